Source: an optimization exercise on an open RTL-to-GDS flow (aim: small area). Production flows keep margins and buffers that such runs may drop.
In this exercise RTL edits were held to simulation tests only and were not proved equivalent to the original.
Runs are listed by start time; runs that overlapped did not see each other's results, and the first one shown may already differ from the original design.
Some runs may be left out. An edit can pass the tests and still lose a function that they never use.
Power and IR drop assume default switching activity.

`flow/config.mk`:
```
export PLATFORM = sky130hd
export DESIGN_NAME = starsea_core
export DESIGN_NICKNAME = starsea_core
export VERILOG_FILES = /design/flow/design.v
export SDC_FILE = /design/flow/constraint.sdc
export NUM_CORES = 4
export LEC_CHECK = 0
export CAP_MARGIN = 35
export CORE_MARGIN = 2
export CORE_UTILIZATION = 30
export SLEW_MARGIN = 35
```
`flow/constraint.sdc`:
```
create_clock -name core_clock -period 12.0 [get_ports {clk}]
set_input_delay 2.4000 -clock core_clock [delete_from_list [all_inputs] [get_ports {clk}]]
set_output_delay 2.4000 -clock core_clock [all_outputs]
set_load 0.01 [all_outputs]
```
`flow/design.v`:
```
module pc
(
    input             clk                       ,
    input             rst_n,
    input             ecall_bran_take           ,
    input             ebreak_bran_take          ,
    input             mret_bran_take            ,
    input     [31:0]  trap_addr                 ,
    input             jalr_inst                 ,
    input     [31:0]  target_addr               ,
    input             jalr_bran_take            ,
    input             jal_inst,
    input     [20:0]  jal_imm                   ,
    input             btype_inst                ,
    input             halt_pc                   ,
    input     [12:0]  b_type_imm_ex             ,
    input     [12:0]  pc_off                    ,
    input             pc_jump_en                ,
    output reg[31:0]  pc                        ,
    output            misalign_exception        ,
    input             misalign_bran_take        ,
    output            j_misalign_exception      ,
    input             j_misalign_bran_take      ,
    output            jalr_misalign_exception   ,
    input             jalr_misalign_bran_take   ,
    input             intr_bran_take
);
reg [12:0] pc_off_d;
reg [12:0] pc_off_d1;
always@(posedge clk or negedge rst_n)
    if(~rst_n)  pc_off_d1 <= 13'b0   ; 
    else        pc_off_d1   <= b_type_imm_ex;
wire  [31:0] pc_nxt;
reg   [31:0] pc_save;
reg   [31:0] pc_inc;
wire  [31:0] pc_add = pc_inc+32'h4;
always@(posedge clk or negedge rst_n)
    if(~rst_n)
        pc_inc <= 32'b0;
    else if(jal_inst)
       pc_inc <= pc + {{(11){jal_imm[20]}},jal_imm};
    else if(pc_jump_en)
        pc_inc <= pc + 32'h4;
    else
        pc_inc <= pc_add;
always@(posedge clk or negedge rst_n)
    if(~rst_n)
        pc_save <= 32'b0;
    else if(pc_jump_en)
        pc_save <= pc;
    else if( btype_inst)
        pc_save <= pc_inc;
reg [31:0] pc_save_d;
always@(posedge clk )
     pc_save_d <= pc_save;  
wire [3:0] pc_sel = {(intr_bran_take|misalign_bran_take|jalr_misalign_bran_take|j_misalign_bran_take | mret_bran_take|ebreak_bran_take),ecall_bran_take,jalr_bran_take,pc_jump_en};
always@(*) begin
    pc = pc_inc;
    case(pc_sel)
    4'b0000  : pc = pc_inc;
    4'b0001  : pc = (pc_save_d + {{(19){pc_off_d1[12]}},pc_off_d1});
    4'b0011  : pc = {target_addr[31:1],1'b0};
    4'b0101  : pc = trap_addr;
    4'b1001  : pc = trap_addr;
    default : pc = pc_inc;
    endcase
end
wire [31:0] jal_pc = pc + {{(11){jal_imm[20]}},jal_imm};
assign j_misalign_exception = (jal_inst & (|jal_pc[1:0]));
assign jalr_misalign_exception = (jalr_bran_take&target_addr[1]);
reg    btype_inst_ex;
reg    btype_inst_wb;
always@(posedge clk)begin
    btype_inst_ex <= btype_inst;
    btype_inst_wb <= btype_inst_ex;
end
assign misalign_exception = btype_inst_wb & (|pc[1:0]);
endmodule
module id(
input                clk                          ,
input                rst_n                        ,
input      [31:0]    inst                         ,
output     [ 4:0]    rs1                          ,
output     [ 4:0]    rs2                          ,
output reg [ 4:0]    rs1_ex                       ,
output reg [ 4:0]    rs2_ex                       ,
output reg [ 4:0]    rd_ex                        ,
input      [31:0]    rs1_din                      ,
input      [31:0]    rs2_din                      ,
output     [ 4:0]    rd                           ,
output               rd_val                       ,
output     [31:0]    rd_dat                       ,
output               sw_en                        ,
output     [11:0]    si_type_imm                  ,
output reg           store_ex                     ,
output reg [ 2:0]    s_type_store_funct3_ex       ,
output reg           load_ex                      ,
output reg [ 2:0]    i_type_load_funct3_ex        ,
output reg           i_type_ari_ex                ,
output reg [ 2:0]    i_type_ari_funct3_ex         ,
output reg [ 6:0]    i_type_ari_funct7_ex         ,
output reg           r_type_ex                    ,
output reg [ 2:0]    r_type_funct3_ex             ,
output reg [ 6:0]    r_type_funct7_ex             ,
output reg           lui_ex                       ,
output reg           auipc_ex                     ,
output     [19:0]    u_type_imm                   ,
output               jal_inst                     ,
output reg           jal_ex                       ,
output     [20:0]    jal_imm                      ,
output reg [20:0]    jal_imm_ex                   ,
output reg           jalr_ex                      ,
output               jalr_inst                    ,
output reg [ 2:0]    b_type_funct3_ex             ,
output               btype_inst                   ,
output reg           btype_ex                     ,
output reg [12:0]    b_type_imm_ex                ,
output     [12:0]    pc_off                       ,
output reg           system_ex                    ,
output reg [ 2:0]    system_funct3_ex             ,
output reg [11:0]    system_funct12_ex
);
wire [ 6:0] opcode                       ;                             
wire [ 2:0] funct3                       ;                             
wire [ 6:0] funct7                       ;                             
wire [12:0] funct12                      ;                             
wire        r_type                       ;                             
wire        s_type                       ;                             
wire        u_type_lui                   ;                             
wire        u_type_auipc                 ;                             
wire        b_type                       ;                             
wire        j_type                       ;
wire        i_type                       ;
assign opcode       = inst[6:0];                                                                                       
assign funct3       = inst[14:12];
assign funct7       = inst[31:25];
assign funct12      = inst[31:20];
assign r_type       = opcode == 7'b0110011 ? 1 : 0;
assign s_type       = opcode == 7'b0100011 ? 1 : 0;
assign i_type       = opcode == 7'b0000011 | opcode == 7'b0010011 | opcode == 7'b1100111;
assign u_type_lui   = opcode == 7'b0110111;
assign u_type_auipc = opcode == 7'b0010111;
assign b_type       = opcode == 7'b1100011;
assign j_type       = opcode == 7'b1101111;
assign rd           = b_type | s_type ? 0 :inst[11:7];
assign rd_val       = 1'b0;
assign rd_dat       = 32'b0;
assign u_type_imm   = u_type_lui | u_type_auipc ? inst[31:12] : 0;
assign jal_imm      = j_type ? {inst[31],inst[19:12],inst[20],inst[30:21],1'b0} : 0;
always@(posedge clk or negedge rst_n)
    if(~rst_n) jal_ex <= 0;
    else       jal_ex <= jal_inst;
always@(posedge clk or negedge rst_n)
    if(~rst_n) jal_imm_ex <= 0;
    else       jal_imm_ex <= jal_imm;
wire [11:0] s_type_imm = s_type ? {inst[31:25],inst[11:7]} :0;
assign      sw_en = funct3 == 3'b010 ;
assign      rs1 = u_type_lui | j_type? 0 : inst[19:15];
assign      rs2 = i_type | j_type? 0 : inst[24:20];
always@(posedge clk or negedge rst_n)
    if(~rst_n) i_type_ari_ex <= 0;
    else       i_type_ari_ex <= opcode == 7'b0010011 ;  
always@(posedge clk or negedge rst_n)
    if(~rst_n) i_type_ari_funct3_ex <= 0;
    else       i_type_ari_funct3_ex <= (opcode == 7'b0010011) ? funct3 : 0;  
always@(posedge clk or negedge rst_n)
    if(~rst_n) i_type_ari_funct7_ex <= 0;
    else       i_type_ari_funct7_ex <= (opcode == 7'b0010011)&&(funct3==3'b001 || funct3==3'b101) ? funct7 : 0;  
always@(posedge clk or negedge rst_n)
    if(~rst_n) load_ex <= 0;
    else       load_ex <= opcode == 7'b0000011;  
always@(posedge clk or negedge rst_n)
    if(~rst_n) i_type_load_funct3_ex <= 0;
    else       i_type_load_funct3_ex <= (opcode == 7'b0000011) ? funct3 : 0;  
always@(posedge clk or negedge rst_n)
    if(~rst_n) store_ex <= 0;
    else       store_ex <= s_type;
always@(posedge clk or negedge rst_n)
    if(~rst_n) s_type_store_funct3_ex <= 0;
    else       s_type_store_funct3_ex <= s_type ? funct3 : 0; 
wire[11:0] i_type_imm  = i_type ? inst[31:20] : 0;
assign     si_type_imm = s_type_imm | i_type_imm;
always@(posedge clk or negedge rst_n)
    if(~rst_n) lui_ex <= 0;
    else       lui_ex <= u_type_lui;
always@(posedge clk or negedge rst_n)
    if(~rst_n) auipc_ex <= 0;
    else       auipc_ex <= u_type_auipc;
always@(posedge clk or negedge rst_n)
    if(~rst_n) r_type_ex <= 0;
    else       r_type_ex <= r_type ;
always@(posedge clk or negedge rst_n)
    if(~rst_n) r_type_funct3_ex <= 0;
    else       r_type_funct3_ex <= r_type ? funct3 : 0;
always@(posedge clk or negedge rst_n)
    if(~rst_n) r_type_funct7_ex <= 0;
    else       r_type_funct7_ex <= r_type ? funct7 : 0;
assign jalr_inst =  opcode == 7'b1100111 & funct3 == 3'b000;  
always@(posedge clk or negedge rst_n)
    if(~rst_n) jalr_ex <= 0;
    else       jalr_ex <= jalr_inst;
assign jal_inst = j_type;
always@(posedge clk or negedge rst_n)
    if(~rst_n) begin rd_ex <= 0; rs1_ex <= 0;   rs2_ex <= 0; end
    else       begin rd_ex <= rd;rs1_ex <= rs1; rs2_ex <= rs2; end
wire [12:0] b_type_imm = b_type ? {inst[31],inst[7],inst[30:25],inst[11:8],1'b0} : 0;
assign pc_off = b_type_imm;
assign btype_inst = b_type;
always@(posedge clk or negedge rst_n)
    if(~rst_n) btype_ex <= 0;
    else       btype_ex <= btype_inst;
always@(posedge clk or negedge rst_n)
    if(~rst_n) b_type_funct3_ex <= 0;
    else       b_type_funct3_ex <= funct3 ;
always@(posedge clk or negedge rst_n)
    if(~rst_n) b_type_imm_ex <= 0;
    else       b_type_imm_ex <= b_type_imm;
always@(posedge clk or negedge rst_n)
    if(~rst_n) system_ex <= 0;
    else       system_ex <= opcode == 'h73;
always@(posedge clk or negedge rst_n)
    if(~rst_n) system_funct12_ex <= 0;
    else       system_funct12_ex <=  funct12;
always@(posedge clk or negedge rst_n)
    if(~rst_n) system_funct3_ex <= 0;
    else       system_funct3_ex <=  funct3;
endmodule
module regs (
input         clk                          ,
input         rst_n                        ,
input  [ 4:0] rs1                          ,
input  [ 4:0] rs2                          ,
output [31:0] rs1_dat                      ,
output [31:0] rs2_dat                      ,
output        rs1_dat_val                  ,
output        rs2_dat_val                  ,
input         alu_rd_val                   ,
input  [ 4:0] rd                           ,
input         rd_val                       ,
input  [31:0] rd_dat
);
reg [32*32-1:0] regs;
always@(posedge clk or negedge rst_n) begin
    if(~rst_n) begin
      regs <= {(32*32){1'b0}};
    end else if(rd_val & (|rd))
        regs[rd*32 +: 32] <= rd_dat;
end
assign rs1_dat = regs[rs1*32 +: 32];
assign rs2_dat = regs[rs2*32 +: 32];
assign rs1_dat_val = (alu_rd_val & rd_val) & (rs1 == rd) ? 0 : 1;
assign rs2_dat_val = (alu_rd_val & rd_val) & (rs2 == rd) ? 0 : 1;
endmodule
module alu(
input                  clk,
input                  rst_n,
input                  hazard_rs1,
input                  hazard_rs2,
input                  hazard_rs_rd,
input                  r_type_ex,
input       [2:0]      r_type_funct3_ex,
input       [6:0]      r_type_funct7_ex,
input                  add_ex,
input                  sub_ex,
input                  alu_rd_val,
input       [4:0]      rd,
input       [31:0]     rd_dat,
input       [31:0]     rs2_dat,
input       [31:0]     rs1_dat_ex,
input       [31:0]     rs2_dat_ex,
input       [31:0]     pc,
input                  lui_ex,
input                  auipc_ex,
input       [19:0]     u_type_imm,
input                  jalr_ex,
output reg  [31:0]     target_addr,
output reg             jalr_bran_take,
input                  i_type_ari_ex,
input       [2:0]      i_type_ari_funct3_ex,
input       [6:0]      i_type_ari_funct7_ex,
input       [31:0]     rs1_dat,
input       [11:0]     imm,
output reg             add_res_val,
output reg  [31:0]     add_res,
input                  store_ex,
input       [2:0]      s_type_store_funct3_ex,
output reg  [31:0]     store_wdat,
output reg             dram_we,
output reg  [2:0]      s_type_store_funct3_wb,
input                  load_ex,
input       [2:0]      i_type_load_funct3_ex,
output reg  [31:0]     dram_addr,
output reg             dram_as,
output reg  [2:0]      i_type_load_funct3_wb,  
output                 load_misalign_exception,
output      [31:0]     load_misalign_addr,
output                 store_misalign_exception,
output      [31:0]     store_misalign_addr,
input                  btype_ex, 
output reg             btype_bran_take, 
input       [2:0]      b_type_funct3_ex,
input                  jal_ex,
input       [20:0]     jal_imm_ex
);
reg   [11:0]     imm_d;
wire  [31:0]     alu_res;
reg   [19:0]     u_type_imm_d;
reg   [31:0]     pc_d;
reg   [31:0]     a;
reg   [31:0]     b;
always@(posedge clk or negedge rst_n)
    if(~rst_n)  pc_d <= 32'b0;
    else        pc_d <= pc;
always@(*) begin
   if((store_ex|load_ex | i_type_ari_ex) & hazard_rs1) begin a=rd_dat; b=$signed({{(20){imm_d[11]}},imm_d}); end
   else if((store_ex|load_ex|i_type_ari_ex))           begin a= rs1_dat_ex; b=$signed({{(20){imm_d[11]}},imm_d});end
   else                                                begin a =0 ; b=0;end
end
wire [31:0] sum = a +b;
always@(posedge clk or negedge rst_n)
    if(~rst_n)  add_res <= 32'b0;
    else if(r_type_ex & hazard_rs2 & hazard_rs1)  
                                         case({r_type_funct7_ex,r_type_funct3_ex})  
                                         {10'b0000000_000}:  add_res <= $signed(rd_dat) + $signed(rd_dat);
                                         {10'b0000000_001}:  add_res <= rd_dat<<rd_dat[4:0];
                                         {10'b0000000_010}:  add_res <= 0;
                                         {10'b0000000_011}:  add_res <= 0;
                                         {10'b0000000_100}:  add_res <= rd_dat^rd_dat;
                                         {10'b0000000_101}:  add_res <= rd_dat>>rd_dat[4:0];
                                         {10'b0000000_110}:  add_res <= rd_dat|rd_dat;
                                         {10'b0000000_111}:  add_res <= rd_dat&rd_dat;
                                         {10'b0100000_000}:  add_res <= 0;
                                         {10'b0100000_101}:  add_res <= ({32{rd_dat[31]}}<<(~rd_dat[4:0]))|rd_dat>>rd_dat[4:0];
                                         endcase
    else if(r_type_ex & hazard_rs2)       
                                         case({r_type_funct7_ex,r_type_funct3_ex})  
                                         {10'b0000000_000}:  add_res <= $signed(rs1_dat_ex) + $signed(rd_dat);
                                         {10'b0000000_001}:  add_res <= rs1_dat_ex<<rd_dat[4:0];
                                         {10'b0000000_010}:  add_res <= $signed(rs1_dat_ex)<$signed(rd_dat) ? 1 :0;
                                         {10'b0000000_011}:  add_res <= (rs1_dat_ex)<(rd_dat) ? 1 :0;
                                         {10'b0000000_100}:  add_res <= rs1_dat_ex^rd_dat;
                                         {10'b0000000_101}:  add_res <= rs1_dat_ex>>rd_dat[4:0];
                                         {10'b0000000_110}:  add_res <= rs1_dat_ex|rd_dat;
                                         {10'b0000000_111}:  add_res <= rs1_dat_ex&rd_dat;
                                         {10'b0100000_000}:  add_res <= $signed(rs1_dat_ex) - $signed(rd_dat);
                                         {10'b0100000_101}:  add_res <= ({32{rs1_dat_ex[31]}}<<(~rd_dat[4:0]))|rs1_dat_ex>>rd_dat[4:0];
                                         endcase
    else if(r_type_ex & hazard_rs1)      
                                         case({r_type_funct7_ex,r_type_funct3_ex})  
                                         {10'b0000000_000}:  add_res <= $signed(rs2_dat_ex) + $signed(rd_dat);
                                         {10'b0000000_001}:  add_res <= rd_dat<<rs2_dat_ex[4:0];
                                         {10'b0000000_010}:  add_res <= $signed(rd_dat)<$signed(rs2_dat_ex) ? 1 :0;
                                         {10'b0000000_011}:  add_res <= (rd_dat)<(rs2_dat_ex) ? 1 :0;
                                         {10'b0000000_100}:  add_res <= rd_dat^rs2_dat_ex;
                                         {10'b0000000_101}:  add_res <= rd_dat>>rs2_dat_ex[4:0];
                                         {10'b0000000_110}:  add_res <= rd_dat|rs2_dat_ex;
                                         {10'b0000000_111}:  add_res <= rd_dat&rs2_dat_ex;
                                         {10'b0100000_000}:  add_res <= $signed(rd_dat) - $signed(rs2_dat_ex);
                                         {10'b0100000_101}:  add_res <= ({32{rd_dat[31]}}<<(~rs2_dat_ex[4:0]))|rd_dat>>rs2_dat_ex[4:0];
                                         endcase
    else if(r_type_ex)        
                                         case({r_type_funct7_ex,r_type_funct3_ex})  
                                         {10'b0000000_000}:  add_res <= $signed(rs1_dat_ex) + $signed(rs2_dat_ex);
                                         {10'b0000000_001}:  add_res <= rs1_dat_ex<<rs2_dat_ex[4:0];
                                         {10'b0000000_010}:  add_res <= $signed(rs1_dat_ex)<$signed(rs2_dat_ex) ? 1 :0;
                                         {10'b0000000_011}:  add_res <= (rs1_dat_ex)<(rs2_dat_ex) ? 1 :0;
                                         {10'b0000000_100}:  add_res <= rs1_dat_ex^rs2_dat_ex;
                                         {10'b0000000_101}:  add_res <= rs1_dat_ex>>rs2_dat_ex[4:0];
                                         {10'b0000000_110}:  add_res <= rs1_dat_ex|rs2_dat_ex;
                                         {10'b0000000_111}:  add_res <= rs1_dat_ex&rs2_dat_ex;
                                         {10'b0100000_000}:  add_res <= $signed(rs1_dat_ex) - $signed(rs2_dat_ex);
                                         {10'b0100000_101}:  add_res <= ({32{rs1_dat_ex[31]}}<<(~rs2_dat_ex[4:0]))|rs1_dat_ex>>rs2_dat_ex[4:0];
                                         endcase
    else if(i_type_ari_ex)        
                                         case({i_type_ari_funct7_ex,i_type_ari_funct3_ex})  
                                         {10'b0000000_000}:  add_res <= $signed(a) + $signed(b);
                                         {10'b0000000_001}:  add_res <= a<<b[4:0];
                                         {10'b0000000_010}:  add_res <= $signed(a)<$signed(b) ? 1 :0;
                                         {10'b0000000_011}:  add_res <= (a)<(b) ? 1 :0;
                                         {10'b0000000_100}:  add_res <= a^b;
                                         {10'b0000000_101}:  add_res <= a>>b[4:0];
                                         {10'b0000000_110}:  add_res <= a|b;
                                         {10'b0000000_111}:  add_res <= a&b;
                                         {10'b0100000_101}:  add_res <= ({32{a[31]}}<<(~b[4:0]))|a>>b[4:0];
                                         endcase
    else if(lui_ex)                   add_res <= {u_type_imm_d,12'b0};
    else if(auipc_ex)                 add_res <= {u_type_imm_d,12'b0} + pc_d;
    else if(jalr_ex | jal_ex )        add_res <= $signed(4) + $signed(pc_d);
always@(posedge clk or negedge rst_n)
    if(~rst_n)  target_addr <= 32'b0;
    else if(jalr_ex & hazard_rs1)        target_addr <= $signed(rd_dat) + $signed({{(20){imm_d[11]}},imm_d});
    else if(jalr_ex )                    target_addr <= $signed(rs1_dat_ex) + $signed({{(20){imm_d[11]}},imm_d});
always@(posedge clk or negedge rst_n)
    if(~rst_n)  store_wdat <= 32'b0;
    else if(store_ex & hazard_rs2)       store_wdat <= $signed(rd_dat);
    else if(store_ex)                    store_wdat <= $signed(rs2_dat_ex) ;
always@(posedge clk or negedge rst_n)
    if(~rst_n)                           begin s_type_store_funct3_wb <= 1'b0; dram_we <= 1'b0;end
    else if(store_ex & ~store_misalign_exception)  begin     s_type_store_funct3_wb <= s_type_store_funct3_ex; dram_we <= 1'b1;end
    else                                 begin s_type_store_funct3_wb <= 0;    dram_we <= 1'b0;end
always@(posedge clk or negedge rst_n)
    if(~rst_n)                           dram_addr <= 32'b0;
    else if(load_ex)                     dram_addr <= sum;
    else if(store_ex)                    dram_addr <= sum;
always@(posedge clk or negedge rst_n)
    if(~rst_n)  dram_as <= 1'b0;
    else if(load_ex & hazard_rs1 & ~load_misalign_exception)        dram_as <= 1;
    else if(load_ex & ~load_misalign_exception)                     dram_as <= 1;
    else                                                            dram_as <= 0;
always@(posedge clk or negedge rst_n)
    if(~rst_n)                           i_type_load_funct3_wb <= 1'b0;
    else if(load_ex & hazard_rs1)        i_type_load_funct3_wb <= i_type_load_funct3_ex;
    else if(load_ex)                     i_type_load_funct3_wb <= i_type_load_funct3_ex;
    else                                 i_type_load_funct3_wb <= 0;
assign load_misalign_exception = ( i_type_load_funct3_ex == 2 & (|sum[1:0]) ) |   
                                 ( i_type_load_funct3_ex == 1 & (sum[0])    ) |   
                                 ( i_type_load_funct3_ex == 5 & (sum[0])    );    
assign load_misalign_addr      = sum;
assign store_misalign_exception= ( s_type_store_funct3_ex == 2 & (|sum[1:0]) ) |  
                                 ( s_type_store_funct3_ex == 1 & (sum[0])    );   
assign store_misalign_addr     = sum;
always@(posedge clk or negedge rst_n)
    if(~rst_n)                           jalr_bran_take <= 1'b0;
    else if(jalr_ex & hazard_rs1)        jalr_bran_take <= 1'b1;
    else if(jalr_ex )                    jalr_bran_take <= 1'b1; 
    else                                 jalr_bran_take <= 1'b0; 
always@(posedge clk or negedge rst_n)
    if(~rst_n)                           add_res_val <= 1'b0;
    else if(i_type_ari_ex )              add_res_val <= 1'b1;
    else if(r_type_ex)                   add_res_val <= 1'b1;
    else if(lui_ex | auipc_ex)           add_res_val <= 1'b1;
    else if(jalr_ex | jal_ex)            add_res_val <= 1'b1;
    else                                 add_res_val <= 1'b0;
always@(posedge clk or negedge rst_n)
    if(~rst_n) begin
        imm_d        <= 11'b0;
        u_type_imm_d <= 20'b0;
    end else begin
        imm_d        <= imm;
        u_type_imm_d <= u_type_imm;
    end
always@(posedge clk or negedge rst_n)
    if(~rst_n)  
         btype_bran_take <= 1'b0;
    else if(btype_ex & hazard_rs2 & hazard_rs1)
         btype_bran_take <= 1'b1;
    else if(btype_ex & hazard_rs2 ) begin
         case(b_type_funct3_ex)
         3'b000:
             btype_bran_take <=  $signed(rs1_dat_ex) == $signed(rd_dat);
         3'b001:
             btype_bran_take <=  $signed(rs1_dat_ex) != $signed(rd_dat);
         3'b100:
             btype_bran_take <=  $signed(rs1_dat_ex) < $signed(rd_dat); 
         3'b101:
             btype_bran_take <=  $signed(rs1_dat_ex) >= $signed(rd_dat);
         3'b110:
             btype_bran_take <=  (rs1_dat_ex) < (rd_dat); 
         3'b111:
             btype_bran_take <=  rs1_dat_ex >= rd_dat;  
         default:
             btype_bran_take <=  $signed(rs1_dat_ex) >= $signed(rd_dat);
         endcase
   end else if(btype_ex & hazard_rs1) begin 
         case(b_type_funct3_ex)
         3'b000:
             btype_bran_take <=  $signed(rd_dat) == $signed(rs2_dat_ex);
         3'b001:
             btype_bran_take <=  $signed(rd_dat) != $signed(rs2_dat_ex);
         3'b100:
             btype_bran_take <=  $signed(rd_dat) < $signed(rs2_dat_ex);
         3'b101:
             btype_bran_take <=  $signed(rd_dat) >= $signed(rs2_dat_ex);
         3'b110:
             btype_bran_take <=  (rd_dat) < (rs2_dat_ex);
         3'b111:
             btype_bran_take <=  rd_dat >= rs2_dat_ex;
         default:
             btype_bran_take <=  $signed(rd_dat) >= $signed(rs2_dat_ex);
         endcase
   end else if(btype_ex)begin 
         case(b_type_funct3_ex)
         3'b000:
             btype_bran_take <=  $signed(rs1_dat_ex) == $signed(rs2_dat_ex);
         3'b001:
             btype_bran_take <=  $signed(rs1_dat_ex) != $signed(rs2_dat_ex);
         3'b100:
             btype_bran_take <=  $signed(rs1_dat_ex) < $signed(rs2_dat_ex);
         3'b101:
             btype_bran_take <=  $signed(rs1_dat_ex) >= $signed(rs2_dat_ex);
         3'b110:
             btype_bran_take <=  (rs1_dat_ex) < (rs2_dat_ex);
         3'b111:
             btype_bran_take <=  (rs1_dat_ex) >= (rs2_dat_ex);
         default:
             btype_bran_take <=  $signed(rs1_dat_ex) >= $signed(rs2_dat_ex);
         endcase
   end else
         btype_bran_take <= 1'b0;
endmodule
module ctrl (
input           clk                          ,
input           rst_n                        ,
input           add_inst                     ,
input           rs1_dat_val                  ,
input           rs2_dat_val                  ,
input  [31:0]   store_wdat                   ,
output [31:0]   dram_wdat                    ,
input           dram_we                      ,
input  [ 2:0]   s_type_store_funct3_wb       ,
output [ 3:0]   dram_we_byte                 ,
input           dram_dout_wb                 ,
input  [31:0]   dram_addr                    ,
input  [31:0]   dram_dout                    ,
input  [ 2:0]   i_type_load_funct3_wb        ,
input  [ 4:0]   inst_rd                      ,
input           inst_rd_val                  ,
input  [31:0]   inst_rd_dat                  ,
input  [ 4:0]   alu_rd                       ,
input           alu_rd_val                   ,
input  [31:0]   alu_rd_dat                   ,
output [ 4:0]   rd                           ,
output          rd_val                       ,
output [31:0]   rd_dat                       ,
output          add_en                       ,
output          halt_pc                      
);                             
wire [31:0] load_data;
reg rd_val_d;
reg add_en_d;                             
always@(posedge clk or negedge rst_n)
    if(~rst_n)
        add_en_d <= 1'b0;                             
    else if(add_inst & ~(rs1_dat_val & rs2_dat_val))
        add_en_d <= 1'b1;                             
    else
        add_en_d <= 1'b0;
assign add_en = (add_inst&rs1_dat_val&rs2_dat_val) | add_en_d;
always@(posedge clk or negedge rst_n)
    if(~rst_n)
        rd_val_d <= 1'b0;
    else if(alu_rd_val & inst_rd_val) 
        rd_val_d <= 1'b1;
    else
        rd_val_d <= 1'b0;
assign load_data = i_type_load_funct3_wb == 3'b000 & dram_addr[1:0]==0? {{(24){dram_dout[7]}},dram_dout[7:0]} :
                   i_type_load_funct3_wb == 3'b000 & dram_addr[1:0]==1? {{(24){dram_dout[15]}},dram_dout[15:8]} :
                   i_type_load_funct3_wb == 3'b000 & dram_addr[1:0]==2? {{(24){dram_dout[23]}},dram_dout[23:16]} :
                   i_type_load_funct3_wb == 3'b000 & dram_addr[1:0]==3? {{(24){dram_dout[31]}},dram_dout[31:24]} :
                   i_type_load_funct3_wb == 3'b100 & dram_addr[1:0]==0? {24'b0,dram_dout[7:0]} :
                   i_type_load_funct3_wb == 3'b100 & dram_addr[1:0]==1? {24'b0,dram_dout[15:8]} :
                   i_type_load_funct3_wb == 3'b100 & dram_addr[1:0]==2? {24'b0,dram_dout[23:16]} :
                   i_type_load_funct3_wb == 3'b100 & dram_addr[1:0]==3? {24'b0,dram_dout[31:24]} :
                   i_type_load_funct3_wb == 3'b001 & dram_addr[1:0]==0? {{(16){dram_dout[15]}},dram_dout[15:0]} :
                   i_type_load_funct3_wb == 3'b001 & dram_addr[1:0]==2? {{(16){dram_dout[31]}},dram_dout[31:16]} :
                   i_type_load_funct3_wb == 3'b101 & dram_addr[1:0]==0? {16'b0,dram_dout[15:0]} :  
                   i_type_load_funct3_wb == 3'b101 & dram_addr[1:0]==2? {16'b0,dram_dout[31:16]} :
                   i_type_load_funct3_wb == 3'b010 & dram_addr[1:0]==0? {dram_dout} : 
                   0;
assign halt_pc = 1'b0;
assign rd_val =  dram_dout_wb | alu_rd_val; 
assign rd     =  alu_rd       ;
assign rd_dat =  dram_dout_wb ? load_data : alu_rd_dat; 
assign dram_we_byte = s_type_store_funct3_wb == 3'b000 & dram_addr[1:0]==0? {3'b0,dram_we}  : 
                      s_type_store_funct3_wb == 3'b000 & dram_addr[1:0]==1? {2'b0,dram_we,1'b0}  : 
                      s_type_store_funct3_wb == 3'b000 & dram_addr[1:0]==2? {1'b0,dram_we,2'b0}  : 
                      s_type_store_funct3_wb == 3'b000 & dram_addr[1:0]==3? {dram_we,3'b0}       : 
                      s_type_store_funct3_wb == 3'b001 & dram_addr[1:0]==0? {2'b0,dram_we,dram_we}  : 
                      s_type_store_funct3_wb == 3'b001 & dram_addr[1:0]==1? {1'b0,dram_we,dram_we,1'b0}  : 
                      s_type_store_funct3_wb == 3'b001 & dram_addr[1:0]==2? {dram_we,dram_we,2'b0}  : 
                      s_type_store_funct3_wb == 3'b010 ? {4{dram_we}}  : 
                      0;
assign  dram_wdat = s_type_store_funct3_wb == 3'b000 & dram_addr[1:0]==0 ? {24'b0,store_wdat[7:0]} :
                    s_type_store_funct3_wb == 3'b000 & dram_addr[1:0]==1 ? {16'b0,store_wdat[7:0],8'b0} :
                    s_type_store_funct3_wb == 3'b000 & dram_addr[1:0]==2 ? {8'b0,store_wdat[7:0],16'b0} :
                    s_type_store_funct3_wb == 3'b000 & dram_addr[1:0]==3 ? {store_wdat[7:0],24'b0} :
                    s_type_store_funct3_wb == 3'b001 & dram_addr[1:0]==0 ? {16'b0,store_wdat[15:0]} :
                    s_type_store_funct3_wb == 3'b001 & dram_addr[1:0]==1 ? {8'b0,store_wdat[15:0],8'b0} :
                    s_type_store_funct3_wb == 3'b001 & dram_addr[1:0]==2 ? {store_wdat[15:0],16'b0} :
                    s_type_store_funct3_wb == 3'b010  ? {store_wdat} :
                    0;
endmodule
module machine (
input               clk                          ,
input               rst_n                        ,
input       [31:0]  rs1_dat_ex                   ,
input       [31:0]  rd_dat                       ,
input               hazard_rs1                   ,
input       [31:0]  pc                           ,
input               system_ex                    ,
input       [ 2:0]  system_funct3_ex             ,
input       [11:0]  system_funct12_ex            ,
output  reg         ecall_bran_take              ,
output  reg         ebreak_bran_take             ,
output  reg         mret_bran_take               ,
output      [31:0]  trap_addr                    ,
output  reg         csrr_rd_en                   ,
output  reg [31:0]  csrr_rd_dat                  ,
input               store_misalign_exception     ,
input       [31:0]  store_misalign_addr          ,
input               load_misalign_exception      ,
input       [31:0]  load_misalign_addr           ,
input               misalign_exception           ,
output  reg         misalign_bran_take           ,
input               jalr_misalign_exception      ,
output  reg         jalr_misalign_bran_take      ,
input               j_misalign_exception         ,
output  reg         j_misalign_bran_take         ,
input               intr                         ,
output  reg         intr_bran_take
);
reg  [31:0] mtvec                        ;                             
reg  [31:0] mcause                       ;                             
reg  [31:0] mepc                         ;                             
reg  [31:0] mstatus                      ;                             
wire        mret_ex                      ;                             
reg  [31:0] mtval                        ;
reg  [31:0] mret_addr                    ;
wire [6:0]  system_funct7_ex = system_funct12_ex[11:5];
assign trap_addr = mret_bran_take ? mret_addr : mtvec;
reg intr_d;
always@(posedge clk or negedge rst_n)
    if(~rst_n) 
        intr_d <= 0;
    else
        intr_d <= intr;
always@(posedge clk or negedge rst_n)
    if(~rst_n) 
        ecall_bran_take <= 0;
    else if(system_ex & system_funct12_ex==0 &&system_funct3_ex==0)
        ecall_bran_take <= 1;
    else
        ecall_bran_take <= 0;
always@(posedge clk or negedge rst_n)
    if(~rst_n) 
        ebreak_bran_take <= 0;
    else if(system_ex & system_funct12_ex==1 &&system_funct3_ex==0)
        ebreak_bran_take <= 1;
    else
        ebreak_bran_take <= 0;
always@(posedge clk or negedge rst_n)
    if(~rst_n) 
        mret_addr <= 0;
    else if(system_ex & system_funct7_ex=='h18 &&system_funct3_ex==0)
        mret_addr <= mepc;
always@(posedge clk or negedge rst_n)
    if(~rst_n) 
        mret_bran_take <= 0;
    else if(system_ex & system_funct7_ex=='h18 &&system_funct3_ex==0)
        mret_bran_take <= 1;
    else
        mret_bran_take <= 0;
reg [31:0] pc_ex;
always@(posedge clk or negedge rst_n)
    if(~rst_n)   pc_ex <= 0;
    else         pc_ex <= pc;
always@(posedge clk or negedge rst_n)
    if(~rst_n) 
        mcause <= 32'h0; 
    else if(system_ex & system_funct12_ex==0 &&system_funct3_ex==0)
        mcause <= 11;
    else if(system_ex & system_funct12_ex==1 &&system_funct3_ex==0) 
        mcause <= 3;
    else if(load_misalign_exception)
        mcause <= 4;
    else if(store_misalign_exception)
        mcause <= 6;
    else if(misalign_exception)
        mcause <= 0;
always@(posedge clk or negedge rst_n)
    if(~rst_n) 
        csrr_rd_en <= 0;
    else if(system_ex &&(system_funct3_ex==2 || system_funct3_ex==1
                                             || system_funct3_ex==7 ))  
        csrr_rd_en <= 1;
    else
        csrr_rd_en <= 0;
always@(posedge clk or negedge rst_n)
    if(~rst_n) 
        csrr_rd_dat <= 0;
    else if(system_ex &&system_funct3_ex==2)
        case (system_funct12_ex)
        12'h300 :  csrr_rd_dat <= mstatus;
        12'h305 :  csrr_rd_dat <= mtvec;
        12'h341 :  csrr_rd_dat <= mepc;
        12'h342 :  csrr_rd_dat <= mcause;
        12'h343 :  csrr_rd_dat <= mtval;
        default:   csrr_rd_dat <= 0;
        endcase
    else
        csrr_rd_dat <= 0;
always@(posedge clk or negedge rst_n)
    if(~rst_n) 
        mtvec <= 4;
    else if(system_ex && (system_funct3_ex==1) && system_funct12_ex == 'h305)
        mtvec <= hazard_rs1 ? rd_dat : rs1_dat_ex;
always@(posedge clk or negedge rst_n)
    if(~rst_n) 
        mstatus <= 0;
    else if(system_ex && (system_funct3_ex==1) && system_funct12_ex == 'h300)
        mstatus <= hazard_rs1 ? rd_dat : rs1_dat_ex;
wire MIE = mstatus[3]; 
always@(posedge clk or negedge rst_n)
    if(~rst_n) 
        mepc <= 0;
    else if(system_ex & system_funct12_ex==0 &&system_funct3_ex==0) 
        mepc <= pc_ex;
    else if(system_ex & system_funct12_ex==1 &&system_funct3_ex==0) 
        mepc <= pc_ex;
    else if(system_ex && (system_funct3_ex==1) && system_funct12_ex == 'h341)
        mepc <= hazard_rs1 ? rd_dat : rs1_dat_ex;
    else if (store_misalign_exception | load_misalign_exception | misalign_exception)
        mepc <= pc_ex;
    else if(intr & ~intr_d & MIE)
        mepc <= pc_ex;
reg j_misalign_exception_ex;
always@(posedge clk or negedge rst_n)
    if(~rst_n) 
        j_misalign_exception_ex <= 0;
    else
        j_misalign_exception_ex <= j_misalign_exception;
always@(posedge clk or negedge rst_n)
    if(~rst_n) 
        j_misalign_bran_take <= 0;
    else if(j_misalign_exception_ex)
        j_misalign_bran_take <= 1;
    else
        j_misalign_bran_take <= 0;
always@(posedge clk or negedge rst_n)
    if(~rst_n) 
        mtval <= 0;
    else if (misalign_exception|jalr_misalign_exception | j_misalign_exception_ex)
        mtval <= pc;
    else if (load_misalign_exception)
        mtval <= load_misalign_addr;
    else if (store_misalign_exception)
        mtval <= store_misalign_addr;
always@(posedge clk or negedge rst_n)
    if(~rst_n) 
        jalr_misalign_bran_take <= 0;
    else if(jalr_misalign_exception)
        jalr_misalign_bran_take <= 1;
    else
        jalr_misalign_bran_take <= 0;
always@(posedge clk or negedge rst_n)
    if(~rst_n) 
        misalign_bran_take <= 0;
    else if(misalign_exception | load_misalign_exception| store_misalign_exception)
        misalign_bran_take <= 1;
    else
        misalign_bran_take <= 0;
always@(posedge clk or negedge rst_n)
    if(~rst_n) 
        intr_bran_take <= 0;
    else if(intr & ~intr_d & MIE)
        intr_bran_take <= 1;
    else
        intr_bran_take <= 0;
endmodule
module starsea_core
(
  input          clk                ,
  input          rst_n              ,
  input          intr               ,
  output  [31:0] inst_addr          ,
  input   [31:0] inst_data          ,
  output         dram_we_o          ,
  output  [ 3:0] dram_be_o          ,
  output         dram_rd_o          ,
  output  [31:0] dram_addr_o        ,
  output  [31:0] dram_wdat_o        ,
  input   [31:0] dram_rdat          ,
  output         reg_bus_we         ,
  output  [31:0] reg_bus_addr       ,
  output  [31:0] reg_bus_wdat       ,
  output         reg_bus_rd         ,
  input   [31:0] reg_bus_rdat
);
wire [31:0] pc;
wire [31:0] inst_to_id  ;
wire [31:0] inst_dout = inst_data;
wire [31:0] dram_addr   ;
wire [31:0] dram_dout   ;
wire        dram_as     ;
wire [31:0] dram_wdat   ;
wire        dram_we     ;
wire [ 3:0] dram_we_byte;
wire [ 4:0] rs1         ;
wire [ 4:0] rs2         ;
wire [ 4:0] rd_ex       ;
wire [ 4:0] rs1_ex      ;
wire [ 4:0] rs2_ex      ;
wire [31:0] rs1_dat     ;
wire [31:0] rs2_dat     ;
wire [31:0] rs1_dat_ex  ;
wire [31:0] rs2_dat_ex  ;
reg  [31:0] rs2_dat_d   ;
reg  [31:0] rs2_dat_d_pre;
wire [ 4:0] rd          ;
wire        rd_val      ;
wire [31:0] rd_dat      ;
reg  [ 4:0] rd_d        ;
reg  [ 4:0] rd_d_pre    ;
wire        sw_en       ;
wire [11:0] si_type_imm ;
wire        i_type_ari_ex;
wire [ 2:0] i_type_ari_funct3_ex;
wire [ 6:0] i_type_ari_funct7_ex;
wire        r_type_ex           ;
wire [ 2:0] r_type_funct3_ex    ;
wire [ 6:0] r_type_funct7_ex    ;
wire        lui_ex              ;
wire        auipc_ex            ;
wire [19:0] u_type_imm          ;
wire        add_en              ;
wire        btype_inst          ;
wire        jal_inst            ;
wire        jalr_inst           ;
wire        jalr_ex             ;
wire        jal_ex              ;
wire [20:0] jal_imm             ;
wire [20:0] jal_imm_ex          ;
wire        btype_ex            ;
wire [ 2:0] b_type_funct3_ex    ;                    
wire [12:0] b_type_imm_ex       ;                    
wire [ 4:0] inst_rd             ;                    
wire        inst_rd_val         ;                    
wire [31:0] inst_rd_dat         ;                    
wire        load_ex             ;                    
wire [ 2:0] i_type_load_funct3_ex;                    
wire [ 2:0] i_type_load_funct3_wb;                    
wire        load_misalign_exception;                    
wire [31:0] load_misalign_addr  ;                    
wire        store_misalign_exception;                    
wire [31:0] store_misalign_addr ;                    
wire        store_ex            ;                    
wire [ 2:0] s_type_store_funct3_ex;                    
wire [ 2:0] s_type_store_funct3_wb;                    
wire        system_ex           ;                    
wire [11:0] system_funct12_ex   ;                    
wire [ 2:0] system_funct3_ex    ;                    
wire [12:0] pc_off              ;                    
wire        pc_jump_en          ;                                         
wire        misalign_exception  ;                     
wire        j_misalign_exception;                     
wire        jalr_misalign_exception;                     
wire [31:0] add_res             ;                     
wire        add_res_val         ;                     
wire        btype_bran_take     ;                     
wire        alu_rd_val          ;                     
wire [31:0] alu_rd_dat          ;                     
wire        jalr_bran_take      ;                     
wire [31:0] target_addr         ;                     
wire [31:0] store_wdat          ;                     
wire [31:0] dbus_addr           ;                     
wire [31:0] dbus_dat            ;                     
wire        wr_dub_en           ;                     
wire        wr_rd_en            ;                     
wire        add_inst            ;                     
wire        rs1_dat_val         ;
wire        rs2_dat_val         ;
wire        halt_pc             ;
wire        hazard_rs1          ;
wire        hazard_rs2          ;
wire        hazard_rs_rd        ;
wire        ecall_bran_take     ;
wire        ebreak_bran_take    ;
wire        mret_bran_take      ;
wire        misalign_bran_take  ;
wire        j_misalign_bran_take;
wire        jalr_misalign_bran_take;
wire        intr_bran_take      ;
wire [31:0] trap_addr           ;
wire        csrr_rd_en          ;
wire [31:0] csrr_rd_dat         ;
wire        dram_dout_wb        ;
assign      inst_addr  = pc;
assign      inst_to_id = inst_dout;
assign      dbus_addr  = add_res_val ? add_res   : 0;
assign      dbus_dat   = add_res_val ? rs2_dat_d : 0;
assign rs1_dat  = 32'b0;
assign rs2_dat  = 32'b0;
assign add_inst = 1'b0;
always@(posedge clk or negedge rst_n)
    if(~rst_n)  begin rd_d <= 5'b0; rd_d_pre <= 5'b0;end
    else        begin rd_d <= rd_d_pre; rd_d_pre <= inst_rd;end
always@(posedge clk or negedge rst_n)
    if(~rst_n)  begin rs2_dat_d <= 32'b0;rs2_dat_d_pre <= 32'b0; end
    else        begin rs2_dat_d <= rs2_dat_d_pre;rs2_dat_d_pre <= rs2_dat; end
assign  pc_jump_en = intr_bran_take |   
                    misalign_bran_take |jalr_misalign_bran_take|j_misalign_bran_take | mret_bran_take | ebreak_bran_take | ecall_bran_take | jalr_bran_take | btype_bran_take;
pc u_pc
(
.clk                          (clk                          ),
.rst_n                        (rst_n                        ),
.misalign_bran_take           (misalign_bran_take           ),
.j_misalign_bran_take         (j_misalign_bran_take         ),
.jalr_misalign_bran_take      (jalr_misalign_bran_take      ),
.intr_bran_take               (intr_bran_take               ),
.ecall_bran_take              (ecall_bran_take              ),
.ebreak_bran_take             (ebreak_bran_take             ),
.mret_bran_take               (mret_bran_take               ),
.trap_addr                    (trap_addr                    ),
.jal_inst                     (jal_inst                     ),
.jalr_inst                    (jalr_inst                    ),
.jalr_bran_take               (jalr_bran_take               ),
.target_addr                  (target_addr                  ),
.jal_imm                      (jal_imm                      ),
.halt_pc                      (halt_pc                      ),
.btype_inst                   (btype_inst                   ),
.pc_off                       (pc_off                       ),
.b_type_imm_ex                (b_type_imm_ex                ),
.pc_jump_en                   (pc_jump_en                   ),
.pc                           (pc                           ),
.misalign_exception           (misalign_exception           ),
.j_misalign_exception         (j_misalign_exception         ),
.jalr_misalign_exception      (jalr_misalign_exception      )
);
wire[31:0] dram_dout_to_dbus = dram_rdat;
assign dram_we_o   = dram_we&(~dram_addr[31]);
assign dram_be_o   = dram_we_byte;
assign dram_rd_o   = ~dram_addr[31] & dram_dout_wb;
assign dram_addr_o = dram_addr-'h4000_0000;
assign dram_wdat_o = dram_wdat;
assign dram_dout_wb  = dram_as;
assign reg_bus_we    = dram_addr[31] ? dram_we   : 0;
assign reg_bus_addr  = dram_addr[31] ? dram_addr : 0;
assign reg_bus_wdat  = dram_addr[31] ? dram_wdat : 0;
assign reg_bus_rd    = dram_addr[31] & dram_dout_wb;
assign dram_dout     = dram_addr[31] ? reg_bus_rdat : dram_dout_to_dbus;
id u_id
(
.clk                          (clk                          ),
.rst_n                        (rst_n                        ),
.inst                         (inst_to_id                   ),
.rs1                          (rs1                          ),
.rs2                          (rs2                          ),
.rd_ex                        (rd_ex                        ),
.rs1_ex                       (rs1_ex                       ),
.rs2_ex                       (rs2_ex                       ),
.rs1_din                      (rs1_dat                      ),
.rs2_din                      (rs2_dat                      ),
.rd                           (inst_rd                      ),
.rd_val                       (inst_rd_val                  ),
.rd_dat                       (inst_rd_dat                  ),
.sw_en                        (sw_en                        ),
.si_type_imm                  (si_type_imm                  ),
.store_ex                     (store_ex                     ),
.s_type_store_funct3_ex       (s_type_store_funct3_ex       ),
.load_ex                      (load_ex                      ),
.i_type_load_funct3_ex        (i_type_load_funct3_ex        ),
.i_type_ari_ex                (i_type_ari_ex                ),
.i_type_ari_funct3_ex         (i_type_ari_funct3_ex         ),
.i_type_ari_funct7_ex         (i_type_ari_funct7_ex         ),
.r_type_funct3_ex             (r_type_funct3_ex             ),
.r_type_funct7_ex             (r_type_funct7_ex             ),
.r_type_ex                    (r_type_ex                    ),
.lui_ex                       (lui_ex                       ),
.auipc_ex                     (auipc_ex                     ),
.u_type_imm                   (u_type_imm                   ),
.pc_off                       (pc_off                       ),
.b_type_funct3_ex             (b_type_funct3_ex             ),
.btype_inst                   (btype_inst                   ),
.btype_ex                     (btype_ex                     ),
.b_type_imm_ex                (b_type_imm_ex                ),
.jalr_inst                    (jalr_inst                    ),
.jalr_ex                      (jalr_ex                      ),
.jal_inst                     (jal_inst                     ),
.jal_ex                       (jal_ex                       ),
.jal_imm_ex                   (jal_imm_ex                   ),
.jal_imm                      (jal_imm                      ),
.system_ex                    (system_ex                    ),
.system_funct3_ex             (system_funct3_ex             ),
.system_funct12_ex            (system_funct12_ex            )
);
regs u_regs
(                             
.clk                          (clk                          ),
.rst_n                        (rst_n                        ),
.rs1                          (rs1_ex                       ),
.rs2                          (rs2_ex                       ),
.rs1_dat                      (rs1_dat_ex                   ),
.rs2_dat                      (rs2_dat_ex                   ),
.rs1_dat_val                  (rs1_dat_val                  ),
.rs2_dat_val                  (rs2_dat_val                  ),
.rd                           (rd                           ),
.alu_rd_val                   (add_res_val                  ),
.rd_val                       (rd_val                       ),
.rd_dat                       (rd_dat                       )
);
reg pc_jump_en_d;
always@(posedge                       clk)
    pc_jump_en_d <= pc_jump_en;
wire [4:0] rd_d_wb    = rd_d & ~pc_jump_en_d; 
wire [4:0] rs2_ex_vld = pc_jump_en_d ? 0 : rs2_ex ;  
wire [4:0] rs1_ex_vld = pc_jump_en_d ? 0 : rs1_ex ;  
assign hazard_rs2     = rs2_ex_vld == rd_d_wb && |rd_d_wb;
assign hazard_rs1     = rs1_ex_vld == rd_d_wb && |rd_d_wb;  
assign hazard_rs_rd   = rs1_ex == rd_ex && |rd_ex;  
alu u_alu
(                             
.clk                          (clk                          ),
.rst_n                        (rst_n                        ),
.hazard_rs1                   (hazard_rs1                   ),
.hazard_rs2                   (hazard_rs2                   ),
.hazard_rs_rd                 (hazard_rs_rd                 ),
.r_type_funct3_ex             (r_type_funct3_ex             ),
.r_type_funct7_ex             (r_type_funct7_ex             ),
.r_type_ex                    (r_type_ex & ~pc_jump_en      ),
.rd                           (rd                           ),
.alu_rd_val                   (add_res_val                  ),
.rd_dat                       (rd_dat                       ),
.rs2_dat                      (rs2_dat                      ),
.rs1_dat_ex                   (rs1_dat_ex                   ),
.rs2_dat_ex                   (rs2_dat_ex                   ),
.pc                           (pc                           ),
.lui_ex                       (lui_ex  & ~pc_jump_en        ),
.auipc_ex                     (auipc_ex& ~pc_jump_en        ),
.u_type_imm                   (u_type_imm                   ),
.i_type_ari_funct3_ex         (i_type_ari_funct3_ex         ),
.i_type_ari_funct7_ex         (i_type_ari_funct7_ex         ),
.i_type_ari_ex                (i_type_ari_ex & ~pc_jump_en  ),
.rs1_dat                      (rs1_dat                      ),
.imm                          (si_type_imm                  ),
.add_res_val                  (add_res_val                  ),
.add_res                      (add_res                      ),
.store_ex                     (store_ex& ~pc_jump_en        ),
.s_type_store_funct3_ex       (s_type_store_funct3_ex       ),
.store_wdat                   (store_wdat                   ),
.dram_we                      (dram_we                      ),
.s_type_store_funct3_wb       (s_type_store_funct3_wb       ),
.load_ex                      (load_ex & ~pc_jump_en        ),
.i_type_load_funct3_ex        (i_type_load_funct3_ex        ),
.dram_addr                    (dram_addr                    ),
.dram_as                      (dram_as                      ),
.i_type_load_funct3_wb        (i_type_load_funct3_wb        ),
.load_misalign_addr           (load_misalign_addr           ),
.load_misalign_exception      (load_misalign_exception      ),
.store_misalign_addr          (store_misalign_addr          ),
.store_misalign_exception     (store_misalign_exception     ),
.btype_ex                     (btype_ex & ~pc_jump_en       ),
.btype_bran_take              (btype_bran_take              ),
.b_type_funct3_ex             (b_type_funct3_ex             ),
.jal_ex                       (jal_ex & ~pc_jump_en                      ),
.jalr_ex                      (jalr_ex& ~pc_jump_en         ),
.jalr_bran_take               (jalr_bran_take               ),
.target_addr                  (target_addr                  )
);
ctrl                          u_ctrl(                             
.clk                          (clk                          ),
.rst_n                        (rst_n                        ),
.add_inst                     (add_inst                     ),
.rs1_dat_val                  (rs1_dat_val                  ),
.rs2_dat_val                  (rs2_dat_val                  ),
.inst_rd                      (inst_rd                      ),
.inst_rd_val                  (inst_rd_val                  ),
.inst_rd_dat                  (inst_rd_dat                  ),
.store_wdat                   (store_wdat                   ),
.dram_wdat                    (dram_wdat                    ),
.dram_we                      (dram_we                      ),
.dram_we_byte                 (dram_we_byte                 ),
.s_type_store_funct3_wb       (s_type_store_funct3_wb       ),
.dram_dout_wb                 (dram_dout_wb                 ),
.dram_addr                    (dram_addr                    ),
.dram_dout                    (dram_dout                    ),
.i_type_load_funct3_wb        (i_type_load_funct3_wb        ),
.alu_rd                       (rd_d                         ),
.alu_rd_val                   (add_res_val | csrr_rd_en     ),
.alu_rd_dat                   (csrr_rd_en ? csrr_rd_dat : add_res   ),
.rd                           (rd                           ),
.rd_val                       (rd_val                       ),
.rd_dat                       (rd_dat                       ),
.add_en                       (                             ),
.halt_pc                      (halt_pc                      )
);
machine u_machine(                             
.clk                          (clk                          ),
.rst_n                        (rst_n                        ),
.rs1_dat_ex                   (rs1_dat_ex                   ),
.rd_dat                       (rd_dat                       ),
.hazard_rs1                   (hazard_rs1                   ),
.pc                           (pc                           ),
.system_ex                    (system_ex&~pc_jump_en        ),
.system_funct3_ex             (system_funct3_ex             ),
.system_funct12_ex            (system_funct12_ex            ),
.ecall_bran_take              (ecall_bran_take              ),
.ebreak_bran_take             (ebreak_bran_take             ),
.mret_bran_take               (mret_bran_take               ),
.trap_addr                    (trap_addr                    ),
.store_misalign_exception     (store_misalign_exception     ),
.store_misalign_addr          (store_misalign_addr          ),
.load_misalign_exception      (load_misalign_exception      ),
.load_misalign_addr           (load_misalign_addr           ),
.misalign_exception           (misalign_exception           ),
.misalign_bran_take           (misalign_bran_take           ),
.j_misalign_exception         (j_misalign_exception         ),
.j_misalign_bran_take         (j_misalign_bran_take         ),
.jalr_misalign_exception      (jalr_misalign_exception      ),
.jalr_misalign_bran_take      (jalr_misalign_bran_take      ),
.intr                         (intr                         ),
.intr_bran_take               (intr_bran_take               ),
.csrr_rd_en                   (csrr_rd_en                   ),
.csrr_rd_dat                  (csrr_rd_dat                  )
);
endmodule
```
`flow/run.sh`:
```
#!/bin/bash
# synth_recipe.tcl (not shown) runs the flow's synth.tcl, then flattens the netlist and writes it again
# the make line also repeats each setting of config.mk as NAME=value (left out here)
make -C /OpenROAD-flow-scripts/flow DESIGN_CONFIG=/design/flow/config.mk WORK_HOME=/design/flow/orfs CLKGATE_MAP_FILE= SYNTH_SCRIPT=/design/flow/synth_recipe.tcl finish
```
==> impl_metrics.csv, run 1 <==
group,metric,value,unit
global_routing,grt-ovfl-total,0,
clock_tree,clock_latency,0.94,ns
worst_setup_path,critPathMaxFanout,28,
global_routing,grt_pass1_wl,978,mm
routing,drc,0,
finish,fill_cells,42400,
logic_synthesis,yosysWarnings,7,
floorplanning,dieArea,418000,um^2
routing,drt_pass1_iterations,9,
worst_setup_path,ff2ff_path_depth,25,
global_routing,antenna_found_initial,98,
finish,area_growth,13.2,%
clock_tree,cts.sinks,1626,
sta,finalHoldViolations,0,
placement,place_congestion,1.15,
routing,wirelength,718,mm
worst_hold_path,hp-class,"flip-flop to flip-flop",
placement,hpwlAfterDp,514,mm
sta,min_period_over_period,77.9,%
worst_hold_path,worst_hold_startpoint,"u_pc.btype_inst_ex$_DFF_P_",
finish,largest_register_ffs,1024,
sta,fmax,107,MHz
floorplanning,die_h,646,um
logic_synthesis,syn-cell-area,124000,um^2
logic_synthesis,synth.top_cell.area_share,32.1,%
clock_tree,cts_tree,"done",
floorplanning,core-area,410000,um^2
logic_synthesis,synth_seq_cells,1626,
worst_setup_path,end_kind,"flip-flop",
worst_setup_path,required,12.73,ns
logic_synthesis,synth.net_count,14900,
logic_synthesis,synthDistinctLibCells,114,
placement,place_ws,2.46,ns
worst_setup_path,worstReg2RegEnd,"u_alu.add_res[26]$_DFFE_PN0P_",
logic_synthesis,syn-instance-count,14300,
finish,seq_area,40600,um^2
status,outcome,"timing/DRC/antenna clean",
floorplanning,start_util,30.2,%
sta,final-max-slew-violation-count,0,
finish,drive_above_1_share,13.1,%
clock_tree,hold_buffers,0,
sta,timing.final.ws_setup,2.65,ns
clock_tree,ctsLongestPathBuffers,4,
worst_setup_path,arrival,10.08,ns
placement,io_buffers,266,
job,maxCapViolCount,0,
logic_synthesis,yosysMostFrequentCell,"nand2_1",
logic_synthesis,synth_flop_cell,"dfrtp_1",
logic_synthesis,synth_top_cells_by_count,"nand2_1, o21ai_0, dfrtp_1",
logic_synthesis,yosysSeqAreaShare,32.7,%
sta,whs,0.327,ns
logic_synthesis,async_reset_ff_share,97.8,%
worst_setup_path,critical_path_class,"flip-flop to flip-flop",
sta,setup_violations,0,
worst_setup_path,max_stage_delay,0.68,ns
global_routing,grt_usage,33.2,%
power_and_ir_drop,powerDensity,167,nW/um^2
clock_tree,clk_pin_slew,0.06,ns
clock_tree,cts-root-buf,"clkbuf_16",
routing,postRouteAntennaNets,0,
sta,setup-tns-final,0,ns
floorplanning,die_w,646,um
worst_hold_path,whs_path_depth,0,
sta,worstMarginPinSlew,1.16,ns
routing,drt_iter0_drc,18700,
finish,top_register,"u_regs.regs",
sta,min_period,9.35,ns
logic_synthesis,yosys.area.top_type,"dfrtp_1",
finish,multiInputGateArea,77600,um^2
finish,num-nets-final,14600,
placement,place_area,133000,um^2
logic_synthesis,syn_area_per_cell,8.66,um^2
routing,wl_per_cell,36.5,um
sta,rsz0062_at_grt,"no",
routing,routed_via_density,6.39,
worst_setup_path,r2r_slack,2.65,ns
routing,num_vias,126000,
global_routing,grt_max_degree,172,
worst_setup_path,crit_path_top_delay_cell,"dfrtp_4",
global_routing,grt_pass1_vias,116000,
floorplanning,top_level_ports,267,
sta,final.setup_skew,0.0582,ns
finish,final_cell_area,140000,um^2
power_and_ir_drop,ir_worst_vdd,0.113,mV
floorplanning,rows,235,
worst_setup_path,cpMostUsedCell,"buf_4",
sta,max-slew-margin-rel,21.5,%
clock_tree,cts_max_level,4,
logic_synthesis,synth_edf_count,0,
power_and_ir_drop,p_leak,0.0587,uW
worst_setup_path,start_kind,"flip-flop",
worst_setup_path,timing.rr.start,"u_id.rs1_ex[1]$_DFF_PN0_",
clock_tree,cts_made_buffers,191,
logic_synthesis,synth_area_leaders,"dfrtp_1, mux4_2, o21ai_0",
worst_hold_path,min_to,"u_pc.btype_inst_wb$_DFF_P_",
clock_tree,post_cts_resized,0,
clock_tree,post-cts-setup-buffers,0,
-- worst max-delay path, delay by kind of cell (launching register included) --
kind                       cells  cell delay, ns
buffers and inverters          5            2.25
and+or+nand+nor                7            2.33
DFF                            1            0.68
AOI/OAI and AO/OA             11            2.88
adders and majority gates      1            0.37
xor gates and xnor gates       1            0.53
-- layer usage --
layer  up-vias  part of all wire (%)  routed length (um)  global-route usage (%)
met4        55                   8.8               62900                    23.9
li1      51800                     -                   -                       -
met5         -                  0.12                 875                   0.636
met3      2531                    13               91500                    12.5
met2      9189                    40              285000                    45.9
met1     62400                    39              277000                    42.0
-- report_power, final --
group | switching, uW | internal [uW]
combinational | 7670 | 3030
sequential | 489 | 5990
clock | 2620 | 3590
-- per-stage QoR --
step	cells	power (uW)	utilization, %
6_report	19700	23400	34.2
2_1_floorplan	14300	12000	-
3_3_place_gp	19300	16600	32.3
3_5_place_dp	19300	16500	32.4
5_1_grt	19600	23900	34.1
4_1_cts	19600	22800	34.0
-- logic make-up after synthesis --
| family | after synthesis | share of synthesized area (%) |
|---|---|---|
| flops | 1626 | 32.7 |
| compound gates | 4552 | 22.8 |
| mux | 1424 | 16.5 |
| xor+xnor | 253 | 1.79 |
| simple gates | 4313 | 15.4 |
| fa+ha+maj | 513 | 5.25 |
| buf+inv | 1618 | 5.51 |
-- cell type report --
| class | count | share of cell area [%] |
|---|---|---|
| Multi-Input combinational cell | 11100 | 55.4 |
| Sequential cell | 1626 | 28.9 |
| Timing Repair Buffer | 818 | 5.13 |
| Tap cell | 5451 | 4.87 |
| Clock buffer | 271 | 3.89 |
| Inverter | 317 | 0.864 |
| Clock inverter | 81 | 0.815 |
| Antenna cell | 82 | 0.146 |
-- worst max path at each step --
| stage | start | to | slack [ns] | depth (start not counted) |
|---|---|---|---|---|
| CTS | u_id.rs1_ex[1]$_DFF_PN0_ | u_alu.add_res[28]$_DFFE_PN0P_ | 3.24 | 26 |
| floorplan | reg_bus_rdat[18] | u_alu.add_res[28]$_DFFE_PN0P_ | 3.74 | 27 |
| global placement | reg_bus_rdat[19] | u_alu.add_res[28]$_DFFE_PN0P_ | 2.36 | 23 |
| global route | u_id.rs1_ex[1]$_DFF_PN0_ | u_alu.add_res[28]$_DFFE_PN0P_ | 2.77 | 26 |
| finish | u_id.rs1_ex[1]$_DFF_PN0_ | u_alu.add_res[26]$_DFFE_PN0P_ | 2.65 | 25 |
| detailed placement | reg_bus_rdat[23] | u_alu.add_res[28]$_DFFE_PN0P_ | 2.46 | 22 |
-- layout by cell type (no fill, tap or decap), drive strengths merged, types with 101 or more instances in the layout --
master,instances
mux2,192
inv,307
xnor2,170
buf,552
a211oi,163
clkbuf,272
dfrtp,1590
a21o,122
ha,502
mux2i,756
nor2,1080
nand3,225
a221oi,152
mux4,476
a22oi,185
nand2,2022
a31oi,129
nor3,228
clkdlybuf4s50,265
o221ai,101
a21oi,899
o21ai,1866
and2,184
o211ai,139
==> run 2, diff against run 1 <==
==> flow/design.v (replaced) <==
module regs (
input         clk,
input         rst_n,
input  [ 4:0] rs1_nx,      
input  [ 4:0] rs2_nx,
output [31:0] rs1_dat,
output [31:0] rs2_dat,
input         we,
input  [ 4:0] rd,
input  [31:0] rd_dat
);
reg  [31:1] valid;
reg  [32*32-1:32] mem;
reg  [31:1] sel1, sel2;    
wire [31:1] wsel;
genvar i;
generate for (i = 1; i < 32; i = i + 1) begin : g_reg
    assign wsel[i] = we & (rd == i);
    always @(posedge clk or negedge rst_n)
        if (~rst_n)       valid[i] <= 1'b0;
        else if (wsel[i]) valid[i] <= 1'b1;
    always @(posedge clk)
        if (wsel[i]) mem[i*32 +: 32] <= rd_dat;
    always @(posedge clk) begin
        sel1[i] <= (rs1_nx == i) & (valid[i] | wsel[i]);
        sel2[i] <= (rs2_nx == i) & (valid[i] | wsel[i]);
    end
end endgenerate
reg [31:0] r1, r2;
integer k;
always @(*) begin
    r1 = 32'b0;
    r2 = 32'b0;
    for (k = 1; k < 32; k = k + 1) begin
        r1 = r1 | ({32{sel1[k]}} & mem[k*32 +: 32]);
        r2 = r2 | ({32{sel2[k]}} & mem[k*32 +: 32]);
    end
end
assign rs1_dat = r1;
assign rs2_dat = r2;
endmodule
module alu (
input      [31:0] a,
input      [31:0] b,
input      [ 2:0] funct3,
input             arith,      
input             sub,        
input             force_add,  
output     [31:0] sum,
output            eq,
output            lts,
output            ltu,
output reg [31:0] res
);
wire [32:0] s33 = {1'b0, a} + {1'b0, b ^ {32{sub}}} + {32'b0, sub};
assign sum = s33[31:0];
assign eq  = ~|sum;
assign ltu = ~s33[32];
assign lts = (a[31] ^ b[31]) ? a[31] : sum[31];
wire        left = (funct3 == 3'b001);
wire [31:0] a_rev;
wire [31:0] sr;
wire [31:0] sr_rev;
genvar i;
generate for (i = 0; i < 32; i = i + 1) begin : g_rev
    assign a_rev[i]  = a[31-i];
    assign sr_rev[i] = sr[31-i];
end endgenerate
wire [31:0] sin  = left ? a_rev : a;
wire        fill = ~left & arith & a[31];
wire [32:0] sx   = $signed({fill, sin}) >>> b[4:0];
assign sr = sx[31:0];
wire [31:0] shf = left ? sr_rev : sr;
always @(*) begin
    if (force_add) res = sum;
    else case (funct3)
        3'b000: res = sum;
        3'b001: res = shf;
        3'b010: res = {31'b0, lts};
        3'b011: res = {31'b0, ltu};
        3'b100: res = a ^ b;
        3'b101: res = shf;
        3'b110: res = a | b;
        default: res = a & b;
    endcase
end
endmodule
module starsea_core
(
  input          clk                ,
  input          rst_n              ,
  input          intr               ,
  output  [31:0] inst_addr          ,
  input   [31:0] inst_data          ,
  output         dram_we_o          ,
  output  [ 3:0] dram_be_o          ,
  output         dram_rd_o          ,
  output  [31:0] dram_addr_o        ,
  output  [31:0] dram_wdat_o        ,
  input   [31:0] dram_rdat          ,
  output         reg_bus_we         ,
  output  [31:0] reg_bus_addr       ,
  output  [31:0] reg_bus_wdat       ,
  output         reg_bus_rd         ,
  input   [31:0] reg_bus_rdat
);
reg  [31:0] pc_inc;         
reg  [31:0] inst_ex;        
reg  [31:0] pc_d;           
reg         pc_jump_en_d;
reg  [ 4:0] rd_d;           
reg  [31:0] add_res;        
reg         add_res_val;
reg  [31:0] addr;           
reg  [31:0] wdat;           
reg  [ 2:0] funct3_wb;
reg         dram_we;
reg         dram_as;
reg         csrr_rd_en;
reg         btype_inst_wb;
reg         jalr_bran_take;
reg         btype_bran_take;
reg         ecall_bran_take;
reg         ebreak_bran_take;
reg         mret_bran_take;
reg         misalign_bran_take;
reg         jalr_misalign_bran_take;
reg         j_misalign_exception_ex;
reg         j_misalign_bran_take;
reg         intr_d;
reg         intr_bran_take;
reg  [31:0] mtvec;
reg  [31:0] mstatus;
reg  [31:0] mepc;
reg  [31:0] mtval;
reg  [ 3:0] mcause;
wire grp_x      = intr_bran_take | misalign_bran_take | jalr_misalign_bran_take |
                  j_misalign_bran_take | mret_bran_take | ebreak_bran_take;
wire pc_jump_en = grp_x | ecall_bran_take | jalr_bran_take | btype_bran_take;
wire [3:0] pc_sel = {grp_x, ecall_bran_take, jalr_bran_take, pc_jump_en};
reg [31:0] pc;
always @(*) begin
    case (pc_sel)
    4'b0001: pc = addr;
    4'b0011: pc = {addr[31:1], 1'b0};
    4'b0101: pc = mtvec;
    4'b1001: pc = mret_bran_take ? addr : mtvec;
    default: pc = pc_inc;
    endcase
end
assign inst_addr = pc;
wire        jal_inst = inst_data[6:0] == 7'b1101111;
wire [31:0] jal_imm  = {{11{inst_data[31]}}, inst_data[31], inst_data[19:12], inst_data[20], inst_data[30:21], 1'b0};
wire        j_misalign_exception = jal_inst & (pc[0] | (pc[1] ^ inst_data[21]));
always @(posedge clk or negedge rst_n)
    if (~rst_n) pc_inc <= 32'b0;
    else        pc_inc <= pc + (jal_inst ? jal_imm : 32'd4);
always @(posedge clk or negedge rst_n)
    if (~rst_n) inst_ex <= 32'b0;
    else        inst_ex <= inst_data;
always @(posedge clk) begin
    pc_d         <= pc;
    pc_jump_en_d <= pc_jump_en;
end
wire [6:0] op     = inst_ex[6:0];
wire [2:0] f3     = inst_ex[14:12];
wire [6:0] f7     = inst_ex[31:25];
wire [11:0] f12   = inst_ex[31:20];
wire is_r     = op == 7'b0110011;
wire is_iari  = op == 7'b0010011;
wire is_load  = op == 7'b0000011;
wire is_store = op == 7'b0100011;
wire is_lui   = op == 7'b0110111;
wire is_auipc = op == 7'b0010111;
wire is_br    = op == 7'b1100011;
wire is_jal   = op == 7'b1101111;
wire is_jalr  = op == 7'b1100111 && f3 == 3'b000;
wire is_sys   = op == 7'b1110011;
wire is_i     = is_load | is_iari | (op == 7'b1100111);
wire [4:0] rs1_ex = is_lui ? 5'b0 : inst_ex[19:15];
wire [4:0] rs2_ex = inst_ex[24:20];
wire [4:0] rd_ex  = (is_br | is_store) ? 5'b0 : inst_ex[11:7];
wire [31:0] imm_s = {{20{inst_ex[31]}}, inst_ex[31:25], is_store ? inst_ex[11:7] : inst_ex[24:20]};
wire [31:0] imm_u = {inst_ex[31:12], 12'b0};
wire [31:0] imm_b = {{20{inst_ex[31]}}, inst_ex[7], inst_ex[30:25], inst_ex[11:8], 1'b0};
wire go = ~pc_jump_en;
wire [4:0] rs1_nx = (inst_data[6:0] == 7'b0110111) ? 5'b0 : inst_data[19:15];
wire [4:0] rs2_nx = inst_data[24:20];      
wire [31:0] rs1_rf, rs2_rf;
wire [31:0] rd_dat;
wire        rd_val = dram_as | add_res_val | csrr_rd_en;
regs u_regs (
.clk     (clk                ),
.rst_n   (rst_n              ),
.rs1_nx  (rs1_nx             ),
.rs2_nx  (rs2_nx             ),
.rs1_dat (rs1_rf             ),
.rs2_dat (rs2_rf             ),
.we      (rd_val             ),
.rd      (rd_d               ),
.rd_dat  (rd_dat             )
);
wire hazard_rs1 = ~pc_jump_en_d & (rs1_ex == rd_d) & (|rd_d);
wire hazard_rs2 = ~pc_jump_en_d & (rs2_ex == rd_d) & (|rd_d);
wire [31:0] opa = hazard_rs1 ? rd_dat : rs1_rf;
wire [31:0] opb = hazard_rs2 ? rd_dat : rs2_rf;
wire [31:0] alu_b = (is_r | is_br) ? opb : is_lui ? imm_u : imm_s;
wire        alu_sub = is_br | ((is_r | is_iari) & (f3 == 3'b010 | f3 == 3'b011)) |
                      (is_r & f3 == 3'b000 & f7[5]);
wire [31:0] sum, alu_res;
wire        eq, lts, ltu;
alu u_alu (
.a         (opa        ),
.b         (alu_b      ),
.funct3    (f3         ),
.arith     (f7[5]      ),
.sub       (alu_sub    ),
.force_add (is_lui     ),
.sum       (sum        ),
.eq        (eq         ),
.lts       (lts        ),
.ltu       (ltu        ),
.res       (alu_res    )
);
wire op_ok = (f7 == 7'b0000000) |
             (f7 == 7'b0100000 & (f3 == 3'b101 | (is_r & f3 == 3'b000))) |
             (is_iari & f3 != 3'b001 & f3 != 3'b101);
wire [31:0] pc_b   = is_auipc ? imm_u : is_br ? imm_b : 32'd4;
wire [31:0] pc_sum = pc_d + pc_b;
reg br_cond;
always @(*) begin
    case (f3)
    3'b000: br_cond = eq;
    3'b001: br_cond = ~eq;
    3'b100: br_cond = lts;
    3'b110: br_cond = ltu;
    3'b111: br_cond = ~ltu;
    default: br_cond = ~lts;
    endcase
end
wire load_misalign_exception  = go & is_load &
                                ((f3 == 3'b010 & (|sum[1:0])) | ((f3 == 3'b001 | f3 == 3'b101) & sum[0]));
wire store_misalign_exception = go & is_store &
                                ((f3 == 3'b010 & (|sum[1:0])) | (f3 == 3'b001 & sum[0]));
wire misalign_exception       = btype_inst_wb & (|pc[1:0]);
wire jalr_misalign_exception  = jalr_bran_take & addr[1];
wire ecall_ex  = go & is_sys & f12 == 12'h000 & f3 == 3'b000;
wire ebreak_ex = go & is_sys & f12 == 12'h001 & f3 == 3'b000;
wire mret_ex   = go & is_sys & f7 == 7'h18 & f3 == 3'b000;
wire csrw      = go & is_sys & f3 == 3'b001;
wire intr_take = intr & ~intr_d & mstatus[3];
wire upd_res = go & (((is_r | is_iari) & op_ok) | is_lui | is_auipc | is_jal | is_jalr);
always @(posedge clk or negedge rst_n)
    if (~rst_n)       add_res <= 32'b0;
    else if (upd_res) add_res <= (is_auipc | is_jal | is_jalr) ? pc_sum : alu_res;
reg [31:0] csr_rd;
always @(*) begin
    case (f12)
    12'h300: csr_rd = mstatus;
    12'h305: csr_rd = mtvec;
    12'h341: csr_rd = mepc;
    12'h342: csr_rd = {28'b0, mcause};
    12'h343: csr_rd = mtval;
    default: csr_rd = 32'b0;
    endcase
end
always @(posedge clk) begin
    addr          <= is_br ? pc_sum : is_sys ? mepc : sum;
    wdat          <= is_store ? opb : (is_sys & f3 == 3'b010) ? csr_rd : 32'b0;
    funct3_wb     <= f3;
    rd_d          <= rd_ex;
    btype_inst_wb <= is_br;
end
always @(posedge clk or negedge rst_n)
    if (~rst_n) begin
        add_res_val             <= 1'b0;
        dram_we                 <= 1'b0;
        dram_as                 <= 1'b0;
        csrr_rd_en              <= 1'b0;
        jalr_bran_take          <= 1'b0;
        btype_bran_take         <= 1'b0;
        ecall_bran_take         <= 1'b0;
        ebreak_bran_take        <= 1'b0;
        mret_bran_take          <= 1'b0;
        misalign_bran_take      <= 1'b0;
        jalr_misalign_bran_take <= 1'b0;
        j_misalign_exception_ex <= 1'b0;
        j_misalign_bran_take    <= 1'b0;
        intr_d                  <= 1'b0;
        intr_bran_take          <= 1'b0;
    end else begin
        add_res_val             <= go & (is_r | is_iari | is_lui | is_auipc | is_jal | is_jalr);
        dram_we                 <= go & is_store & ~store_misalign_exception;
        dram_as                 <= go & is_load & ~load_misalign_exception;
        csrr_rd_en              <= go & is_sys & (f3 == 3'b001 | f3 == 3'b010 | f3 == 3'b111);
        jalr_bran_take          <= go & is_jalr;
        btype_bran_take         <= go & is_br & ((hazard_rs1 & hazard_rs2) | br_cond);
        ecall_bran_take         <= ecall_ex;
        ebreak_bran_take        <= ebreak_ex;
        mret_bran_take          <= mret_ex;
        misalign_bran_take      <= misalign_exception | load_misalign_exception | store_misalign_exception;
        jalr_misalign_bran_take <= jalr_misalign_exception;
        j_misalign_exception_ex <= j_misalign_exception;
        j_misalign_bran_take    <= j_misalign_exception_ex;
        intr_d                  <= intr;
        intr_bran_take          <= intr_take;
    end
always @(posedge clk or negedge rst_n)
    if (~rst_n)                       mtvec <= 32'd4;
    else if (csrw && f12 == 12'h305)  mtvec <= opa;
always @(posedge clk or negedge rst_n)
    if (~rst_n)                       mstatus <= 32'b0;
    else if (csrw && f12 == 12'h300)  mstatus <= opa;
always @(posedge clk or negedge rst_n)
    if (~rst_n)                       mepc <= 32'b0;
    else if (csrw && f12 == 12'h341)  mepc <= opa;
    else if (ecall_ex | ebreak_ex | store_misalign_exception | load_misalign_exception |
             misalign_exception | intr_take)
                                      mepc <= pc_d;
always @(posedge clk or negedge rst_n)
    if (~rst_n)                       mcause <= 4'd0;
    else if (ecall_ex)                mcause <= 4'd11;
    else if (ebreak_ex)               mcause <= 4'd3;
    else if (load_misalign_exception) mcause <= 4'd4;
    else if (store_misalign_exception) mcause <= 4'd6;
    else if (misalign_exception)      mcause <= 4'd0;
always @(posedge clk or negedge rst_n)
    if (~rst_n) mtval <= 32'b0;
    else if (misalign_exception | jalr_misalign_exception | j_misalign_exception_ex)
                mtval <= pc;
    else if (load_misalign_exception | store_misalign_exception)
                mtval <= sum;
wire [31:0] dout = addr[31] ? reg_bus_rdat : dram_rdat;
reg  [ 7:0] ld_byte;
always @(*) begin
    case (addr[1:0])
    2'd0: ld_byte = dout[ 7: 0];
    2'd1: ld_byte = dout[15: 8];
    2'd2: ld_byte = dout[23:16];
    default: ld_byte = dout[31:24];
    endcase
end
wire [15:0] ld_half = addr[1] ? dout[31:16] : dout[15:0];
reg  [31:0] load_data;
always @(*) begin
    case (funct3_wb)
    3'b000: load_data = {{24{ld_byte[7]}}, ld_byte};
    3'b100: load_data = {24'b0, ld_byte};
    3'b001: load_data = {{16{ld_half[15]}}, ld_half};
    3'b101: load_data = {16'b0, ld_half};
    3'b010: load_data = dout;
    default: load_data = 32'b0;
    endcase
end
assign rd_dat = dram_as ? load_data : csrr_rd_en ? wdat : add_res;
wire sb = funct3_wb == 3'b000;
wire sh = funct3_wb == 3'b001;
wire sw = funct3_wb == 3'b010;
wire [3:0] be;
assign be[0] = (sb & addr[1:0] == 2'd0) | (sh & ~addr[1]) | sw;
assign be[1] = (sb & addr[1:0] == 2'd1) | (sh & ~addr[1]) | sw;
assign be[2] = (sb & addr[1:0] == 2'd2) | (sh &  addr[1]) | sw;
assign be[3] = (sb & addr[1:0] == 2'd3) | (sh &  addr[1]) | sw;
wire [31:0] st_dat;
assign st_dat[ 7: 0] = be[0] ? wdat[7:0] : 8'b0;
assign st_dat[15: 8] = be[1] ? (sb ? wdat[7:0] : wdat[15:8]) : 8'b0;
assign st_dat[23:16] = be[2] ? (sw ? wdat[23:16] : wdat[7:0]) : 8'b0;
assign st_dat[31:24] = be[3] ? (sb ? wdat[7:0] : sh ? wdat[15:8] : wdat[31:24]) : 8'b0;
assign dram_we_o    = dram_we & ~addr[31];
assign dram_rd_o    = dram_as & ~addr[31];
assign dram_be_o    = be;
assign dram_addr_o  = {~addr[30], ~addr[30], addr[29:0]};
assign dram_wdat_o  = st_dat;
assign reg_bus_we   = dram_we & addr[31];
assign reg_bus_rd   = dram_as & addr[31];
assign reg_bus_addr = addr;
assign reg_bus_wdat = st_dat;
endmodule
==> run 2 against run 1 <==
Critical path type is now input port to flip-flop. Sequential power fell by 5.9%. Still clean. Setup slack improved by 0.26 ns. Clock skew rose by 0.0077 ns. Cell area fell by 40%. Total power fell by 40%. Sequential share of layout area rose by 19 points.
==> impl_metrics.csv, run 2 <==
group,metric,value,unit
status,outcome,"timing/DRC/antenna clean",
worst_setup_path,timing.rr.start,"inst_ex[5]$_DFF_PN0_",
clock_tree,clock_latency,0.88,ns
finish,num-nets-final,6666,
finish,fill_cells,23100,
logic_synthesis,synth_top_family_by_area,"compound AO/OA/AOI/OAI gates",
finish,layout_common_cells,"edfxtp_1, a22oi_1, nand2_1, nor2_1, a21oi_1",
logic_synthesis,synthSimpleGateAreaFrac,9.62,%
sta,setup_violations,0,
worst_setup_path,cpLargestDelayFamily,"compound AO/OA/AOI/OAI gates",
logic_synthesis,synth_seq_cells,1434,
logic_synthesis,synth.top_cell.area_share,41.9,%
worst_setup_path,path_buf_inv,2,
finish,area_growth,18.4,%
logic_synthesis,syn-instance-count,6191,
clock_tree,cts_max_level,4,
worst_hold_path,worst_hold_startpoint,"j_misalign_exception_ex$_DFF_PN0_",
clock_tree,cts_tree,"done",
clock_tree,hold_buffers,0,
logic_synthesis,yosysSeqAreaShare,56.2,%
sta,max-slew-margin-rel,22.4,%
finish,final_cell_area,84300,um^2
placement,place_congestion,1.04,
logic_synthesis,syn_area_per_cell,11.5,um^2
sta,rsz0062_at_grt,"no",
routing,num_vias,66100,
logic_synthesis,synthMuxAreaShare,3.70,%
clock_tree,clk_pin_slew,0.06,ns
routing,routed_via_density,6.82,
routing,postRouteAntennaNets,0,
clock_tree,post-cts-setup-buffers,0,
worst_setup_path,startpoint,"reg_bus_rdat[31]",
logic_synthesis,synth_compound_area_share,22.3,%
floorplanning,dieArea,241000,um^2
logic_synthesis,syn-cell-area,71100,um^2
global_routing,grt_pass1_vias,62100,
sta,setup-tns-final,0,ns
global_routing,grt_max_degree,85,
placement,place_ws,2.32,ns
logic_synthesis,synth_flop_cell,"edfxtp_1",
sta,finalHoldViolations,0,
power_and_ir_drop,finalPower,14000,uW
finish,largest_register_ffs,992,
worst_setup_path,cpMostUsedCell,"a21o_1",
routing,wl_per_cell,41.8,um
logic_synthesis,async_reset_ff_share,19.1,%
sta,min_period,9.09,ns
floorplanning,rows,178,
finish,top_register,"u_regs.mem",
sta,worstMarginPinSlew,1.16,ns
worst_setup_path,start_kind,"input port",
floorplanning,die_w,491,um
worst_setup_path,critical_path_class,"input port to flip-flop",
clock_tree,ctsLongestPathBuffers,3,
logic_synthesis,yosys.area.top_type,"edfxtp_1",
clock_tree,cts_made_buffers,157,
worst_setup_path,crit_path_top_delay_cell,"o22ai_2",
placement,place_area,78800,um^2
floorplanning,die_h,491,um
logic_synthesis,synthDistinctLibCells,102,
clock_tree,cts-root-buf,"clkbuf_16",
routing,drt_iter0_drc,14100,
logic_synthesis,yosysWarnings,3,
sta,timing.final.ws_setup,2.91,ns
floorplanning,core-area,236000,um^2
logic_synthesis,synth.net_count,6448,
logic_synthesis,synthAdderAreaFrac,2.81,%
worst_hold_path,hp-class,"flip-flop to flip-flop",
power_and_ir_drop,powerDensity,166,nW/um^2
logic_synthesis,synthXorXnorAreaFrac,1.45,%
finish,layout_commonest_cell,"edfxtp_1",
placement,hpwlAfterDp,259,mm
global_routing,grt_usage,32.3,%
sta,final.setup_skew,0.0659,ns
worst_setup_path,critPathMaxFanout,33,
sta,final-max-slew-violation-count,0,
power_and_ir_drop,ir_worst_vdd,0.135,mV
clock_tree,post_cts_resized,0,
worst_setup_path,max_stage_delay,0.72,ns
finish,postLayoutCoreUtil,35.8,%
placement,io_buffers,266,
power_and_ir_drop,p_leak,0.0297,uW
routing,wirelength,405,mm
routing,drt_pass1_iterations,11,
sta,min_period_over_period,75.7,%
logic_synthesis,synth_area_leaders,"edfxtp_1, dfrtp_1, dfxtp_1",
global_routing,grt-ovfl-total,0,
floorplanning,top_level_ports,267,
routing,drc,0,
worst_setup_path,required,12.76,ns
floorplanning,start_util,30.2,%
worst_setup_path,arrival,9.84,ns
logic_synthesis,synth_top_cells_by_count,"edfxtp_1, a22oi_1, nand2_1",
global_routing,antenna_found_initial,33,
clock_tree,cts.sinks,1434,
finish,drive_above_1_share,12.4,%
worst_setup_path,end_kind,"flip-flop",
job,maxCapViolCount,0,
sta,fmax,110,MHz
global_routing,grt_pass1_wl,539,mm
logic_synthesis,synth_edf_count,992,
logic_synthesis,yosysMostFrequentCell,"edfxtp_1",
## run 2: metrics by stage
| stage | instances | hold slack (ns) |
|---|---|---|
| after floorplan | 6191 | 0.345 |
| after global routing | 9683 | 0.376 |
| after global placement | 9385 | 0.361 |
| after detailed placement | 9397 | 0.362 |
| after CTS | 9678 | 0.362 |
| final | 9693 | 0.370 |
## run 2: power breakdown
| group | internal [uW] | switching (uW) |
|---|---|---|
| combinational | 855 | 2000 |
| clock | 2880 | 2180 |
| sequential | 5870 | 237 |
| total | 9600 | 4420 |
## run 2: final cells by class
class	count	area [um^2]	share of cell area (%)
antenna	12	30.0	0.0356
clock buffer	207	4270	5.07
clock inverter	74	1010	1.20
inverter	161	609	0.723
multi-input combinational	4096	29200	34.7
sequential	1434	40100	47.6
tap	3150	3940	4.68
timing repair buffer	559	5090	6.04
## run 2: worst paths after layout
| check | to | slack, ns | cells past startpoint |
|---|---|---|---|
| max | btype_bran_take$_DFF_PN0_ | 2.91 | 25 |
| min | j_misalign_bran_take$_DFF_PN0_ | 0.37 | 0 |
| max reg2reg | btype_bran_take$_DFF_PN0_ | 3.67 | 26 |
| min reg2reg | j_misalign_bran_take$_DFF_PN0_ | 0.37 | 0 |
| max in group asynchronous | inst_ex[20]$_DFF_PN0_ | 8.53 | 3 |
| min in group asynchronous | add_res[31]$_DFFE_PN0P_ | 1.61 | 1 |
## run 2: cells by family after synthesis
group,after synthesis
AOI/OAI and AO/OA,2169
xor gates and xnor gates,117
adders and majority gates,158
buffers and inverters,661
DFF,1434
muxes,245
and+or+nand+nor,1407
## run 2: metal layers
metal  part of all wire, %  vias to the layer above  track usage, %
li1                      -                    25000               -
met3                    15                     2136            13.2
met1                    32                    32100            36.7
met2                    41                     6845            47.5
met5                  0.11                        -           0.714
met4                    11                       30            26.2
==> run 3, diff against run 2 <==
--- a/flow/design.v
+++ b/flow/design.v
@@ -254,18 +254,13 @@
     if (~rst_n)       add_res <= 32'b0;
     else if (upd_res) add_res <= (is_auipc | is_jal | is_jalr) ? pc_sum : alu_res;
-reg [31:0] csr_rd;
-always @(*) begin
-    case (f12)
-    12'h300: csr_rd = mstatus;
-    12'h305: csr_rd = mtvec;
-    12'h341: csr_rd = mepc;
-    12'h342: csr_rd = {28'b0, mcause};
-    12'h343: csr_rd = mtval;
-    default: csr_rd = 32'b0;
-    endcase
-end
+wire csr_r = is_sys & f3 == 3'b010;
+wire [31:0] csr_rd = ({32{csr_r & f12 == 12'h300}} & mstatus) |
+                     ({32{csr_r & f12 == 12'h305}} & mtvec) |
+                     ({32{(csr_r & f12 == 12'h341) | f3 == 3'b000}} & mepc) |
+                     ({32{csr_r & f12 == 12'h342}} & {28'b0, mcause}) |
+                     ({32{csr_r & f12 == 12'h343}} & mtval);
 always @(posedge clk) begin
-    addr          <= is_br ? pc_sum : is_sys ? mepc : sum;
-    wdat          <= is_store ? opb : (is_sys & f3 == 3'b010) ? csr_rd : 32'b0;
+    addr          <= is_br ? pc_sum : is_sys ? csr_rd : sum;
+    wdat          <= opb;
     funct3_wb     <= f3;
     rd_d          <= rd_ex;
@@ -353,5 +348,5 @@
     endcase
 end
-assign rd_dat = dram_as ? load_data : csrr_rd_en ? wdat : add_res;
+assign rd_dat = dram_as ? load_data : csrr_rd_en ? addr : add_res;
 wire sb = funct3_wb == 3'b000;
 wire sh = funct3_wb == 3'b001;
==> flow/flow/run.sh (new file) <==
#!/bin/bash
# Standard ORFS layout (standard.sh), with these changes to how it is made:
#  - ABC maps the logic with an area-oriented script (abc_area_nf.script) in place
#    of ORFS's delay-oriented one; registers are mapped before ABC, so they are
#    the standard synthesis's registers;
#  - the port buffers are buf_1 cells instead of clkdlybuf4s50_1;
#  - clock tree synthesis uses small clock buffers and no dummy loads.
# ORFS writes each step's full log to orfs/logs/; make's own output goes to
# flow_make.log in the work folder.
set -euo pipefail
cd "$(dirname "$0")/.."
W=$PWD
rm -rf "$W/scripts_alt"
cp -r "$FLOW_HOME/scripts" "$W/scripts_alt"
cp "$W/flow/abc_area_nf.script" "$W/scripts_alt/abc_speed.script"
bash "$W/standard.sh" "SCRIPTS_DIR=$W/scripts_alt" \
    "BUFFER_PORTS_ARGS=-buffer_cell sky130_fd_sc_hd__buf_1" \
    "CTS_ARGS=-sink_clustering_enable -repair_clock_nets -dont_use_dummy_load -buf_list sky130_fd_sc_hd__clkbuf_4 -root_buf sky130_fd_sc_hd__clkbuf_8" \
    finish > "$W/flow_make.log" 2>&1
==> flow/flow/abc_area_nf.script (new file) <==
&get -n
&st
&dch
&nf -R 1000 -p -F 8 -A 4
&put
==> flow/standard.sh (new file) <==
#!/bin/bash
# synth_recipe.tcl (not shown) runs the flow's synth.tcl, then flattens the netlist and writes it again
# the make line also repeats each setting of config.mk as NAME=value (left out here)
make -C /OpenROAD-flow-scripts/flow DESIGN_CONFIG=/design/flow/config.mk WORK_HOME=/design/flow/orfs CLKGATE_MAP_FILE= SYNTH_SCRIPT=/design/flow/synth_recipe.tcl "${@:-finish}"
--- a/flow/config.mk
+++ b/flow/config.mk
@@ -6,6 +6,6 @@
 export NUM_CORES = 4
 export LEC_CHECK = 0
-export CAP_MARGIN = 35
+export CAP_MARGIN = 20
 export CORE_MARGIN = 2
-export CORE_UTILIZATION = 30
-export SLEW_MARGIN = 35
+export CORE_UTILIZATION = 40
+export SLEW_MARGIN = 20
removed: flow/run.sh
==> run 3 against run 2 <==
Critical path depth up 7. Die area down 30%. Final cell count down 11%. Register-to-register slack worse by 1.1 ns. Critical endpoint unchanged. Largest cell class unchanged. Hold slack better by 0.015 ns. Flip-flop and latch count unchanged. Synthesized area down 6.6%. Setup slack worse by 0.41 ns. Critical path type unchanged. Highest routed layer unchanged. Global-route usage up 2.5 points. Clock skew up 0.042 ns.
==> impl_metrics.csv, run 3 <==
group,metric,value,unit
finish,layout_commonest_cell,"edfxtp_1",
worst_setup_path,cpMostUsedCell,"o21ai_0",
logic_synthesis,synthDistinctLibCells,61,
logic_synthesis,yosysMostFrequentCell,"edfxtp_1",
sta,finalHoldViolations,0,
worst_setup_path,startpoint,"dram_rdat[25]",
clock_tree,hold_buffers,0,
logic_synthesis,synth_top_cells_by_count,"edfxtp_1, nand2_1, a222oi_1",
sta,final-max-slew-violation-count,0,
sta,timing.final.ws_setup,2.51,ns
worst_setup_path,arrival,10.37,ns
sta,min_period_over_period,79.1,%
routing,wl_per_cell,35.0,um
worst_setup_path,r2r_slack,2.57,ns
sta,fmax,105,MHz
clock_tree,clk_pin_slew,0.05,ns
floorplanning,die_h,411,um
logic_synthesis,synthMuxAreaShare,2.13,%
floorplanning,dieArea,169000,um^2
logic_synthesis,syn-cell-area,66400,um^2
global_routing,grt_usage,34.7,%
logic_synthesis,synthXorXnorAreaFrac,1.70,%
power_and_ir_drop,p_leak,0.0267,uW
floorplanning,start_util,40.3,%
clock_tree,ctsLongestPathBuffers,4,
logic_synthesis,synth.top_cell.area_share,44.8,%
logic_synthesis,async_reset_ff_share,19.1,%
job,maxCapViolCount,0,
floorplanning,rows,149,
power_and_ir_drop,powerDensity,138,nW/um^2
clock_tree,post_cts_resized,0,
routing,wirelength,303,mm
logic_synthesis,syn_area_per_cell,11.8,um^2
sta,setup-tns-final,0,ns
sta,setup_violations,0,
routing,num_vias,59700,
logic_synthesis,synth.net_count,5872,
global_routing,antenna_found_initial,12,
placement,place_congestion,1.04,
status,outcome,"timing/DRC/antenna clean",
sta,max-slew-margin-rel,8.47,%
power_and_ir_drop,ir_worst_vdd,0.129,mV
clock_tree,cts_tree,"done",
clock_tree,post-cts-setup-buffers,0,
finish,top_register,"u_regs.mem",
finish,layout_common_cells,"edfxtp_1, nand2_1, a222oi_1, a21oi_1, nor2_1",
global_routing,grt_max_degree,68,
worst_setup_path,max_stage_delay,0.54,ns
worst_setup_path,timing.rr.start,"addr[0]$_DFF_P_",
logic_synthesis,synth_seq_cells,1434,
routing,drt_iter0_drc,12000,
worst_hold_path,worst_hold_startpoint,"j_misalign_exception_ex$_DFF_PN0_",
worst_setup_path,worstSetupEndpoint,"btype_bran_take$_DFF_PN0_",
routing,drc,0,
clock_tree,cts_max_level,5,
worst_setup_path,critical_path_class,"input port to flip-flop",
sta,worstMarginPinSlew,1.37,ns
logic_synthesis,synthAdderAreaFrac,3.01,%
logic_synthesis,synth_flop_cell,"edfxtp_1",
worst_setup_path,ff2ff_path_depth,33,
logic_synthesis,yosysSeqAreaShare,60.2,%
finish,postLayoutCoreUtil,45.6,%
finish,largest_register_ffs,992,
worst_setup_path,crit_path_top_delay_cell,"fa_1",
sta,rsz0062_at_grt,"no",
floorplanning,top_level_ports,267,
worst_setup_path,critPathMaxFanout,33,
logic_synthesis,synth_edf_count,992,
global_routing,grt-ovfl-total,0,
finish,drive_above_1_share,11.4,%
routing,drt_pass1_iterations,31,
finish,area_growth,13.3,%
placement,hpwlAfterDp,204,mm
clock_tree,cts.sinks,1434,
clock_tree,clock_latency,1.06,ns
logic_synthesis,synth_area_leaders,"edfxtp_1, dfrtp_1, a222oi_1",
logic_synthesis,synth_top_family_by_area,"compound AO/OA/AOI/OAI gates",
worst_setup_path,start_kind,"input port",
worst_setup_path,worstReg2RegEnd,"btype_bran_take$_DFF_PN0_",
global_routing,grt_pass1_vias,57000,
placement,place_ws,1.78,ns
worst_hold_path,hp-class,"flip-flop to flip-flop",
sta,final.setup_skew,0.108,ns
clock_tree,cts-root-buf,"clkbuf_8",
worst_setup_path,required,12.88,ns
logic_synthesis,synthSimpleGateAreaFrac,11.6,%
logic_synthesis,syn-instance-count,5615,
logic_synthesis,synth_compound_area_share,19.9,%
floorplanning,die_w,411,um
global_routing,grt_pass1_wl,418,mm
routing,postRouteAntennaNets,0,
worst_setup_path,end_kind,"flip-flop",
finish,fill_cells,15200,
floorplanning,core-area,165000,um^2
logic_synthesis,yosysWarnings,3,
finish,num-nets-final,6717,
placement,io_buffers,266,
routing,routed_via_density,6.90,
logic_synthesis,yosys.area.top_type,"edfxtp_1",
clock_tree,cts_made_buffers,379,
sta,min_period,9.49,ns
==> run 3: cell types whose count changed after synthesis, sizes merged, moves of 77 or more <==
cell and change:
a21oi +91, mux2i -95, a22oi -118, a22o -271, clkbuf -321, a222oi +325, clkinv +135, a221oi -211
o22ai -77, inv -159, nand2 +354, buf -116
==> run 3: metrics by stage <==
step	hold WS [ns]	power (uW)	instance area, um^2	cells
global placement	0.380	6970	72100	8267
finish	0.385	10300	75300	8657
floorplan	0.369	6410	66400	5615
CTS	0.380	10300	75200	8646
global route	0.390	10700	75200	8650
detailed placement	0.388	6980	72100	8267
==> run 3: worst max-delay path, delay by kind of cell <==
| family | cells | cell delay [ns] |
|---|---|---|
| AOI/OAI and AO/OA | 17 | 4.07 |
| xor gates and xnor gates | 1 | 0.31 |
| and+or+nand+nor | 10 | 2.33 |
| buffers and inverters | 2 | 0.43 |
| muxes | 1 | 0.27 |
| adders and majority gates | 1 | 0.54 |
==> run 3: how the worst min path moves through the flow <==
stage,to,slack [ns],cells after the start
detailed placement,j_misalign_bran_take$_DFF_PN0_,0.39,0
floorplan,j_misalign_bran_take$_DFF_PN0_,0.37,0
finish,j_misalign_bran_take$_DFF_PN0_,0.38,0
global placement,j_misalign_bran_take$_DFF_PN0_,0.38,0
CTS,j_misalign_bran_take$_DFF_PN0_,0.38,0
global route,j_misalign_bran_take$_DFF_PN0_,0.39,0
==> run 3: layout make-up <==
class                      instances  area, um^2  share of cell area [%]
antenna                           10        25.0                  0.0333
sequential                      1434       40000                    53.2
clock buffer                     379        3050                    4.06
multi-input combinational       3981       25900                    34.5
inverter                         137         514                   0.683
timing repair buffer             527        2960                    3.93
tap                             2189        2740                    3.64
==> run 3: cell families (layout without fill, tap and decap cells) <==
group | Yosys count | count (layout)
fa+ha+maj | 158 | 158
xor+xnor | 129 | 129
buf+inv | 200 | 1043
simple gates | 1715 | 1715
other cells | 0 | 10
compound gates | 1841 | 1841
mux | 138 | 138
flops | 1434 | 1434
==> run 3: per-layer routing <==
| layer | vias up | global-route usage (%) | part of all wire (%) |
|---|---|---|---|
| li1 | 24400 | - | - |
| met4 | 17 | 20.5 | 6.4 |
| met5 | - | 0.311 | 0.058 |
| met1 | 29200 | 45.7 | 37 |
| met3 | 892 | 13.1 | 16 |
| met2 | 5226 | 48.5 | 41 |
==> run 3: report_power, final <==
part | switching, uW | leakage [uW] | internal, uW
Clock | 1850 | 0.00183 | 1560
Combinational | 930 | 0.0114 | 370
Sequential | 153 | 0.0135 | 5480
Total | 2930 | 0.0267 | 7420
==> run 4, diff against run 3 <==
--- a/flow/design.v
+++ b/flow/design.v
@@ -2,6 +2,8 @@
 input         clk,
 input         rst_n,
-input  [ 4:0] rs1_nx,      
-input  [ 4:0] rs2_nx,
+input  [ 4:0] rs1,
+input  [ 4:0] rs2,
+input         hz1,         
+input         hz2,
 output [31:0] rs1_dat,
 output [31:0] rs2_dat,
@@ -12,6 +14,7 @@
 reg  [31:1] valid;
 reg  [32*32-1:32] mem;
-reg  [31:1] sel1, sel2;    
 wire [31:1] wsel;
+wire [31:1] sel1;
+wire [31:1] sel2;
 genvar i;
 generate for (i = 1; i < 32; i = i + 1) begin : g_reg
@@ -22,21 +25,17 @@
     always @(posedge clk)
         if (wsel[i]) mem[i*32 +: 32] <= rd_dat;
-    always @(posedge clk) begin
-        sel1[i] <= (rs1_nx == i) & (valid[i] | wsel[i]);
-        sel2[i] <= (rs2_nx == i) & (valid[i] | wsel[i]);
-    end
+    assign sel1[i] = (rs1 == i) & valid[i] & ~hz1;
+    assign sel2[i] = (rs2 == i) & valid[i] & ~hz2;
 end endgenerate
-reg [31:0] r1, r2;
-integer k;
-always @(*) begin
-    r1 = 32'b0;
-    r2 = 32'b0;
-    for (k = 1; k < 32; k = k + 1) begin
-        r1 = r1 | ({32{sel1[k]}} & mem[k*32 +: 32]);
-        r2 = r2 | ({32{sel2[k]}} & mem[k*32 +: 32]);
+genvar b;
+generate for (b = 0; b < 32; b = b + 1) begin : g_rd
+    wire [31:1] t1, t2;
+    for (i = 1; i < 32; i = i + 1) begin : g_t
+        assign t1[i] = sel1[i] & mem[i*32 + b];
+        assign t2[i] = sel2[i] & mem[i*32 + b];
     end
-end
-assign rs1_dat = r1;
-assign rs2_dat = r2;
+    assign rs1_dat[b] = (|t1) | (hz1 & rd_dat[b]);
+    assign rs2_dat[b] = (|t2) | (hz2 & rd_dat[b]);
+end endgenerate
 endmodule
 module alu (
@@ -108,5 +107,4 @@
 reg  [31:0] inst_ex;        
 reg  [31:0] pc_d;           
-reg         pc_jump_en_d;
 reg  [ 4:0] rd_d;           
 reg  [31:0] add_res;        
@@ -135,18 +133,22 @@
 reg  [31:0] mtval;
 reg  [ 3:0] mcause;
+reg         v_mtvec;
+reg         v_mstatus;
+reg         started;
+reg         v_mepc;
+reg         v_mtval;
+reg         v_add_res;
 wire grp_x      = intr_bran_take | misalign_bran_take | jalr_misalign_bran_take |
                   j_misalign_bran_take | mret_bran_take | ebreak_bran_take;
 wire pc_jump_en = grp_x | ecall_bran_take | jalr_bran_take | btype_bran_take;
 wire [3:0] pc_sel = {grp_x, ecall_bran_take, jalr_bran_take, pc_jump_en};
-reg [31:0] pc;
-always @(*) begin
-    case (pc_sel)
-    4'b0001: pc = addr;
-    4'b0011: pc = {addr[31:1], 1'b0};
-    4'b0101: pc = mtvec;
-    4'b1001: pc = mret_bran_take ? addr : mtvec;
-    default: pc = pc_inc;
-    endcase
-end
+wire s_jalr  = pc_sel == 4'b0011;
+wire s_addr  = pc_sel == 4'b0001 | s_jalr | (pc_sel == 4'b1001 & mret_bran_take);
+wire s_mtvec = pc_sel == 4'b0101 | (pc_sel == 4'b1001 & ~mret_bran_take);
+wire s_inc   = ~s_addr & ~s_mtvec & started;
+wire [31:0] pc = ({32{s_addr}} & {addr[31:1], addr[0] & ~s_jalr}) |
+                 ({32{s_mtvec & v_mtvec}} & mtvec) |
+                 ({32{s_mtvec & ~v_mtvec}} & 32'd4) |
+                 ({32{s_inc}} & pc_inc);
 assign inst_addr = pc;
 wire        jal_inst = inst_data[6:0] == 7'b1101111;
@@ -154,12 +156,12 @@
 wire        j_misalign_exception = jal_inst & (pc[0] | (pc[1] ^ inst_data[21]));
 always @(posedge clk or negedge rst_n)
-    if (~rst_n) pc_inc <= 32'b0;
-    else        pc_inc <= pc + (jal_inst ? jal_imm : 32'd4);
-always @(posedge clk or negedge rst_n)
-    if (~rst_n) inst_ex <= 32'b0;
-    else        inst_ex <= inst_data;
+    if (~rst_n) started <= 1'b0;
+    else        started <= 1'b1;
+always @(posedge clk) begin
+    pc_inc  <= pc + (jal_inst ? jal_imm : 32'd4);
+    inst_ex <= inst_data;
+end
 always @(posedge clk) begin
     pc_d         <= pc;
-    pc_jump_en_d <= pc_jump_en;
 end
 wire [6:0] op     = inst_ex[6:0];
@@ -180,12 +182,19 @@
 wire [4:0] rs1_ex = is_lui ? 5'b0 : inst_ex[19:15];
 wire [4:0] rs2_ex = inst_ex[24:20];
-wire [4:0] rd_ex  = (is_br | is_store) ? 5'b0 : inst_ex[11:7];
+wire [4:0] rd_ex  = (is_br | is_store | ~started) ? 5'b0 : inst_ex[11:7];
 wire [31:0] imm_s = {{20{inst_ex[31]}}, inst_ex[31:25], is_store ? inst_ex[11:7] : inst_ex[24:20]};
 wire [31:0] imm_u = {inst_ex[31:12], 12'b0};
 wire [31:0] imm_b = {{20{inst_ex[31]}}, inst_ex[7], inst_ex[30:25], inst_ex[11:8], 1'b0};
-wire go = ~pc_jump_en;
+wire go = ~pc_jump_en & started;      
 wire [4:0] rs1_nx = (inst_data[6:0] == 7'b0110111) ? 5'b0 : inst_data[19:15];
-wire [4:0] rs2_nx = inst_data[24:20];      
-wire [31:0] rs1_rf, rs2_rf;
+wire [4:0] rs2_nx = inst_data[24:20];
+wire hz1_nx = go & (rs1_nx == rd_ex) & (|rd_ex);
+wire hz2_nx = go & (rs2_nx == rd_ex) & (|rd_ex);
+always @(posedge clk) begin
+    hazard_rs1 <= hz1_nx;
+    hazard_rs2 <= hz2_nx;
+end
+wire [31:0] opa, opb;       
+reg         hazard_rs1, hazard_rs2;
 wire [31:0] rd_dat;
 wire        rd_val = dram_as | add_res_val | csrr_rd_en;
@@ -193,16 +202,14 @@
 .clk     (clk                ),
 .rst_n   (rst_n              ),
-.rs1_nx  (rs1_nx             ),
-.rs2_nx  (rs2_nx             ),
-.rs1_dat (rs1_rf             ),
-.rs2_dat (rs2_rf             ),
+.rs1     (rs1_ex             ),
+.rs2     (rs2_ex             ),
+.hz1     (hazard_rs1         ),
+.hz2     (hazard_rs2         ),
+.rs1_dat (opa                ),
+.rs2_dat (opb                ),
 .we      (rd_val             ),
 .rd      (rd_d               ),
 .rd_dat  (rd_dat             )
 );
-wire hazard_rs1 = ~pc_jump_en_d & (rs1_ex == rd_d) & (|rd_d);
-wire hazard_rs2 = ~pc_jump_en_d & (rs2_ex == rd_d) & (|rd_d);
-wire [31:0] opa = hazard_rs1 ? rd_dat : rs1_rf;
-wire [31:0] opb = hazard_rs2 ? rd_dat : rs2_rf;
 wire [31:0] alu_b = (is_r | is_br) ? opb : is_lui ? imm_u : imm_s;
 wire        alu_sub = is_br | ((is_r | is_iari) & (f3 == 3'b010 | f3 == 3'b011)) |
@@ -249,15 +256,15 @@
 wire mret_ex   = go & is_sys & f7 == 7'h18 & f3 == 3'b000;
 wire csrw      = go & is_sys & f3 == 3'b001;
-wire intr_take = intr & ~intr_d & mstatus[3];
+wire intr_take = intr & ~intr_d & mstatus[3] & v_mstatus;
 wire upd_res = go & (((is_r | is_iari) & op_ok) | is_lui | is_auipc | is_jal | is_jalr);
-always @(posedge clk or negedge rst_n)
-    if (~rst_n)       add_res <= 32'b0;
-    else if (upd_res) add_res <= (is_auipc | is_jal | is_jalr) ? pc_sum : alu_res;
+always @(posedge clk)
+    if (upd_res) add_res <= (is_auipc | is_jal | is_jalr) ? pc_sum : alu_res;
 wire csr_r = is_sys & f3 == 3'b010;
-wire [31:0] csr_rd = ({32{csr_r & f12 == 12'h300}} & mstatus) |
-                     ({32{csr_r & f12 == 12'h305}} & mtvec) |
-                     ({32{(csr_r & f12 == 12'h341) | f3 == 3'b000}} & mepc) |
+wire [31:0] csr_rd = ({32{csr_r & f12 == 12'h300 & v_mstatus}} & mstatus) |
+                     ({32{csr_r & f12 == 12'h305 & v_mtvec}} & mtvec) |
+                     ({32{csr_r & f12 == 12'h305 & ~v_mtvec}} & 32'd4) |
+                     ({32{((csr_r & f12 == 12'h341) | f3 == 3'b000) & v_mepc}} & mepc) |
                      ({32{csr_r & f12 == 12'h342}} & {28'b0, mcause}) |
-                     ({32{csr_r & f12 == 12'h343}} & mtval);
+                     ({32{csr_r & f12 == 12'h343 & v_mtval}} & mtval);
 always @(posedge clk) begin
     addr          <= is_br ? pc_sum : is_sys ? csr_rd : sum;
@@ -265,5 +272,5 @@
     funct3_wb     <= f3;
     rd_d          <= rd_ex;
-    btype_inst_wb <= is_br;
+    btype_inst_wb <= is_br & started;
 end
 always @(posedge clk or negedge rst_n)
@@ -301,16 +308,35 @@
         intr_bran_take          <= intr_take;
     end
+always @(posedge clk)
+    if (wr_mtvec) mtvec <= opa;
+wire wr_mtvec   = csrw && f12 == 12'h305;
+wire wr_mstatus = csrw && f12 == 12'h300;
+wire wr_mepc_rs = csrw && f12 == 12'h341;
+wire wr_mepc_pc = ecall_ex | ebreak_ex | store_misalign_exception | load_misalign_exception |
+                  misalign_exception | intr_take;
+wire wr_mtval_pc  = misalign_exception | jalr_misalign_exception | j_misalign_exception_ex;
+wire wr_mtval_sum = load_misalign_exception | store_misalign_exception;
+always @(posedge clk)
+    if (wr_mstatus) mstatus <= opa;
+always @(posedge clk)
+    if (wr_mepc_rs)      mepc <= opa;
+    else if (wr_mepc_pc) mepc <= pc_d;
+always @(posedge clk)
+    if (wr_mtval_pc)       mtval <= pc;
+    else if (wr_mtval_sum) mtval <= sum;
 always @(posedge clk or negedge rst_n)
-    if (~rst_n)                       mtvec <= 32'd4;
-    else if (csrw && f12 == 12'h305)  mtvec <= opa;
-always @(posedge clk or negedge rst_n)
-    if (~rst_n)                       mstatus <= 32'b0;
-    else if (csrw && f12 == 12'h300)  mstatus <= opa;
-always @(posedge clk or negedge rst_n)
-    if (~rst_n)                       mepc <= 32'b0;
-    else if (csrw && f12 == 12'h341)  mepc <= opa;
-    else if (ecall_ex | ebreak_ex | store_misalign_exception | load_misalign_exception |
-             misalign_exception | intr_take)
-                                      mepc <= pc_d;
+    if (~rst_n) begin
+        v_mtvec   <= 1'b0;
+        v_mstatus <= 1'b0;
+        v_mepc    <= 1'b0;
+        v_mtval   <= 1'b0;
+        v_add_res <= 1'b0;
+    end else begin
+        if (wr_mtvec)                   v_mtvec   <= 1'b1;
+        if (wr_mstatus)                 v_mstatus <= 1'b1;
+        if (wr_mepc_rs | wr_mepc_pc)    v_mepc    <= 1'b1;
+        if (wr_mtval_pc | wr_mtval_sum) v_mtval   <= 1'b1;
+        if (upd_res)                    v_add_res <= 1'b1;
+    end
 always @(posedge clk or negedge rst_n)
     if (~rst_n)                       mcause <= 4'd0;
@@ -320,10 +346,4 @@
     else if (store_misalign_exception) mcause <= 4'd6;
     else if (misalign_exception)      mcause <= 4'd0;
-always @(posedge clk or negedge rst_n)
-    if (~rst_n) mtval <= 32'b0;
-    else if (misalign_exception | jalr_misalign_exception | j_misalign_exception_ex)
-                mtval <= pc;
-    else if (load_misalign_exception | store_misalign_exception)
-                mtval <= sum;
 wire [31:0] dout = addr[31] ? reg_bus_rdat : dram_rdat;
 reg  [ 7:0] ld_byte;
@@ -348,5 +368,5 @@
     endcase
 end
-assign rd_dat = dram_as ? load_data : csrr_rd_en ? addr : add_res;
+assign rd_dat = dram_as ? load_data : csrr_rd_en ? addr : (add_res & {32{v_add_res}});
 wire sb = funct3_wb == 3'b000;
 wire sh = funct3_wb == 3'b001;
==> flow/flow/run.sh (replaced) <==
#!/bin/bash
# Standard ORFS layout (standard.sh), with these changes to how it is made:
#  - ABC maps the logic with an area-oriented script (abc_area_nf.script) in place
#    of ORFS's delay-oriented one; registers are mapped before ABC, so they are
#    the standard synthesis's registers; adders are mapped with Yosys's own
#    carry-lookahead instead of ORFS's Kogge-Stone map;
#  - the port buffers are buf_1 cells instead of clkdlybuf4s50_1;
#  - clock tree synthesis uses small clock buffers, larger sink clusters and
#    no dummy loads.
# ORFS writes each step's full log to orfs/logs/; make's own output goes to
# flow_make.log in the work folder.
set -euo pipefail
cd "$(dirname "$0")/.."
W=$PWD
rm -rf "$W/scripts_alt"
cp -r "$FLOW_HOME/scripts" "$W/scripts_alt"
cp "$W/flow/abc_area_nf.script" "$W/scripts_alt/abc_speed.script"
bash "$W/standard.sh" "SCRIPTS_DIR=$W/scripts_alt" \
    "SYNTH_OPERATIONS_ARGS=-nofsm" \
    "BUFFER_PORTS_ARGS=-buffer_cell sky130_fd_sc_hd__buf_1" \
    'CTS_ARGS=-sink_clustering_enable -repair_clock_nets -dont_use_dummy_load -buf_list sky130_fd_sc_hd__clkbuf_8 -root_buf sky130_fd_sc_hd__clkbuf_8 -sink_clustering_size 12 -sink_clustering_max_diameter 60' \
    finish > "$W/flow_make.log" 2>&1
==> run 4 against run 3 <==
Still clean. Synthesized area decreased by 3.6%. Setup slack got worse by 1.4 ns. Combinational power shrank 49%. Highest routed layer unchanged.
==> impl_metrics.csv, run 4 <==
group,metric,value,unit
status,outcome,"timing/DRC/antenna clean",
global_routing,grt_pass1_wl,433,mm
routing,drc,0,
logic_synthesis,synth_edf_count,1152,
clock_tree,cts_tree,"done",
clock_tree,post_cts_resized,0,
worst_setup_path,crit_path_top_delay_cell,"clkinv_1",
routing,postRouteAntennaNets,0,
logic_synthesis,synth_seq_cells,1378,
worst_setup_path,end_kind,"flip-flop",
clock_tree,post-cts-setup-buffers,0,
logic_synthesis,yosysWarnings,3,
logic_synthesis,synthDistinctLibCells,61,
logic_synthesis,synth_top_cells_by_count,"edfxtp_1, a22oi_1, nand2_1",
placement,io_buffers,266,
placement,place_congestion,1.01,
logic_synthesis,yosysSeqAreaShare,61.5,%
logic_synthesis,syn-instance-count,5009,
logic_synthesis,synth.net_count,5305,
logic_synthesis,syn_area_per_cell,12.8,um^2
floorplanning,top_level_ports,267,
logic_synthesis,yosysMostFrequentCell,"edfxtp_1",
routing,wirelength,325,mm
clock_tree,cts.sinks,1378,
logic_synthesis,syn-cell-area,64000,um^2
routing,routed_via_density,7.38,
floorplanning,die_h,404,um
routing,drt_iter0_drc,13300,
worst_setup_path,start_kind,"flip-flop",
finish,layout_common_cells,"edfxtp_1, a22oi_1, nand2_1, a222oi_1, buf_1",
power_and_ir_drop,p_leak,0.0248,uW
clock_tree,hold_buffers,0,
logic_synthesis,synth.top_cell.area_share,54.0,%
sta,setup-tns-final,0,ns
logic_synthesis,synth_area_leaders,"edfxtp_1, a22oi_1, dfxtp_1",
clock_tree,cts_made_buffers,142,
sta,finalHoldViolations,0,
global_routing,grt_usage,38.6,%
routing,num_vias,56800,
logic_synthesis,async_reset_ff_share,4.06,%
placement,placed_cells,7536,
finish,largest_register_ffs,992,
finish,top_register,"u_regs.mem",
floorplanning,core-area,159000,um^2
worst_setup_path,critPathMaxFanout,16,
placement,hpwlAfterDp,211,mm
floorplanning,rows,146,
floorplanning,dieArea,163000,um^2
clock_tree,cts_max_level,4,
floorplanning,die_w,404,um
worst_setup_path,arrival,11.46,ns
sta,max-slew-margin-rel,12.3,%
worst_setup_path,required,12.61,ns
power_and_ir_drop,ir_worst_vdd,0.118,mV
sta,final.setup_skew,0.170,ns
routing,wl_per_cell,42.2,um
power_and_ir_drop,powerDensity,120,nW/um^2
sta,fmax,92.2,MHz
global_routing,grt-ovfl-total,0,
sta,setup_violations,0,
finish,layout_commonest_cell,"edfxtp_1",
sta,min_period,10.85,ns
global_routing,grt_max_degree,66,
job,maxCapViolCount,0,
worst_setup_path,max_stage_delay,0.78,ns
finish,num-nets-final,5905,
finish,fill_cells,14400,
sta,rsz0062_at_grt,"no",
clock_tree,clk_pin_slew,0.07,ns
logic_synthesis,yosys.area.top_type,"edfxtp_1",
finish,area_growth,12.2,%
sta,min_period_over_period,90.4,%
clock_tree,clock_latency,0.99,ns
global_routing,grt_pass1_vias,52700,
global_routing,antenna_found_initial,31,
floorplanning,start_util,40.3,%
worst_setup_path,critical_path_class,"flip-flop to flip-flop",
sta,final-max-slew-violation-count,0,
worst_hold_path,hp-class,"flip-flop to flip-flop",
finish,drive_above_1_share,9.97,%
clock_tree,ctsLongestPathBuffers,3,
clock_tree,cts-root-buf,"clkbuf_8",
finish,final_cells,7697,
routing,drt_pass1_iterations,14,
logic_synthesis,synth_flop_cell,"edfxtp_1",
worst_setup_path,cpMostUsedCell,"a211oi_1",
sta,worstMarginPinSlew,1.31,ns
[run 4: cell types whose count changed after synthesis, sizes merged, moves of 45 or more]
cell,before,now
a21oi,392,224
a222oi,422,282
a22o,25,73
a22oi,315,518
dfrtp,273,56
edfxtp,992,1152
nand2,738,474
nand3,178,133
nand4,109,163
nor2,389,265
o21ai,356,222
[run 4: kinds of logic (layout without fill, tap and decap cells)]
group                      after synthesis  in the layout  synth area share [%]
AOI/OAI and AO/OA                     1667           1667                  19.4
xor gates and xnor gates                85             85                  1.16
adders and majority gates              197            197                  4.38
buffers and inverters                  223            821                  1.68
DFF                                   1378           1378                  61.5
muxes                                  123            123                  1.97
other                                    1             19               0.00586
and+or+nand+nor                       1335           1335                  9.85
[run 4: worst paths after layout]
kind,startpoint,to,slack (ns),cells after the start
min in group asynchronous,rst_n,u_regs.valid[22]$_DFFE_PN0P_,1.66,2
max in group asynchronous,rst_n,dram_as$_DFF_PN0_,9.63,2
worst min register to register,j_misalign_exception_ex$_DFF_PN0_,j_misalign_bran_take$_DFF_PN0_,0.38,0
worst max register to register,hazard_rs1$_DFF_P_,add_res[0]$_DFFE_PP_,1.15,32
worst max-delay path,hazard_rs1$_DFF_P_,add_res[0]$_DFFE_PP_,1.15,32
worst min-delay path,j_misalign_exception_ex$_DFF_PN0_,j_misalign_bran_take$_DFF_PN0_,0.38,0
[run 4: report_power, final]
group | internal (uW) | leakage (uW) | switching [uW]
clock network | 1050 | 0.00102 | 1640
logic | 178 | 0.0104 | 483
registers | 5190 | 0.0133 | 70.1
[run 4: worst max-delay path, delay by kind of cell (launching register included)]
| family | cells | cell delay, ns |
|---|---|---|
| AOI/OAI and AO/OA | 16 | 4.40 |
| xor gates and xnor gates | 1 | 0.25 |
| adders and majority gates | 2 | 1.08 |
| buffers and inverters | 2 | 0.96 |
| DFF | 1 | 0.62 |
| muxes | 1 | 0.49 |
| and+or+nand+nor | 10 | 2.71 |
[run 4: per-layer routing]
metal  global-route usage [%]  vias up  routed length, um
met1                     48.1    27900             112000
met5                     1.69        -                441
li1                         -    21800                  -
met3                     18.6     1342              56600
met4                     23.1       20              23700
met2                     53.9     5715             132000
[run 4: per-stage QoR]
| stage | setup WS [ns] | utilization (%) | hold slack, ns | instance area [um^2] | power [uW] |
|---|---|---|---|---|---|
| floorplan | 0.872 | - | 0.348 | 64000 | 5670 |
| global placement | 1.01 | 43.9 | 0.371 | 69800 | 5990 |
| detailed placement | 0.789 | 44.0 | 0.385 | 69800 | 5990 |
| CTS | 1.74 | 45.2 | 0.392 | 71800 | 8560 |
| global route | 1.06 | 45.3 | 0.394 | 71800 | 8780 |
| finish | 1.15 | 45.3 | 0.385 | 71900 | 8610 |
[run 4: cell type report]
cell class                 instances  area [um^2]  share of cell area (%)
multi-input combinational       3408        24400                    33.9
timing repair buffer             519         2900                    4.03
inverter                         160          601                   0.836
antenna                           18         45.0                  0.0627
sequential                      1378        39400                    54.8
tap                             2072         2590                    3.61
clock buffer                     142         1950                    2.72
==> run 5, diff against run 4 <==
--- a/flow/flow/run.sh
+++ b/flow/flow/run.sh
@@ -5,4 +5,6 @@
 #    the standard synthesis's registers; adders are mapped with Yosys's own
 #    carry-lookahead instead of ORFS's Kogge-Stone map;
+#  - after global routing, gates off the critical paths are downsized
+#    (ORFS's power recovery, RECOVER_POWER 100);
 #  - the port buffers are buf_1 cells instead of clkdlybuf4s50_1;
 #  - clock tree synthesis uses small clock buffers, larger sink clusters and
@@ -17,5 +19,5 @@
 cp "$W/flow/abc_area_nf.script" "$W/scripts_alt/abc_speed.script"
 bash "$W/standard.sh" "SCRIPTS_DIR=$W/scripts_alt" \
-    "SYNTH_OPERATIONS_ARGS=-nofsm" \
+    "SYNTH_OPERATIONS_ARGS=-nofsm" "RECOVER_POWER=100" \
     "BUFFER_PORTS_ARGS=-buffer_cell sky130_fd_sc_hd__buf_1" \
     'CTS_ARGS=-sink_clustering_enable -repair_clock_nets -dont_use_dummy_load -buf_list sky130_fd_sc_hd__clkbuf_8 -root_buf sky130_fd_sc_hd__clkbuf_8 -sink_clustering_size 12 -sink_clustering_max_diameter 60' \
==> run 5 against run 4 <==
Now fails the layout checks on capacitance limit, slew limit. Via count hardly changed. Die area stayed put. Hold slack worse by 0.0068 ns. Clock skew is 0.0095 ns lower. Non-clock buffer count stayed put. Clock power hardly changed. Sequential power hardly changed. Total power hardly changed. Count of clock-buffer cells in the layout stayed put. Flip-flop and latch count stayed put. Largest cell class unchanged.
==> impl_metrics.csv, run 5 <==
group,metric,value,unit
floorplanning,die_w,404,um
global_routing,grt_pass1_vias,52700,
floorplanning,core-area,159000,um^2
logic_synthesis,yosysSeqAreaShare,61.5,%
clock_tree,cts_tree,"done",
finish,layout_commonest_cell,"edfxtp_1",
worst_setup_path,arrival,11.96,ns
job,maxCapViolCount,70,
finish,num-nets-final,5905,
logic_synthesis,synth_seq_cells,1378,
sta,min_period_over_period,94.5,%
clock_tree,cts_made_buffers,142,
floorplanning,dieArea,163000,um^2
status,checkFailReasons,"capacitance limit, slew limit",
logic_synthesis,synth_top_cells_by_count,"edfxtp_1, a22oi_1, nand2_1",
routing,postRouteAntennaNets,0,
power_and_ir_drop,powerDensity,121,nW/um^2
sta,fmax,88.2,MHz
sta,finalHoldViolations,0,
finish,layout_common_cells,"edfxtp_1, a22oi_1, nand2_1, a222oi_1, buf_1",
logic_synthesis,syn_area_per_cell,12.8,um^2
worst_setup_path,critical_path_class,"input port to flip-flop",
placement,hpwlAfterDp,211,mm
placement,placed_cells,7536,
clock_tree,hold_buffers,0,
logic_synthesis,synth_edf_count,1152,
logic_synthesis,yosysWarnings,3,
clock_tree,cts_max_level,4,
sta,setup_violations,0,
finish,top_register,"u_regs.mem",
worst_setup_path,r2r_slack,0.76,ns
clock_tree,cts.sinks,1378,
finish,largest_register_ffs,992,
routing,routed_via_density,7.36,
floorplanning,die_h,404,um
logic_synthesis,yosys.area.top_type,"edfxtp_1",
global_routing,grt_max_degree,66,
logic_synthesis,syn-instance-count,5009,
floorplanning,start_util,40.3,%
sta,min_period,11.34,ns
sta,worstMarginPinSlew,4.25,ns
logic_synthesis,synth_flop_cell,"edfxtp_1",
clock_tree,post_cts_resized,0,
finish,postLayoutCoreUtil,44.9,%
finish,final_cells,7719,
routing,drc,0,
worst_hold_path,hp-class,"flip-flop to flip-flop",
power_and_ir_drop,ir_worst_vdd,0.118,mV
clock_tree,clock_latency,0.99,ns
worst_setup_path,critPathMaxFanout,32,
routing,drt_pass1_iterations,11,
floorplanning,top_level_ports,267,
worst_setup_path,max_stage_delay,0.93,ns
worst_setup_path,crit_path_top_delay_cell,"clkbuf_1",
placement,io_buffers,266,
worst_setup_path,start_kind,"input port",
global_routing,grt-ovfl-total,0,
clock_tree,clk_pin_slew,0.07,ns
worst_setup_path,end_kind,"flip-flop",
logic_synthesis,synthDistinctLibCells,61,
logic_synthesis,yosysMostFrequentCell,"edfxtp_1",
worst_setup_path,cpMostUsedCell,"a211oi_1",
power_and_ir_drop,p_leak,0.0244,uW
sta,final-max-slew-violation-count,1837,
clock_tree,ctsLongestPathBuffers,3,
finish,drive_above_1_share,7.33,%
routing,wirelength,324,mm
finish,area_growth,11.3,%
sta,rsz0062_at_grt,"no",
logic_synthesis,syn-cell-area,64000,um^2
logic_synthesis,synth_area_leaders,"edfxtp_1, a22oi_1, dfxtp_1",
sta,final.setup_skew,0.161,ns
logic_synthesis,synth.top_cell.area_share,54.0,%
global_routing,antenna_found_initial,33,
global_routing,grt_usage,38.6,%
routing,wl_per_cell,42.0,um
global_routing,grt_pass1_wl,433,mm
clock_tree,cts-root-buf,"clkbuf_8",
sta,max-slew-margin-rel,-183,%
floorplanning,rows,146,
clock_tree,post-cts-setup-buffers,0,
logic_synthesis,async_reset_ff_share,4.06,%
routing,drt_iter0_drc,12700,
logic_synthesis,synth.net_count,5305,
sta,setup-tns-final,0,ns
routing,num_vias,56800,
status,outcome,"complete, but fails checks",
placement,place_congestion,1.01,
worst_setup_path,required,12.62,ns
==> run 5: worst max-delay path, delay by kind of cell <==
family                     cells  cell delay, ns
xor gates and xnor gates       2            0.43
AOI/OAI and AO/OA             17            4.65
muxes                          3            0.98
and+or+nand+nor                8            1.02
buffers and inverters          4            1.65
adders and majority gates      2            0.81
==> run 5: final cells by class <==
cell class,instances,area (um^2)
Antenna cell,40,100
Inverter,160,601
Tap cell,2072,2590
Sequential cell,1378,39400
Multi-Input combinational cell,3408,24100
Clock buffer,142,1950
Timing Repair Buffer,519,2550
Fill cell,14500,87500
==> run 5: power by group <==
group,switching [uW],internal (uW)
combinational,480,171
clock,1640,1050
sequential,69.8,5190
total,2190,6410
==> run 5: path summary, 6_finish.rpt <==
path                                                   start                        endpoint  depth (start not counted)
setup / recovery                               dram_rdat[11]            add_res[0]$_DFFE_PP_                         36
hold / removal             j_misalign_exception_ex$_DFF_PN0_  j_misalign_bran_take$_DFF_PN0_                          0
setup reg to reg                        csrr_rd_en$_DFF_PN0_            add_res[0]$_DFFE_PP_                         29
hold reg to reg            j_misalign_exception_ex$_DFF_PN0_  j_misalign_bran_take$_DFF_PN0_                          0
max in group asynchronous                              rst_n       btype_bran_take$_DFF_PN0_                          2
min in group asynchronous                              rst_n               dram_we$_DFF_PN0_                          2
==> run 5: routing by layer <==
layer / vias to the layer above / track usage, % / routed length (um)
met2: 5775 / 53.9 / 131000
met4: 22 / 23.1 / 24100
met5: - / 1.69 / 616
li1: 21900 / - / -
met1: 27800 / 48.1 / 114000
met3: 1336 / 18.6 / 54900
==> run 5: cell families after synthesis <==
logic type | Yosys count | synth area share (%)
AOI/OAI and AO/OA | 1667 | 19.4
DFF | 1378 | 61.5
and+or+nand+nor | 1335 | 9.85
buffers and inverters | 223 | 1.68
adders and majority gates | 197 | 4.38
muxes | 123 | 1.97
xor gates and xnor gates | 85 | 1.16
other | 1 | 0.00586
==> run 5: through the flow <==
step                      total power [uW]  worst slack, ns  cell area, um^2  hold slack, ns
after detailed placement              5990            0.789            69800           0.385
final                                 8600            0.657            71300           0.378
after global placement                5990             1.01            69800           0.371
after floorplan                       5670            0.872            64000           0.348
after CTS                             8560             1.74            71800           0.392
after global routing                  8770            0.555            71200           0.386
==> run 6, diff against run 5 <==
--- a/flow/config.mk
+++ b/flow/config.mk
@@ -8,4 +8,4 @@
 export CAP_MARGIN = 20
 export CORE_MARGIN = 2
-export CORE_UTILIZATION = 40
+export CORE_UTILIZATION = 50
 export SLEW_MARGIN = 20
==> run 6 against run 5 <==
The layout still fails its checks (capacitance limit, slew limit). Synthesized area is the same. Count of clock-buffer cells in the layout grew 1. Setup slack improved by 0.054 ns. Maximum frequency increased by 0.48%. Critical path depth shrank 3. Combinational power is 1% higher. Largest cell class unchanged.
==> impl_metrics.csv, run 6 <==
group,metric,value,unit
status,outcome,"complete, but fails checks",
status,checkFailReasons,"capacitance limit, slew limit",
global_routing,antenna_found_initial,22,
sta,fmax,88.6,MHz
power_and_ir_drop,powerDensity,122,nW/um^2
clock_tree,cts.sinks,1378,
power_and_ir_drop,swShare,25.2,%
clock_tree,cts_max_level,4,
worst_setup_path,cpMostUsedCell,"a211oi_1",
floorplanning,start_util,50.3,%
finish,layout_common_cells,"edfxtp_1, a22oi_1, nand2_1, a222oi_1, buf_1",
logic_synthesis,synth.net_count,5305,
sta,worstMarginPinSlew,4.33,ns
clock_tree,clock_latency,0.92,ns
routing,wirelength,316,mm
sta,setup-tns-final,0,ns
finish,seq_area,39400,um^2
sta,rsz0062_at_grt,"no",
routing,wl_met1,115,mm
worst_setup_path,cpLargestDelayFamily,"simple AND/OR/NAND/NOR gates",
global_routing,grt_max_degree,66,
routing,drt_pass1_iterations,14,
power_and_ir_drop,switchingPower,2160,uW
routing,wl_met2,120,mm
finish,area_growth,10.2,%
logic_synthesis,yosys.area.top_type,"edfxtp_1",
global_routing,grt_pass1_vias,51600,
sta,min_period,11.29,ns
routing,drc,0,
worst_setup_path,path_buf_inv,2,
worst_setup_path,critical_path_class,"flip-flop to flip-flop",
power_and_ir_drop,clkPwrFrac,31.1,%
worst_setup_path,end_kind,"flip-flop",
routing,met3_length,59.1,mm
placement,place_congestion,1.03,
logic_synthesis,syn-cell-area,64000,um^2
finish,multiInputGateArea,24100,um^2
sta,max-slew-margin-rel,-189,%
placement,hpwlAfterDp,208,mm
worst_setup_path,crit_path_top_delay_cell,"and3_1",
clock_tree,post-cts-setup-buffers,0,
sta,setup_violations,0,
sta,final.setup_skew,0.123,ns
routing,num_vias,56400,
job,maxCapViolCount,70,
sta,min_period_over_period,94.1,%
power_and_ir_drop,p_int,6420,uW
sta,finalHoldViolations,0,
clock_tree,post_cts_resized,0,
logic_synthesis,async_reset_ff_share,4.06,%
worst_setup_path,start_kind,"flip-flop",
global_routing,grt-ovfl-total,0,
finish,fill_cells,10800,
clock_tree,ctsLongestPathBuffers,3,
power_and_ir_drop,ir_worst_vdd,0.132,mV
placement,io_buffers,266,
worst_hold_path,hp-class,"flip-flop to flip-flop",
logic_synthesis,synth_top_cells_by_count,"edfxtp_1, a22oi_1, nand2_1",
logic_synthesis,syn_area_per_cell,12.8,um^2
logic_synthesis,synth.top_cell.area_share,54.0,%
finish,layout_commonest_cell,"edfxtp_1",
logic_synthesis,syn-instance-count,5009,
logic_synthesis,synth_seq_cells,1378,
clock_tree,cts_tree,"done",
routing,postRouteAntennaNets,0,
finish,top_register,"u_regs.mem",
clock_tree,cts_made_buffers,143,
floorplanning,dieArea,131000,um^2
floorplanning,die_w,362,um
floorplanning,core-area,127000,um^2
worst_setup_path,critPathMaxFanout,17,
finish,largest_register_ffs,992,
routing,top_layer,"met5",
logic_synthesis,synth_area_leaders,"edfxtp_1, a22oi_1, dfxtp_1",
power_and_ir_drop,p_leak,0.0242,uW
logic_synthesis,synth_flop_cell,"edfxtp_1",
floorplanning,top_level_ports,267,
worst_setup_path,max_stage_delay,1.53,ns
routing,wl_per_cell,43.5,um
power_and_ir_drop,pwr-share-comb,7.7,%
clock_tree,clk_pin_slew,0.09,ns
logic_synthesis,yosysWarnings,3,
logic_synthesis,yosysMostFrequentCell,"edfxtp_1",
logic_synthesis,synth_edf_count,1152,
worst_setup_path,required,12.55,ns
floorplanning,rows,131,
finish,drive_above_1_share,6.99,%
finish,postLayoutCoreUtil,55.4,%
floorplanning,die_h,362,um
sta,final-max-slew-violation-count,2040,
worst_setup_path,arrival,11.84,ns
finish,num-nets-final,5891,
global_routing,grt_usage,47.0,%
global_routing,grt_pass1_wl,423,mm
logic_synthesis,synthDistinctLibCells,61,
routing,routed_via_density,7.76,
clock_tree,hold_buffers,0,
logic_synthesis,yosysSeqAreaShare,61.5,%
clock_tree,cts-root-buf,"clkbuf_8",
power_and_ir_drop,sequentialPowerShare,61.3,%
routing,drt_iter0_drc,13100,
## run 6: power groups by stage
stage	Sequential [uW]	Combinational [uW]	Clock, uW
after floorplan	5340	332	0
after global routing	5260	684	2810
after CTS	5250	631	2650
after global placement	5360	628	0
final	5260	659	2660
after detailed placement	5360	629	0
## run 6: routing by layer
layer / up-vias / global-route usage (%)
li1: 21800 / -
met1: 27700 / 64.4
met2: 5756 / 61.5
met3: 1081 / 21.7
met4: 14 / 25.1
met5: - / 0
## run 6: cells by family (layout without fill, tap and decap cells)
family | Yosys count | after routing | share of synthesized area [%]
adders and majority gates | 197 | 197 | 4.38
muxes | 123 | 123 | 1.97
xor gates and xnor gates | 85 | 85 | 1.16
AOI/OAI and AO/OA | 1667 | 1667 | 19.4
and+or+nand+nor | 1335 | 1335 | 9.85
DFF | 1378 | 1378 | 61.5
other | 1 | 10 | 0.00586
buffers and inverters | 223 | 807 | 1.68
## run 6: per-stage QoR
step / setup WS, ns / hold WS, ns / instance area (um^2) / cells / total power, uW
final: 0.711 / 0.363 / 70600 / 7264 / 8580
after global routing: 0.416 / 0.383 / 70500 / 7256 / 8750
after CTS: 1.63 / 0.367 / 71100 / 7253 / 8530
after detailed placement: 1.11 / 0.364 / 69100 / 7110 / 5990
after global placement: 1.29 / 0.366 / 69100 / 7110 / 5990
after floorplan: 0.872 / 0.348 / 64000 / 5009 / 5670
## run 6: worst paths after layout
kind / start / to / slack [ns] / cells after the start
max: inst_ex[6]$_DFF_P_ / add_res[0]$_DFFE_PP_ / 0.71 / 33
min: j_misalign_exception_ex$_DFF_PN0_ / j_misalign_bran_take$_DFF_PN0_ / 0.36 / 0
max reg2reg: inst_ex[6]$_DFF_P_ / add_res[0]$_DFFE_PP_ / 0.71 / 33
min reg2reg: j_misalign_exception_ex$_DFF_PN0_ / j_misalign_bran_take$_DFF_PN0_ / 0.36 / 0
max in group asynchronous: rst_n / dram_as$_DFF_PN0_ / 6.61 / 2
min in group asynchronous: rst_n / j_misalign_bran_take$_DFF_PN0_ / 2.91 / 2
## run 6: cell type report
type | instances | share of cell area, %
Multi-Input combinational cell | 3408 | 34.1
Clock buffer | 143 | 2.79
Sequential cell | 1378 | 55.8
Antenna cell | 9 | 0.0319
Timing Repair Buffer | 504 | 3.42
Inverter | 160 | 0.851
Tap cell | 1662 | 2.95
==> run 7, diff against run 6 <==
--- a/flow/flow/run.sh
+++ b/flow/flow/run.sh
@@ -5,6 +5,4 @@
 #    the standard synthesis's registers; adders are mapped with Yosys's own
 #    carry-lookahead instead of ORFS's Kogge-Stone map;
-#  - after global routing, gates off the critical paths are downsized
-#    (ORFS's power recovery, RECOVER_POWER 100);
 #  - the port buffers are buf_1 cells instead of clkdlybuf4s50_1;
 #  - clock tree synthesis uses small clock buffers, larger sink clusters and
@@ -19,5 +17,5 @@
 cp "$W/flow/abc_area_nf.script" "$W/scripts_alt/abc_speed.script"
 bash "$W/standard.sh" "SCRIPTS_DIR=$W/scripts_alt" \
-    "SYNTH_OPERATIONS_ARGS=-nofsm" "RECOVER_POWER=100" \
+    "SYNTH_OPERATIONS_ARGS=-nofsm" \
     "BUFFER_PORTS_ARGS=-buffer_cell sky130_fd_sc_hd__buf_1" \
     'CTS_ARGS=-sink_clustering_enable -repair_clock_nets -dont_use_dummy_load -buf_list sky130_fd_sc_hd__clkbuf_8 -root_buf sky130_fd_sc_hd__clkbuf_8 -sink_clustering_size 12 -sink_clustering_max_diameter 60' \
==> run 7 against run 6 <==
Global-route usage is the same. Clock skew up 0.0058 ns. Critical endpoint unchanged. Hold slack worse by 0.00068 ns. Largest cell class unchanged. Now clean on timing, DRC and antenna.
==> impl_metrics.csv, run 7 <==
group,metric,value,unit
routing,wl_per_cell,43.5,um
logic_synthesis,yosysMostFrequentCell,"edfxtp_1",
power_and_ir_drop,swShare,25.2,%
logic_synthesis,synthMuxAreaShare,1.97,%
logic_synthesis,synth.top_cell.area_share,54.0,%
logic_synthesis,synthAdderAreaFrac,4.38,%
global_routing,grt_usage,47.0,%
floorplanning,core-area,127000,um^2
logic_synthesis,async_reset_ff_share,4.06,%
logic_synthesis,synth_edf_count,1152,
placement,io_buffers,266,
routing,drt_pass1_iterations,10,
sta,final.setup_skew,0.129,ns
job,maxCapViolCount,0,
worst_hold_path,hp-class,"flip-flop to flip-flop",
sta,max-slew-margin-rel,8.50,%
logic_synthesis,syn-instance-count,5009,
worst_setup_path,cpLargestDelayFamily,"compound AO/OA/AOI/OAI gates",
global_routing,antenna_found_initial,21,
worst_setup_path,end_kind,"flip-flop",
sta,setup_violations,0,
logic_synthesis,synthSimpleGateAreaFrac,9.85,%
floorplanning,die_h,362,um
sta,setup-tns-final,0,ns
global_routing,grt_max_degree,66,
power_and_ir_drop,p_int,6420,uW
logic_synthesis,yosysSeqAreaShare,61.5,%
placement,placed_cells,7110,
sta,rsz0062_at_grt,"no",
worst_setup_path,critical_path_class,"flip-flop to flip-flop",
floorplanning,rows,131,
clock_tree,clock_latency,0.92,ns
power_and_ir_drop,switchingPower,2160,uW
logic_synthesis,synth_compound_area_share,19.4,%
sta,min_period,10.94,ns
logic_synthesis,synth.net_count,5305,
worst_setup_path,critPathMaxFanout,17,
finish,layout_common_cells,"edfxtp_1, a22oi_1, nand2_1, a222oi_1, buf_1",
logic_synthesis,syn_area_per_cell,12.8,um^2
clock_tree,post_cts_resized,0,
routing,drc,0,
global_routing,grt_pass1_vias,51600,
power_and_ir_drop,ir_worst_vdd,0.132,mV
floorplanning,dieArea,131000,um^2
worst_setup_path,required,12.53,ns
sta,worstMarginPinSlew,1.36,ns
logic_synthesis,synthXorXnorAreaFrac,1.16,%
clock_tree,cts_tree,"done",
logic_synthesis,synth_top_cells_by_count,"edfxtp_1, a22oi_1, nand2_1",
worst_setup_path,path_buf_inv,1,
logic_synthesis,synthDistinctLibCells,61,
finish,seq_area,39400,um^2
clock_tree,cts_max_level,4,
sta,min_period_over_period,91.2,%
logic_synthesis,synth_seq_cells,1378,
logic_synthesis,syn-cell-area,64000,um^2
routing,routed_via_density,7.78,
worst_setup_path,crit_path_top_delay_cell,"a21oi_1",
routing,num_vias,56500,
finish,layout_commonest_cell,"edfxtp_1",
worst_setup_path,cpMostUsedCell,"a211oi_1",
placement,hpwlAfterDp,208,mm
worst_setup_path,max_stage_delay,1.08,ns
clock_tree,ctsLongestPathBuffers,3,
finish,fill_cells,10700,
finish,top_register,"u_regs.mem",
sta,finalHoldViolations,0,
power_and_ir_drop,powerDensity,121,nW/um^2
power_and_ir_drop,p_leak,0.0247,uW
logic_synthesis,yosys.area.top_type,"edfxtp_1",
sta,timing.final.ws_setup,1.06,ns
power_and_ir_drop,pwr-share-comb,7.8,%
global_routing,grt_pass1_wl,423,mm
sta,final-max-slew-violation-count,0,
logic_synthesis,synth_top_family_by_area,"compound AO/OA/AOI/OAI gates",
global_routing,grt-ovfl-total,0,
finish,drive_above_1_share,9.49,%
placement,place_ws,1.11,ns
logic_synthesis,synth_area_leaders,"edfxtp_1, a22oi_1, dfxtp_1",
power_and_ir_drop,sequentialPowerShare,61.2,%
logic_synthesis,synth_flop_cell,"edfxtp_1",
routing,drt_iter0_drc,13300,
finish,num-nets-final,5891,
clock_tree,hold_buffers,0,
finish,multiInputGateArea,24300,um^2
power_and_ir_drop,finalPower,8580,uW
worst_setup_path,start_kind,"flip-flop",
worst_setup_path,arrival,11.48,ns
routing,wirelength,316,mm
clock_tree,cts_made_buffers,143,
clock_tree,clk_pin_slew,0.08,ns
floorplanning,die_w,362,um
clock_tree,cts.sinks,1378,
logic_synthesis,yosysWarnings,3,
power_and_ir_drop,clkPwrFrac,31.0,%
floorplanning,top_level_ports,267,
finish,largest_register_ffs,992,
placement,place_congestion,1.03,
floorplanning,start_util,50.3,%
clock_tree,post-cts-setup-buffers,0,
finish,postLayoutCoreUtil,55.8,%
sta,fmax,91.4,MHz
status,outcome,"timing/DRC/antenna clean",
finish,final_cells,7258,
clock_tree,cts-root-buf,"clkbuf_8",
routing,postRouteAntennaNets,0,
finish,area_growth,11.1,%
[run 7: changes by cell type in the layout (fill, tap and decap cells not counted), sizes merged]
cell	previous run	this run
diode	9	3
buf	386	503
clkbuf	261	144
[run 7: metrics by stage]
stage	hold slack (ns)	area, um^2
floorplan	0.348	64000
global placement	0.366	69100
detailed placement	0.364	69100
CTS	0.367	71100
global route	0.383	71100
finish	0.362	71100
[run 7: layout make-up]
| type | instances | area share (%) |
|---|---|---|
| Clock buffer | 143 | 2.77 |
| Antenna cell | 3 | 0.0106 |
| Tap cell | 1662 | 2.92 |
| Multi-Input combinational cell | 3408 | 34.1 |
| Timing Repair Buffer | 504 | 3.92 |
| Sequential cell | 1378 | 55.4 |
| Inverter | 160 | 0.844 |
[run 7: power groups by stage]
stage	clock network (uW)	registers (uW)	logic, uW
2_1_floorplan	0	5340	332
3_3_place_gp	0	5360	628
3_5_place_dp	0	5360	629
4_1_cts	2650	5250	631
5_1_grt	2810	5250	691
6_report	2660	5250	666
[run 7: logic make-up (layout without fill, tap and decap cells)]
family | after synthesis | count (layout)
XOR/XNOR | 85 | 85
other | 1 | 4
adder cells (fa/ha/maj) | 197 | 197
AO/OA/AOI/OAI | 1667 | 1667
buffers and inverters | 223 | 807
flip-flops | 1378 | 1378
AND/OR/NAND/NOR | 1335 | 1335
multiplexers | 123 | 123
[run 7: per-layer routing]
layer	vias to the layer above	global-route usage (%)	part of all wire [%]
met2	5902	61.5	38
met4	12	25.1	6.6
met5	-	0	0.022
met1	27700	64.4	37
li1	21800	-	-
met3	1068	21.7	18
[run 7: path summary, 6_finish.rpt]
| kind | cells after the start | endpoint | slack (ns) | from |
|---|---|---|---|---|
| max | 31 | add_res[0]$_DFFE_PP_ | 1.06 | inst_ex[6]$_DFF_P_ |
| max in group asynchronous | 2 | csrr_rd_en$_DFF_PN0_ | 9.56 | rst_n |
| min in group asynchronous | 2 | j_misalign_bran_take$_DFF_PN0_ | 1.70 | rst_n |
| max reg2reg | 31 | add_res[0]$_DFFE_PP_ | 1.06 | inst_ex[6]$_DFF_P_ |
| min reg2reg | 0 | j_misalign_bran_take$_DFF_PN0_ | 0.36 | j_misalign_exception_ex$_DFF_PN0_ |
| min | 0 | j_misalign_bran_take$_DFF_PN0_ | 0.36 | j_misalign_exception_ex$_DFF_PN0_ |
==> run 8, diff against run 7 <==
--- a/flow/design.v
+++ b/flow/design.v
@@ -179,5 +179,4 @@
 wire is_jalr  = op == 7'b1100111 && f3 == 3'b000;
 wire is_sys   = op == 7'b1110011;
-wire is_i     = is_load | is_iari | (op == 7'b1100111);
 wire [4:0] rs1_ex = is_lui ? 5'b0 : inst_ex[19:15];
 wire [4:0] rs2_ex = inst_ex[24:20];
@@ -191,4 +190,5 @@
 wire hz1_nx = go & (rs1_nx == rd_ex) & (|rd_ex);
 wire hz2_nx = go & (rs2_nx == rd_ex) & (|rd_ex);
+reg  hazard_rs1, hazard_rs2;
 always @(posedge clk) begin
     hazard_rs1 <= hz1_nx;
@@ -196,5 +196,4 @@
 end
 wire [31:0] opa, opb;       
-reg         hazard_rs1, hazard_rs2;
 wire [31:0] rd_dat;
 wire        rd_val = dram_as | add_res_val | csrr_rd_en;
--- a/flow/config.mk
+++ b/flow/config.mk
@@ -9,3 +9,4 @@
 export CORE_MARGIN = 2
 export CORE_UTILIZATION = 50
+export PLACE_DENSITY = 0.75
 export SLEW_MARGIN = 20
==> run 8 against run 7 <==
Sequential share of layout area hardly changed. Hold slack better by 0.055 ns. Setup slack better by 0.12 ns. Highest routed layer unchanged.
==> impl_metrics.csv, run 8 <==
group,metric,value,unit
finish,postLayoutCoreUtil,55.9,%
logic_synthesis,yosysMostFrequentCell,"edfxtp_1",
logic_synthesis,synth_area_leaders,"edfxtp_1, a22oi_1, dfxtp_1",
finish,multiInputGateArea,24300,um^2
logic_synthesis,synthXorXnorAreaFrac,1.16,%
sta,rsz0062_at_grt,"no",
finish,seq_area,39400,um^2
routing,drt_iter0_drc,14400,
worst_setup_path,max_stage_delay,1.21,ns
sta,worstMarginPinSlew,1.34,ns
routing,num_vias,57100,
clock_tree,cts.sinks,1378,
sta,setup_violations,0,
clock_tree,clk_pin_slew,0.09,ns
sta,finalHoldViolations,0,
sta,final.setup_skew,0.121,ns
logic_synthesis,async_reset_ff_share,4.06,%
finish,area_growth,11.2,%
finish,drive_above_1_share,9.07,%
global_routing,antenna_found_initial,12,
clock_tree,cts-root-buf,"clkbuf_8",
logic_synthesis,yosysSeqAreaShare,61.5,%
logic_synthesis,syn_area_per_cell,12.8,um^2
clock_tree,cts_made_buffers,143,
routing,wl_per_cell,41.3,um
clock_tree,post-cts-setup-buffers,0,
placement,place_congestion,1.09,
logic_synthesis,synth.net_count,5305,
floorplanning,dieArea,131000,um^2
sta,max-slew-margin-rel,10.4,%
sta,min_period_over_period,90.2,%
worst_setup_path,end_kind,"flip-flop",
clock_tree,clock_latency,0.95,ns
logic_synthesis,synth_top_family_by_area,"compound AO/OA/AOI/OAI gates",
placement,hpwlAfterDp,196,mm
logic_synthesis,synth_seq_cells,1378,
power_and_ir_drop,powerDensity,120,nW/um^2
logic_synthesis,yosys.area.top_type,"edfxtp_1",
sta,min_period,10.82,ns
finish,num-nets-final,5899,
clock_tree,post_cts_resized,0,
global_routing,grt_usage,44.7,%
logic_synthesis,synth_edf_count,1152,
logic_synthesis,synthMuxAreaShare,1.97,%
floorplanning,top_level_ports,267,
logic_synthesis,yosysWarnings,3,
global_routing,grt_pass1_wl,407,mm
logic_synthesis,synthAdderAreaFrac,4.38,%
routing,routed_via_density,7.86,
power_and_ir_drop,p_leak,0.0248,uW
finish,top_register,"u_regs.mem",
placement,io_buffers,266,
worst_setup_path,required,12.65,ns
sta,fmax,92.4,MHz
clock_tree,cts_max_level,4,
worst_hold_path,hp-class,"flip-flop to flip-flop",
clock_tree,hold_buffers,0,
worst_setup_path,arrival,11.47,ns
global_routing,grt_max_degree,65,
logic_synthesis,synth_compound_area_share,19.4,%
routing,postRouteAntennaNets,0,
routing,wirelength,300,mm
finish,fill_cells,10400,
global_routing,grt_pass1_vias,53600,
worst_setup_path,critical_path_class,"input port to flip-flop",
finish,layout_common_cells,"edfxtp_1, a22oi_1, nand2_1, a222oi_1, buf_1",
logic_synthesis,synth_flop_cell,"edfxtp_1",
worst_setup_path,crit_path_top_delay_cell,"a2111oi_1",
sta,final-max-slew-violation-count,0,
sta,timing.final.ws_setup,1.18,ns
finish,layout_commonest_cell,"edfxtp_1",
routing,drc,0,
floorplanning,core-area,127000,um^2
worst_setup_path,start_kind,"input port",
floorplanning,rows,131,
status,outcome,"timing/DRC/antenna clean",
floorplanning,die_h,362,um
logic_synthesis,syn-cell-area,64000,um^2
routing,drt_pass1_iterations,14,
floorplanning,die_w,362,um
logic_synthesis,synth.top_cell.area_share,54.0,%
global_routing,grt-ovfl-total,0,
sta,setup-tns-final,0,ns
worst_setup_path,critPathMaxFanout,33,
placement,place_ws,0.931,ns
logic_synthesis,synth_top_cells_by_count,"edfxtp_1, a22oi_1, nand2_1",
clock_tree,ctsLongestPathBuffers,3,
power_and_ir_drop,ir_worst_vdd,0.121,mV
logic_synthesis,synthSimpleGateAreaFrac,9.85,%
floorplanning,start_util,50.3,%
finish,largest_register_ffs,992,
clock_tree,cts_tree,"done",
logic_synthesis,syn-instance-count,5009,
job,maxCapViolCount,0,
logic_synthesis,synthDistinctLibCells,61,
==> run 8: cell counts after synthesis <==
Identical to the previous run, type by type.
==> run 8: final cells by class <==
| class | instances | area share (%) |
|---|---|---|
| Sequential cell | 1378 | 55.4 |
| Timing Repair Buffer | 512 | 4.00 |
| Clock buffer | 143 | 2.77 |
| Tap cell | 1662 | 2.92 |
| Antenna cell | 9 | 0.0316 |
| Multi-Input combinational cell | 3408 | 34.1 |
| Inverter | 160 | 0.844 |
==> run 8: cell families after synthesis <==
family	Yosys count
AOI/OAI and AO/OA	1667
xor gates and xnor gates	85
adders and majority gates	197
buffers and inverters	223
DFF	1378
muxes	123
other	1
and+or+nand+nor	1335
==> run 8: path summary, 6_finish.rpt <==
check / end / cells past startpoint / slack, ns / start
setup / recovery: add_res[0]$_DFFE_PP_ / 35 / 1.18 / reg_bus_rdat[23]
hold / removal: j_misalign_bran_take$_DFF_PN0_ / 0 / 0.42 / j_misalign_exception_ex$_DFF_PN0_
setup reg to reg: add_res[0]$_DFFE_PP_ / 35 / 1.52 / addr[31]$_DFF_P_
hold reg to reg: j_misalign_bran_take$_DFF_PN0_ / 0 / 0.42 / j_misalign_exception_ex$_DFF_PN0_
max in group asynchronous: dram_as$_DFF_PN0_ / 2 / 9.67 / rst_n
min in group asynchronous: u_regs.valid[11]$_DFFE_PN0P_ / 2 / 1.66 / rst_n
==> run 8: metal layers <==
metal | global-route usage (%) | vias up | share of wire (%)
met2 | 58.2 | 6559 | 38
met1 | 57.4 | 27300 | 34
li1 | - | 21800 | -
met5 | 3.88 | - | 0.33
met3 | 23.5 | 1437 | 20
met4 | 28.4 | 28 | 8.3
==> run 8: power breakdown <==
part	switching [uW]	total (uW)	internal, uW
logic	488	668	179
registers	73.9	5260	5190
clock network	1590	2650	1060
==> run 8: worst max-delay path: cells and delay by family <==
family | cells | cell delay, ns
compound gates | 17 | 4.88
buf+inv | 4 | 0.73
xor+xnor | 2 | 0.78
fa+ha+maj | 2 | 0.82
mux | 3 | 0.71
simple gates | 7 | 1.12
==> run 8: per-stage QoR <==
| step | cell area, um^2 | instances | total power (uW) | hold WS [ns] |
|---|---|---|---|---|
| 2_1_floorplan | 64000 | 5009 | 5670 | 0.348 |
| 3_3_place_gp | 69100 | 7114 | 5980 | 0.398 |
| 3_5_place_dp | 69100 | 7117 | 5980 | 0.393 |
| 4_1_cts | 71100 | 7260 | 8490 | 0.417 |
| 5_1_grt | 71200 | 7265 | 8730 | 0.434 |
| 6_report | 71200 | 7272 | 8580 | 0.417 |
==> run 9, diff against run 8 <==
--- a/flow/config.mk
+++ b/flow/config.mk
@@ -9,4 +9,4 @@
 export CORE_MARGIN = 2
 export CORE_UTILIZATION = 50
-export PLACE_DENSITY = 0.75
+export PLACE_DENSITY = 0.9
 export SLEW_MARGIN = 20
==> run 9 against run 8 <==
Maximum frequency rose by 4.9%. Non-clock buffer count fell by 7. Wire length fell by 0.30%. Register-to-register slack improved by 0.22 ns. Critical path type unchanged. Synthesized cell count did not move. Count of clock-buffer cells in the layout did not move. Setup slack improved by 0.51 ns. Cell area fell by 0.10%. Sequential share of layout area rose by 0.056 points. Global-route usage fell by 0.13 points. Utilization fell by 0.056 points. Via count rose by 0.48%.
==> impl_metrics.csv, run 9 <==
group,metric,value,unit
logic_synthesis,yosysMostFrequentCell,"edfxtp_1",
status,outcome,"timing/DRC/antenna clean",
sta,worstMarginPinSlew,1.33,ns
worst_hold_path,worst_hold_startpoint,"j_misalign_exception_ex$_DFF_PN0_",
finish,layout_commonest_cell,"edfxtp_1",
worst_setup_path,critical_path_class,"input port to flip-flop",
power_and_ir_drop,p_leak,0.0247,uW
logic_synthesis,synthDistinctLibCells,61,
clock_tree,hold_buffers,0,
finish,top_register,"u_regs.mem",
worst_hold_path,whs_path_depth,0,
sta,timing.final.ws_setup,1.69,ns
floorplanning,top_level_ports,267,
logic_synthesis,synth.top_cell.area_share,54.0,%
clock_tree,cts_tree,"done",
routing,drt_iter0_drc,14500,
logic_synthesis,syn-cell-area,64000,um^2
logic_synthesis,synth_seq_cells,1378,
worst_hold_path,hp-class,"flip-flop to flip-flop",
sta,fmax,97.0,MHz
clock_tree,cts-root-buf,"clkbuf_8",
logic_synthesis,synth_edf_count,1152,
routing,drt_pass1_iterations,15,
worst_setup_path,start_kind,"input port",
floorplanning,start_util,50.3,%
logic_synthesis,synth_flop_cell,"edfxtp_1",
clock_tree,cts.sinks,1378,
worst_setup_path,crit_path_top_delay_cell,"nor4_1",
finish,fill_cells,10200,
worst_setup_path,required,12.74,ns
logic_synthesis,yosysSeqAreaShare,61.5,%
sta,setup_violations,0,
placement,placed_cells,7109,
routing,num_vias,57400,
clock_tree,clock_latency,0.93,ns
logic_synthesis,yosysWarnings,3,
sta,max-slew-margin-rel,11.2,%
floorplanning,die_h,362,um
floorplanning,core-area,127000,um^2
worst_setup_path,cpLargestDelayFamily,"compound AO/OA/AOI/OAI gates",
sta,min_period_over_period,85.9,%
floorplanning,die_w,362,um
clock_tree,clk_pin_slew,0.09,ns
finish,num-nets-final,5892,
logic_synthesis,yosys.area.top_type,"edfxtp_1",
clock_tree,cts_max_level,4,
sta,whs,0.405,ns
floorplanning,dieArea,131000,um^2
logic_synthesis,synth_top_cells_by_count,"edfxtp_1, a22oi_1, nand2_1",
power_and_ir_drop,powerDensity,120,nW/um^2
global_routing,grt_pass1_wl,408,mm
finish,largest_register_ffs,992,
worst_setup_path,startpoint,"reg_bus_rdat[28]",
sta,final-max-slew-violation-count,0,
global_routing,grt-ovfl-total,0,
sta,setup-tns-final,0,ns
clock_tree,ctsLongestPathBuffers,3,
power_and_ir_drop,finalPower,8530,uW
logic_synthesis,synth_area_leaders,"edfxtp_1, a22oi_1, dfxtp_1",
worst_setup_path,path_buf_inv,4,
sta,final.setup_skew,0.124,ns
worst_setup_path,cpMostUsedCell,"nand2_1",
floorplanning,rows,131,
logic_synthesis,syn_area_per_cell,12.8,um^2
job,maxCapViolCount,0,
finish,layout_common_cells,"edfxtp_1, a22oi_1, nand2_1, a222oi_1, buf_1",
logic_synthesis,syn-instance-count,5009,
power_and_ir_drop,ir_worst_vdd,0.112,mV
worst_setup_path,critPathMaxFanout,32,
global_routing,grt_usage,44.6,%
clock_tree,post-cts-setup-buffers,0,
placement,place_ws,1.09,ns
finish,final_cells,7272,
sta,rsz0062_at_grt,"no",
placement,place_congestion,1.05,
worst_setup_path,timing.rr.start,"inst_ex[4]$_DFF_P_",
finish,drive_above_1_share,8.87,%
worst_setup_path,end_kind,"flip-flop",
logic_synthesis,synth.net_count,5305,
sta,finalHoldViolations,0,
placement,hpwlAfterDp,197,mm
clock_tree,post_cts_resized,0,
routing,drc,0,
worst_setup_path,critical_path_depth,33,
worst_setup_path,ff2ff_path_depth,29,
finish,area_growth,11.0,%
routing,routed_via_density,7.90,
clock_tree,cts_made_buffers,143,
worst_setup_path,arrival,11.05,ns
logic_synthesis,async_reset_ff_share,4.06,%
worst_setup_path,r2r_slack,1.74,ns
routing,wirelength,300,mm
global_routing,grt_pass1_vias,54000,
sta,min_period,10.31,ns
routing,wl_per_cell,41.2,um
global_routing,grt_max_degree,66,
global_routing,antenna_found_initial,26,
worst_setup_path,max_stage_delay,0.84,ns
routing,postRouteAntennaNets,0,
placement,io_buffers,266,
## run 9: cell counts after synthesis
No cell type changed its count.
## run 9: path summary, 6_finish.rpt
path                                                        to
worst max-delay path                 btype_bran_take$_DFF_PN0_
worst min-delay path            j_misalign_bran_take$_DFF_PN0_
worst max register to register       btype_bran_take$_DFF_PN0_
worst min register to register  j_misalign_bran_take$_DFF_PN0_
max in group asynchronous                    dram_as$_DFF_PN0_
min in group asynchronous                    dram_we$_DFF_PN0_
## run 9: per-layer routing
metal | global-route usage [%] | share of wire, %
met2 | 60.6 | 39
met1 | 53.1 | 32
met3 | 23.2 | 19
met5 | 2.74 | 0.26
met4 | 33.5 | 9.7
## run 9: where the power goes
part | switching, uW | internal, uW
Sequential | 63.9 | 5190
Clock | 1580 | 1060
Combinational | 471 | 177
Total | 2110 | 6420
## run 9: kinds of logic (layout without fill, tap and decap cells)
kind of cell	Yosys count	count (layout)	synth area share [%]
AO/OA/AOI/OAI	1667	1667	19.4
XOR/XNOR	85	85	1.16
buffers and inverters	223	808	1.68
flip-flops	1378	1378	61.5
AND/OR/NAND/NOR	1335	1335	9.85
multiplexers	123	123	1.97
adder cells (fa/ha/maj)	197	197	4.38
other	1	17	0.00586
## run 9: cell type report
| class | instances | area [um^2] | share of cell area, % |
|---|---|---|---|
| flip-flops and latches | 1378 | 39400 | 55.4 |
| repair buffers | 505 | 2800 | 3.94 |
| multi-input cells | 3408 | 24200 | 34.1 |
| well taps | 1662 | 2080 | 2.92 |
| clock buffers | 143 | 1970 | 2.77 |
| diodes | 16 | 40.0 | 0.0563 |
| inverters | 160 | 601 | 0.845 |
## run 9: metrics by stage
step	cell area, um^2	utilization, %
floorplan	64000	-
global placement	69000	54.2
detailed placement	69000	54.2
CTS	71000	55.7
global route	71100	55.8
finish	71100	55.8
==> run 10, diff against run 9 <==
--- a/flow/config.mk
+++ b/flow/config.mk
@@ -9,4 +9,4 @@
 export CORE_MARGIN = 2
 export CORE_UTILIZATION = 50
-export PLACE_DENSITY = 0.9
+export GPL_ROUTABILITY_DRIVEN = 0
 export SLEW_MARGIN = 20
==> run 10 against run 9 <==
Register-to-register slack got worse by 0.10 ns. Cell area about the same. Synthesized cell count unchanged. Die area unchanged. Hold slack got worse by 0.00061 ns. Highest routed layer unchanged. Non-clock buffer count decreased by 5. Wire length increased by 3.3%.
==> impl_metrics.csv, run 10 <==
group,metric,value,unit
status,outcome,"timing/DRC/antenna clean",
job,maxCapViolCount,0,
floorplanning,die_w,362,um
sta,min_period_over_period,86.4,%
floorplanning,top_level_ports,267,
sta,setup_violations,0,
clock_tree,ctsLongestPathBuffers,3,
floorplanning,die_h,362,um
worst_hold_path,hp-class,"flip-flop to flip-flop",
finish,area_growth,11.0,%
placement,placed_cells,7107,
logic_synthesis,synth_top_cells_by_count,"edfxtp_1, a22oi_1, nand2_1",
worst_setup_path,critical_path_class,"flip-flop to flip-flop",
finish,postLayoutCoreUtil,55.8,%
logic_synthesis,yosys.area.top_type,"edfxtp_1",
logic_synthesis,synth.top_cell.area_share,54.0,%
routing,routed_via_density,7.91,
clock_tree,clk_pin_slew,0.08,ns
clock_tree,cts_tree,"done",
logic_synthesis,synth_seq_cells,1378,
global_routing,grt_pass1_vias,52700,
sta,setup-tns-final,0,ns
floorplanning,dieArea,131000,um^2
finish,layout_commonest_cell,"edfxtp_1",
global_routing,grt_pass1_wl,417,mm
worst_setup_path,max_stage_delay,1.15,ns
logic_synthesis,synthMuxAreaShare,1.97,%
power_and_ir_drop,ir_worst_vdd,0.127,mV
logic_synthesis,synth_top_family_by_area,"compound AO/OA/AOI/OAI gates",
power_and_ir_drop,clkPwrFrac,31.2,%
clock_tree,cts_max_level,4,
logic_synthesis,synth_compound_area_share,19.4,%
worst_setup_path,crit_path_top_delay_cell,"a21oi_1",
sta,fmax,96.5,MHz
power_and_ir_drop,powerDensity,121,nW/um^2
placement,hpwlAfterDp,200,mm
global_routing,grt-ovfl-total,0,
logic_synthesis,yosysMostFrequentCell,"edfxtp_1",
logic_synthesis,async_reset_ff_share,4.06,%
worst_setup_path,end_kind,"flip-flop",
logic_synthesis,yosysSeqAreaShare,61.5,%
routing,wirelength,309,mm
routing,drc,0,
routing,num_vias,57500,
clock_tree,cts_made_buffers,142,
logic_synthesis,synthDistinctLibCells,61,
logic_synthesis,synthAdderAreaFrac,4.38,%
sta,finalHoldViolations,0,
floorplanning,rows,131,
clock_tree,hold_buffers,0,
clock_tree,clock_latency,0.94,ns
routing,drt_pass1_iterations,15,
floorplanning,start_util,50.3,%
logic_synthesis,synthSimpleGateAreaFrac,9.85,%
sta,timing.final.ws_setup,1.64,ns
logic_synthesis,syn_area_per_cell,12.8,um^2
worst_setup_path,start_kind,"flip-flop",
logic_synthesis,syn-instance-count,5009,
global_routing,grt_usage,46.1,%
clock_tree,post-cts-setup-buffers,0,
sta,min_period,10.36,ns
power_and_ir_drop,p_int,6410,uW
clock_tree,cts-root-buf,"clkbuf_8",
sta,final.setup_skew,0.101,ns
finish,drive_above_1_share,9.34,%
sta,rsz0062_at_grt,"no",
finish,largest_register_ffs,992,
logic_synthesis,synth_edf_count,1152,
logic_synthesis,yosysWarnings,3,
worst_hold_path,whs_path_depth,0,
finish,fill_cells,10600,
logic_synthesis,synth_area_leaders,"edfxtp_1, a22oi_1, dfxtp_1",
logic_synthesis,synth.net_count,5305,
worst_setup_path,ff2ff_path_depth,32,
finish,layout_common_cells,"edfxtp_1, a22oi_1, nand2_1, a222oi_1, buf_1",
power_and_ir_drop,sequentialPowerShare,61.3,%
routing,wl_per_cell,42.6,um
finish,top_register,"u_regs.mem",
clock_tree,post_cts_resized,0,
logic_synthesis,syn-cell-area,64000,um^2
clock_tree,cts.sinks,1378,
worst_setup_path,required,12.69,ns
power_and_ir_drop,p_leak,0.0247,uW
routing,drt_iter0_drc,14500,
placement,place_area,69100,um^2
logic_synthesis,synthXorXnorAreaFrac,1.16,%
placement,place_ws,1.49,ns
global_routing,antenna_found_initial,20,
sta,max-slew-margin-rel,9.67,%
finish,final_cell_area,71100,um^2
worst_setup_path,cpMostUsedCell,"a211oi_1",
finish,num-nets-final,5886,
power_and_ir_drop,swShare,25.2,%
logic_synthesis,synth_flop_cell,"edfxtp_1",
power_and_ir_drop,switchingPower,2160,uW
worst_setup_path,critPathMaxFanout,19,
routing,postRouteAntennaNets,0,
worst_setup_path,arrival,11.06,ns
placement,io_buffers,266,
finish,final_cells,7268,
sta,worstMarginPinSlew,1.34,ns
floorplanning,core-area,127000,um^2
sta,final-max-slew-violation-count,0,
global_routing,grt_max_degree,66,
power_and_ir_drop,pwr-share-comb,7.5,%
## run 10: cell type report
type                            count  area (um^2)  share of cell area, %
Sequential cell                  1378        39400                   55.4
Multi-Input combinational cell   3408        24300                   34.1
Timing Repair Buffer              500         2760                   3.88
Tap cell                         1662         2080                   2.92
Clock buffer                      142         1950                   2.75
Inverter                          160          601                  0.845
Antenna cell                       18         45.0                 0.0634
## run 10: power groups by stage
stage          combinational, uW  sequential, uW  clock (uW)
2_1_floorplan                332            5340           0
5_1_grt                      664            5250        2810
3_3_place_gp                 595            5360           0
4_1_cts                      601            5250        2650
3_5_place_dp                 599            5360           0
6_report                     644            5260        2670
## run 10: worst paths after layout
kind	start	endpoint	slack [ns]
min in group asynchronous	rst_n	j_misalign_exception_ex$_DFF_PN0_	1.69
worst max register to register	inst_ex[6]$_DFF_P_	add_res[0]$_DFFE_PP_	1.64
worst min register to register	j_misalign_exception_ex$_DFF_PN0_	j_misalign_bran_take$_DFF_PN0_	0.40
worst min-delay path	j_misalign_exception_ex$_DFF_PN0_	j_misalign_bran_take$_DFF_PN0_	0.40
max in group asynchronous	rst_n	dram_as$_DFF_PN0_	9.67
worst max-delay path	inst_ex[6]$_DFF_P_	add_res[0]$_DFFE_PP_	1.64
## run 10: through the flow
stage | power [uW] | hold slack (ns)
final | 8570 | 0.405
after floorplan | 5670 | 0.348
after detailed placement | 5960 | 0.373
after CTS | 8500 | 0.404
after global placement | 5950 | 0.378
after global routing | 8720 | 0.409
## run 10: logic make-up after synthesis
family | count (synthesis)
AOI/OAI and AO/OA | 1667
xor gates and xnor gates | 85
adders and majority gates | 197
buffers and inverters | 223
DFF | 1378
muxes | 123
other | 1
and+or+nand+nor | 1335
## run 10: routing by layer
metal | vias up | track usage (%) | wire [um] | share of wire (%)
li1 | 21800 | - | - | -
met1 | 27900 | 60.0 | 106000 | 34
met2 | 6374 | 59.8 | 117000 | 38
met3 | 1462 | 23.3 | 60000 | 19
met4 | 32 | 28.8 | 24800 | 8.0
met5 | - | 4.11 | 942 | 0.30
## run 10: critical path: cells and delay by family (launching register included)
family	cells	cell delay (ns)
AOI/OAI and AO/OA	16	4.64
DFF	1	0.40
muxes	1	0.27
xor gates and xnor gates	1	0.52
buffers and inverters	1	0.18
adders and majority gates	2	0.80
and+or+nand+nor	11	3.32
==> run 11, diff against run 10 <==
--- a/flow/flow/run.sh
+++ b/flow/flow/run.sh
@@ -19,4 +19,4 @@
     "SYNTH_OPERATIONS_ARGS=-nofsm" \
     "BUFFER_PORTS_ARGS=-buffer_cell sky130_fd_sc_hd__buf_1" \
-    'CTS_ARGS=-sink_clustering_enable -repair_clock_nets -dont_use_dummy_load -buf_list sky130_fd_sc_hd__clkbuf_8 -root_buf sky130_fd_sc_hd__clkbuf_8 -sink_clustering_size 12 -sink_clustering_max_diameter 60' \
+    'CTS_ARGS=-sink_clustering_enable -repair_clock_nets -dont_use_dummy_load -buf_list sky130_fd_sc_hd__clkbuf_8 -root_buf sky130_fd_sc_hd__clkbuf_8 -sink_clustering_size 14 -sink_clustering_max_diameter 60' \
     finish > "$W/flow_make.log" 2>&1
--- a/flow/config.mk
+++ b/flow/config.mk
@@ -9,4 +9,4 @@
 export CORE_MARGIN = 2
 export CORE_UTILIZATION = 50
-export GPL_ROUTABILITY_DRIVEN = 0
+export PLACE_DENSITY = 0.9
 export SLEW_MARGIN = 20
==> run 11 against run 10 <==
Combinational power about the same. Via count down 0.30%. First-iteration DRC count up 4.5%. Synthesized cell count unchanged. Largest power group unchanged. Clock skew up 0.10 ns. Still clean on timing, DRC and antenna. Non-clock buffer count up 3. Die area unchanged. Final cell count down 0.18%.
==> impl_metrics.csv, run 11 <==
group,metric,value,unit
floorplanning,dieArea,131000,um^2
job,maxCapViolCount,0,
worst_setup_path,cpLargestDelayFamily,"compound AO/OA/AOI/OAI gates",
finish,largest_register_ffs,992,
logic_synthesis,synth_seq_cells,1378,
finish,fill_cells,10200,
finish,num-nets-final,5866,
placement,place_congestion,1.05,
clock_tree,clk_pin_slew,0.08,ns
logic_synthesis,synth_top_cells_by_count,"edfxtp_1, a22oi_1, nand2_1",
finish,drive_above_1_share,8.44,%
placement,hpwlAfterDp,197,mm
sta,final-max-slew-violation-count,0,
sta,fmax,94.2,MHz
routing,drt_iter0_drc,15100,
logic_synthesis,yosysSeqAreaShare,61.5,%
sta,rsz0062_at_grt,"no",
worst_setup_path,path_buf_inv,3,
worst_setup_path,critical_path_class,"input port to flip-flop",
worst_hold_path,hp-class,"flip-flop to flip-flop",
logic_synthesis,yosysWarnings,3,
floorplanning,die_w,362,um
worst_setup_path,ff2ff_path_depth,34,
sta,setup_violations,0,
logic_synthesis,synthDistinctLibCells,61,
worst_hold_path,whs_path_depth,0,
worst_setup_path,worstReg2RegEnd,"add_res[0]$_DFFE_PP_",
clock_tree,cts_made_buffers,119,
clock_tree,clock_latency,0.97,ns
clock_tree,post_cts_resized,0,
floorplanning,rows,131,
clock_tree,cts-root-buf,"clkbuf_8",
routing,drt_pass1_iterations,15,
floorplanning,top_level_ports,267,
routing,postRouteAntennaNets,0,
logic_synthesis,async_reset_ff_share,4.06,%
clock_tree,cts.sinks,1378,
routing,wirelength,299,mm
floorplanning,core-area,127000,um^2
sta,finalHoldViolations,0,
worst_setup_path,critical_path_depth,36,
worst_hold_path,worst_hold_startpoint,"j_misalign_exception_ex$_DFF_PN0_",
power_and_ir_drop,ir_worst_vdd,0.116,mV
clock_tree,post-cts-setup-buffers,0,
logic_synthesis,syn-instance-count,5009,
logic_synthesis,synth.net_count,5305,
routing,num_vias,57400,
worst_setup_path,required,12.57,ns
worst_setup_path,r2r_slack,1.63,ns
worst_hold_path,min_to,"j_misalign_bran_take$_DFF_PN0_",
power_and_ir_drop,p_leak,0.0246,uW
logic_synthesis,syn_area_per_cell,12.8,um^2
sta,final.setup_skew,0.202,ns
worst_setup_path,crit_path_top_delay_cell,"clkinv_1",
logic_synthesis,synth_edf_count,1152,
global_routing,grt_usage,44.3,%
finish,layout_common_cells,"edfxtp_1, a22oi_1, nand2_1, a222oi_1, buf_1",
worst_setup_path,cpMostUsedCell,"nand2_1",
clock_tree,hold_buffers,0,
logic_synthesis,yosysMostFrequentCell,"edfxtp_1",
worst_setup_path,max_stage_delay,0.67,ns
power_and_ir_drop,powerDensity,117,nW/um^2
finish,top_register,"u_regs.mem",
worst_setup_path,critPathMaxFanout,32,
global_routing,antenna_found_initial,30,
logic_synthesis,synth_flop_cell,"edfxtp_1",
worst_setup_path,start_kind,"input port",
worst_setup_path,timing.rr.start,"addr[31]$_DFF_P_",
finish,layout_commonest_cell,"edfxtp_1",
global_routing,grt_max_degree,66,
status,outcome,"timing/DRC/antenna clean",
logic_synthesis,synth.top_cell.area_share,54.0,%
power_and_ir_drop,finalPower,8300,uW
sta,min_period,10.62,ns
clock_tree,cts_max_level,3,
finish,area_growth,10.5,%
sta,max-slew-margin-rel,13.8,%
worst_setup_path,end_kind,"flip-flop",
clock_tree,cts_tree,"done",
floorplanning,die_h,362,um
worst_setup_path,arrival,11.19,ns
floorplanning,start_util,50.3,%
placement,io_buffers,266,
routing,drc,0,
logic_synthesis,yosys.area.top_type,"edfxtp_1",
sta,setup-tns-final,0,ns
clock_tree,ctsLongestPathBuffers,3,
sta,min_period_over_period,88.5,%
logic_synthesis,syn-cell-area,64000,um^2
sta,worstMarginPinSlew,1.29,ns
routing,routed_via_density,7.91,
global_routing,grt_pass1_vias,53800,
global_routing,grt-ovfl-total,0,
global_routing,grt_pass1_wl,406,mm
logic_synthesis,synth_area_leaders,"edfxtp_1, a22oi_1, dfxtp_1",
routing,wl_per_cell,41.2,um
[run 11: cell counts after synthesis]
Identical to the previous run, type by type.
[run 11: kinds of logic (layout without fill, tap and decap cells)]
| kind of cell | after synthesis | after routing | synth area share (%) |
|---|---|---|---|
| muxes | 123 | 123 | 1.97 |
| buffers and inverters | 223 | 782 | 1.68 |
| other | 1 | 26 | 0.00586 |
| AOI/OAI and AO/OA | 1667 | 1667 | 19.4 |
| and+or+nand+nor | 1335 | 1335 | 9.85 |
| xor gates and xnor gates | 85 | 85 | 1.16 |
| DFF | 1378 | 1378 | 61.5 |
| adders and majority gates | 197 | 197 | 4.38 |
[run 11: layout make-up]
class	instances	area [um^2]	area share [%]
flip-flops and latches	1378	39400	55.7
well taps	1662	2080	2.94
multi-input cells	3408	24200	34.2
repair buffers	503	2780	3.93
clock buffers	119	1640	2.31
diodes	25	62.6	0.0884
inverters	160	601	0.849
[run 11: per-stage QoR]
step / area (um^2) / hold WS, ns / worst slack [ns] / util, % / instances
after floorplan: 64000 / 0.348 / 0.872 / - / 5009
after global placement: 69000 / 0.357 / 1.12 / 54.2 / 7109
after detailed placement: 69000 / 0.376 / 1.09 / 54.2 / 7109
after CTS: 70700 / 0.379 / 1.94 / 55.5 / 7228
after global routing: 70700 / 0.386 / 0.929 / 55.5 / 7234
final: 70800 / 0.382 / 1.38 / 55.6 / 7255
[run 11: how the worst max path moves through the flow]
stage                             from                    to
floorplan           inst_ex[2]$_DFF_P_  add_res[0]$_DFFE_PP_
global placement      reg_bus_rdat[25]  add_res[0]$_DFFE_PP_
detailed placement    reg_bus_rdat[25]  add_res[0]$_DFFE_PP_
CTS                   reg_bus_rdat[25]  add_res[0]$_DFFE_PP_
global route          reg_bus_rdat[28]  add_res[0]$_DFFE_PP_
finish                reg_bus_rdat[28]  add_res[0]$_DFFE_PP_
[run 11: layer usage]
| metal | part of all wire [%] | GRT usage (%) | wire [um] |
|---|---|---|---|
| met5 | 0.29 | 2.92 | 858 |
| met4 | 9.9 | 32.5 | 29400 |
| met3 | 19 | 22.4 | 56400 |
| met2 | 39 | 60.4 | 117000 |
| met1 | 32 | 53.4 | 95100 |
[run 11: worst reg2reg max path: cells and delay by family (launching register included)]
| kind | cells | cell delay (ns) |
|---|---|---|
| mux | 2 | 0.75 |
| compound gates | 15 | 4.17 |
| buf+inv | 3 | 1.41 |
| xor+xnor | 2 | 0.42 |
| fa+ha+maj | 2 | 0.77 |
| flops | 1 | 0.85 |
| simple gates | 10 | 1.71 |
[run 11: power breakdown]
| group | internal [uW] | switching [uW] |
|---|---|---|
| Combinational | 177 | 470 |
| Clock | 875 | 1530 |
| Sequential | 5190 | 63.8 |
==> run 12, diff against run 11 <==
--- a/flow/config.mk
+++ b/flow/config.mk
@@ -9,4 +9,4 @@
 export CORE_MARGIN = 2
 export CORE_UTILIZATION = 50
-export PLACE_DENSITY = 0.9
+export GPL_ROUTABILITY_DRIVEN = 0
 export SLEW_MARGIN = 20
==> run 12 against run 11 <==
Maximum frequency grew 0.89%. Critical path depth shrank 4. Synthesized cell count is the same. Total power grew 2.0%. Clock skew shrank 0.092 ns. Sequential share of layout area shrank 0.11 points. First-iteration DRC count shrank 4.9%. Flip-flop and latch count is the same. Die area is the same. Largest cell class unchanged.
==> impl_metrics.csv, run 12 <==
group,metric,value,unit
floorplanning,rows,131,
placement,io_buffers,266,
global_routing,grt_pass1_wl,418,mm
worst_setup_path,critPathMaxFanout,19,
logic_synthesis,yosysMostFrequentCell,"edfxtp_1",
logic_synthesis,synth.top_cell.area_share,54.0,%
finish,final_cells,7248,
logic_synthesis,synthDistinctLibCells,61,
floorplanning,dieArea,131000,um^2
worst_setup_path,cpMostUsedCell,"a211oi_1",
worst_setup_path,cpLargestDelayFamily,"compound AO/OA/AOI/OAI gates",
logic_synthesis,synth_area_leaders,"edfxtp_1, a22oi_1, dfxtp_1",
global_routing,grt_usage,46.0,%
worst_hold_path,hp-class,"flip-flop to flip-flop",
worst_setup_path,required,12.67,ns
placement,placed_cells,7107,
clock_tree,post_cts_resized,0,
clock_tree,clock_latency,0.92,ns
clock_tree,cts_made_buffers,131,
floorplanning,core-area,127000,um^2
sta,finalHoldViolations,0,
worst_setup_path,crit_path_top_delay_cell,"a21oi_1",
finish,drive_above_1_share,9.16,%
logic_synthesis,synth.net_count,5305,
power_and_ir_drop,finalPower,8460,uW
clock_tree,cts_tree,"done",
routing,drc,0,
clock_tree,post-cts-setup-buffers,0,
worst_setup_path,critical_path_class,"flip-flop to flip-flop",
finish,largest_register_ffs,992,
sta,rsz0062_at_grt,"no",
finish,layout_commonest_cell,"edfxtp_1",
logic_synthesis,syn_area_per_cell,12.8,um^2
sta,setup-tns-final,0,ns
routing,drt_pass1_iterations,15,
global_routing,grt_max_degree,66,
sta,setup_violations,0,
logic_synthesis,syn-instance-count,5009,
placement,hpwlAfterDp,200,mm
logic_synthesis,synth_seq_cells,1378,
clock_tree,cts-root-buf,"clkbuf_8",
logic_synthesis,synth_top_cells_by_count,"edfxtp_1, a22oi_1, nand2_1",
routing,wl_per_cell,42.6,um
floorplanning,die_w,362,um
clock_tree,hold_buffers,0,
sta,max-slew-margin-rel,13.0,%
worst_setup_path,max_stage_delay,1.16,ns
power_and_ir_drop,powerDensity,119,nW/um^2
clock_tree,cts_max_level,4,
routing,postRouteAntennaNets,0,
sta,final-max-slew-violation-count,0,
worst_setup_path,start_kind,"flip-flop",
finish,fill_cells,10700,
floorplanning,top_level_ports,267,
logic_synthesis,yosys.area.top_type,"edfxtp_1",
global_routing,grt-ovfl-total,0,
job,maxCapViolCount,0,
logic_synthesis,syn-cell-area,64000,um^2
clock_tree,clk_pin_slew,0.09,ns
global_routing,grt_pass1_vias,52500,
sta,final.setup_skew,0.109,ns
global_routing,antenna_found_initial,19,
finish,layout_common_cells,"edfxtp_1, a22oi_1, nand2_1, a222oi_1, buf_1",
worst_setup_path,arrival,11.20,ns
logic_synthesis,yosysWarnings,3,
power_and_ir_drop,p_leak,0.0246,uW
worst_setup_path,path_buf_inv,1,
routing,routed_via_density,7.87,
floorplanning,start_util,50.3,%
sta,fmax,95.0,MHz
logic_synthesis,synth_edf_count,1152,
power_and_ir_drop,ir_worst_vdd,0.100,mV
sta,min_period_over_period,87.7,%
clock_tree,ctsLongestPathBuffers,3,
floorplanning,die_h,362,um
finish,area_growth,10.8,%
logic_synthesis,async_reset_ff_share,4.06,%
logic_synthesis,yosysSeqAreaShare,61.5,%
routing,wirelength,309,mm
routing,drt_iter0_drc,14400,
status,outcome,"timing/DRC/antenna clean",
clock_tree,cts.sinks,1378,
finish,top_register,"u_regs.mem",
sta,min_period,10.53,ns
sta,worstMarginPinSlew,1.29,ns
worst_setup_path,end_kind,"flip-flop",
routing,num_vias,57100,
finish,num-nets-final,5875,
logic_synthesis,synth_flop_cell,"edfxtp_1",
## run 12: cell counts after synthesis
No cell type changed its count.
## run 12: final timing paths
check	from	endpoint	slack (ns)	cells past startpoint
max in group asynchronous	rst_n	dram_as$_DFF_PN0_	9.66	2
worst max-delay path	inst_ex[6]$_DFF_P_	add_res[0]$_DFFE_PP_	1.47	32
worst max register to register	inst_ex[6]$_DFF_P_	add_res[0]$_DFFE_PP_	1.47	32
min in group asynchronous	rst_n	j_misalign_exception_ex$_DFF_PN0_	1.71	2
worst min register to register	j_misalign_exception_ex$_DFF_PN0_	j_misalign_bran_take$_DFF_PN0_	0.41	0
worst min-delay path	j_misalign_exception_ex$_DFF_PN0_	j_misalign_bran_take$_DFF_PN0_	0.41	0
## run 12: final cells by class
type,instances,area (um^2),share of cell area (%)
diodes,9,22.5,0.0318
clock buffers,131,1800,2.54
inverters,160,601,0.847
multi-input cells,3408,24300,34.2
flip-flops and latches,1378,39400,55.6
well taps,1662,2080,2.93
repair buffers,500,2760,3.90
## run 12: through the flow
step	setup slack, ns	instance area (um^2)	hold WS, ns	utilization [%]
after floorplan	0.872	64000	0.348	-
after global placement	1.68	69100	0.378	54.2
after detailed placement	1.49	69100	0.373	54.2
after CTS	2.13	70900	0.406	55.6
after global routing	1.04	70900	0.412	55.7
final	1.47	70900	0.407	55.7
## run 12: cell families (layout without fill, tap and decap cells)
logic type,Yosys count,in the layout,synth area share [%]
multiplexers,123,123,1.97
other,1,10,0.00586
flip-flops,1378,1378,61.5
AO/OA/AOI/OAI,1667,1667,19.4
XOR/XNOR,85,85,1.16
buffers and inverters,223,791,1.68
AND/OR/NAND/NOR,1335,1335,9.85
adder cells (fa/ha/maj),197,197,4.38
## run 12: layer usage
metal | routed length (um) | share of wire (%) | global-route usage [%]
met1 | 106000 | 34 | 60.6
met2 | 118000 | 38 | 60.0
met3 | 59900 | 19 | 22.4
met4 | 24200 | 7.8 | 28.5
met5 | 1050 | 0.34 | 3.88
## run 12: power breakdown
| group | switching, uW | total (uW) | internal [uW] |
|---|---|---|---|
| registers | 69.8 | 5260 | 5190 |
| clock network | 1590 | 2560 | 975 |
| logic | 470 | 644 | 174 |

[what the ideal ports hide]
The results above use ideal ports. As a check the final layouts listed here were re-extracted and re-timed, cells and wires unchanged. Step 1: set_driving_cell puts a clkbuf_16 on clk and a buf_2 on each other input, an assumption about the parent block. Step 2 moves the port delays by t, midway between the first and last clock arrival at a register: inputs arrive t later, outputs are due t later. That takes back most of the time a late clock gives input paths. Three values: no drivers, after step 1, after step 2; two values: the first two.
| run | t (ns) | slack for setup (ns) | latest minus earliest clock arrival (ns) |
|---|---|---|---|
| run 1 | 1.016 | 2.652 / 2.652 / 1.940 | 0.058 / 0.059 |
| run 2 | 0.930 | 2.914 / 2.978 / 2.048 | 0.073 / 0.074 |
| run 3 | 1.096 | 2.506 / 2.564 / 1.468 | 0.111 / 0.112 |
| run 4 | 0.997 | 1.155 / 1.155 / 0.329 | 0.171 / 0.171 |
| run 5 | 0.996 | 0.657 / 0.708 / -0.289 | 0.161 / 0.161 |
| run 6 | 0.944 | 0.711 / 0.711 / 0.025 | 0.123 / 0.123 |
| run 7 | 0.931 | 1.057 / 1.057 / 0.536 | 0.128 / 0.129 |
| run 8 | 0.978 | 1.179 / 1.246 / 0.269 | 0.122 / 0.121 |
| run 9 | 0.939 | 1.688 / 1.741 / 0.803 | 0.124 / 0.124 |
| run 10 | 0.972 | 1.637 / 1.637 / 0.966 | 0.101 / 0.101 |
| run 11 | 0.952 | 1.379 / 1.443 / 0.491 | 0.201 / 0.202 |
| run 12 | 0.954 | 1.473 / 1.473 / 0.807 | 0.109 / 0.110 |
The setup slack of run 3, which loses most, moves by +0.058 ns with the drivers and by -1.038 ns with both steps.
